This design comes from an exercise in tuning for small area and a short achievable clock period on the open sky130 flow, not from production work.
Function was checked by simulation only, so behaviour that the tests miss may differ from the original.
Order is by start time. A run may have started before the one above it ended, and the first run may already hold edits.
The series may have gaps, and a smaller design here may also do less where the tests do not look.

==> flow/design.v <==
module adder #(
    parameter  WIDTH = 32
) (
    input  [WIDTH-1:0] operand_a,
    input  [WIDTH-1:0] operand_b,
    output [WIDTH-1:0] result
);
    assign result = operand_a + operand_b;
endmodule
module multiplexer #(
    parameter  WIDTH    = 32,
    parameter  CHANNELS = 2) (
        input  [(CHANNELS * WIDTH) - 1:0]   in_bus,
        input  [$clog2(CHANNELS) - 1:0]     sel,
        output [WIDTH - 1:0]                out
);
    genvar ig;
    logic  [WIDTH - 1:0] input_array [0:CHANNELS - 1];
    assign out = input_array[sel];
    for(ig = 0; ig < CHANNELS; ig = ig + 1) begin: array_assignments
        assign input_array[(CHANNELS - 1) - ig] = in_bus[(ig * WIDTH) +: WIDTH];
    end
endmodule
module multiplexer2 #(
    parameter  WIDTH = 32
) (
    input  [WIDTH-1:0] in0,
    input  [WIDTH-1:0] in1,
    input              sel,
    output [WIDTH-1:0] out
);
    multiplexer #(
        .WIDTH(WIDTH),
        .CHANNELS(2)
    ) multiplexer (
        .in_bus({in0, in1}),
        .sel(sel),
        .out(out)
    );
endmodule
module multiplexer4 #(
    parameter  WIDTH = 32
) (
    input  [WIDTH-1:0] in0,
    input  [WIDTH-1:0] in1,
    input  [WIDTH-1:0] in2,
    input  [WIDTH-1:0] in3,
    input  [1:0]       sel,
    output [WIDTH-1:0] out
);
    multiplexer #(
        .WIDTH(WIDTH),
        .CHANNELS(4)
    ) multiplexer (
        .in_bus({in0, in1, in2, in3}),
        .sel(sel),
        .out(out)
    );
endmodule
module multiplexer8 #(
    parameter  WIDTH = 32
) (
    input  [WIDTH-1:0] in0,
    input  [WIDTH-1:0] in1,
    input  [WIDTH-1:0] in2,
    input  [WIDTH-1:0] in3,
    input  [WIDTH-1:0] in4,
    input  [WIDTH-1:0] in5,
    input  [WIDTH-1:0] in6,
    input  [WIDTH-1:0] in7,
    input  [2:0]       sel,
    output [WIDTH-1:0] out
);
    multiplexer #(
        .WIDTH(WIDTH),
        .CHANNELS(8)
    ) multiplexer (
        .in_bus({in0, in1, in2, in3, in4, in5, in6, in7}),
        .sel(sel),
        .out(out)
    );
endmodule
module register #(
    parameter  WIDTH    = 32,
    parameter  INITIAL  = 0
) (
    input  clock,
    input  reset,
    input  write_enable,
    input  [WIDTH-1:0] next,
    output logic [WIDTH-1:0] value
);
   always_ff @ (posedge clock or posedge reset)
       if (reset) value <= INITIAL;
       else if (write_enable) value <= next;
endmodule
module regfile (
    input  clock,
    input  write_enable,
    input  [4:0] rd_address,
    input  [4:0] rs1_address,
    input  [4:0] rs2_address,
    input  [31:0] rd_data,
    output [31:0] rs1_data,
    output [31:0] rs2_data
);
    logic [31:0] register [0:31];
    assign rs1_data = (rs1_address == 5'b0) ? 32'b0 : register[rs1_address];
    assign rs2_data = (rs2_address == 5'b0) ? 32'b0 : register[rs2_address];
    always_ff @(posedge clock)
        if (write_enable)
            if (rd_address != 5'b0) register[rd_address] <= rd_data;
endmodule
module instruction_decoder(
    input [31:0] inst,
    output [6:0] inst_opcode,
    output [2:0] inst_funct3,
    output [6:0] inst_funct7,
    output [4:0] inst_rd,
    output [4:0] inst_rs1,
    output [4:0] inst_rs2
);
    assign inst_opcode = inst[6:0];
    assign inst_funct3 = inst[14:12];
    assign inst_funct7 = inst[31:25];
    assign inst_rd     = inst[11:7];
    assign inst_rs1    = inst[19:15];
    assign inst_rs2    = inst[24:20];
endmodule
module immediate_generator (
    input        [31:0] inst,
    output logic [31:0] immediate
);
    always_comb begin
        immediate = 32'b0;
        case (inst[6:0])  
            7'b0000011,
            7'b0000111,
            7'b0010011,
            7'b1100111:    
                immediate = { {21{inst[31]}}, inst[30:25], inst[24:20] };
            7'b0100111,
            7'b0100011:   
                immediate = { {21{inst[31]}}, inst[30:25], inst[11:7] };
            7'b1100011:  
                immediate = { {20{inst[31]}}, inst[7], inst[30:25], inst[11:8], 1'b0 };
            7'b0010111,
            7'b0110111:     
                immediate = { {1{inst[31]}}, inst[30:20], inst[19:12], 12'b0 };
            7'b1101111:     
                immediate = { {12{inst[31]}}, inst[19:12], inst[20], inst[30:25], inst[24:21], 1'b0 };
            default: immediate = 32'b0;
        endcase
    end
endmodule
module alu (
    input        [4:0]  alu_function,
    input signed [31:0] operand_a,
    input signed [31:0] operand_b,
    output logic [31:0] result,
    output              result_equal_zero
);
        logic [63:0] signed_multiplication;
        logic [63:0] unsigned_multiplication;
        logic [63:0] signed_unsigned_multiplication;
    assign result_equal_zero = (result == 32'b0);
    always_comb begin
        result = 32'b0;
        case (alu_function)
            5'b00001:   result = operand_a +    operand_b;
            5'b00010:   result = operand_a -    operand_b;
            5'b00011:   result = operand_a <<   operand_b[4:0];
            5'b00100:   result = operand_a >>   operand_b[4:0];
            5'b00101:   result = operand_a >>>  operand_b[4:0];
            5'b00110:   result = {31'b0, operand_a == operand_b};
            5'b00111:   result = {31'b0, operand_a < operand_b};
            5'b01000:  result = {31'b0, $unsigned(operand_a) < $unsigned(operand_b)};
            5'b01001:   result = operand_a ^    operand_b;
            5'b01010:    result = operand_a |    operand_b;
            5'b01011:   result = operand_a &    operand_b;
            5'b01100:   result = signed_multiplication[31:0];
            5'b01101:  result = signed_multiplication[63:32];
            5'b01110:    result = signed_unsigned_multiplication[63:32];
            5'b01111: result = unsigned_multiplication[63:32];
            5'b10000:
                if (operand_b == 32'b0)
                    result = 32'b1;
                else if ((operand_a == 32'h80000000) && (operand_b == 32'b1))
                    result = 32'h80000000;
                else
                    result = operand_a / operand_b;
            5'b10001:
                if (operand_b == 32'b0)
                    result = 32'b1;
                else
                    result = $unsigned(operand_a) / $unsigned(operand_b);
            5'b10010:
                if (operand_b == 32'b0)
                    result = operand_a;
                else if ((operand_a == 32'h80000000) && (operand_b == 32'b1))
                    result = 32'b0;
                else
                    result = operand_a % operand_b;
            5'b10011:
                if (operand_b == 32'b0)
                    result = operand_a;
                else
                    result = $unsigned(operand_a) % $unsigned(operand_b);
            default:
                result = 32'b0;
        endcase
    end
        always_comb begin
            signed_multiplication   = operand_a * operand_b;
            unsigned_multiplication = $unsigned(operand_a) * $unsigned(operand_b);
            signed_unsigned_multiplication = $signed(operand_a) * $unsigned(operand_b);
        end
endmodule
module alu_control (
    input        [1:0] alu_op_type,
    input        [2:0] inst_funct3,
    input        [6:0] inst_funct7,
    output logic [4:0] alu_function
);
    logic [4:0] default_funct;
    logic [4:0] secondary_funct;
    logic [4:0] op_funct;
    logic [4:0] op_imm_funct;
    logic [4:0] branch_funct;
    logic [4:0] m_extension_funct;
    always_comb
        case (alu_op_type)
            2'b00:           alu_function = 5'b00001;
            2'b10:            alu_function = op_funct;
            2'b11:        alu_function = op_imm_funct;
            2'b01:        alu_function = branch_funct;
            default:                alu_function = 5'b00000;
        endcase
    always_comb
        if (inst_funct7[5])     op_funct = secondary_funct;
        else if(inst_funct7[0]) op_funct = m_extension_funct;
        else                    op_funct = default_funct;
    always_comb
        if (inst_funct7[5] && inst_funct3[1:0] == 2'b01)
                op_imm_funct = secondary_funct;
        else    op_imm_funct = default_funct;
    always_comb
        case (inst_funct3)
            3'b000:    default_funct = 5'b00001;
            3'b001:        default_funct = 5'b00011;
            3'b010:        default_funct = 5'b00111;
            3'b011:       default_funct = 5'b01000;
            3'b100:        default_funct = 5'b01001;
            3'b101:     default_funct = 5'b00100;
            3'b110:         default_funct = 5'b01010;
            3'b111:        default_funct = 5'b01011;
            default:                default_funct = 5'b00000;
        endcase
    always_comb
        case (inst_funct3)
            3'b000:    secondary_funct = 5'b00010;
            3'b101:     secondary_funct = 5'b00101;
            default:                secondary_funct = 5'b00000;
        endcase
    always_comb
        case (inst_funct3)
            3'b000:  branch_funct = 5'b00110;
            3'b001:  branch_funct = 5'b00110;
            3'b100:  branch_funct = 5'b00111;
            3'b101:  branch_funct = 5'b00111;
            3'b110: branch_funct = 5'b01000;
            3'b111: branch_funct = 5'b01000;
            default:            branch_funct = 5'b00000;
        endcase
        always_comb
            case (inst_funct3)
                3'b000:    m_extension_funct = 5'b01100;
                3'b001:   m_extension_funct = 5'b01101;
                3'b010: m_extension_funct = 5'b01110;
                3'b011:  m_extension_funct = 5'b01111;
                3'b100:    m_extension_funct = 5'b10000;
                3'b101:   m_extension_funct = 5'b10001;
                3'b110:    m_extension_funct = 5'b10010;
                3'b111:   m_extension_funct = 5'b10011;
                default:            m_extension_funct = 5'b00000;
            endcase
endmodule
module control_transfer (
    input  result_equal_zero,
    input  [2:0] inst_funct3,
    output reg take_branch
);
    always_comb
        case (inst_funct3)
            3'b000:  take_branch = !result_equal_zero;
            3'b001:  take_branch = result_equal_zero;
            3'b100:  take_branch = !result_equal_zero;
            3'b101:  take_branch = result_equal_zero;
            3'b110: take_branch = !result_equal_zero;
            3'b111: take_branch = result_equal_zero;
            default: take_branch = 1'b0;
        endcase
endmodule
module pipeline_control (
    input  [6:0] inst_opcode,
    input  take_branch,
    input  [1:0] branch_status,
    input  want_stall,
    output logic pc_write_enable,
    output logic no_stall,
    output logic jump_start,
    output logic inject_bubble,
    output logic regfile_write_enable,
    output logic alu_operand_a_select,
    output logic alu_operand_b_select,
    output logic [1:0] alu_op_type,
    output logic data_mem_read_enable,
    output logic data_mem_write_enable,
    output logic [2:0] reg_writeback_select,
    output logic [1:0] next_pc_select
);
    logic [1:0] next_pc_select_temp;
    always_comb begin
        if (branch_status[0])
        case (inst_opcode)
            7'b1100011: next_pc_select_temp = (take_branch == 1'b1) ? 2'b01 : 2'b11;
            7'b1100111:   next_pc_select_temp = 2'b10;
            7'b1101111:    next_pc_select_temp = 2'b01;
            default:        next_pc_select_temp = 2'b00;
        endcase
        else next_pc_select_temp = 2'b00;
        next_pc_select = next_pc_select_temp;
    end
    always_comb begin
        pc_write_enable         = 1'b1;
        no_stall                = 1'b1;
        jump_start              = 1'b0;
        inject_bubble           = 1'b0;
        if (want_stall) begin
            pc_write_enable = 1'b0;
            no_stall        = 1'b0;
            inject_bubble   = 1'b1;
        end else case (inst_opcode)
            7'b1100111, 7'b1101111,7'b1100011:
            begin
                pc_write_enable         = |branch_status;
                no_stall                = branch_status[1];
                jump_start              = !(|branch_status);
            end
            default: ;
        endcase
    end
    always_comb begin
        regfile_write_enable    = 1'b0;
        data_mem_read_enable    = 1'b0;
        data_mem_write_enable   = 1'b0;
        case (inst_opcode)
            7'b0000011,7'b0000111:
            begin
                regfile_write_enable    = 1'b1;
                data_mem_read_enable    = 1'b1;
            end
            7'b0100011:
            begin
                regfile_write_enable    = 1'b0;
                data_mem_write_enable   = 1'b1;
            end
            7'b0110011, 7'b0010011, 7'b0110111, 7'b0010111:
                regfile_write_enable    = 1'b1;
            7'b1100111, 7'b1101111:
                regfile_write_enable    = !(|branch_status);
            default: ;
        endcase
    end
    always_comb begin
        alu_operand_a_select    = 1'b1;  
        alu_operand_b_select    = 1'b1;  
        alu_op_type             = 2'b00;
        reg_writeback_select    = 3'b000;
        case (inst_opcode)
            7'b0000011:
            begin
                alu_operand_a_select    = 1'b0;
                alu_operand_b_select    = 1'b1;
                alu_op_type             = 2'b00;
                reg_writeback_select    = 3'b001;
            end
            7'b0001111:
            begin
            end
            7'b0010011:
            begin
                alu_operand_a_select    = 1'b0;
                alu_operand_b_select    = 1'b1;
                alu_op_type             = 2'b11;
                reg_writeback_select    = 3'b000;
            end
            7'b0010111:
            begin
                alu_operand_a_select    = 1'b1;
                alu_operand_b_select    = 1'b1;
                alu_op_type             = 2'b00;
                reg_writeback_select    = 3'b000;
            end
            7'b0100011:
            begin
                alu_operand_a_select    = 1'b0;
                alu_operand_b_select    = 1'b1;
                alu_op_type             = 2'b00;
            end
            7'b0110011:
            begin
                alu_operand_a_select    = 1'b0;
                alu_operand_b_select    = 1'b0;
                reg_writeback_select    = 3'b000;
                alu_op_type             = 2'b10;
            end
            7'b0110111:
            begin
                alu_operand_a_select    = 1'b0;
                alu_operand_b_select    = 1'b0;
                reg_writeback_select    = 3'b011;
            end
            7'b1100011:
            begin
                alu_operand_a_select    = 1'b0;
                alu_operand_b_select    = 1'b0;
                alu_op_type             = 2'b01;
            end
            7'b1100111:
            begin
                alu_operand_a_select    = 1'b0;
                alu_operand_b_select    = 1'b1;
                alu_op_type             = 2'b00;
                reg_writeback_select    = 3'b010;
            end
            7'b1101111:
            begin
                alu_operand_a_select    = 1'b1;
                alu_operand_b_select    = 1'b1;
                alu_op_type             = 2'b00;
                reg_writeback_select    = 3'b010;
            end
            default: ;
        endcase
    end
endmodule
module pipeline_ctlpath (
    input  [6:0] inst_opcode,
    input  [2:0] inst_funct3,
    input  [6:0] inst_funct7,
    input  alu_result_equal_zero,
    input  [1:0] branch_status,
    input  want_stall,
    output pc_write_enable,
    output no_stall,
    output jump_start,
    output inject_bubble,
    output regfile_write_enable,
    output alu_operand_a_select,
    output alu_operand_b_select,
    output data_mem_read_enable,
    output data_mem_write_enable,
    output [2:0] reg_writeback_select,
    output [4:0] alu_function,
    output [1:0] next_pc_select
);
    logic take_branch;
    logic [1:0] alu_op_type;
    pipeline_control pipeline_control(
        .inst_opcode            (inst_opcode),
        .pc_write_enable        (pc_write_enable),
        .no_stall               (no_stall),
        .want_stall             (want_stall),
        .jump_start             (jump_start),
        .inject_bubble          (inject_bubble),
        .regfile_write_enable   (regfile_write_enable),
        .alu_operand_a_select   (alu_operand_a_select),
        .alu_operand_b_select   (alu_operand_b_select),
        .alu_op_type            (alu_op_type),
        .data_mem_read_enable   (data_mem_read_enable),
        .data_mem_write_enable  (data_mem_write_enable),
        .reg_writeback_select   (reg_writeback_select),
        .take_branch            (take_branch),
        .next_pc_select         (next_pc_select),
        .branch_status          (branch_status)
    );
    control_transfer control_transfer (
        .result_equal_zero  (alu_result_equal_zero),
        .inst_funct3        (inst_funct3),
        .take_branch        (take_branch)
    );
    alu_control alu_control(
        .alu_op_type        (alu_op_type),
        .inst_funct3        (inst_funct3),
        .inst_funct7        (inst_funct7),
        .alu_function       (alu_function)
    );
endmodule
module data_memory_interface (
    input  clock,
    input  read_enable,
    input  write_enable,
    input  [2:0]  data_format,
    input  [31:0] address,
    input  [31:0] write_data,
    output [31:0] read_data,
    output       [31:0] bus_address,
    input        [31:0] bus_read_data,
    output       [31:0] bus_write_data,
    output logic [3:0]  bus_byte_enable,
    output              bus_read_enable,
    output              bus_write_enable
);
    logic [31:0] position_fix;
    logic [31:0] sign_fix;
    assign bus_address      = address;
    assign bus_write_enable = write_enable;
    assign bus_read_enable  = read_enable;
    assign bus_write_data   = write_data << (8*address[1:0]);
    always_comb begin
       bus_byte_enable = 4'b0000;
       case (data_format[1:0])
           2'b00:   bus_byte_enable = 4'b0001 << address[1:0];
           2'b01:   bus_byte_enable = 4'b0011 << address[1:0];
           2'b10:   bus_byte_enable = 4'b1111 << address[1:0];
           default: bus_byte_enable = 4'b0000;
       endcase
    end
    always_comb begin
       position_fix = bus_read_data >> ({address[1:0],{3{1'b0}}});
    end
    always_comb begin
       case (data_format[1:0])
           2'b00:   sign_fix = {{24{~data_format[2] & position_fix[7]}}, position_fix[7:0]};
           2'b01:   sign_fix = {{16{~data_format[2] & position_fix[15]}}, position_fix[15:0]};
           2'b10:   sign_fix = position_fix[31:0];
           default: sign_fix = 32'b0;
       endcase
    end
    assign read_data = sign_fix;
endmodule
module pipeline_datapath (
    input  clock,
    input  reset,
    input  [31:0] _data_mem_read_data,
    output [31:0] _data_mem_address,
    output [31:0] _data_mem_write_data,
    output _data_mem_read_enable,
    output _data_mem_write_enable,
    output [2:0] _data_mem_format,
    input  [31:0] _inst,
    output [31:0] _pc,
    output [6:0] inst_opcode,
    output [2:0] inst_funct3,
    output [6:0] inst_funct7,
    output alu_result_equal_zero,
    output [1:0] _branch_status,
    output want_stall,
    input pc_write_enable,
    input no_stall,
    input jump_start,
    input inject_bubble,
    input _regfile_write_enable,
    input _alu_operand_a_select,
    input _alu_operand_b_select,
    input [2:0] _reg_writeback_select,
    input [1:0] next_pc_select,
    input [4:0] _alu_function,
    input _read_enable,
    input _write_enable
);
    localparam PL_IF  = 0;  
    localparam PL_ID  = 1;  
    localparam PL_EX  = 2;  
    localparam PL_MEM = 3;  
    localparam PL_WB  = 4;  
    logic [31:0] inst[PL_IF:PL_MEM];
    logic [31:0] pc[PL_IF:PL_EX];
    logic [31:0] data_mem_read_data[PL_MEM:PL_WB];
    logic regfile_write_enable[PL_ID:PL_WB];
    logic alu_operand_a_select[PL_ID:PL_EX];
    logic alu_operand_b_select[PL_ID:PL_EX];
    logic [4:0] alu_function[PL_ID:PL_EX];
    logic [2:0] reg_writeback_select[PL_ID:PL_WB];
    logic [2:0] data_mem_format[PL_ID:PL_MEM];
    logic data_mem_read_enable[PL_ID:PL_MEM];
    logic data_mem_write_enable[PL_ID:PL_MEM];
    logic branch_status[PL_ID:PL_MEM];
    logic [31:0] rd_data[PL_WB:PL_WB];
    logic [31:0] rs1_data[PL_ID:PL_EX];
    logic [31:0] rs2_data[PL_ID:PL_MEM];
    logic [31:0] pc_plus_4[PL_IF:PL_WB];
    logic [31:0] pc_plus_immediate[PL_EX:PL_EX];
    logic [31:0] next_pc;
    logic [4:0] inst_rd[PL_ID:PL_WB];
    logic [4:0] inst_rs1[PL_ID:PL_MEM];
    logic [4:0] inst_rs2[PL_ID:PL_ID];
    logic [31:0] alu_operand_a[PL_EX:PL_EX];
    logic [31:0] alu_operand_b[PL_EX:PL_EX];
    logic [31:0] alu_result[PL_EX:PL_WB];
    logic [31:0] immediate[PL_ID:PL_WB];
    logic prev_is_load;
    always_ff @(posedge clock or posedge reset) if (reset) begin
        inst[PL_ID] <= 32'h00000013;  
    end else if (no_stall) begin
        inst[PL_ID] <= inst[PL_IF];
        pc[PL_ID] <= pc[PL_IF];
        pc_plus_4[PL_ID] <= pc_plus_4[PL_IF];
    end
    always_ff @(posedge clock or posedge reset) if (reset) begin
        prev_is_load <= 1'b0;
        regfile_write_enable[PL_EX] <= 1'b0;
        data_mem_read_enable[PL_EX] <= 1'b0;
        data_mem_write_enable[PL_EX] <= 1'b0;
        branch_status[PL_EX] <= 1'b0;
    end else begin
        prev_is_load <= (inst[PL_ID][6:0] == 7'b0000011 ) || (inst[PL_ID][6:0] == 7'b0000111);
        rs1_data[PL_EX] <= (~prev_is_load) && (regfile_write_enable[PL_EX] && |inst_rd[PL_EX] && (inst_rd[PL_EX] == inst_rs1[PL_ID])) ? alu_result[PL_EX] : (regfile_write_enable[PL_MEM] && |inst_rd[PL_MEM] && (inst_rd[PL_MEM] == inst_rs1[PL_ID])) && data_mem_read_enable[PL_MEM] ? data_mem_read_data[PL_MEM] : rs1_data[PL_ID];
        rs2_data[PL_EX] <= (~prev_is_load) && (regfile_write_enable[PL_EX] && |inst_rd[PL_EX] && (inst_rd[PL_EX] == inst_rs2[PL_ID])) ? alu_result[PL_EX] : (regfile_write_enable[PL_MEM] && |inst_rd[PL_MEM] && (inst_rd[PL_MEM] == inst_rs2[PL_ID])) && data_mem_read_enable[PL_MEM] ? data_mem_read_data[PL_MEM] : rs2_data[PL_ID];
        immediate[PL_EX] <= immediate[PL_ID];
        pc[PL_EX] <= pc[PL_ID];
        pc_plus_4[PL_EX ] <= pc_plus_4[PL_ID];
        inst_rd[PL_EX] <= inst_rd[PL_ID];
        regfile_write_enable[PL_EX] <= regfile_write_enable[PL_ID];
        alu_operand_a_select[PL_EX] <= alu_operand_a_select[PL_ID];
        alu_operand_b_select[PL_EX] <= alu_operand_b_select[PL_ID];
        alu_function[PL_EX] <= alu_function[PL_ID];
        reg_writeback_select[PL_EX] <= reg_writeback_select[PL_ID];
        data_mem_format[PL_EX] <= data_mem_format[PL_ID];
        data_mem_read_enable[PL_EX] <= data_mem_read_enable[PL_ID];
        data_mem_write_enable[PL_EX] <= data_mem_write_enable[PL_ID];
        branch_status[PL_EX] <= branch_status[PL_ID];
        inst[PL_EX] <= inst[PL_ID];
        inst_rs1[PL_EX] <= inst_rs1[PL_ID];
        if (inject_bubble) begin
            inst[PL_EX] <= 32'h0;
            branch_status[PL_EX] <= 1'b0;
            regfile_write_enable[PL_EX] <= 1'b0;
            data_mem_read_enable[PL_EX] <= 1'b0;
            data_mem_write_enable[PL_EX] <= 1'b0;
        end
    end
    always_ff @(posedge clock or posedge reset) if (reset) begin
        regfile_write_enable[PL_MEM] <= 1'b0;
        data_mem_read_enable[PL_MEM] <= 1'b0;
        data_mem_write_enable[PL_MEM] <= 1'b0;
    end else begin
        inst[PL_MEM] <= inst[PL_EX];
        rs2_data[PL_MEM] <= rs2_data[PL_EX];
        immediate[PL_MEM] <= immediate[PL_EX];
        alu_result[PL_MEM] <= alu_result[PL_EX];
        pc_plus_4[PL_MEM] <= pc_plus_4[PL_EX];
        inst_rd[PL_MEM] <= inst_rd[PL_EX];
        regfile_write_enable[PL_MEM] <= regfile_write_enable[PL_EX];
        reg_writeback_select[PL_MEM] <= reg_writeback_select[PL_EX];
        data_mem_format[PL_MEM] <= data_mem_format[PL_EX];
        data_mem_read_enable[PL_MEM] <= data_mem_read_enable[PL_EX];
        data_mem_write_enable[PL_MEM] <= data_mem_write_enable[PL_EX];
        branch_status[PL_MEM] <= branch_status[PL_EX];
        inst_rs1[PL_MEM] <= inst_rs1[PL_EX];
    end
    always_ff @(posedge clock or posedge reset) if (reset) begin
        regfile_write_enable[PL_WB] <= 1'b0;
    end else begin
        immediate[PL_WB] <= immediate[PL_MEM];
        alu_result[PL_WB] <= alu_result[PL_MEM];
        data_mem_read_data[PL_WB] <= data_mem_read_data[PL_MEM];
        pc_plus_4[PL_WB] <= pc_plus_4[PL_MEM];
        inst_rd[PL_WB] <= inst_rd[PL_MEM];
        regfile_write_enable[PL_WB] <= regfile_write_enable[PL_MEM];
        reg_writeback_select[PL_WB] <= reg_writeback_select[PL_MEM];
    end
    assign inst[PL_IF] = _inst;
    assign data_mem_read_data[PL_MEM]   = _data_mem_read_data;
    assign regfile_write_enable[PL_ID]  = reset ? 1'b0 : _regfile_write_enable;
    assign alu_operand_a_select[PL_ID]  = _alu_operand_a_select;
    assign alu_operand_b_select[PL_ID]  = _alu_operand_b_select;
    assign alu_function[PL_ID]          = _alu_function;
    assign reg_writeback_select[PL_ID]  = _reg_writeback_select;
    assign data_mem_read_enable[PL_ID]  = _read_enable;
    assign data_mem_write_enable[PL_ID] = _write_enable;
    assign data_mem_format[PL_ID] = inst_funct3;
    assign branch_status[PL_ID] = jump_start;
    assign _pc = pc[PL_IF];
    assign _data_mem_address      = alu_result[PL_MEM];
    assign _data_mem_read_enable  = data_mem_read_enable[PL_MEM];
    assign _data_mem_write_data   = rs2_data[PL_MEM];
    assign _data_mem_format       = data_mem_format[PL_MEM];
    assign _data_mem_write_enable = data_mem_write_enable[PL_MEM];
    assign _branch_status         = {branch_status[PL_MEM], branch_status[PL_EX]};
    assign want_stall =
        prev_is_load && ((regfile_write_enable[PL_EX] && inst_rd[PL_EX] == inst_rs1[PL_ID] && |inst_rd[PL_EX] && alu_operand_a_select[PL_ID] == 1'b0)
        || (regfile_write_enable[PL_EX] &&(inst_rd[PL_EX] == inst_rs2[PL_ID] && |inst_rd[PL_EX]) && (alu_operand_b_select[PL_ID] == 1'b0 || data_mem_read_enable[PL_ID])));
    adder #(
        .WIDTH(32)
    ) adder_pc_plus_4 (
        .operand_a      (32'h00000004),
        .operand_b      (pc[PL_IF]),
        .result         (pc_plus_4[PL_IF])
    );
    adder #(
       .WIDTH(32)
    ) adder_pc_plus_immediate (
        .operand_a      (pc[PL_EX]),
        .operand_b      (immediate[PL_EX]),
        .result         (pc_plus_immediate[PL_EX])
    );
    alu alu(
        .alu_function       (alu_function[PL_EX]),
        .operand_a          (alu_operand_a[PL_EX]),
        .operand_b          (alu_operand_b[PL_EX]),
        .result             (alu_result[PL_EX]),
        .result_equal_zero  (alu_result_equal_zero)
    );
    multiplexer4 #(
        .WIDTH(32)
    ) mux_next_pc_select (
        .in0 (pc_plus_4[PL_IF]),
        .in1 (pc_plus_immediate[PL_EX]),
        .in2 ({alu_result[PL_EX][31:1], 1'b0}),
        .in3 (pc_plus_4[PL_EX]),
        .sel (next_pc_select),
        .out (next_pc)
    );
    multiplexer2 #(
        .WIDTH(32)
    ) mux_operand_a (
        .in0 (rs1_data[PL_EX]),
        .in1 (pc[PL_EX]),
        .sel (alu_operand_a_select[PL_EX]),
        .out (alu_operand_a[PL_EX])
    );
    multiplexer2 #(
        .WIDTH(32)
    ) mux_operand_b (
        .in0 (rs2_data[PL_EX]),
        .in1 (immediate[PL_EX]),
        .sel (alu_operand_b_select[PL_EX]),
        .out (alu_operand_b[PL_EX])
    );
    multiplexer8 #(
        .WIDTH(32)
    ) mux_reg_writeback (
        .in0 (alu_result[PL_WB]),
        .in1 (data_mem_read_data[PL_WB]),
        .in2 (pc_plus_4[PL_WB]),
        .in3 (immediate[PL_WB]),
        .in4 (32'b0),
        .in5 (32'b0),
        .in6 (32'b0),
        .in7 (32'b0),
        .sel (reg_writeback_select[PL_WB]),
        .out (rd_data[PL_WB])
    );
    register #(
        .WIDTH(32),
        .INITIAL(32'h00400000)
    ) program_counter(
        .clock              (clock),
        .reset              (reset),
        .write_enable       (pc_write_enable),
        .next               (next_pc),
        .value              (pc[PL_IF])
    );
    regfile regfile(
        .clock              (clock),
        .write_enable       (regfile_write_enable[PL_WB]),
        .rd_address         (inst_rd[PL_WB]),
        .rs1_address        (inst_rs1[PL_ID]),
        .rs2_address        (inst_rs2[PL_ID]),
        .rd_data            (rd_data[PL_WB]),
        .rs1_data           (rs1_data[PL_ID]),
        .rs2_data           (rs2_data[PL_ID])
    );
    instruction_decoder instruction_decoder(
        .inst                   (inst[PL_ID]),
        .inst_opcode            (inst_opcode),
        .inst_funct7            (inst_funct7),
        .inst_funct3            (inst_funct3),
        .inst_rd                (inst_rd[PL_ID]),
        .inst_rs1               (inst_rs1[PL_ID]),
        .inst_rs2               (inst_rs2[PL_ID])
    );
    immediate_generator immediate_generator(
        .inst                   (inst[PL_ID]),
        .immediate              (immediate[PL_ID])
    );
endmodule
module riscv_core (
    input  clock,
    input  reset,
    output [31:0] bus_address,
    input  [31:0] bus_read_data,
    output [31:0] bus_write_data,
    output [3:0]  bus_byte_enable,
    output        bus_read_enable,
    output        bus_write_enable,
    input  [31:0] inst,
    output [31:0] pc
);
    logic pc_write_enable;
    logic regfile_write_enable;
    logic alu_operand_a_select;
    logic alu_operand_b_select;
    logic [2:0] reg_writeback_select;
    logic [6:0] inst_opcode;
    logic [2:0] inst_funct3;
    logic [2:0] data_format;
    logic [6:0] inst_funct7;
    logic [1:0] next_pc_select;
    logic [4:0] alu_function;
    logic alu_result_equal_zero;
    logic [31:0] read_data;
    logic [31:0] write_data;
    logic [31:0] address;
    logic read_enable_id;
    logic write_enable_id;
    logic read_enable;
    logic write_enable;
    logic [1:0] branch_status;
    logic no_stall;
    logic jump_start;
    logic want_stall;
    logic inject_bubble;
    pipeline_datapath pipeline_datapath (
        .clock                  (clock),
        .reset                  (reset),
        ._inst                  (inst),
        ._data_mem_read_data    (read_data),
        ._data_mem_address      (address),
        ._data_mem_write_data   (write_data),
        ._data_mem_read_enable  (read_enable),
        ._data_mem_write_enable (write_enable),
        ._data_mem_format       (data_format),
        ._pc                    (pc),
        .inst_opcode            (inst_opcode),
        .inst_funct3            (inst_funct3),
        .inst_funct7            (inst_funct7),
        .pc_write_enable        (pc_write_enable),
        ._regfile_write_enable  (regfile_write_enable),
        ._alu_operand_a_select  (alu_operand_a_select),
        ._alu_operand_b_select  (alu_operand_b_select),
        ._reg_writeback_select  (reg_writeback_select),
        .next_pc_select         (next_pc_select),
        .alu_result_equal_zero  (alu_result_equal_zero),
        ._alu_function          (alu_function),
        ._read_enable           (read_enable_id),
        ._write_enable          (write_enable_id),
        ._branch_status         (branch_status),
        .no_stall               (no_stall),
        .jump_start             (jump_start),
        .want_stall             (want_stall),
        .inject_bubble          (inject_bubble)
    );
    pipeline_ctlpath pipeline_ctlpath(
        .inst_opcode            (inst_opcode),
        .inst_funct3            (inst_funct3),
        .inst_funct7            (inst_funct7),
        .alu_result_equal_zero  (alu_result_equal_zero),
        .pc_write_enable        (pc_write_enable),
        .regfile_write_enable   (regfile_write_enable),
        .alu_operand_a_select   (alu_operand_a_select),
        .alu_operand_b_select   (alu_operand_b_select),
        .data_mem_read_enable   (read_enable_id),
        .data_mem_write_enable  (write_enable_id),
        .reg_writeback_select   (reg_writeback_select),
        .alu_function           (alu_function),
        .next_pc_select         (next_pc_select),
        .branch_status          (branch_status),
        .no_stall               (no_stall),
        .jump_start             (jump_start),
        .want_stall             (want_stall),
        .inject_bubble          (inject_bubble)
        );
    data_memory_interface data_memory_interface (
        .clock                  (clock),
        .read_enable            (read_enable),
        .write_enable           (write_enable),
        .data_format            (data_format),
        .address                (address),
        .write_data             (write_data),
        .read_data              (read_data),
        .bus_address            (bus_address),
        .bus_read_data          (bus_read_data),
        .bus_write_data         (bus_write_data),
        .bus_read_enable        (bus_read_enable),
        .bus_write_enable       (bus_write_enable),
        .bus_byte_enable        (bus_byte_enable)
    );
endmodule
==> flow/run.sh <==
#!/bin/bash
# synth_recipe.tcl (not shown) runs the flow's synth.tcl, then flattens the netlist and writes it again
# the make line also repeats each setting of config.mk as NAME=value (left out here)
make -C /OpenROAD-flow-scripts/flow DESIGN_CONFIG=/design/flow/config.mk WORK_HOME=/design/flow/orfs CLKGATE_MAP_FILE= SYNTH_SCRIPT=/design/flow/synth_recipe.tcl finish
==> flow/config.mk <==
export PLATFORM = sky130hd
export DESIGN_NAME = riscv_core
export DESIGN_NICKNAME = riscv_core
export VERILOG_FILES = /design/flow/design.v
export SDC_FILE = /design/flow/constraint.sdc
export NUM_CORES = 4
export LEC_CHECK = 0
export CAP_MARGIN = 20
export CORE_MARGIN = 2
export CORE_UTILIZATION = 45
export PLACE_DENSITY = 0.55
export SLEW_MARGIN = 20
==> flow/constraint.sdc <==
create_clock -name core_clock -period 100.0 [get_ports {clock}]
set_input_delay 20.0000 -clock core_clock [delete_from_list [all_inputs] [get_ports {clock}]]
set_output_delay 20.0000 -clock core_clock [all_outputs]
set_load 0.01 [all_outputs]
==> run notes, run 1 <==
* Status: finished clean
* CP Capture Type: register
* Hold Path Class: register to register
* DRC at 0
* Area of the core at 434000 um2
* Worst Min Path Start: pipeline_datapath.data_mem_read_enable[2]$_DFF_PP0_
* Port Buf Inserts at 167
* CTS H-tree depth at 4
* Hold_buf cts at 0
* Slowest stage delay, CP at 0.88 ns
* Nets@finish at 23900
* Hpwl dp at 768000 um
* Initial antenna violation count at 113
* WS Path Type: register to register
* Met1 GRT Util at 57.3%
* Slowest-stage cell, CP: a31oi_1
* Clk_skew at 0.0734 ns
* Final worst slack at 3.74 ns
* Synth Cell Area at 196000 um2
* Total wire length at 989000 um
* Gr ovfl total at 0
* Slew @ Worst Pin at 1.32 ns
* Clk sinks at 1608
* Register area share after synthesis at 24.4%
* CP Data Arrival Time at 96.89 ns
* Layout cells sized above 1 at 12.0%
* #FFs+latches synth at 1608
* Final Hold Violating Endpoints at 0
* Via count of the routed design at 179000
* Fmax at 0.0104 GHz
* # rows at 242
* Slew Viols, Final at 0
* CP max FO at 41
* Crit path top cell by count: ha_1
* Cell count of the worst hold path at 0
* Grt met3 use at 12.2%
* Die Width at 664 um
* Cells on worst reg2reg path at 348
* Avg WL per Cell at 37.1 um
* Final Wtd Congestion at 1.12
* Beginning of the critical path: pipeline_datapath.alu_operand_b_select[2]$_DFFE_PN_
* Initial DRC Count at 24800
* Die H at 664 um
* TritonCTS Buffers at 163
* First-pass GRT wire length at 1370000 um
* Syn Area/Cell at 9.57 um2
* Setup crit start kind: register
* Ys flop type: edfxtp_1
* Clk Latency, worst-skew pair at 0.82 ns
* Starting Density at 45.1%
* Global route hottest layer: met2
* Worst R2R Setup Slack at 3.74 ns
* WHS Endpoint: pipeline_datapath.data_mem_read_enable[3]$_DFF_PP0_
* All-layer global routing usage at 44.0%
* MaxCap Viol Count at 0
* CTS max path bufs at 4
* Fin crit share at 96.3%
* Vias in the first global route at 171000
* Met2 Resource Use GR at 64.2%
* Largest net degree at the start of global routing at 194
* Die Area at 441000 um2
* Filler cell count at 40900
* Worst reg2reg path endpoint: pipeline_datapath.program_counter.value[9]$_DFFE_PP0P_
* R2R Path Start: pipeline_datapath.alu_operand_b_select[2]$_DFFE_PN_
* Area grow syn2layout at 9.64%
* Routed Antenna Nets at 0
* Root buf cell: clkbuf_16
* Slew Limit Headroom at 12.3%
* Clk slew on worst S/H paths at 0.07 ns
* Final worst path period need at 96.26 ns
* Synth warnings at 88
* Required @ worst endpoint at 100.62 ns
* Final Setup Violations at 0
* Mapped Cells at 20500
* DRT Pass-1 Iters at 9
* Io pins at 168
* Vias/cell at 6.70
* Distinct cells, synth at 127
* Number of synthesized flops with an enable pin at 1535
* Async set-reset flop share out of synthesis at 4.54%
* CTS tree: built
* Dpl ws at 0.561 ns
[metrics by stage]
stage                     utilization, %  TNS, ns  cell area [um2]  hold slack [ns]  std cells
after floorplan                        -        0           196000            0.331      20500
after global placement              48.1        0           209000            0.337      26300
after detailed placement            48.1        0           209000            0.344      26300
after CTS                           49.3        0           214000            0.358      26600
after global routing                49.5  -0.0238           215000            0.379      26600
final                               49.5        0           215000            0.356      26700
[layer usage]
layer,vias up,part of all wire [%]
li1,74400,-
met1,89900,38
met2,11500,42
met3,2612,12
met4,66,8.2
met5,-,0.068
[logic make-up (layout without fill, tap and decap cells)]
kind of cell    Yosys count  after routing  synth area share (%)
simple gates           6075           6075                  14.2
other cells               1             94               0.00191
xor+xnor               1052           1052                  4.71
compound gates         4724           4724                  15.8
buf+inv                2845           3208                  5.52
fa+ha+maj              3066           3066                  25.2
mux                    1106           1106                  10.1
flops                  1608           1608                  24.4
[synthesized netlist by cell type (43+ instances only)]
| cell | n | share of area [%] |
|---|---|---|
| nor2b_1 | 172 | 0.55 |
| clkbuf_1 | 694 | 1.3 |
| o31ai_1 | 108 | 0.41 |
| inv_1 | 1899 | 3.6 |
| nand3_1 | 384 | 0.98 |
| o21ai_0 | 852 | 2.2 |
| or3_1 | 157 | 0.50 |
| o2111ai_1 | 43 | 0.19 |
| and3_1 | 120 | 0.38 |
| o22ai_1 | 78 | 0.25 |
| a21o_1 | 436 | 1.7 |
| nor3_1 | 413 | 1.1 |
| a2111oi_0 | 45 | 0.20 |
| nand2_1 | 2203 | 4.2 |
| mux2i_1 | 195 | 1.0 |
| o211ai_1 | 170 | 0.65 |
| xnor2_1 | 676 | 3.0 |
| and4_1 | 47 | 0.21 |
| a221oi_1 | 139 | 0.62 |
| nor2_1 | 1744 | 3.3 |
| mux2_2 | 222 | 1.3 |
| buf_1 | 180 | 0.34 |
| nand4_1 | 174 | 0.56 |
| fa_1 | 1476 | 15 |
| and2_1 | 114 | 0.36 |
| or2_2 | 95 | 0.30 |
| edfxtp_1 | 1535 | 24 |
| ha_1 | 1590 | 10 |
| o21a_1 | 263 | 1.0 |
| o21bai_1 | 145 | 0.56 |
| a22oi_1 | 51 | 0.20 |
| nor4_1 | 94 | 0.30 |
| o31a_1 | 48 | 0.21 |
| a211oi_1 | 166 | 0.64 |
| a31oi_1 | 209 | 0.67 |
| xor2_1 | 374 | 1.7 |
| a21oi_1 | 1346 | 3.4 |
| nand2b_1 | 144 | 0.46 |
| dfrtp_1 | 69 | 0.88 |
| a211o_1 | 54 | 0.24 |
| o221ai_1 | 62 | 0.28 |
| mux4_2 | 672 | 7.7 |
[cells in the final DEF, fill, tap and decap left out, types with 143 or more instances in the layout]
cell type,count
o21a_1,263
a31oi_1,202
o21ai_0,838
nand2_1,2197
or3_1,157
clkbuf_16,165
nor2_1,1692
mux2_2,222
nor2b_1,169
nand3_1,384
xnor2_1,656
a21o_1,435
ha_1,1587
fa_1,1475
xor2_1,370
mux4_2,672
buf_4,811
a21oi_1,1330
edfxtp_1,1535
nand2b_1,144
inv_1,1871
o211ai_1,170
nor3_1,403
nand4_1,174
a211oi_1,157
mux2i_1,143
o21bai_1,145
clkdlybuf4s50_1,167
[repair_timing]
action                                  4_1_cts  5_1_grt
buffers inserted                              0       26
endpoints found under the setup margin        0      128
endpoints found under the hold margin         0        0
resized for setup                             0       62
[sequential cells by signal (all words and copies together) (netlist names)]
name / count
pipeline_datapath.data_mem_write_enable: 2
pipeline_datapath.pc_plus_4: 128
pipeline_datapath.alu_result: 64
pipeline_datapath.program_counter.value: 32
pipeline_datapath.data_mem_read_data: 32
pipeline_datapath.data_mem_read_enable: 2
pipeline_datapath.rs2_data: 64
pipeline_datapath.branch_status: 2
pipeline_datapath.immediate: 96
pipeline_datapath.inst: 32
pipeline_datapath.regfile_write_enable: 3
pipeline_datapath.data_mem_format: 6
pipeline_datapath.pc: 60
pipeline_datapath.rs1_data: 32
pipeline_datapath.regfile.register: 1024
pipeline_datapath.alu_operand_b_select: 1
pipeline_datapath.alu_function: 5
pipeline_datapath.alu_operand_a_select: 1
pipeline_datapath.inst_rd: 15
pipeline_datapath.reg_writeback_select: 6
pipeline_datapath.prev_is_load: 1
[worst max-delay path: cells and delay by family (launching register included)]
family | cells | cell delay [ns]
mux | 7 | 2.55
fa+ha+maj | 32 | 10.95
compound gates | 158 | 42.78
flops | 1 | 0.65
buf+inv | 30 | 7.54
xor+xnor | 2 | 0.62
simple gates | 119 | 30.62
[area by class of cell]
| class | count | area [um2] | share of cell area [%] |
|---|---|---|---|
| timing repair buffer | 1003 | 8150 | 3.79 |
| tap | 5734 | 7170 | 3.34 |
| multi-input combinational | 16100 | 139000 | 64.8 |
| antenna | 62 | 155 | 0.0722 |
| clock buffer | 193 | 4250 | 1.98 |
| sequential | 1608 | 48000 | 22.3 |
| clock inverter | 91 | 807 | 0.375 |
| inverter | 1921 | 7230 | 3.37 |
[how the worst max path moves through the flow]
stage | endpoint | depth (start not counted)
floorplan | pipeline_datapath.program_counter.value[2]$_DFFE_PP0P_ | 382
global placement | pipeline_datapath.program_counter.value[9]$_DFFE_PP0P_ | 339
detailed placement | pipeline_datapath.program_counter.value[9]$_DFFE_PP0P_ | 341
CTS | pipeline_datapath.program_counter.value[9]$_DFFE_PP0P_ | 342
global route | pipeline_datapath.program_counter.value[9]$_DFFE_PP0P_ | 360
finish | pipeline_datapath.program_counter.value[9]$_DFFE_PP0P_ | 348
Power of run 1 is not shown: default switching activity piles up to over one toggle a cycle in this logic, so the estimate is an artifact.
==> run 2: too many edits to list; what changed since run 1 <==
flow/design.v: 891 -> 3412 lines; modules unchanged: 0
  mul33: new, 3077 lines, shown in part
  regfile: edited, 17 -> 16 lines
  mdu: new, 28 lines
  alu: edited, 63 -> 46 lines
  riscv_core: edited, 102 -> 245 lines
  removed: adder, multiplexer, multiplexer2, multiplexer4, multiplexer8, register, instruction_decoder, immediate_generator, alu_control, control_transfer, pipeline_control, pipeline_ctlpath, data_memory_interface, pipeline_datapath
==> module mul33 as of run 2, first 61 of 3077 lines <==
module mul33 (input [32:0] a, input [32:0] b, output [63:0] p);
    wire w1 = a[0] & b[0];
    wire w2 = a[0] & b[1];
    wire w3 = a[0] & b[2];
    wire w4 = a[0] & b[3];
    wire w5 = a[0] & b[4];
    wire w6 = a[0] & b[5];
    wire w7 = a[0] & b[6];
    wire w8 = a[0] & b[7];
    wire w9 = a[0] & b[8];
    wire w10 = a[0] & b[9];
    wire w11 = a[0] & b[10];
    wire w12 = a[0] & b[11];
    wire w13 = a[0] & b[12];
    wire w14 = a[0] & b[13];
    wire w15 = a[0] & b[14];
    wire w16 = a[0] & b[15];
    wire w17 = a[0] & b[16];
    wire w18 = a[0] & b[17];
    wire w19 = a[0] & b[18];
    wire w20 = a[0] & b[19];
    wire w21 = a[0] & b[20];
    wire w22 = a[0] & b[21];
    wire w23 = a[0] & b[22];
    wire w24 = a[0] & b[23];
    wire w25 = a[0] & b[24];
    wire w26 = a[0] & b[25];
    wire w27 = a[0] & b[26];
    wire w28 = a[0] & b[27];
    wire w29 = a[0] & b[28];
    wire w30 = a[0] & b[29];
    wire w31 = a[0] & b[30];
    wire w32 = a[0] & b[31];
    wire w33 = ~(a[0] & b[32]);
    wire w34 = a[1] & b[0];
    wire w35 = a[1] & b[1];
    wire w36 = a[1] & b[2];
    wire w37 = a[1] & b[3];
    wire w38 = a[1] & b[4];
    wire w39 = a[1] & b[5];
    wire w40 = a[1] & b[6];
    wire w41 = a[1] & b[7];
    wire w42 = a[1] & b[8];
    wire w43 = a[1] & b[9];
    wire w44 = a[1] & b[10];
    wire w45 = a[1] & b[11];
    wire w46 = a[1] & b[12];
    wire w47 = a[1] & b[13];
    wire w48 = a[1] & b[14];
    wire w49 = a[1] & b[15];
    wire w50 = a[1] & b[16];
    wire w51 = a[1] & b[17];
    wire w52 = a[1] & b[18];
    wire w53 = a[1] & b[19];
    wire w54 = a[1] & b[20];
    wire w55 = a[1] & b[21];
    wire w56 = a[1] & b[22];
    wire w57 = a[1] & b[23];
    wire w58 = a[1] & b[24];
    wire w59 = a[1] & b[25];
    wire w60 = a[1] & b[26];
==> module regfile as of run 2 <==
module regfile (
    input         clock,
    input         write_enable,
    input  [4:0]  rd_address,
    input  [31:0] rd_data,
    input  [4:0]  rs1_address,
    input  [4:0]  rs2_address,
    output [31:0] rs1_data,
    output [31:0] rs2_data
);
    logic [31:0] register [1:31];
    assign rs1_data = (rs1_address == 5'd0) ? 32'b0 : register[rs1_address];
    assign rs2_data = (rs2_address == 5'd0) ? 32'b0 : register[rs2_address];
    always_ff @(posedge clock)
        if (write_enable && rd_address != 5'd0) register[rd_address] <= rd_data;
endmodule
==> module mdu as of run 2 <==
module mdu (
    input  [4:0]  fn,
    input  [31:0] a,
    input  [31:0] b,
    output [31:0] mul_result,
    output [31:0] div_result
);
    wire mul_signed = (fn == 5'b01101);
    wire [63:0] product;
    mul33 multiplier (
        .a ({mul_signed & a[31], a}),
        .b ({mul_signed & b[31], b}),
        .p (product)
    );
    assign mul_result = (fn == 5'b01100) ? product[31:0] : product[63:32];
    wire div_signed = (fn == 5'b10000) || (fn == 5'b10010);
    wire is_rem     = (fn == 5'b10010) || (fn == 5'b10011);
    wire a_neg = div_signed & a[31];
    wire b_neg = div_signed & b[31];
    wire [31:0] ua = a_neg ? -a : a;
    wire [31:0] ub = b_neg ? -b : b;
    wire [31:0] uq = ua / ub;
    wire [31:0] ur = ua % ub;
    wire [31:0] q = (a_neg ^ b_neg) ? -uq : uq;
    wire [31:0] r = a_neg ? -ur : ur;
    wire b_zero = (b == 32'b0);
    assign div_result = b_zero ? (is_rem ? a : 32'd1) : (is_rem ? r : q);
endmodule
==> module alu as of run 2 <==
module alu (
    input  [4:0]  fn,
    input  [31:0] a,
    input  [31:0] b,
    output logic [31:0] result,
    output [31:0] sum,       
    output        eq,
    output        lt,
    output        ltu
);
    wire sub = (fn == 5'b00010) || (fn == 5'b00110) || (fn == 5'b00111) || (fn == 5'b01000);
    wire [32:0] diff = {1'b0, a} + {1'b0, sub ? ~b : b} + {32'b0, sub};
    assign sum = diff[31:0];
    assign eq  = (a == b);
    assign ltu = ~diff[32];
    assign lt  = (a[31] ^ b[31]) ? a[31] : diff[31];
    wire left = (fn == 5'b00011);
    wire arith = (fn == 5'b00101);
    logic [31:0] a_rev, sh_in, sh_out, sh_rev;
    always_comb for (int i = 0; i < 32; i++) a_rev[i] = a[31 - i];
    assign sh_in = left ? a_rev : a;
    wire [32:0] sh_ext = {arith & a[31], sh_in};
    wire [32:0] sh_full = $signed(sh_ext) >>> b[4:0];
    assign sh_out = sh_full[31:0];
    always_comb for (int i = 0; i < 32; i++) sh_rev[i] = sh_out[31 - i];
    wire [31:0] mul_result, div_result;
    mdu mdu (.fn(fn), .a(a), .b(b), .mul_result(mul_result), .div_result(div_result));
    always_comb begin
        case (fn)
            5'b00001, 5'b00010:          result = sum;
            5'b00011:                    result = sh_rev;
            5'b00100, 5'b00101:          result = sh_out;
            5'b00110:                    result = {31'b0, eq};
            5'b00111:                    result = {31'b0, lt};
            5'b01000:                   result = {31'b0, ltu};
            5'b01001:                    result = a ^ b;
            5'b01010:                     result = a | b;
            5'b01011:                    result = a & b;
            5'b01100, 5'b01101,
            5'b01110, 5'b01111:     result = mul_result;
            5'b10000, 5'b10001,
            5'b10010, 5'b10011:         result = div_result;
            default:                     result = 32'b0;
        endcase
    end
endmodule
==> module riscv_core as of run 2 <==
module riscv_core (
    input  clock,
    input  reset,
    output [31:0] bus_address,
    input  [31:0] bus_read_data,
    output [31:0] bus_write_data,
    output [3:0]  bus_byte_enable,
    output        bus_read_enable,
    output        bus_write_enable,
    input  [31:0] inst,
    output [31:0] pc
);
    logic [31:0] pc_q;                   
    logic [31:0] inst_d, pc_d;           
    logic        prev_is_load;
    logic [31:0] opa_e, opb_e, sd_e;     
    logic [4:0]  rd_e, fn_e;
    logic [2:0]  fmt_e;
    logic        we_e, re_e, wr_e, bs_e, wload_e, wlink_e, wlui_e;
    logic [31:0] res_m, sd_m;            
    logic [4:0]  rd_m;
    logic [2:0]  fmt_m;
    logic        we_m, re_m, wr_m, bs_m, wload_m;
    logic [31:0] res_w;                  
    logic [4:0]  rd_w;
    logic        we_w;
    wire [6:0] opcode = inst_d[6:0];
    wire [2:0] f3     = inst_d[14:12];
    wire [6:0] f7     = inst_d[31:25];
    wire [4:0] rd     = inst_d[11:7];
    wire [4:0] rs1    = inst_d[19:15];
    wire [4:0] rs2    = inst_d[24:20];
    wire is_load    = opcode == 7'b0000011;
    wire is_load_fp = opcode == 7'b0000111;
    wire is_store   = opcode == 7'b0100011;
    wire is_op      = opcode == 7'b0110011;
    wire is_op_imm  = opcode == 7'b0010011;
    wire is_lui     = opcode == 7'b0110111;
    wire is_auipc   = opcode == 7'b0010111;
    wire is_branch  = opcode == 7'b1100011;
    wire is_jalr    = opcode == 7'b1100111;
    wire is_jal     = opcode == 7'b1101111;
    wire is_ctl     = is_branch | is_jal | is_jalr;
    wire [1:0] bs = {bs_m, bs_e};
    wire asel_d = ~(is_load | is_op_imm | is_store | is_op | is_lui | is_branch | is_jalr);
    wire bsel_d = ~(is_op | is_lui | is_branch);
    wire re_d   = is_load | is_load_fp;
    wire wr_d   = is_store;
    wire we_d   = is_load | is_load_fp | is_op | is_op_imm | is_lui | is_auipc |
                  ((is_jal | is_jalr) & ~|bs);
    logic [31:0] imm_d;
    always_comb begin
        case (opcode)
            7'b0000011, 7'b0000111, 7'b0010011, 7'b1100111:
                imm_d = {{21{inst_d[31]}}, inst_d[30:20]};
            7'b0100111, 7'b0100011:
                imm_d = {{21{inst_d[31]}}, inst_d[30:25], inst_d[11:7]};
            7'b1100011:
                imm_d = {{20{inst_d[31]}}, inst_d[7], inst_d[30:25], inst_d[11:8], 1'b0};
            7'b0010111, 7'b0110111:
                imm_d = {inst_d[31:12], 12'b0};
            7'b1101111:
                imm_d = {{12{inst_d[31]}}, inst_d[19:12], inst_d[20], inst_d[30:21], 1'b0};
            default:
                imm_d = 32'b0;
        endcase
    end
    logic [4:0] default_funct, secondary_funct, branch_funct, m_funct, op_funct, op_imm_funct;
    logic [4:0] fn_d;
    always_comb begin
        case (f3)
            3'b000: default_funct = 5'b00001;
            3'b001: default_funct = 5'b00011;
            3'b010: default_funct = 5'b00111;
            3'b011: default_funct = 5'b01000;
            3'b100: default_funct = 5'b01001;
            3'b101: default_funct = 5'b00100;
            3'b110: default_funct = 5'b01010;
            default: default_funct = 5'b01011;
        endcase
        case (f3)
            3'b000: secondary_funct = 5'b00010;
            3'b101: secondary_funct = 5'b00101;
            default: secondary_funct = 5'b00000;
        endcase
        case (f3)
            3'b000, 3'b001: branch_funct = 5'b00110;
            3'b100, 3'b101: branch_funct = 5'b00111;
            3'b110, 3'b111: branch_funct = 5'b01000;
            default:        branch_funct = 5'b00000;
        endcase
        case (f3)
            3'b000: m_funct = 5'b01100;
            3'b001: m_funct = 5'b01101;
            3'b010: m_funct = 5'b01110;
            3'b011: m_funct = 5'b01111;
            3'b100: m_funct = 5'b10000;
            3'b101: m_funct = 5'b10001;
            3'b110: m_funct = 5'b10010;
            default: m_funct = 5'b10011;
        endcase
        op_funct     = f7[5] ? secondary_funct : (f7[0] ? m_funct : default_funct);
        op_imm_funct = (f7[5] && f3[1:0] == 2'b01) ? secondary_funct : default_funct;
        if (is_op)           fn_d = op_funct;
        else if (is_op_imm)  fn_d = op_imm_funct;
        else if (is_branch)  fn_d = branch_funct;
        else                 fn_d = 5'b00001;
    end
    wire rd_e_nz   = |rd_e;
    wire want_stall = prev_is_load & we_e & rd_e_nz &
                      (((rd_e == rs1) & ~asel_d) | ((rd_e == rs2) & (~bsel_d | re_d)));
    wire pc_we      = ~want_stall & (~is_ctl | (|bs));
    wire no_stall   = ~want_stall & (~is_ctl | bs[1]);
    wire jump_start = ~want_stall & is_ctl & ~|bs;
    wire [31:0] rf_rs1, rf_rs2;
    regfile regfile (
        .clock        (clock),
        .write_enable (we_w),
        .rd_address   (rd_w),
        .rd_data      (res_w),
        .rs1_address  (rs1),
        .rs2_address  (rs2),
        .rs1_data     (rf_rs1),
        .rs2_data     (rf_rs2)
    );
    wire [31:0] alu_result, alu_sum;
    wire eq, lt, ltu;
    alu alu (
        .fn     (fn_e),
        .a      (opa_e),
        .b      (opb_e),
        .result (alu_result),
        .sum    (alu_sum),
        .eq     (eq),
        .lt     (lt),
        .ltu    (ltu)
    );
    wire [31:0] load_data;
    logic [31:0] load_data_r;
    logic [3:0]  bus_byte_enable_r;
    wire [31:0] shifted = bus_read_data >> {res_m[1:0], 3'b000};
    always_comb begin
        case (fmt_m[1:0])
            2'b00:   load_data_r = {{24{~fmt_m[2] & shifted[7]}}, shifted[7:0]};
            2'b01:   load_data_r = {{16{~fmt_m[2] & shifted[15]}}, shifted[15:0]};
            2'b10:   load_data_r = shifted;
            default: load_data_r = 32'b0;
        endcase
    end
    assign load_data = load_data_r;
    assign pc               = pc_q;
    assign bus_address      = res_m;
    assign bus_read_enable  = re_m;
    assign bus_write_enable = wr_m;
    assign bus_write_data   = sd_m << {res_m[1:0], 3'b000};
    always_comb begin
        case (fmt_m[1:0])
            2'b00:   bus_byte_enable_r = 4'b0001 << res_m[1:0];
            2'b01:   bus_byte_enable_r = 4'b0011 << res_m[1:0];
            2'b10:   bus_byte_enable_r = 4'b1111 << res_m[1:0];
            default: bus_byte_enable_r = 4'b0000;
        endcase
    end
    assign bus_byte_enable = bus_byte_enable_r;
    wire fwd_e1 = ~prev_is_load & we_e & rd_e_nz & (rd_e == rs1);
    wire fwd_e2 = ~prev_is_load & we_e & rd_e_nz & (rd_e == rs2);
    wire fwd_m1 = we_m & re_m & (|rd_m) & (rd_m == rs1);
    wire fwd_m2 = we_m & re_m & (|rd_m) & (rd_m == rs2);
    wire [31:0] rs1_old = fwd_m1 ? load_data : rf_rs1;
    wire [31:0] rs2_old = fwd_m2 ? load_data : rf_rs2;
    wire [31:0] rs2_val = fwd_e2 ? alu_result : rs2_old;
    wire [31:0] opa_next = (fwd_e1 & ~asel_d) ? alu_result : (asel_d ? pc_d : rs1_old);
    wire [31:0] opb_next = (fwd_e2 & ~bsel_d) ? alu_result : (bsel_d ? imm_d : rs2_old);
    wire [31:0] sd_next  = is_lui ? imm_d : rs2_val;
    logic take;
    always_comb begin
        case (f3)
            3'b000: take = eq;
            3'b001: take = ~eq;
            3'b100: take = lt;
            3'b101: take = ~lt;
            3'b110: take = ltu;
            3'b111: take = ~ltu;
            default: take = 1'b0;
        endcase
    end
    wire [31:0] pc_target = pc_d + imm_d;
    logic [31:0] next_pc;
    always_comb begin
        if (bs_e & is_jalr)                      next_pc = {alu_sum[31:1], 1'b0};
        else if (bs_e & (is_jal | (is_branch & take))) next_pc = pc_target;
        else if (bs_e & is_branch)               next_pc = pc_q;
        else                                     next_pc = pc_q + 32'd4;
    end
    always_ff @(posedge clock or posedge reset)
        if (reset)       pc_q <= 32'h00400000;
        else if (pc_we)  pc_q <= next_pc;
    always_ff @(posedge clock or posedge reset)
        if (reset)          inst_d <= 32'h00000013;
        else if (no_stall)  inst_d <= inst;
    always_ff @(posedge clock)
        if (no_stall) pc_d <= pc_q;
    always_ff @(posedge clock or posedge reset)
        if (reset) begin
            prev_is_load <= 1'b0;
            we_e <= 1'b0;
            re_e <= 1'b0;
            wr_e <= 1'b0;
            bs_e <= 1'b0;
            we_m <= 1'b0;
            re_m <= 1'b0;
            wr_m <= 1'b0;
            bs_m <= 1'b0;
            we_w <= 1'b0;
        end else begin
            prev_is_load <= is_load | is_load_fp;
            we_e <= we_d & ~want_stall;
            re_e <= re_d & ~want_stall;
            wr_e <= wr_d & ~want_stall;
            bs_e <= jump_start;
            we_m <= we_e;
            re_m <= re_e;
            wr_m <= wr_e;
            bs_m <= bs_e;
            we_w <= we_m;
        end
    always_ff @(posedge clock) begin
        opa_e   <= opa_next;
        opb_e   <= opb_next;
        sd_e    <= sd_next;
        rd_e    <= rd;
        fn_e    <= fn_d;
        fmt_e   <= f3;
        wload_e <= is_load;
        wlink_e <= is_jal | is_jalr;
        wlui_e  <= is_lui;
        res_m   <= wlink_e ? pc_q : (wlui_e ? sd_e : alu_result);
        sd_m    <= sd_e;
        rd_m    <= rd_e;
        fmt_m   <= fmt_e;
        wload_m <= wload_e;
        res_w   <= wload_m ? load_data : res_m;
        rd_w    <= rd_m;
    end
endmodule
==> run 2 against run 1 <==
Net effect:
- die area decreased by 31%
- final cell count fell by 33%
- flip-flop and latch count is 288 lower
- critical path depth decreased by 13
- via count decreased by 32%
- first-iteration DRC count shrank 30%
- still clean
- count of clock-buffer cells in the layout shrank 6
- worst hold slack got worse by 0.028 ns
- non-clock buffer count decreased by 451
- highest routed layer unchanged
==> run notes, run 2 <==
* CP Capture Type: register
* WHS Endpoint: fmt_m[2]$_DFF_P_
* Synth cell count leaders: nor2_1, nand2_1, inv_1
* Worst Min Path Start: fmt_e[2]$_DFF_P_
* Most flops, register: regfile.register
* Initial DRC Count at 17400 (-30%)
* Hold_buf cts at 0 (unchanged)
* Largest family of logic cells by synthesized area: adder cells
* Simple-gate share of the synthesized area at 14.1% (-0.043 points)
* First-pass GRT wire length at 914000 um (-33%)
* Slew Limit Headroom at 7.47% (-4.8 points)
* Root buf cell: clkbuf_16
* Crit path top cell by count: ha_1
* Slew Viols, Final at 0 (unchanged)
* Synth Cell Area at 134000 um2 (-32%)
* Cell taking the most area after synthesis: edfxtp_1
* Async set-reset flop share out of synthesis at 5.61% (+1.1 points)
* Hold Path Class: register to register
* Area grow syn2layout at 8.88%
* TritonCTS Buffers at 143 (-12%)
* CTS H-tree depth at 4 (unchanged)
* Starting Density at 45.2% (+0.052 points)
* # rows at 200 (-17%)
* Max reg flops at 992 (-3.1%)
* Final Instance Area at 146000 um2 (-32%)
* Routed Antenna Nets at 0 (unchanged)
* Clk slew on worst S/H paths at 0.07 ns (about the same)
* Final worst path period need at 95.58 ns (-0.683 ns)
* Cells on worst reg2reg path at 335 (-3.7%)
* Required @ worst endpoint at 100.65 ns (+0.03 ns)
* #FFs+latches synth at 1320 (-18%)
* Cell count of the worst hold path at 0 (unchanged)
* WS Path Type: register to register
* Final Hold Violating Endpoints at 0 (unchanged)
* MaxCap Viol Count at 0 (unchanged)
* CTS tree: built
* Register area share after synthesis at 27.6% (+3.2 points)
* Syn Area/Cell at 9.62 um2 (+0.50%)
* Slowest-stage cell, CP: o21ai_0
* Setup crit start kind: register
* Most common cell in the netlist: nor2_1
* Layout cells sized above 1 at 11.5% (-0.51 points)
* Port Buf Inserts at 167 (unchanged)
* Clk Latency, worst-skew pair at 0.81 ns (about the same)
* Die Area at 302000 um2 (-31%)
* Final Setup Violations at 0 (unchanged)
* Fmax at 0.0105 GHz (+0.71%)
* Placed instance area at 141000 um2 (-32%)
* CP Data Arrival Time at 96.23 ns (-0.66 ns)
* Worst R2R Setup Slack at 4.42 ns (+0.68 ns)
* R2R Path Start: opb_e[1]$_DFF_P_
* Number of synthesized flops with an enable pin at 1024 (-33%)
* Slowest stage delay, CP at 0.86 ns (-0.02 ns)
* Io pins at 168 (unchanged)
* Most common cell after layout, fill and taps aside: nor2_1
* Area of the core at 297000 um2 (-32%)
* Via count of the routed design at 121000 (-32%)
* Clk_skew at 0.0824 ns (+0.00895 ns)
* Die H at 550 um (-17%)
* Vias/cell at 6.78 (+1.3%)
* Distinct cells, synth at 137 (+7.9%)
* Synth warnings at 3 (-97%)
* DRT Pass-1 Iters at 8 (-1)
* Status: finished clean
* Fin crit share at 95.6% (-0.68 points)
* Final Wtd Congestion at 1.07 (-5.2%)
* Synth Area in Compound Gates at 15.1% (-0.76 points)
* Synth top area cells: edfxtp_1, fa_1, mux4_2, ha_1, nor2_1
* Nets@finish at 15600 (-35%)
* DRC at 0 (unchanged)
* Gr ovfl total at 0 (unchanged)
* Worst reg2reg path endpoint: sd_e[22]$_DFF_P_
* Commonest non-fill, non-tap cells in the layout: nor2_1, nand2_1, inv_1
* Top cell type's share of synthesized area at 22.9% (-0.57 points)
* Total wire length at 662000 um (-33%)
* Xor-xnor portion of the synthesized cell area at 4.11% (-0.60 points)
* Initial antenna violation count at 40 (-65%)
* Synth Area in Adders at 21.5% (-3.8 points)
* Ys flop type: edfxtp_1
* CP max FO at 38 (-7.3%)
* Mux cell area share after synthesis at 11.8% (+1.7 points)
* Die Width at 550 um (-17%)
* Hpwl dp at 478000 um (-38%)
* CTS max path bufs at 4 (unchanged)
* Vias in the first global route at 119000 (-30%)
* Avg WL per Cell at 36.9 um (-0.43%)
* Slew @ Worst Pin at 1.39 ns (+0.0720 ns)
* Clk sinks at 1320 (-18%)
* Largest net degree at the start of global routing at 104 (-46%)
* All-layer global routing usage at 42.9% (-1.1 points)
* Mapped Cells at 13900 (-32%)
run 2: changes by cell type in the layout (fill, tap and decap cells not counted), sizes merged, moves of 447 or more:
| cell | change |
|---|---|
| buf | -447 |
| edfxtp | -511 |
| fa | -513 |
| inv | -695 |
| nand2 | -971 |
| ha | -832 |
run 2: worst max path at each step:
stage / endpoint / cells after the start / startpoint
floorplan: opb_e[23]$_DFF_P_ / 366 / opb_e[0]$_DFF_P_
global placement: sd_e[22]$_DFF_P_ / 336 / opb_e[1]$_DFF_P_
detailed placement: sd_e[22]$_DFF_P_ / 333 / opb_e[1]$_DFF_P_
CTS: sd_e[22]$_DFF_P_ / 332 / opb_e[1]$_DFF_P_
global route: opb_e[24]$_DFF_P_ / 341 / opb_e[1]$_DFF_P_
finish: sd_e[22]$_DFF_P_ / 335 / opb_e[1]$_DFF_P_
run 2: worst max-delay path, delay by kind of cell (launching register included):
family,cells,cell delay [ns]
adder cells (fa/ha/maj),33,10.03
XOR/XNOR,2,1.01
flip-flops,1,0.30
AO/OA/AOI/OAI,173,48.53
buffers and inverters,28,7.68
multiplexers,4,1.25
AND/OR/NAND/NOR,95,26.16
run 2: cell type report:
type	instances	area, um2
Inverter	1234	4640
Clock inverter	61	566
Fill cell	27600	151000
Timing Repair Buffer	552	4640
Tap cell	3939	4930
Antenna cell	26	65.1
Clock buffer	187	3890
Sequential cell	1320	37100
Multi-Input combinational cell	10600	90100
run 2: repair_timing:
item / 4_1_cts / 5_1_grt
buffers inserted: 0 / 2
gates resized for setup: 0 / 40
setup endpoints to repair: 0 / 128
run 2: metrics by stage:
stage | hold WS, ns | setup slack [ns] | TNS (ns) | utilization [%] | instances
final | 0.328 | 4.42 | 0 | 49.2 | 17900
after floorplan | 0.310 | 19.41 | 0 | - | 13900
after detailed placement | 0.316 | 1.51 | 0 | 47.6 | 17600
after CTS | 0.332 | 1.10 | 0 | 49.1 | 17900
after global placement | 0.323 | 2.99 | 0 | 47.6 | 17600
after global routing | 0.337 | -0.0244 | -0.0433 | 49.2 | 17900
run 2: layer usage:
metal	GRT usage, %	up-vias	wire [um]
li1	-	49600	-
met1	54.1	61100	245000
met2	64.0	8555	283000
met3	10.9	2185	75900
met4	30.7	24	57700
met5	0	-	164
run 2: cells by family after synthesis:
group                    count (synthesis)
AND/OR/NAND/NOR                       4139
AO/OA/AOI/OAI                         3091
buffers and inverters                 2023
adder cells (fa/ha/maj)               1721
flip-flops                            1320
multiplexers                          1011
XOR/XNOR                               626
Power of run 2 is left out for the same reason.
==> run 3: too many edits to list; what changed since run 2 <==
flow/design.v: 3412 -> 3810 lines; modules unchanged: 2
  mul33: edited, 3077 -> 3077 lines, shown in part
  regfile: edited, 16 -> 25 lines
  mdu: edited, 28 -> 28 lines
  divx: new, 389 lines
==> module mul33, changes in run 3, first 40 of 3909 lines <==
@@ -1090,1986 +1090,1986 @@
     wire w1089 = w29 ^ w61;
     wire w1090 = w29 & w61;
-    wire w1091 = w30 ^ w62 ^ w94;
-    wire w1092 = (w30 & w62) | (w30 & w94) | (w62 & w94);
+    wire w1091, w1092;
+    assign {w1092, w1091} = {1'b0, w30} + {1'b0, w62} + {1'b0, w94};
     wire w1093 = w126 ^ w158;
     wire w1094 = w126 & w158;
-    wire w1095 = w31 ^ w63 ^ w95;
-    wire w1096 = (w31 & w63) | (w31 & w95) | (w63 & w95);
-    wire w1097 = w127 ^ w159 ^ w191;
-    wire w1098 = (w127 & w159) | (w127 & w191) | (w159 & w191);
+    wire w1095, w1096;
+    assign {w1096, w1095} = {1'b0, w31} + {1'b0, w63} + {1'b0, w95};
+    wire w1097, w1098;
+    assign {w1098, w1097} = {1'b0, w127} + {1'b0, w159} + {1'b0, w191};
     wire w1099 = w223 ^ w255;
     wire w1100 = w223 & w255;
-    wire w1101 = w32 ^ w64 ^ w96;
-    wire w1102 = (w32 & w64) | (w32 & w96) | (w64 & w96);
-    wire w1103 = w128 ^ w160 ^ w192;
-    wire w1104 = (w128 & w160) | (w128 & w192) | (w160 & w192);
-    wire w1105 = w224 ^ w256 ^ w288;
-    wire w1106 = (w224 & w256) | (w224 & w288) | (w256 & w288);
+    wire w1101, w1102;
+    assign {w1102, w1101} = {1'b0, w32} + {1'b0, w64} + {1'b0, w96};
+    wire w1103, w1104;
+    assign {w1104, w1103} = {1'b0, w128} + {1'b0, w160} + {1'b0, w192};
+    wire w1105, w1106;
+    assign {w1106, w1105} = {1'b0, w224} + {1'b0, w256} + {1'b0, w288};
     wire w1107 = w320 ^ w352;
     wire w1108 = w320 & w352;
-    wire w1109 = w33 ^ w65 ^ w97;
-    wire w1110 = (w33 & w65) | (w33 & w97) | (w65 & w97);
-    wire w1111 = w129 ^ w161 ^ w193;
-    wire w1112 = (w129 & w161) | (w129 & w193) | (w161 & w193);
-    wire w1113 = w225 ^ w257 ^ w289;
-    wire w1114 = (w225 & w257) | (w225 & w289) | (w257 & w289);
-    wire w1115 = w321 ^ w353 ^ w385;
==> module regfile as of run 3 <==
module regfile (
    input         clock,
    input         write_enable,
    input  [4:0]  rd_address,
    input  [31:0] rd_data,
    input  [4:0]  rs1_address,
    input  [4:0]  rs2_address,
    output [31:0] rs1_data,
    output [31:0] rs2_data
);
    logic [31:0] register [1:31];
    logic [31:0] rs1_or, rs2_or;
    always_comb begin
        rs1_or = 32'b0;
        rs2_or = 32'b0;
        for (int i = 1; i < 32; i++) begin
            rs1_or = rs1_or | ({32{rs1_address == 5'(i)}} & register[i]);
            rs2_or = rs2_or | ({32{rs2_address == 5'(i)}} & register[i]);
        end
    end
    assign rs1_data = rs1_or;
    assign rs2_data = rs2_or;
    always_ff @(posedge clock)
        if (write_enable && rd_address != 5'd0) register[rd_address] <= rd_data;
endmodule
==> module mdu, changes in run 3 <==
@@ -20,6 +20,6 @@
     wire [31:0] ua = a_neg ? -a : a;
     wire [31:0] ub = b_neg ? -b : b;
-    wire [31:0] uq = ua / ub;
-    wire [31:0] ur = ua % ub;
+    wire [31:0] uq, ur;
+    divx divider (.a(ua), .d(ub), .q(uq), .r(ur));
     wire [31:0] q = (a_neg ^ b_neg) ? -uq : uq;
     wire [31:0] r = a_neg ? -ur : ur;
==> module divx as of run 3 <==
module divx (input [31:0] a, input [31:0] d, output [31:0] q, output [31:0] r);
    logic [31:0] R [0:16];
    assign R[0] = 32'b0;
    wire [1:0] x1 = a[31:30];
    wire [1:0] k1_1 = 2'(1) * d[1:0];
    wire f1_1 = d <= 32'd3;
    wire [2:0] s1_1 = {1'b0, x1} - {1'b0, k1_1};
    wire g1_1 = f1_1 & ~s1_1[2];
    wire [1:0] k1_2 = 2'(2) * d[1:0];
    wire f1_2 = d <= 32'd1;
    wire [2:0] s1_2 = {1'b0, x1} - {1'b0, k1_2};
    wire g1_2 = f1_2 & ~s1_2[2];
    wire [1:0] k1_3 = 2'(3) * d[1:0];
    wire f1_3 = d <= 32'd1;
    wire [2:0] s1_3 = {1'b0, x1} - {1'b0, k1_3};
    wire g1_3 = f1_3 & ~s1_3[2];
    wire o1_0 = ~g1_1;
    wire o1_1 = g1_1 & ~g1_2;
    wire o1_2 = g1_2 & ~g1_3;
    wire o1_3 = g1_3;
    wire [1:0] n1 = ({2{o1_0}} & x1)
        | ({2{o1_1}} & s1_1[1:0])
        | ({2{o1_2}} & s1_2[1:0])
        | ({2{o1_3}} & s1_3[1:0]);
    assign R[1] = {30'b0, n1[1:0]};
    assign q[30] = o1_1 | o1_3;
    assign q[31] = o1_2 | o1_3;
    wire [3:0] x2 = {R[1][1:0], a[29:28]};
    wire [3:0] k2_1 = 4'(1) * d[3:0];
    wire f2_1 = d <= 32'd15;
    wire [4:0] s2_1 = {1'b0, x2} - {1'b0, k2_1};
    wire g2_1 = f2_1 & ~s2_1[4];
    wire [3:0] k2_2 = 4'(2) * d[3:0];
    wire f2_2 = d <= 32'd7;
    wire [4:0] s2_2 = {1'b0, x2} - {1'b0, k2_2};
    wire g2_2 = f2_2 & ~s2_2[4];
    wire [3:0] k2_3 = 4'(3) * d[3:0];
    wire f2_3 = d <= 32'd5;
    wire [4:0] s2_3 = {1'b0, x2} - {1'b0, k2_3};
    wire g2_3 = f2_3 & ~s2_3[4];
    wire o2_0 = ~g2_1;
    wire o2_1 = g2_1 & ~g2_2;
    wire o2_2 = g2_2 & ~g2_3;
    wire o2_3 = g2_3;
    wire [3:0] n2 = ({4{o2_0}} & x2)
        | ({4{o2_1}} & s2_1[3:0])
        | ({4{o2_2}} & s2_2[3:0])
        | ({4{o2_3}} & s2_3[3:0]);
    assign R[2] = {28'b0, n2[3:0]};
    assign q[28] = o2_1 | o2_3;
    assign q[29] = o2_2 | o2_3;
    wire [5:0] x3 = {R[2][3:0], a[27:26]};
    wire [5:0] k3_1 = 6'(1) * d[5:0];
    wire f3_1 = d <= 32'd63;
    wire [6:0] s3_1 = {1'b0, x3} - {1'b0, k3_1};
    wire g3_1 = f3_1 & ~s3_1[6];
    wire [5:0] k3_2 = 6'(2) * d[5:0];
    wire f3_2 = d <= 32'd31;
    wire [6:0] s3_2 = {1'b0, x3} - {1'b0, k3_2};
    wire g3_2 = f3_2 & ~s3_2[6];
    wire [5:0] k3_3 = 6'(3) * d[5:0];
    wire f3_3 = d <= 32'd21;
    wire [6:0] s3_3 = {1'b0, x3} - {1'b0, k3_3};
    wire g3_3 = f3_3 & ~s3_3[6];
    wire o3_0 = ~g3_1;
    wire o3_1 = g3_1 & ~g3_2;
    wire o3_2 = g3_2 & ~g3_3;
    wire o3_3 = g3_3;
    wire [5:0] n3 = ({6{o3_0}} & x3)
        | ({6{o3_1}} & s3_1[5:0])
        | ({6{o3_2}} & s3_2[5:0])
        | ({6{o3_3}} & s3_3[5:0]);
    assign R[3] = {26'b0, n3[5:0]};
    assign q[26] = o3_1 | o3_3;
    assign q[27] = o3_2 | o3_3;
    wire [7:0] x4 = {R[3][5:0], a[25:24]};
    wire [7:0] k4_1 = 8'(1) * d[7:0];
    wire f4_1 = d <= 32'd255;
    wire [8:0] s4_1 = {1'b0, x4} - {1'b0, k4_1};
    wire g4_1 = f4_1 & ~s4_1[8];
    wire [7:0] k4_2 = 8'(2) * d[7:0];
    wire f4_2 = d <= 32'd127;
    wire [8:0] s4_2 = {1'b0, x4} - {1'b0, k4_2};
    wire g4_2 = f4_2 & ~s4_2[8];
    wire [7:0] k4_3 = 8'(3) * d[7:0];
    wire f4_3 = d <= 32'd85;
    wire [8:0] s4_3 = {1'b0, x4} - {1'b0, k4_3};
    wire g4_3 = f4_3 & ~s4_3[8];
    wire o4_0 = ~g4_1;
    wire o4_1 = g4_1 & ~g4_2;
    wire o4_2 = g4_2 & ~g4_3;
    wire o4_3 = g4_3;
    wire [7:0] n4 = ({8{o4_0}} & x4)
        | ({8{o4_1}} & s4_1[7:0])
        | ({8{o4_2}} & s4_2[7:0])
        | ({8{o4_3}} & s4_3[7:0]);
    assign R[4] = {24'b0, n4[7:0]};
    assign q[24] = o4_1 | o4_3;
    assign q[25] = o4_2 | o4_3;
    wire [9:0] x5 = {R[4][7:0], a[23:22]};
    wire [9:0] k5_1 = 10'(1) * d[9:0];
    wire f5_1 = d <= 32'd1023;
    wire [10:0] s5_1 = {1'b0, x5} - {1'b0, k5_1};
    wire g5_1 = f5_1 & ~s5_1[10];
    wire [9:0] k5_2 = 10'(2) * d[9:0];
    wire f5_2 = d <= 32'd511;
    wire [10:0] s5_2 = {1'b0, x5} - {1'b0, k5_2};
    wire g5_2 = f5_2 & ~s5_2[10];
    wire [9:0] k5_3 = 10'(3) * d[9:0];
    wire f5_3 = d <= 32'd341;
    wire [10:0] s5_3 = {1'b0, x5} - {1'b0, k5_3};
    wire g5_3 = f5_3 & ~s5_3[10];
    wire o5_0 = ~g5_1;
    wire o5_1 = g5_1 & ~g5_2;
    wire o5_2 = g5_2 & ~g5_3;
    wire o5_3 = g5_3;
    wire [9:0] n5 = ({10{o5_0}} & x5)
        | ({10{o5_1}} & s5_1[9:0])
        | ({10{o5_2}} & s5_2[9:0])
        | ({10{o5_3}} & s5_3[9:0]);
    assign R[5] = {22'b0, n5[9:0]};
    assign q[22] = o5_1 | o5_3;
    assign q[23] = o5_2 | o5_3;
    wire [11:0] x6 = {R[5][9:0], a[21:20]};
    wire [11:0] k6_1 = 12'(1) * d[11:0];
    wire f6_1 = d <= 32'd4095;
    wire [12:0] s6_1 = {1'b0, x6} - {1'b0, k6_1};
    wire g6_1 = f6_1 & ~s6_1[12];
    wire [11:0] k6_2 = 12'(2) * d[11:0];
    wire f6_2 = d <= 32'd2047;
    wire [12:0] s6_2 = {1'b0, x6} - {1'b0, k6_2};
    wire g6_2 = f6_2 & ~s6_2[12];
    wire [11:0] k6_3 = 12'(3) * d[11:0];
    wire f6_3 = d <= 32'd1365;
    wire [12:0] s6_3 = {1'b0, x6} - {1'b0, k6_3};
    wire g6_3 = f6_3 & ~s6_3[12];
    wire o6_0 = ~g6_1;
    wire o6_1 = g6_1 & ~g6_2;
    wire o6_2 = g6_2 & ~g6_3;
    wire o6_3 = g6_3;
    wire [11:0] n6 = ({12{o6_0}} & x6)
        | ({12{o6_1}} & s6_1[11:0])
        | ({12{o6_2}} & s6_2[11:0])
        | ({12{o6_3}} & s6_3[11:0]);
    assign R[6] = {20'b0, n6[11:0]};
    assign q[20] = o6_1 | o6_3;
    assign q[21] = o6_2 | o6_3;
    wire [13:0] x7 = {R[6][11:0], a[19:18]};
    wire [13:0] k7_1 = 14'(1) * d[13:0];
    wire f7_1 = d <= 32'd16383;
    wire [14:0] s7_1 = {1'b0, x7} - {1'b0, k7_1};
    wire g7_1 = f7_1 & ~s7_1[14];
    wire [13:0] k7_2 = 14'(2) * d[13:0];
    wire f7_2 = d <= 32'd8191;
    wire [14:0] s7_2 = {1'b0, x7} - {1'b0, k7_2};
    wire g7_2 = f7_2 & ~s7_2[14];
    wire [13:0] k7_3 = 14'(3) * d[13:0];
    wire f7_3 = d <= 32'd5461;
    wire [14:0] s7_3 = {1'b0, x7} - {1'b0, k7_3};
    wire g7_3 = f7_3 & ~s7_3[14];
    wire o7_0 = ~g7_1;
    wire o7_1 = g7_1 & ~g7_2;
    wire o7_2 = g7_2 & ~g7_3;
    wire o7_3 = g7_3;
    wire [13:0] n7 = ({14{o7_0}} & x7)
        | ({14{o7_1}} & s7_1[13:0])
        | ({14{o7_2}} & s7_2[13:0])
        | ({14{o7_3}} & s7_3[13:0]);
    assign R[7] = {18'b0, n7[13:0]};
    assign q[18] = o7_1 | o7_3;
    assign q[19] = o7_2 | o7_3;
    wire [15:0] x8 = {R[7][13:0], a[17:16]};
    wire [15:0] k8_1 = 16'(1) * d[15:0];
    wire f8_1 = d <= 32'd65535;
    wire [16:0] s8_1 = {1'b0, x8} - {1'b0, k8_1};
    wire g8_1 = f8_1 & ~s8_1[16];
    wire [15:0] k8_2 = 16'(2) * d[15:0];
    wire f8_2 = d <= 32'd32767;
    wire [16:0] s8_2 = {1'b0, x8} - {1'b0, k8_2};
    wire g8_2 = f8_2 & ~s8_2[16];
    wire [15:0] k8_3 = 16'(3) * d[15:0];
    wire f8_3 = d <= 32'd21845;
    wire [16:0] s8_3 = {1'b0, x8} - {1'b0, k8_3};
    wire g8_3 = f8_3 & ~s8_3[16];
    wire o8_0 = ~g8_1;
    wire o8_1 = g8_1 & ~g8_2;
    wire o8_2 = g8_2 & ~g8_3;
    wire o8_3 = g8_3;
    wire [15:0] n8 = ({16{o8_0}} & x8)
        | ({16{o8_1}} & s8_1[15:0])
        | ({16{o8_2}} & s8_2[15:0])
        | ({16{o8_3}} & s8_3[15:0]);
    assign R[8] = {16'b0, n8[15:0]};
    assign q[16] = o8_1 | o8_3;
    assign q[17] = o8_2 | o8_3;
    wire [17:0] x9 = {R[8][15:0], a[15:14]};
    wire [17:0] k9_1 = 18'(1) * d[17:0];
    wire f9_1 = d <= 32'd262143;
    wire [18:0] s9_1 = {1'b0, x9} - {1'b0, k9_1};
    wire g9_1 = f9_1 & ~s9_1[18];
    wire [17:0] k9_2 = 18'(2) * d[17:0];
    wire f9_2 = d <= 32'd131071;
    wire [18:0] s9_2 = {1'b0, x9} - {1'b0, k9_2};
    wire g9_2 = f9_2 & ~s9_2[18];
    wire [17:0] k9_3 = 18'(3) * d[17:0];
    wire f9_3 = d <= 32'd87381;
    wire [18:0] s9_3 = {1'b0, x9} - {1'b0, k9_3};
    wire g9_3 = f9_3 & ~s9_3[18];
    wire o9_0 = ~g9_1;
    wire o9_1 = g9_1 & ~g9_2;
    wire o9_2 = g9_2 & ~g9_3;
    wire o9_3 = g9_3;
    wire [17:0] n9 = ({18{o9_0}} & x9)
        | ({18{o9_1}} & s9_1[17:0])
        | ({18{o9_2}} & s9_2[17:0])
        | ({18{o9_3}} & s9_3[17:0]);
    assign R[9] = {14'b0, n9[17:0]};
    assign q[14] = o9_1 | o9_3;
    assign q[15] = o9_2 | o9_3;
    wire [19:0] x10 = {R[9][17:0], a[13:12]};
    wire [19:0] k10_1 = 20'(1) * d[19:0];
    wire f10_1 = d <= 32'd1048575;
    wire [20:0] s10_1 = {1'b0, x10} - {1'b0, k10_1};
    wire g10_1 = f10_1 & ~s10_1[20];
    wire [19:0] k10_2 = 20'(2) * d[19:0];
    wire f10_2 = d <= 32'd524287;
    wire [20:0] s10_2 = {1'b0, x10} - {1'b0, k10_2};
    wire g10_2 = f10_2 & ~s10_2[20];
    wire [19:0] k10_3 = 20'(3) * d[19:0];
    wire f10_3 = d <= 32'd349525;
    wire [20:0] s10_3 = {1'b0, x10} - {1'b0, k10_3};
    wire g10_3 = f10_3 & ~s10_3[20];
    wire o10_0 = ~g10_1;
    wire o10_1 = g10_1 & ~g10_2;
    wire o10_2 = g10_2 & ~g10_3;
    wire o10_3 = g10_3;
    wire [19:0] n10 = ({20{o10_0}} & x10)
        | ({20{o10_1}} & s10_1[19:0])
        | ({20{o10_2}} & s10_2[19:0])
        | ({20{o10_3}} & s10_3[19:0]);
    assign R[10] = {12'b0, n10[19:0]};
    assign q[12] = o10_1 | o10_3;
    assign q[13] = o10_2 | o10_3;
    wire [21:0] x11 = {R[10][19:0], a[11:10]};
    wire [21:0] k11_1 = 22'(1) * d[21:0];
    wire f11_1 = d <= 32'd4194303;
    wire [22:0] s11_1 = {1'b0, x11} - {1'b0, k11_1};
    wire g11_1 = f11_1 & ~s11_1[22];
    wire [21:0] k11_2 = 22'(2) * d[21:0];
    wire f11_2 = d <= 32'd2097151;
    wire [22:0] s11_2 = {1'b0, x11} - {1'b0, k11_2};
    wire g11_2 = f11_2 & ~s11_2[22];
    wire [21:0] k11_3 = 22'(3) * d[21:0];
    wire f11_3 = d <= 32'd1398101;
    wire [22:0] s11_3 = {1'b0, x11} - {1'b0, k11_3};
    wire g11_3 = f11_3 & ~s11_3[22];
    wire o11_0 = ~g11_1;
    wire o11_1 = g11_1 & ~g11_2;
    wire o11_2 = g11_2 & ~g11_3;
    wire o11_3 = g11_3;
    wire [21:0] n11 = ({22{o11_0}} & x11)
        | ({22{o11_1}} & s11_1[21:0])
        | ({22{o11_2}} & s11_2[21:0])
        | ({22{o11_3}} & s11_3[21:0]);
    assign R[11] = {10'b0, n11[21:0]};
    assign q[10] = o11_1 | o11_3;
    assign q[11] = o11_2 | o11_3;
    wire [23:0] x12 = {R[11][21:0], a[9:8]};
    wire [23:0] k12_1 = 24'(1) * d[23:0];
    wire f12_1 = d <= 32'd16777215;
    wire [24:0] s12_1 = {1'b0, x12} - {1'b0, k12_1};
    wire g12_1 = f12_1 & ~s12_1[24];
    wire [23:0] k12_2 = 24'(2) * d[23:0];
    wire f12_2 = d <= 32'd8388607;
    wire [24:0] s12_2 = {1'b0, x12} - {1'b0, k12_2};
    wire g12_2 = f12_2 & ~s12_2[24];
    wire [23:0] k12_3 = 24'(3) * d[23:0];
    wire f12_3 = d <= 32'd5592405;
    wire [24:0] s12_3 = {1'b0, x12} - {1'b0, k12_3};
    wire g12_3 = f12_3 & ~s12_3[24];
    wire o12_0 = ~g12_1;
    wire o12_1 = g12_1 & ~g12_2;
    wire o12_2 = g12_2 & ~g12_3;
    wire o12_3 = g12_3;
    wire [23:0] n12 = ({24{o12_0}} & x12)
        | ({24{o12_1}} & s12_1[23:0])
        | ({24{o12_2}} & s12_2[23:0])
        | ({24{o12_3}} & s12_3[23:0]);
    assign R[12] = {8'b0, n12[23:0]};
    assign q[8] = o12_1 | o12_3;
    assign q[9] = o12_2 | o12_3;
    wire [25:0] x13 = {R[12][23:0], a[7:6]};
    wire [25:0] k13_1 = 26'(1) * d[25:0];
    wire f13_1 = d <= 32'd67108863;
    wire [26:0] s13_1 = {1'b0, x13} - {1'b0, k13_1};
    wire g13_1 = f13_1 & ~s13_1[26];
    wire [25:0] k13_2 = 26'(2) * d[25:0];
    wire f13_2 = d <= 32'd33554431;
    wire [26:0] s13_2 = {1'b0, x13} - {1'b0, k13_2};
    wire g13_2 = f13_2 & ~s13_2[26];
    wire [25:0] k13_3 = 26'(3) * d[25:0];
    wire f13_3 = d <= 32'd22369621;
    wire [26:0] s13_3 = {1'b0, x13} - {1'b0, k13_3};
    wire g13_3 = f13_3 & ~s13_3[26];
    wire o13_0 = ~g13_1;
    wire o13_1 = g13_1 & ~g13_2;
    wire o13_2 = g13_2 & ~g13_3;
    wire o13_3 = g13_3;
    wire [25:0] n13 = ({26{o13_0}} & x13)
        | ({26{o13_1}} & s13_1[25:0])
        | ({26{o13_2}} & s13_2[25:0])
        | ({26{o13_3}} & s13_3[25:0]);
    assign R[13] = {6'b0, n13[25:0]};
    assign q[6] = o13_1 | o13_3;
    assign q[7] = o13_2 | o13_3;
    wire [27:0] x14 = {R[13][25:0], a[5:4]};
    wire [27:0] k14_1 = 28'(1) * d[27:0];
    wire f14_1 = d <= 32'd268435455;
    wire [28:0] s14_1 = {1'b0, x14} - {1'b0, k14_1};
    wire g14_1 = f14_1 & ~s14_1[28];
    wire [27:0] k14_2 = 28'(2) * d[27:0];
    wire f14_2 = d <= 32'd134217727;
    wire [28:0] s14_2 = {1'b0, x14} - {1'b0, k14_2};
    wire g14_2 = f14_2 & ~s14_2[28];
    wire [27:0] k14_3 = 28'(3) * d[27:0];
    wire f14_3 = d <= 32'd89478485;
    wire [28:0] s14_3 = {1'b0, x14} - {1'b0, k14_3};
    wire g14_3 = f14_3 & ~s14_3[28];
    wire o14_0 = ~g14_1;
    wire o14_1 = g14_1 & ~g14_2;
    wire o14_2 = g14_2 & ~g14_3;
    wire o14_3 = g14_3;
    wire [27:0] n14 = ({28{o14_0}} & x14)
        | ({28{o14_1}} & s14_1[27:0])
        | ({28{o14_2}} & s14_2[27:0])
        | ({28{o14_3}} & s14_3[27:0]);
    assign R[14] = {4'b0, n14[27:0]};
    assign q[4] = o14_1 | o14_3;
    assign q[5] = o14_2 | o14_3;
    wire [29:0] x15 = {R[14][27:0], a[3:2]};
    wire [29:0] k15_1 = 30'(1) * d[29:0];
    wire f15_1 = d <= 32'd1073741823;
    wire [30:0] s15_1 = {1'b0, x15} - {1'b0, k15_1};
    wire g15_1 = f15_1 & ~s15_1[30];
    wire [29:0] k15_2 = 30'(2) * d[29:0];
    wire f15_2 = d <= 32'd536870911;
    wire [30:0] s15_2 = {1'b0, x15} - {1'b0, k15_2};
    wire g15_2 = f15_2 & ~s15_2[30];
    wire [29:0] k15_3 = 30'(3) * d[29:0];
    wire f15_3 = d <= 32'd357913941;
    wire [30:0] s15_3 = {1'b0, x15} - {1'b0, k15_3};
    wire g15_3 = f15_3 & ~s15_3[30];
    wire o15_0 = ~g15_1;
    wire o15_1 = g15_1 & ~g15_2;
    wire o15_2 = g15_2 & ~g15_3;
    wire o15_3 = g15_3;
    wire [29:0] n15 = ({30{o15_0}} & x15)
        | ({30{o15_1}} & s15_1[29:0])
        | ({30{o15_2}} & s15_2[29:0])
        | ({30{o15_3}} & s15_3[29:0]);
    assign R[15] = {2'b0, n15[29:0]};
    assign q[2] = o15_1 | o15_3;
    assign q[3] = o15_2 | o15_3;
    wire [31:0] x16 = {R[15][29:0], a[1:0]};
    wire [31:0] k16_1 = 32'(1) * d[31:0];
    wire f16_1 = d <= 32'd4294967295;
    wire [32:0] s16_1 = {1'b0, x16} - {1'b0, k16_1};
    wire g16_1 = f16_1 & ~s16_1[32];
    wire [31:0] k16_2 = 32'(2) * d[31:0];
    wire f16_2 = d <= 32'd2147483647;
    wire [32:0] s16_2 = {1'b0, x16} - {1'b0, k16_2};
    wire g16_2 = f16_2 & ~s16_2[32];
    wire [31:0] k16_3 = 32'(3) * d[31:0];
    wire f16_3 = d <= 32'd1431655765;
    wire [32:0] s16_3 = {1'b0, x16} - {1'b0, k16_3};
    wire g16_3 = f16_3 & ~s16_3[32];
    wire o16_0 = ~g16_1;
    wire o16_1 = g16_1 & ~g16_2;
    wire o16_2 = g16_2 & ~g16_3;
    wire o16_3 = g16_3;
    wire [31:0] n16 = ({32{o16_0}} & x16)
        | ({32{o16_1}} & s16_1[31:0])
        | ({32{o16_2}} & s16_2[31:0])
        | ({32{o16_3}} & s16_3[31:0]);
    assign R[16] = n16[31:0];
    assign q[0] = o16_1 | o16_3;
    assign q[1] = o16_2 | o16_3;
    assign r = R[16];
endmodule
==> run 3 against run 2 <==
Net effect:
- clock skew rose by 0.0089 ns
- register-to-register slack gained 29 ns
- count of clock-buffer cells in the layout decreased by 11
- worst hold slack improved by 0.0036 ns
- wire length is 22% higher
- final area is 8.1% higher
- sequential share of layout area shrank 1.9 points
- flip-flop and latch count unchanged
- setup slack improved by 29 ns
- global-route usage is 5.4 points higher
- non-clock buffer count rose by 148
- final cell count is 13% higher
- critical path type unchanged
- critical endpoint is now opb_e[28]$_DFF_P_
- largest cell class unchanged
==> run notes, run 3 <==
* Status: finished clean
* Hpwl dp at 579000 um (+21%)
* Synth cell count leaders: nor2_1, inv_1, ha_1
* Slew Viols, Final at 0 (unchanged)
* DRC at 0 (unchanged)
* Hold_buf cts at 0 (unchanged)
* Cell taking the most area after synthesis: edfxtp_1
* Nets@finish at 18100 (+16%)
* Synth top area cells: edfxtp_1, fa_1, ha_1, nor2_1, xnor2_1
* Post-CTS Resized at 0 (unchanged)
* Final Hold Violating Endpoints at 0 (unchanged)
* Filler cell count at 30700 (+11%)
* CTS H-tree depth at 4 (unchanged)
* Routed Antenna Nets at 0 (unchanged)
* Slew @ Worst Pin at 1.34 ns (-0.0433 ns)
* Placed cells at 20000 (+13%)
* Most common cell after layout, fill and taps aside: nor2_1
* Postcts setup bufs at 0 (unchanged)
* Final worst slack at 33.40 ns (+28.98 ns)
* Vias/cell at 7.07 (+4.3%)
* WS Path Type: register to register
* Syn Area/Cell at 9.04 um2 (-6.0%)
* Final Instance Area at 158000 um2 (+8.1%)
* MaxCap Viol Count at 0 (unchanged)
* Avg WL per Cell at 39.8 um (+7.8%)
* CP Data Arrival Time at 67.25 ns (-28.98 ns)
* Crit path to: opb_e[28]$_DFF_P_
* Fin crit share at 66.6% (-29 points)
* Io pins at 168 (unchanged)
* Synth Cell Area at 144000 um2 (+7.3%)
* Xor-xnor portion of the synthesized cell area at 5.46% (+1.4 points)
* Most flops, register: regfile.register
* Clk Latency, worst-skew pair at 0.85 ns (+0.04 ns)
* Mapped Cells at 15900 (+14%)
* Starting Density at 45.2% (about the same)
* Largest family of logic cells by synthesized area: adder cells
* Final worst path period need at 66.60 ns (-28.98 ns)
* Area of the core at 318000 um2 (+7.3%)
* Cells on worst reg2reg path at 191 (-43%)
* Largest net degree at the start of global routing at 69 (-34%)
* Dpl ws at 35.94 ns (+34.43 ns)
* CP max FO at 21 (-45%)
* Worst R2R Setup Slack at 33.40 ns (+28.98 ns)
* Setup_tns at 0 ns (unchanged)
* Clk_skew at 0.0912 ns (+0.00888 ns)
* Commonest non-fill, non-tap cells in the layout: nor2_1, inv_1, ha_1
* Distinct cells, synth at 128 (-6.6%)
* Mux cell area share after synthesis at 2.39% (-9.4 points)
* Initial antenna violation count at 76 (+90%)
* Cell count of the worst hold path at 0 (unchanged)
* Fin cells at 20300 (+13%)
* TritonCTS Buffers at 140 (-2.1%)
* Synth warnings at 5 (+2)
* Ys flop type: edfxtp_1
* Clk slew on worst S/H paths at 0.09 ns (+0.02 ns)
* Vias in the first global route at 136000 (+14%)
* Port Buf Inserts at 167 (unchanged)
* Slowest stage delay, CP at 0.98 ns (+0.12 ns)
* Die Width at 569 um (+3.6%)
* R2R Path Start: opb_e[5]$_DFF_P_
* CTS max path bufs at 4 (unchanged)
* Placed instance area at 153000 um2 (+8.2%)
* First-pass GRT wire length at 1090000 um (+20%)
* Async set-reset flop share out of synthesis at 5.61% (unchanged)
* Setup crit start kind: register
* Layout cells sized above 1 at 8.09% (-3.4 points)
* Simple-gate share of the synthesized area at 14.8% (+0.69 points)
* Number of synthesized flops with an enable pin at 1024 (unchanged)
* Area grow syn2layout at 9.65%
* Most common cell in the netlist: nor2_1
* Clk sinks at 1320 (unchanged)
* All-layer global routing usage at 48.3% (+5.4 points)
* RSZ-0062 raised after global routing: false
* Register area share after synthesis at 25.8% (-1.9 points)
* Beginning of the critical path: opb_e[5]$_DFF_P_
* Die H at 569 um (+3.6%)
* Final Setup Violations at 0 (unchanged)
* Total wire length at 808000 um (+22%)
* DRT Pass-1 Iters at 10 (+2)
* Required @ worst endpoint at 100.65 ns (about the same)
* Hold Path Class: register to register
* Via count of the routed design at 143000 (+18%)
* Synth Area in Compound Gates at 22.9% (+7.8 points)
* Fmax at 0.0150 GHz (+44%)
* CTS tree: built
* Final Wtd Congestion at 1.09 (+2.2%)
* CP Capture Type: register
* # rows at 207 (+3.5%)
* Root buf cell: clkbuf_16
* Synth Area in Adders at 23.4% (+1.9 points)
* Slowest-stage cell, CP: nor2_1
* Initial DRC Count at 22700 (+30%)
* Gr ovfl total at 0 (unchanged)
* Top cell type's share of synthesized area at 21.4% (-1.6 points)
* Die Area at 324000 um2 (+7.2%)
* Crit path top cell by count: a21oi_1
* Worst reg2reg path endpoint: opb_e[28]$_DFF_P_
* Max reg flops at 992 (unchanged)
* #FFs+latches synth at 1320 (unchanged)
* Slew Limit Headroom at 9.53% (+2.1 points)
==> run 3: cell types whose count changed after synthesis, sizes merged, moves of 99 or more <==
cell,change
mux4,-434
nand2,-227
ha,+312
nand3,+101
a22o,+244
mux2i,-164
o21ai,+99
a22oi,+417
nor2,+297
a21o,+144
nand4,+149
xnor2,+188
a221oi,+213
==> run 3: critical path, delay by kind of cell, from the launching register on <==
| kind | cells | cell delay, ns |
|---|---|---|
| simple gates | 46 | 16.39 |
| buf+inv | 11 | 2.62 |
| compound gates | 115 | 39.08 |
| xor+xnor | 2 | 0.55 |
| flops | 1 | 0.44 |
| fa+ha+maj | 17 | 7.08 |
==> run 3: layout make-up <==
type	instances	area, um2	area share [%]
Timing Repair Buffer	700	5710	3.62
Multi-Input combinational cell	12600	100000	63.7
Clock inverter	70	772	0.490
Sequential cell	1320	37100	23.5
Inverter	1201	4510	2.86
Antenna cell	52	130	0.0825
Clock buffer	176	3870	2.45
Tap cell	4180	5230	3.32
==> run 3: routing by layer <==
layer / wire length, um / vias up / GRT usage (%)
met5: 601 / - / 0.699
met4: 87400 / 56 / 41.9
met3: 101000 / 3529 / 15.2
met2: 341000 / 11600 / 72.1
met1: 277000 / 69700 / 55.9
li1: - / 58500 / -
==> run 3: cell families after synthesis <==
family / after synthesis
adders and majority gates: 2081
AOI/OAI and AO/OA: 4683
DFF: 1320
xor gates and xnor gates: 897
muxes: 323
and+or+nand+nor: 4588
buffers and inverters: 2017
==> run 3: how the worst min path moves through the flow <==
stage                           startpoint          endpoint
after floorplan           fmt_e[0]$_DFF_P_  fmt_m[0]$_DFF_P_
after global placement    fmt_e[1]$_DFF_P_  fmt_m[1]$_DFF_P_
after detailed placement  fmt_e[1]$_DFF_P_  fmt_m[1]$_DFF_P_
after CTS                 fmt_e[1]$_DFF_P_  fmt_m[1]$_DFF_P_
after global routing      fmt_e[1]$_DFF_P_  fmt_m[1]$_DFF_P_
final                     fmt_e[1]$_DFF_P_  fmt_m[1]$_DFF_P_
==> run 3: metrics by stage <==
stage	util (%)	hold slack (ns)
after floorplan	-	0.310
after global placement	48.0	0.311
after detailed placement	48.0	0.315
after CTS	49.5	0.329
after global routing	49.5	0.335
final	49.6	0.332
Power of run 3 is left out for the same reason.
==> run 4, diff against run 3 <==
--- a/flow/design.v
+++ b/flow/design.v
@@ -3176,391 +3176,521 @@
 endmodule
 module divx (input [31:0] a, input [31:0] d, output [31:0] q, output [31:0] r);
-    logic [31:0] R [0:16];
+    logic [31:0] R [0:11];
     assign R[0] = 32'b0;
-    wire [1:0] x1 = a[31:30];
-    wire [1:0] k1_1 = 2'(1) * d[1:0];
-    wire f1_1 = d <= 32'd3;
-    wire [2:0] s1_1 = {1'b0, x1} - {1'b0, k1_1};
-    wire g1_1 = f1_1 & ~s1_1[2];
-    wire [1:0] k1_2 = 2'(2) * d[1:0];
-    wire f1_2 = d <= 32'd1;
-    wire [2:0] s1_2 = {1'b0, x1} - {1'b0, k1_2};
-    wire g1_2 = f1_2 & ~s1_2[2];
-    wire [1:0] k1_3 = 2'(3) * d[1:0];
-    wire f1_3 = d <= 32'd1;
-    wire [2:0] s1_3 = {1'b0, x1} - {1'b0, k1_3};
-    wire g1_3 = f1_3 & ~s1_3[2];
+    wire [2:0] x1 = a[31:29];
+    wire [2:0] k1_1 = 3'(1) * d[2:0];
+    wire f1_1 = d <= 32'd7;
+    wire [3:0] s1_1 = {1'b0, x1} - {1'b0, k1_1};
+    wire g1_1 = f1_1 & ~s1_1[3];
+    wire [2:0] k1_2 = 3'(2) * d[2:0];
+    wire f1_2 = d <= 32'd3;
+    wire [3:0] s1_2 = {1'b0, x1} - {1'b0, k1_2};
+    wire g1_2 = f1_2 & ~s1_2[3];
+    wire [2:0] k1_3 = 3'(3) * d[2:0];
+    wire f1_3 = d <= 32'd2;
+    wire [3:0] s1_3 = {1'b0, x1} - {1'b0, k1_3};
+    wire g1_3 = f1_3 & ~s1_3[3];
+    wire [2:0] k1_4 = 3'(4) * d[2:0];
+    wire f1_4 = d <= 32'd1;
+    wire [3:0] s1_4 = {1'b0, x1} - {1'b0, k1_4};
+    wire g1_4 = f1_4 & ~s1_4[3];
+    wire [2:0] k1_5 = 3'(5) * d[2:0];
+    wire f1_5 = d <= 32'd1;
+    wire [3:0] s1_5 = {1'b0, x1} - {1'b0, k1_5};
+    wire g1_5 = f1_5 & ~s1_5[3];
+    wire [2:0] k1_6 = 3'(6) * d[2:0];
+    wire f1_6 = d <= 32'd1;
+    wire [3:0] s1_6 = {1'b0, x1} - {1'b0, k1_6};
+    wire g1_6 = f1_6 & ~s1_6[3];
+    wire [2:0] k1_7 = 3'(7) * d[2:0];
+    wire f1_7 = d <= 32'd1;
+    wire [3:0] s1_7 = {1'b0, x1} - {1'b0, k1_7};
+    wire g1_7 = f1_7 & ~s1_7[3];
     wire o1_0 = ~g1_1;
     wire o1_1 = g1_1 & ~g1_2;
     wire o1_2 = g1_2 & ~g1_3;
-    wire o1_3 = g1_3;
-    wire [1:0] n1 = ({2{o1_0}} & x1)
-        | ({2{o1_1}} & s1_1[1:0])
-        | ({2{o1_2}} & s1_2[1:0])
-        | ({2{o1_3}} & s1_3[1:0]);
-    assign R[1] = {30'b0, n1[1:0]};
-    assign q[30] = o1_1 | o1_3;
-    assign q[31] = o1_2 | o1_3;
-    wire [3:0] x2 = {R[1][1:0], a[29:28]};
-    wire [3:0] k2_1 = 4'(1) * d[3:0];
-    wire f2_1 = d <= 32'd15;
-    wire [4:0] s2_1 = {1'b0, x2} - {1'b0, k2_1};
-    wire g2_1 = f2_1 & ~s2_1[4];
-    wire [3:0] k2_2 = 4'(2) * d[3:0];
-    wire f2_2 = d <= 32'd7;
-    wire [4:0] s2_2 = {1'b0, x2} - {1'b0, k2_2};
-    wire g2_2 = f2_2 & ~s2_2[4];
-    wire [3:0] k2_3 = 4'(3) * d[3:0];
-    wire f2_3 = d <= 32'd5;
-    wire [4:0] s2_3 = {1'b0, x2} - {1'b0, k2_3};
-    wire g2_3 = f2_3 & ~s2_3[4];
+    wire o1_3 = g1_3 & ~g1_4;
+    wire o1_4 = g1_4 & ~g1_5;
+    wire o1_5 = g1_5 & ~g1_6;
+    wire o1_6 = g1_6 & ~g1_7;
+    wire o1_7 = g1_7;
+    wire [2:0] n1 = ({3{o1_0}} & x1)
+        | ({3{o1_1}} & s1_1[2:0])
+        | ({3{o1_2}} & s1_2[2:0])
+        | ({3{o1_3}} & s1_3[2:0])
+        | ({3{o1_4}} & s1_4[2:0])
+        | ({3{o1_5}} & s1_5[2:0])
+        | ({3{o1_6}} & s1_6[2:0])
+        | ({3{o1_7}} & s1_7[2:0]);
+    assign R[1] = {29'b0, n1[2:0]};
+    assign q[29] = o1_1 | o1_3 | o1_5 | o1_7;
+    assign q[30] = o1_2 | o1_3 | o1_6 | o1_7;
+    assign q[31] = o1_4 | o1_5 | o1_6 | o1_7;
+    wire [5:0] x2 = {R[1][2:0], a[28:26]};
+    wire [5:0] k2_1 = 6'(1) * d[5:0];
+    wire f2_1 = d <= 32'd63;
+    wire [6:0] s2_1 = {1'b0, x2} - {1'b0, k2_1};
+    wire g2_1 = f2_1 & ~s2_1[6];
+    wire [5:0] k2_2 = 6'(2) * d[5:0];
+    wire f2_2 = d <= 32'd31;
+    wire [6:0] s2_2 = {1'b0, x2} - {1'b0, k2_2};
+    wire g2_2 = f2_2 & ~s2_2[6];
+    wire [5:0] k2_3 = 6'(3) * d[5:0];
+    wire f2_3 = d <= 32'd21;
+    wire [6:0] s2_3 = {1'b0, x2} - {1'b0, k2_3};
+    wire g2_3 = f2_3 & ~s2_3[6];
+    wire [5:0] k2_4 = 6'(4) * d[5:0];
+    wire f2_4 = d <= 32'd15;
+    wire [6:0] s2_4 = {1'b0, x2} - {1'b0, k2_4};
+    wire g2_4 = f2_4 & ~s2_4[6];
+    wire [5:0] k2_5 = 6'(5) * d[5:0];
+    wire f2_5 = d <= 32'd12;
+    wire [6:0] s2_5 = {1'b0, x2} - {1'b0, k2_5};
+    wire g2_5 = f2_5 & ~s2_5[6];
+    wire [5:0] k2_6 = 6'(6) * d[5:0];
+    wire f2_6 = d <= 32'd10;
+    wire [6:0] s2_6 = {1'b0, x2} - {1'b0, k2_6};
+    wire g2_6 = f2_6 & ~s2_6[6];
+    wire [5:0] k2_7 = 6'(7) * d[5:0];
+    wire f2_7 = d <= 32'd9;
+    wire [6:0] s2_7 = {1'b0, x2} - {1'b0, k2_7};
+    wire g2_7 = f2_7 & ~s2_7[6];
     wire o2_0 = ~g2_1;
     wire o2_1 = g2_1 & ~g2_2;
     wire o2_2 = g2_2 & ~g2_3;
-    wire o2_3 = g2_3;
-    wire [3:0] n2 = ({4{o2_0}} & x2)
-        | ({4{o2_1}} & s2_1[3:0])
-        | ({4{o2_2}} & s2_2[3:0])
-        | ({4{o2_3}} & s2_3[3:0]);
-    assign R[2] = {28'b0, n2[3:0]};
-    assign q[28] = o2_1 | o2_3;
-    assign q[29] = o2_2 | o2_3;
-    wire [5:0] x3 = {R[2][3:0], a[27:26]};
-    wire [5:0] k3_1 = 6'(1) * d[5:0];
-    wire f3_1 = d <= 32'd63;
-    wire [6:0] s3_1 = {1'b0, x3} - {1'b0, k3_1};
-    wire g3_1 = f3_1 & ~s3_1[6];
-    wire [5:0] k3_2 = 6'(2) * d[5:0];
-    wire f3_2 = d <= 32'd31;
-    wire [6:0] s3_2 = {1'b0, x3} - {1'b0, k3_2};
-    wire g3_2 = f3_2 & ~s3_2[6];
-    wire [5:0] k3_3 = 6'(3) * d[5:0];
-    wire f3_3 = d <= 32'd21;
-    wire [6:0] s3_3 = {1'b0, x3} - {1'b0, k3_3};
-    wire g3_3 = f3_3 & ~s3_3[6];
+    wire o2_3 = g2_3 & ~g2_4;
+    wire o2_4 = g2_4 & ~g2_5;
+    wire o2_5 = g2_5 & ~g2_6;
+    wire o2_6 = g2_6 & ~g2_7;
+    wire o2_7 = g2_7;
+    wire [5:0] n2 = ({6{o2_0}} & x2)
+        | ({6{o2_1}} & s2_1[5:0])
+        | ({6{o2_2}} & s2_2[5:0])
+        | ({6{o2_3}} & s2_3[5:0])
+        | ({6{o2_4}} & s2_4[5:0])
+        | ({6{o2_5}} & s2_5[5:0])
+        | ({6{o2_6}} & s2_6[5:0])
+        | ({6{o2_7}} & s2_7[5:0]);
+    assign R[2] = {26'b0, n2[5:0]};
+    assign q[26] = o2_1 | o2_3 | o2_5 | o2_7;
+    assign q[27] = o2_2 | o2_3 | o2_6 | o2_7;
+    assign q[28] = o2_4 | o2_5 | o2_6 | o2_7;
+    wire [8:0] x3 = {R[2][5:0], a[25:23]};
+    wire [8:0] k3_1 = 9'(1) * d[8:0];
+    wire f3_1 = d <= 32'd511;
+    wire [9:0] s3_1 = {1'b0, x3} - {1'b0, k3_1};
+    wire g3_1 = f3_1 & ~s3_1[9];
+    wire [8:0] k3_2 = 9'(2) * d[8:0];
+    wire f3_2 = d <= 32'd255;
+    wire [9:0] s3_2 = {1'b0, x3} - {1'b0, k3_2};
+    wire g3_2 = f3_2 & ~s3_2[9];
+    wire [8:0] k3_3 = 9'(3) * d[8:0];
+    wire f3_3 = d <= 32'd170;
+    wire [9:0] s3_3 = {1'b0, x3} - {1'b0, k3_3};
+    wire g3_3 = f3_3 & ~s3_3[9];
+    wire [8:0] k3_4 = 9'(4) * d[8:0];
+    wire f3_4 = d <= 32'd127;
+    wire [9:0] s3_4 = {1'b0, x3} - {1'b0, k3_4};
+    wire g3_4 = f3_4 & ~s3_4[9];
+    wire [8:0] k3_5 = 9'(5) * d[8:0];
+    wire f3_5 = d <= 32'd102;
+    wire [9:0] s3_5 = {1'b0, x3} - {1'b0, k3_5};
+    wire g3_5 = f3_5 & ~s3_5[9];
+    wire [8:0] k3_6 = 9'(6) * d[8:0];
+    wire f3_6 = d <= 32'd85;
+    wire [9:0] s3_6 = {1'b0, x3} - {1'b0, k3_6};
+    wire g3_6 = f3_6 & ~s3_6[9];
+    wire [8:0] k3_7 = 9'(7) * d[8:0];
+    wire f3_7 = d <= 32'd73;
+    wire [9:0] s3_7 = {1'b0, x3} - {1'b0, k3_7};
+    wire g3_7 = f3_7 & ~s3_7[9];
     wire o3_0 = ~g3_1;
     wire o3_1 = g3_1 & ~g3_2;
     wire o3_2 = g3_2 & ~g3_3;
-    wire o3_3 = g3_3;
-    wire [5:0] n3 = ({6{o3_0}} & x3)
-        | ({6{o3_1}} & s3_1[5:0])
-        | ({6{o3_2}} & s3_2[5:0])
-        | ({6{o3_3}} & s3_3[5:0]);
-    assign R[3] = {26'b0, n3[5:0]};
-    assign q[26] = o3_1 | o3_3;
-    assign q[27] = o3_2 | o3_3;
-    wire [7:0] x4 = {R[3][5:0], a[25:24]};
-    wire [7:0] k4_1 = 8'(1) * d[7:0];
-    wire f4_1 = d <= 32'd255;
-    wire [8:0] s4_1 = {1'b0, x4} - {1'b0, k4_1};
-    wire g4_1 = f4_1 & ~s4_1[8];
-    wire [7:0] k4_2 = 8'(2) * d[7:0];
-    wire f4_2 = d <= 32'd127;
-    wire [8:0] s4_2 = {1'b0, x4} - {1'b0, k4_2};
-    wire g4_2 = f4_2 & ~s4_2[8];
-    wire [7:0] k4_3 = 8'(3) * d[7:0];
-    wire f4_3 = d <= 32'd85;
-    wire [8:0] s4_3 = {1'b0, x4} - {1'b0, k4_3};
-    wire g4_3 = f4_3 & ~s4_3[8];
+    wire o3_3 = g3_3 & ~g3_4;
+    wire o3_4 = g3_4 & ~g3_5;
+    wire o3_5 = g3_5 & ~g3_6;
+    wire o3_6 = g3_6 & ~g3_7;
+    wire o3_7 = g3_7;
+    wire [8:0] n3 = ({9{o3_0}} & x3)
+        | ({9{o3_1}} & s3_1[8:0])
+        | ({9{o3_2}} & s3_2[8:0])
+        | ({9{o3_3}} & s3_3[8:0])
+        | ({9{o3_4}} & s3_4[8:0])
+        | ({9{o3_5}} & s3_5[8:0])
+        | ({9{o3_6}} & s3_6[8:0])
+        | ({9{o3_7}} & s3_7[8:0]);
+    assign R[3] = {23'b0, n3[8:0]};
+    assign q[23] = o3_1 | o3_3 | o3_5 | o3_7;
+    assign q[24] = o3_2 | o3_3 | o3_6 | o3_7;
+    assign q[25] = o3_4 | o3_5 | o3_6 | o3_7;
+    wire [11:0] x4 = {R[3][8:0], a[22:20]};
+    wire [11:0] k4_1 = 12'(1) * d[11:0];
+    wire f4_1 = d <= 32'd4095;
+    wire [12:0] s4_1 = {1'b0, x4} - {1'b0, k4_1};
+    wire g4_1 = f4_1 & ~s4_1[12];
+    wire [11:0] k4_2 = 12'(2) * d[11:0];
+    wire f4_2 = d <= 32'd2047;
+    wire [12:0] s4_2 = {1'b0, x4} - {1'b0, k4_2};
+    wire g4_2 = f4_2 & ~s4_2[12];
+    wire [11:0] k4_3 = 12'(3) * d[11:0];
+    wire f4_3 = d <= 32'd1365;
+    wire [12:0] s4_3 = {1'b0, x4} - {1'b0, k4_3};
+    wire g4_3 = f4_3 & ~s4_3[12];
+    wire [11:0] k4_4 = 12'(4) * d[11:0];
+    wire f4_4 = d <= 32'd1023;
+    wire [12:0] s4_4 = {1'b0, x4} - {1'b0, k4_4};
+    wire g4_4 = f4_4 & ~s4_4[12];
+    wire [11:0] k4_5 = 12'(5) * d[11:0];
+    wire f4_5 = d <= 32'd819;
+    wire [12:0] s4_5 = {1'b0, x4} - {1'b0, k4_5};
+    wire g4_5 = f4_5 & ~s4_5[12];
+    wire [11:0] k4_6 = 12'(6) * d[11:0];
+    wire f4_6 = d <= 32'd682;
+    wire [12:0] s4_6 = {1'b0, x4} - {1'b0, k4_6};
+    wire g4_6 = f4_6 & ~s4_6[12];
+    wire [11:0] k4_7 = 12'(7) * d[11:0];
+    wire f4_7 = d <= 32'd585;
+    wire [12:0] s4_7 = {1'b0, x4} - {1'b0, k4_7};
+    wire g4_7 = f4_7 & ~s4_7[12];
     wire o4_0 = ~g4_1;
     wire o4_1 = g4_1 & ~g4_2;
     wire o4_2 = g4_2 & ~g4_3;
-    wire o4_3 = g4_3;
-    wire [7:0] n4 = ({8{o4_0}} & x4)
-        | ({8{o4_1}} & s4_1[7:0])
-        | ({8{o4_2}} & s4_2[7:0])
-        | ({8{o4_3}} & s4_3[7:0]);
-    assign R[4] = {24'b0, n4[7:0]};
-    assign q[24] = o4_1 | o4_3;
-    assign q[25] = o4_2 | o4_3;
-    wire [9:0] x5 = {R[4][7:0], a[23:22]};
-    wire [9:0] k5_1 = 10'(1) * d[9:0];
-    wire f5_1 = d <= 32'd1023;
-    wire [10:0] s5_1 = {1'b0, x5} - {1'b0, k5_1};
-    wire g5_1 = f5_1 & ~s5_1[10];
-    wire [9:0] k5_2 = 10'(2) * d[9:0];
-    wire f5_2 = d <= 32'd511;
-    wire [10:0] s5_2 = {1'b0, x5} - {1'b0, k5_2};
-    wire g5_2 = f5_2 & ~s5_2[10];
-    wire [9:0] k5_3 = 10'(3) * d[9:0];
-    wire f5_3 = d <= 32'd341;
-    wire [10:0] s5_3 = {1'b0, x5} - {1'b0, k5_3};
-    wire g5_3 = f5_3 & ~s5_3[10];
+    wire o4_3 = g4_3 & ~g4_4;
+    wire o4_4 = g4_4 & ~g4_5;
+    wire o4_5 = g4_5 & ~g4_6;
+    wire o4_6 = g4_6 & ~g4_7;
+    wire o4_7 = g4_7;
+    wire [11:0] n4 = ({12{o4_0}} & x4)
+        | ({12{o4_1}} & s4_1[11:0])
+        | ({12{o4_2}} & s4_2[11:0])
+        | ({12{o4_3}} & s4_3[11:0])
+        | ({12{o4_4}} & s4_4[11:0])
+        | ({12{o4_5}} & s4_5[11:0])
+        | ({12{o4_6}} & s4_6[11:0])
+        | ({12{o4_7}} & s4_7[11:0]);
+    assign R[4] = {20'b0, n4[11:0]};
+    assign q[20] = o4_1 | o4_3 | o4_5 | o4_7;
+    assign q[21] = o4_2 | o4_3 | o4_6 | o4_7;
+    assign q[22] = o4_4 | o4_5 | o4_6 | o4_7;
+    wire [14:0] x5 = {R[4][11:0], a[19:17]};
+    wire [14:0] k5_1 = 15'(1) * d[14:0];
+    wire f5_1 = d <= 32'd32767;
+    wire [15:0] s5_1 = {1'b0, x5} - {1'b0, k5_1};
+    wire g5_1 = f5_1 & ~s5_1[15];
+    wire [14:0] k5_2 = 15'(2) * d[14:0];
+    wire f5_2 = d <= 32'd16383;
+    wire [15:0] s5_2 = {1'b0, x5} - {1'b0, k5_2};
+    wire g5_2 = f5_2 & ~s5_2[15];
+    wire [14:0] k5_3 = 15'(3) * d[14:0];
+    wire f5_3 = d <= 32'd10922;
+    wire [15:0] s5_3 = {1'b0, x5} - {1'b0, k5_3};
+    wire g5_3 = f5_3 & ~s5_3[15];
+    wire [14:0] k5_4 = 15'(4) * d[14:0];
+    wire f5_4 = d <= 32'd8191;
+    wire [15:0] s5_4 = {1'b0, x5} - {1'b0, k5_4};
+    wire g5_4 = f5_4 & ~s5_4[15];
+    wire [14:0] k5_5 = 15'(5) * d[14:0];
+    wire f5_5 = d <= 32'd6553;
+    wire [15:0] s5_5 = {1'b0, x5} - {1'b0, k5_5};
+    wire g5_5 = f5_5 & ~s5_5[15];
+    wire [14:0] k5_6 = 15'(6) * d[14:0];
+    wire f5_6 = d <= 32'd5461;
+    wire [15:0] s5_6 = {1'b0, x5} - {1'b0, k5_6};
+    wire g5_6 = f5_6 & ~s5_6[15];
+    wire [14:0] k5_7 = 15'(7) * d[14:0];
+    wire f5_7 = d <= 32'd4681;
+    wire [15:0] s5_7 = {1'b0, x5} - {1'b0, k5_7};
+    wire g5_7 = f5_7 & ~s5_7[15];
     wire o5_0 = ~g5_1;
     wire o5_1 = g5_1 & ~g5_2;
     wire o5_2 = g5_2 & ~g5_3;
-    wire o5_3 = g5_3;
-    wire [9:0] n5 = ({10{o5_0}} & x5)
-        | ({10{o5_1}} & s5_1[9:0])
-        | ({10{o5_2}} & s5_2[9:0])
-        | ({10{o5_3}} & s5_3[9:0]);
-    assign R[5] = {22'b0, n5[9:0]};
-    assign q[22] = o5_1 | o5_3;
-    assign q[23] = o5_2 | o5_3;
-    wire [11:0] x6 = {R[5][9:0], a[21:20]};
-    wire [11:0] k6_1 = 12'(1) * d[11:0];
-    wire f6_1 = d <= 32'd4095;
-    wire [12:0] s6_1 = {1'b0, x6} - {1'b0, k6_1};
-    wire g6_1 = f6_1 & ~s6_1[12];
-    wire [11:0] k6_2 = 12'(2) * d[11:0];
-    wire f6_2 = d <= 32'd2047;
-    wire [12:0] s6_2 = {1'b0, x6} - {1'b0, k6_2};
-    wire g6_2 = f6_2 & ~s6_2[12];
-    wire [11:0] k6_3 = 12'(3) * d[11:0];
-    wire f6_3 = d <= 32'd1365;
-    wire [12:0] s6_3 = {1'b0, x6} - {1'b0, k6_3};
-    wire g6_3 = f6_3 & ~s6_3[12];
+    wire o5_3 = g5_3 & ~g5_4;
+    wire o5_4 = g5_4 & ~g5_5;
+    wire o5_5 = g5_5 & ~g5_6;
+    wire o5_6 = g5_6 & ~g5_7;
+    wire o5_7 = g5_7;
+    wire [14:0] n5 = ({15{o5_0}} & x5)
+        | ({15{o5_1}} & s5_1[14:0])
+        | ({15{o5_2}} & s5_2[14:0])
+        | ({15{o5_3}} & s5_3[14:0])
+        | ({15{o5_4}} & s5_4[14:0])
+        | ({15{o5_5}} & s5_5[14:0])
+        | ({15{o5_6}} & s5_6[14:0])
+        | ({15{o5_7}} & s5_7[14:0]);
+    assign R[5] = {17'b0, n5[14:0]};
+    assign q[17] = o5_1 | o5_3 | o5_5 | o5_7;
+    assign q[18] = o5_2 | o5_3 | o5_6 | o5_7;
+    assign q[19] = o5_4 | o5_5 | o5_6 | o5_7;
+    wire [17:0] x6 = {R[5][14:0], a[16:14]};
+    wire [17:0] k6_1 = 18'(1) * d[17:0];
+    wire f6_1 = d <= 32'd262143;
+    wire [18:0] s6_1 = {1'b0, x6} - {1'b0, k6_1};
+    wire g6_1 = f6_1 & ~s6_1[18];
+    wire [17:0] k6_2 = 18'(2) * d[17:0];
+    wire f6_2 = d <= 32'd131071;
+    wire [18:0] s6_2 = {1'b0, x6} - {1'b0, k6_2};
+    wire g6_2 = f6_2 & ~s6_2[18];
+    wire [17:0] k6_3 = 18'(3) * d[17:0];
+    wire f6_3 = d <= 32'd87381;
+    wire [18:0] s6_3 = {1'b0, x6} - {1'b0, k6_3};
+    wire g6_3 = f6_3 & ~s6_3[18];
+    wire [17:0] k6_4 = 18'(4) * d[17:0];
+    wire f6_4 = d <= 32'd65535;
+    wire [18:0] s6_4 = {1'b0, x6} - {1'b0, k6_4};
+    wire g6_4 = f6_4 & ~s6_4[18];
+    wire [17:0] k6_5 = 18'(5) * d[17:0];
+    wire f6_5 = d <= 32'd52428;
+    wire [18:0] s6_5 = {1'b0, x6} - {1'b0, k6_5};
+    wire g6_5 = f6_5 & ~s6_5[18];
+    wire [17:0] k6_6 = 18'(6) * d[17:0];
+    wire f6_6 = d <= 32'd43690;
+    wire [18:0] s6_6 = {1'b0, x6} - {1'b0, k6_6};
+    wire g6_6 = f6_6 & ~s6_6[18];
+    wire [17:0] k6_7 = 18'(7) * d[17:0];
+    wire f6_7 = d <= 32'd37449;
+    wire [18:0] s6_7 = {1'b0, x6} - {1'b0, k6_7};
+    wire g6_7 = f6_7 & ~s6_7[18];
     wire o6_0 = ~g6_1;
     wire o6_1 = g6_1 & ~g6_2;
     wire o6_2 = g6_2 & ~g6_3;
-    wire o6_3 = g6_3;
-    wire [11:0] n6 = ({12{o6_0}} & x6)
-        | ({12{o6_1}} & s6_1[11:0])
-        | ({12{o6_2}} & s6_2[11:0])
-        | ({12{o6_3}} & s6_3[11:0]);
-    assign R[6] = {20'b0, n6[11:0]};
-    assign q[20] = o6_1 | o6_3;
-    assign q[21] = o6_2 | o6_3;
-    wire [13:0] x7 = {R[6][11:0], a[19:18]};
-    wire [13:0] k7_1 = 14'(1) * d[13:0];
-    wire f7_1 = d <= 32'd16383;
-    wire [14:0] s7_1 = {1'b0, x7} - {1'b0, k7_1};
-    wire g7_1 = f7_1 & ~s7_1[14];
-    wire [13:0] k7_2 = 14'(2) * d[13:0];
-    wire f7_2 = d <= 32'd8191;
-    wire [14:0] s7_2 = {1'b0, x7} - {1'b0, k7_2};
-    wire g7_2 = f7_2 & ~s7_2[14];
-    wire [13:0] k7_3 = 14'(3) * d[13:0];
-    wire f7_3 = d <= 32'd5461;
-    wire [14:0] s7_3 = {1'b0, x7} - {1'b0, k7_3};
-    wire g7_3 = f7_3 & ~s7_3[14];
+    wire o6_3 = g6_3 & ~g6_4;
+    wire o6_4 = g6_4 & ~g6_5;
+    wire o6_5 = g6_5 & ~g6_6;
+    wire o6_6 = g6_6 & ~g6_7;
+    wire o6_7 = g6_7;
+    wire [17:0] n6 = ({18{o6_0}} & x6)
+        | ({18{o6_1}} & s6_1[17:0])
+        | ({18{o6_2}} & s6_2[17:0])
+        | ({18{o6_3}} & s6_3[17:0])
+        | ({18{o6_4}} & s6_4[17:0])
+        | ({18{o6_5}} & s6_5[17:0])
+        | ({18{o6_6}} & s6_6[17:0])
+        | ({18{o6_7}} & s6_7[17:0]);
+    assign R[6] = {14'b0, n6[17:0]};
+    assign q[14] = o6_1 | o6_3 | o6_5 | o6_7;
+    assign q[15] = o6_2 | o6_3 | o6_6 | o6_7;
+    assign q[16] = o6_4 | o6_5 | o6_6 | o6_7;
+    wire [20:0] x7 = {R[6][17:0], a[13:11]};
+    wire [20:0] k7_1 = 21'(1) * d[20:0];
+    wire f7_1 = d <= 32'd2097151;
+    wire [21:0] s7_1 = {1'b0, x7} - {1'b0, k7_1};
+    wire g7_1 = f7_1 & ~s7_1[21];
+    wire [20:0] k7_2 = 21'(2) * d[20:0];
+    wire f7_2 = d <= 32'd1048575;
+    wire [21:0] s7_2 = {1'b0, x7} - {1'b0, k7_2};
+    wire g7_2 = f7_2 & ~s7_2[21];
+    wire [20:0] k7_3 = 21'(3) * d[20:0];
+    wire f7_3 = d <= 32'd699050;
+    wire [21:0] s7_3 = {1'b0, x7} - {1'b0, k7_3};
+    wire g7_3 = f7_3 & ~s7_3[21];
+    wire [20:0] k7_4 = 21'(4) * d[20:0];
+    wire f7_4 = d <= 32'd524287;
+    wire [21:0] s7_4 = {1'b0, x7} - {1'b0, k7_4};
+    wire g7_4 = f7_4 & ~s7_4[21];
+    wire [20:0] k7_5 = 21'(5) * d[20:0];
+    wire f7_5 = d <= 32'd419430;
+    wire [21:0] s7_5 = {1'b0, x7} - {1'b0, k7_5};
+    wire g7_5 = f7_5 & ~s7_5[21];
+    wire [20:0] k7_6 = 21'(6) * d[20:0];
+    wire f7_6 = d <= 32'd349525;
+    wire [21:0] s7_6 = {1'b0, x7} - {1'b0, k7_6};
+    wire g7_6 = f7_6 & ~s7_6[21];
+    wire [20:0] k7_7 = 21'(7) * d[20:0];
+    wire f7_7 = d <= 32'd299593;
+    wire [21:0] s7_7 = {1'b0, x7} - {1'b0, k7_7};
+    wire g7_7 = f7_7 & ~s7_7[21];
     wire o7_0 = ~g7_1;
     wire o7_1 = g7_1 & ~g7_2;
     wire o7_2 = g7_2 & ~g7_3;
-    wire o7_3 = g7_3;
-    wire [13:0] n7 = ({14{o7_0}} & x7)
-        | ({14{o7_1}} & s7_1[13:0])
-        | ({14{o7_2}} & s7_2[13:0])
-        | ({14{o7_3}} & s7_3[13:0]);
-    assign R[7] = {18'b0, n7[13:0]};
-    assign q[18] = o7_1 | o7_3;
-    assign q[19] = o7_2 | o7_3;
-    wire [15:0] x8 = {R[7][13:0], a[17:16]};
-    wire [15:0] k8_1 = 16'(1) * d[15:0];
-    wire f8_1 = d <= 32'd65535;
-    wire [16:0] s8_1 = {1'b0, x8} - {1'b0, k8_1};
-    wire g8_1 = f8_1 & ~s8_1[16];
-    wire [15:0] k8_2 = 16'(2) * d[15:0];
-    wire f8_2 = d <= 32'd32767;
-    wire [16:0] s8_2 = {1'b0, x8} - {1'b0, k8_2};
-    wire g8_2 = f8_2 & ~s8_2[16];
-    wire [15:0] k8_3 = 16'(3) * d[15:0];
-    wire f8_3 = d <= 32'd21845;
-    wire [16:0] s8_3 = {1'b0, x8} - {1'b0, k8_3};
-    wire g8_3 = f8_3 & ~s8_3[16];
+    wire o7_3 = g7_3 & ~g7_4;
+    wire o7_4 = g7_4 & ~g7_5;
+    wire o7_5 = g7_5 & ~g7_6;
+    wire o7_6 = g7_6 & ~g7_7;
+    wire o7_7 = g7_7;
+    wire [20:0] n7 = ({21{o7_0}} & x7)
+        | ({21{o7_1}} & s7_1[20:0])
+        | ({21{o7_2}} & s7_2[20:0])
+        | ({21{o7_3}} & s7_3[20:0])
+        | ({21{o7_4}} & s7_4[20:0])
+        | ({21{o7_5}} & s7_5[20:0])
+        | ({21{o7_6}} & s7_6[20:0])
+        | ({21{o7_7}} & s7_7[20:0]);
+    assign R[7] = {11'b0, n7[20:0]};
+    assign q[11] = o7_1 | o7_3 | o7_5 | o7_7;
+    assign q[12] = o7_2 | o7_3 | o7_6 | o7_7;
+    assign q[13] = o7_4 | o7_5 | o7_6 | o7_7;
+    wire [23:0] x8 = {R[7][20:0], a[10:8]};
+    wire [23:0] k8_1 = 24'(1) * d[23:0];
+    wire f8_1 = d <= 32'd16777215;
+    wire [24:0] s8_1 = {1'b0, x8} - {1'b0, k8_1};
+    wire g8_1 = f8_1 & ~s8_1[24];
+    wire [23:0] k8_2 = 24'(2) * d[23:0];
+    wire f8_2 = d <= 32'd8388607;
+    wire [24:0] s8_2 = {1'b0, x8} - {1'b0, k8_2};
+    wire g8_2 = f8_2 & ~s8_2[24];
+    wire [23:0] k8_3 = 24'(3) * d[23:0];
+    wire f8_3 = d <= 32'd5592405;
+    wire [24:0] s8_3 = {1'b0, x8} - {1'b0, k8_3};
+    wire g8_3 = f8_3 & ~s8_3[24];
+    wire [23:0] k8_4 = 24'(4) * d[23:0];
+    wire f8_4 = d <= 32'd4194303;
+    wire [24:0] s8_4 = {1'b0, x8} - {1'b0, k8_4};
+    wire g8_4 = f8_4 & ~s8_4[24];
+    wire [23:0] k8_5 = 24'(5) * d[23:0];
+    wire f8_5 = d <= 32'd3355443;
+    wire [24:0] s8_5 = {1'b0, x8} - {1'b0, k8_5};
+    wire g8_5 = f8_5 & ~s8_5[24];
+    wire [23:0] k8_6 = 24'(6) * d[23:0];
+    wire f8_6 = d <= 32'd2796202;
+    wire [24:0] s8_6 = {1'b0, x8} - {1'b0, k8_6};
+    wire g8_6 = f8_6 & ~s8_6[24];
+    wire [23:0] k8_7 = 24'(7) * d[23:0];
+    wire f8_7 = d <= 32'd2396745;
+    wire [24:0] s8_7 = {1'b0, x8} - {1'b0, k8_7};
+    wire g8_7 = f8_7 & ~s8_7[24];
     wire o8_0 = ~g8_1;
     wire o8_1 = g8_1 & ~g8_2;
     wire o8_2 = g8_2 & ~g8_3;
-    wire o8_3 = g8_3;
-    wire [15:0] n8 = ({16{o8_0}} & x8)
-        | ({16{o8_1}} & s8_1[15:0])
-        | ({16{o8_2}} & s8_2[15:0])
-        | ({16{o8_3}} & s8_3[15:0]);
-    assign R[8] = {16'b0, n8[15:0]};
-    assign q[16] = o8_1 | o8_3;
-    assign q[17] = o8_2 | o8_3;
-    wire [17:0] x9 = {R[8][15:0], a[15:14]};
-    wire [17:0] k9_1 = 18'(1) * d[17:0];
-    wire f9_1 = d <= 32'd262143;
-    wire [18:0] s9_1 = {1'b0, x9} - {1'b0, k9_1};
-    wire g9_1 = f9_1 & ~s9_1[18];
-    wire [17:0] k9_2 = 18'(2) * d[17:0];
-    wire f9_2 = d <= 32'd131071;
-    wire [18:0] s9_2 = {1'b0, x9} - {1'b0, k9_2};
-    wire g9_2 = f9_2 & ~s9_2[18];
-    wire [17:0] k9_3 = 18'(3) * d[17:0];
-    wire f9_3 = d <= 32'd87381;
-    wire [18:0] s9_3 = {1'b0, x9} - {1'b0, k9_3};
-    wire g9_3 = f9_3 & ~s9_3[18];
+    wire o8_3 = g8_3 & ~g8_4;
+    wire o8_4 = g8_4 & ~g8_5;
+    wire o8_5 = g8_5 & ~g8_6;
+    wire o8_6 = g8_6 & ~g8_7;
+    wire o8_7 = g8_7;
+    wire [23:0] n8 = ({24{o8_0}} & x8)
+        | ({24{o8_1}} & s8_1[23:0])
+        | ({24{o8_2}} & s8_2[23:0])
+        | ({24{o8_3}} & s8_3[23:0])
+        | ({24{o8_4}} & s8_4[23:0])
+        | ({24{o8_5}} & s8_5[23:0])
+        | ({24{o8_6}} & s8_6[23:0])
+        | ({24{o8_7}} & s8_7[23:0]);
+    assign R[8] = {8'b0, n8[23:0]};
+    assign q[8] = o8_1 | o8_3 | o8_5 | o8_7;
+    assign q[9] = o8_2 | o8_3 | o8_6 | o8_7;
+    assign q[10] = o8_4 | o8_5 | o8_6 | o8_7;
+    wire [26:0] x9 = {R[8][23:0], a[7:5]};
+    wire [26:0] k9_1 = 27'(1) * d[26:0];
+    wire f9_1 = d <= 32'd134217727;
+    wire [27:0] s9_1 = {1'b0, x9} - {1'b0, k9_1};
+    wire g9_1 = f9_1 & ~s9_1[27];
+    wire [26:0] k9_2 = 27'(2) * d[26:0];
+    wire f9_2 = d <= 32'd67108863;
+    wire [27:0] s9_2 = {1'b0, x9} - {1'b0, k9_2};
+    wire g9_2 = f9_2 & ~s9_2[27];
+    wire [26:0] k9_3 = 27'(3) * d[26:0];
+    wire f9_3 = d <= 32'd44739242;
+    wire [27:0] s9_3 = {1'b0, x9} - {1'b0, k9_3};
+    wire g9_3 = f9_3 & ~s9_3[27];
+    wire [26:0] k9_4 = 27'(4) * d[26:0];
+    wire f9_4 = d <= 32'd33554431;
+    wire [27:0] s9_4 = {1'b0, x9} - {1'b0, k9_4};
+    wire g9_4 = f9_4 & ~s9_4[27];
+    wire [26:0] k9_5 = 27'(5) * d[26:0];
+    wire f9_5 = d <= 32'd26843545;
+    wire [27:0] s9_5 = {1'b0, x9} - {1'b0, k9_5};
+    wire g9_5 = f9_5 & ~s9_5[27];
+    wire [26:0] k9_6 = 27'(6) * d[26:0];
+    wire f9_6 = d <= 32'd22369621;
+    wire [27:0] s9_6 = {1'b0, x9} - {1'b0, k9_6};
+    wire g9_6 = f9_6 & ~s9_6[27];
+    wire [26:0] k9_7 = 27'(7) * d[26:0];
+    wire f9_7 = d <= 32'd19173961;
+    wire [27:0] s9_7 = {1'b0, x9} - {1'b0, k9_7};
+    wire g9_7 = f9_7 & ~s9_7[27];
     wire o9_0 = ~g9_1;
     wire o9_1 = g9_1 & ~g9_2;
     wire o9_2 = g9_2 & ~g9_3;
-    wire o9_3 = g9_3;
-    wire [17:0] n9 = ({18{o9_0}} & x9)
-        | ({18{o9_1}} & s9_1[17:0])
-        | ({18{o9_2}} & s9_2[17:0])
-        | ({18{o9_3}} & s9_3[17:0]);
-    assign R[9] = {14'b0, n9[17:0]};
-    assign q[14] = o9_1 | o9_3;
-    assign q[15] = o9_2 | o9_3;
-    wire [19:0] x10 = {R[9][17:0], a[13:12]};
-    wire [19:0] k10_1 = 20'(1) * d[19:0];
-    wire f10_1 = d <= 32'd1048575;
-    wire [20:0] s10_1 = {1'b0, x10} - {1'b0, k10_1};
-    wire g10_1 = f10_1 & ~s10_1[20];
-    wire [19:0] k10_2 = 20'(2) * d[19:0];
-    wire f10_2 = d <= 32'd524287;
-    wire [20:0] s10_2 = {1'b0, x10} - {1'b0, k10_2};
-    wire g10_2 = f10_2 & ~s10_2[20];
-    wire [19:0] k10_3 = 20'(3) * d[19:0];
-    wire f10_3 = d <= 32'd349525;
-    wire [20:0] s10_3 = {1'b0, x10} - {1'b0, k10_3};
-    wire g10_3 = f10_3 & ~s10_3[20];
+    wire o9_3 = g9_3 & ~g9_4;
+    wire o9_4 = g9_4 & ~g9_5;
+    wire o9_5 = g9_5 & ~g9_6;
+    wire o9_6 = g9_6 & ~g9_7;
+    wire o9_7 = g9_7;
+    wire [26:0] n9 = ({27{o9_0}} & x9)
+        | ({27{o9_1}} & s9_1[26:0])
+        | ({27{o9_2}} & s9_2[26:0])
+        | ({27{o9_3}} & s9_3[26:0])
+        | ({27{o9_4}} & s9_4[26:0])
+        | ({27{o9_5}} & s9_5[26:0])
+        | ({27{o9_6}} & s9_6[26:0])
+        | ({27{o9_7}} & s9_7[26:0]);
+    assign R[9] = {5'b0, n9[26:0]};
+    assign q[5] = o9_1 | o9_3 | o9_5 | o9_7;
+    assign q[6] = o9_2 | o9_3 | o9_6 | o9_7;
+    assign q[7] = o9_4 | o9_5 | o9_6 | o9_7;
+    wire [29:0] x10 = {R[9][26:0], a[4:2]};
+    wire [29:0] k10_1 = 30'(1) * d[29:0];
+    wire f10_1 = d <= 32'd1073741823;
+    wire [30:0] s10_1 = {1'b0, x10} - {1'b0, k10_1};
+    wire g10_1 = f10_1 & ~s10_1[30];
+    wire [29:0] k10_2 = 30'(2) * d[29:0];
+    wire f10_2 = d <= 32'd536870911;
+    wire [30:0] s10_2 = {1'b0, x10} - {1'b0, k10_2};
+    wire g10_2 = f10_2 & ~s10_2[30];
+    wire [29:0] k10_3 = 30'(3) * d[29:0];
+    wire f10_3 = d <= 32'd357913941;
+    wire [30:0] s10_3 = {1'b0, x10} - {1'b0, k10_3};
+    wire g10_3 = f10_3 & ~s10_3[30];
+    wire [29:0] k10_4 = 30'(4) * d[29:0];
+    wire f10_4 = d <= 32'd268435455;
+    wire [30:0] s10_4 = {1'b0, x10} - {1'b0, k10_4};
+    wire g10_4 = f10_4 & ~s10_4[30];
+    wire [29:0] k10_5 = 30'(5) * d[29:0];
+    wire f10_5 = d <= 32'd214748364;
+    wire [30:0] s10_5 = {1'b0, x10} - {1'b0, k10_5};
+    wire g10_5 = f10_5 & ~s10_5[30];
+    wire [29:0] k10_6 = 30'(6) * d[29:0];
+    wire f10_6 = d <= 32'd178956970;
+    wire [30:0] s10_6 = {1'b0, x10} - {1'b0, k10_6};
+    wire g10_6 = f10_6 & ~s10_6[30];
+    wire [29:0] k10_7 = 30'(7) * d[29:0];
+    wire f10_7 = d <= 32'd153391689;
+    wire [30:0] s10_7 = {1'b0, x10} - {1'b0, k10_7};
+    wire g10_7 = f10_7 & ~s10_7[30];
     wire o10_0 = ~g10_1;
     wire o10_1 = g10_1 & ~g10_2;
     wire o10_2 = g10_2 & ~g10_3;
-    wire o10_3 = g10_3;
-    wire [19:0] n10 = ({20{o10_0}} & x10)
-        | ({20{o10_1}} & s10_1[19:0])
-        | ({20{o10_2}} & s10_2[19:0])
-        | ({20{o10_3}} & s10_3[19:0]);
-    assign R[10] = {12'b0, n10[19:0]};
-    assign q[12] = o10_1 | o10_3;
-    assign q[13] = o10_2 | o10_3;
-    wire [21:0] x11 = {R[10][19:0], a[11:10]};
-    wire [21:0] k11_1 = 22'(1) * d[21:0];
-    wire f11_1 = d <= 32'd4194303;
-    wire [22:0] s11_1 = {1'b0, x11} - {1'b0, k11_1};
-    wire g11_1 = f11_1 & ~s11_1[22];
-    wire [21:0] k11_2 = 22'(2) * d[21:0];
-    wire f11_2 = d <= 32'd2097151;
-    wire [22:0] s11_2 = {1'b0, x11} - {1'b0, k11_2};
-    wire g11_2 = f11_2 & ~s11_2[22];
-    wire [21:0] k11_3 = 22'(3) * d[21:0];
-    wire f11_3 = d <= 32'd1398101;
-    wire [22:0] s11_3 = {1'b0, x11} - {1'b0, k11_3};
-    wire g11_3 = f11_3 & ~s11_3[22];
+    wire o10_3 = g10_3 & ~g10_4;
+    wire o10_4 = g10_4 & ~g10_5;
+    wire o10_5 = g10_5 & ~g10_6;
+    wire o10_6 = g10_6 & ~g10_7;
+    wire o10_7 = g10_7;
+    wire [29:0] n10 = ({30{o10_0}} & x10)
+        | ({30{o10_1}} & s10_1[29:0])
+        | ({30{o10_2}} & s10_2[29:0])
+        | ({30{o10_3}} & s10_3[29:0])
+        | ({30{o10_4}} & s10_4[29:0])
+        | ({30{o10_5}} & s10_5[29:0])
+        | ({30{o10_6}} & s10_6[29:0])
+        | ({30{o10_7}} & s10_7[29:0]);
+    assign R[10] = {2'b0, n10[29:0]};
+    assign q[2] = o10_1 | o10_3 | o10_5 | o10_7;
+    assign q[3] = o10_2 | o10_3 | o10_6 | o10_7;
+    assign q[4] = o10_4 | o10_5 | o10_6 | o10_7;
+    wire [31:0] x11 = {R[10][29:0], a[1:0]};
+    wire [31:0] k11_1 = 32'(1) * d[31:0];
+    wire f11_1 = d <= 32'd4294967295;
+    wire [32:0] s11_1 = {1'b0, x11} - {1'b0, k11_1};
+    wire g11_1 = f11_1 & ~s11_1[32];
+    wire [31:0] k11_2 = 32'(2) * d[31:0];
+    wire f11_2 = d <= 32'd2147483647;
+    wire [32:0] s11_2 = {1'b0, x11} - {1'b0, k11_2};
+    wire g11_2 = f11_2 & ~s11_2[32];
+    wire [31:0] k11_3 = 32'(3) * d[31:0];
+    wire f11_3 = d <= 32'd1431655765;
+    wire [32:0] s11_3 = {1'b0, x11} - {1'b0, k11_3};
+    wire g11_3 = f11_3 & ~s11_3[32];
     wire o11_0 = ~g11_1;
     wire o11_1 = g11_1 & ~g11_2;
     wire o11_2 = g11_2 & ~g11_3;
     wire o11_3 = g11_3;
-    wire [21:0] n11 = ({22{o11_0}} & x11)
-        | ({22{o11_1}} & s11_1[21:0])
-        | ({22{o11_2}} & s11_2[21:0])
-        | ({22{o11_3}} & s11_3[21:0]);
-    assign R[11] = {10'b0, n11[21:0]};
-    assign q[10] = o11_1 | o11_3;
-    assign q[11] = o11_2 | o11_3;
-    wire [23:0] x12 = {R[11][21:0], a[9:8]};
-    wire [23:0] k12_1 = 24'(1) * d[23:0];
-    wire f12_1 = d <= 32'd16777215;
-    wire [24:0] s12_1 = {1'b0, x12} - {1'b0, k12_1};
-    wire g12_1 = f12_1 & ~s12_1[24];
-    wire [23:0] k12_2 = 24'(2) * d[23:0];
-    wire f12_2 = d <= 32'd8388607;
-    wire [24:0] s12_2 = {1'b0, x12} - {1'b0, k12_2};
-    wire g12_2 = f12_2 & ~s12_2[24];
-    wire [23:0] k12_3 = 24'(3) * d[23:0];
-    wire f12_3 = d <= 32'd5592405;
-    wire [24:0] s12_3 = {1'b0, x12} - {1'b0, k12_3};
-    wire g12_3 = f12_3 & ~s12_3[24];
-    wire o12_0 = ~g12_1;
-    wire o12_1 = g12_1 & ~g12_2;
-    wire o12_2 = g12_2 & ~g12_3;
-    wire o12_3 = g12_3;
-    wire [23:0] n12 = ({24{o12_0}} & x12)
-        | ({24{o12_1}} & s12_1[23:0])
-        | ({24{o12_2}} & s12_2[23:0])
-        | ({24{o12_3}} & s12_3[23:0]);
-    assign R[12] = {8'b0, n12[23:0]};
-    assign q[8] = o12_1 | o12_3;
-    assign q[9] = o12_2 | o12_3;
-    wire [25:0] x13 = {R[12][23:0], a[7:6]};
-    wire [25:0] k13_1 = 26'(1) * d[25:0];
-    wire f13_1 = d <= 32'd67108863;
-    wire [26:0] s13_1 = {1'b0, x13} - {1'b0, k13_1};
-    wire g13_1 = f13_1 & ~s13_1[26];
-    wire [25:0] k13_2 = 26'(2) * d[25:0];
-    wire f13_2 = d <= 32'd33554431;
-    wire [26:0] s13_2 = {1'b0, x13} - {1'b0, k13_2};
-    wire g13_2 = f13_2 & ~s13_2[26];
-    wire [25:0] k13_3 = 26'(3) * d[25:0];
-    wire f13_3 = d <= 32'd22369621;
-    wire [26:0] s13_3 = {1'b0, x13} - {1'b0, k13_3};
-    wire g13_3 = f13_3 & ~s13_3[26];
-    wire o13_0 = ~g13_1;
-    wire o13_1 = g13_1 & ~g13_2;
-    wire o13_2 = g13_2 & ~g13_3;
-    wire o13_3 = g13_3;
-    wire [25:0] n13 = ({26{o13_0}} & x13)
-        | ({26{o13_1}} & s13_1[25:0])
-        | ({26{o13_2}} & s13_2[25:0])
-        | ({26{o13_3}} & s13_3[25:0]);
-    assign R[13] = {6'b0, n13[25:0]};
-    assign q[6] = o13_1 | o13_3;
-    assign q[7] = o13_2 | o13_3;
-    wire [27:0] x14 = {R[13][25:0], a[5:4]};
-    wire [27:0] k14_1 = 28'(1) * d[27:0];
-    wire f14_1 = d <= 32'd268435455;
-    wire [28:0] s14_1 = {1'b0, x14} - {1'b0, k14_1};
-    wire g14_1 = f14_1 & ~s14_1[28];
-    wire [27:0] k14_2 = 28'(2) * d[27:0];
-    wire f14_2 = d <= 32'd134217727;
-    wire [28:0] s14_2 = {1'b0, x14} - {1'b0, k14_2};
-    wire g14_2 = f14_2 & ~s14_2[28];
-    wire [27:0] k14_3 = 28'(3) * d[27:0];
-    wire f14_3 = d <= 32'd89478485;
-    wire [28:0] s14_3 = {1'b0, x14} - {1'b0, k14_3};
-    wire g14_3 = f14_3 & ~s14_3[28];
-    wire o14_0 = ~g14_1;
-    wire o14_1 = g14_1 & ~g14_2;
-    wire o14_2 = g14_2 & ~g14_3;
-    wire o14_3 = g14_3;
-    wire [27:0] n14 = ({28{o14_0}} & x14)
-        | ({28{o14_1}} & s14_1[27:0])
-        | ({28{o14_2}} & s14_2[27:0])
-        | ({28{o14_3}} & s14_3[27:0]);
-    assign R[14] = {4'b0, n14[27:0]};
-    assign q[4] = o14_1 | o14_3;
-    assign q[5] = o14_2 | o14_3;
-    wire [29:0] x15 = {R[14][27:0], a[3:2]};
-    wire [29:0] k15_1 = 30'(1) * d[29:0];
-    wire f15_1 = d <= 32'd1073741823;
-    wire [30:0] s15_1 = {1'b0, x15} - {1'b0, k15_1};
-    wire g15_1 = f15_1 & ~s15_1[30];
-    wire [29:0] k15_2 = 30'(2) * d[29:0];
-    wire f15_2 = d <= 32'd536870911;
-    wire [30:0] s15_2 = {1'b0, x15} - {1'b0, k15_2};
-    wire g15_2 = f15_2 & ~s15_2[30];
-    wire [29:0] k15_3 = 30'(3) * d[29:0];
-    wire f15_3 = d <= 32'd357913941;
-    wire [30:0] s15_3 = {1'b0, x15} - {1'b0, k15_3};
-    wire g15_3 = f15_3 & ~s15_3[30];
-    wire o15_0 = ~g15_1;
-    wire o15_1 = g15_1 & ~g15_2;
-    wire o15_2 = g15_2 & ~g15_3;
-    wire o15_3 = g15_3;
-    wire [29:0] n15 = ({30{o15_0}} & x15)
-        | ({30{o15_1}} & s15_1[29:0])
-        | ({30{o15_2}} & s15_2[29:0])
-        | ({30{o15_3}} & s15_3[29:0]);
-    assign R[15] = {2'b0, n15[29:0]};
-    assign q[2] = o15_1 | o15_3;
-    assign q[3] = o15_2 | o15_3;
-    wire [31:0] x16 = {R[15][29:0], a[1:0]};
-    wire [31:0] k16_1 = 32'(1) * d[31:0];
-    wire f16_1 = d <= 32'd4294967295;
-    wire [32:0] s16_1 = {1'b0, x16} - {1'b0, k16_1};
-    wire g16_1 = f16_1 & ~s16_1[32];
-    wire [31:0] k16_2 = 32'(2) * d[31:0];
-    wire f16_2 = d <= 32'd2147483647;
-    wire [32:0] s16_2 = {1'b0, x16} - {1'b0, k16_2};
-    wire g16_2 = f16_2 & ~s16_2[32];
-    wire [31:0] k16_3 = 32'(3) * d[31:0];
-    wire f16_3 = d <= 32'd1431655765;
-    wire [32:0] s16_3 = {1'b0, x16} - {1'b0, k16_3};
-    wire g16_3 = f16_3 & ~s16_3[32];
-    wire o16_0 = ~g16_1;
-    wire o16_1 = g16_1 & ~g16_2;
-    wire o16_2 = g16_2 & ~g16_3;
-    wire o16_3 = g16_3;
-    wire [31:0] n16 = ({32{o16_0}} & x16)
-        | ({32{o16_1}} & s16_1[31:0])
-        | ({32{o16_2}} & s16_2[31:0])
-        | ({32{o16_3}} & s16_3[31:0]);
-    assign R[16] = n16[31:0];
-    assign q[0] = o16_1 | o16_3;
-    assign q[1] = o16_2 | o16_3;
-    assign r = R[16];
+    wire [31:0] n11 = ({32{o11_0}} & x11)
+        | ({32{o11_1}} & s11_1[31:0])
+        | ({32{o11_2}} & s11_2[31:0])
+        | ({32{o11_3}} & s11_3[31:0]);
+    assign R[11] = n11[31:0];
+    assign q[0] = o11_1 | o11_3;
+    assign q[1] = o11_2 | o11_3;
+    assign r = R[11];
 endmodule
 module riscv_core (
==> run 4 against run 3 <==
Net effect:
- now fails the layout checks on capacitance limit, slew limit
- final area is 16% higher
- global-route usage is 4.3 points higher
- critical path type unchanged
- worst hold slack worse by 0.0051 ns
- synthesized area increased by 16%
- synthesized cell count grew 19%
- wire length rose by 25%
- die area is 15% higher
- clock skew shrank 0.044 ns
- sequential share of layout area fell by 3.2 points
- highest routed layer unchanged
- first-iteration DRC count up 29%
==> run notes, run 4 <==
* All-layer global routing usage at 52.5% (+4.3 points)
* CTS max path bufs at 3 (-1)
* Largest net degree at the start of global routing at 69 (unchanged)
* Vias in the first global route at 162000 (+19%)
* Final Hold Violating Endpoints at 0 (unchanged)
* Synth Cell Area at 166000 um2 (+16%)
* Max reg flops at 992 (unchanged)
* Commonest non-fill, non-tap cells in the layout: nor2_1, ha_1, inv_1
* Routed Antenna Nets at 0 (unchanged)
* Cell taking the most area after synthesis: edfxtp_1
* Initial DRC Count at 29300 (+29%)
* Fin crit share at 54.5% (-12 points)
* Port Buf Inserts at 167 (unchanged)
* Post-CTS Resized at 0 (unchanged)
* Die Width at 612 um (+7.5%)
* Die Area at 374000 um2 (+15%)
* RSZ-0062 raised after global routing: false
* Required @ worst endpoint at 100.71 ns (+0.06 ns)
* Layout cells sized above 1 at 8.27% (+0.18 points)
* Postcts setup bufs at 0 (unchanged)
* Slew Limit Headroom at -22.5% (-32 points)
* Area of the core at 368000 um2 (+16%)
* CTS tree: built
* Final worst path period need at 54.51 ns (-12.08 ns)
* Crit path top cell by count: ha_1
* Hold Path Class: register to register
* DRC at 0 (unchanged)
* Async set-reset flop share out of synthesis at 5.61% (unchanged)
* Syn Area/Cell at 8.82 um2 (-2.5%)
* Most flops, register: regfile.register
* CP top delay family: compound AO/OA/AOI/OAI gates
* CP max FO at 32 (+52%)
* Top cell type's share of synthesized area at 18.5% (-2.9 points)
* Filler cell count at 35300 (+15%)
* Distinct cells, synth at 130 (+1.6%)
* Clk slew on worst S/H paths at 0.07 ns (-0.02 ns)
* Placed cells at 23700 (+19%)
* Crit path to: opb_e[15]$_DFF_P_
* Mapped Cells at 18900 (+19%)
* Synth top area cells: edfxtp_1, fa_1, ha_1, nor2_1, xnor2_1
* Slew @ Worst Pin at 1.83 ns (+0.487 ns)
* Status: complete, but fails checks
* DRT Pass-1 Iters at 13 (+3)
* Root buf cell: clkbuf_16
* Placed instance area at 177000 um2 (+16%)
* CTS H-tree depth at 4 (unchanged)
* Setup crit start kind: register
* Hold_buf cts at 0 (unchanged)
* Slowest stage delay, CP at 0.98 ns (about the same)
* CP Capture Type: register
* Most common cell after layout, fill and taps aside: nor2_1
* Hpwl dp at 738000 um (+27%)
* TritonCTS Buffers at 135 (-3.6%)
* Via count of the routed design at 176000 (+23%)
* Ys flop type: edfxtp_1
* Setup_tns at 0 ns (unchanged)
* Final worst slack at 45.49 ns (+12.08 ns)
* Cells on worst reg2reg path at 149 (-22%)
* Number of synthesized flops with an enable pin at 1024 (unchanged)
* #FFs+latches synth at 1320 (unchanged)
* Crit path depth at 149 (-22%)
* Clk_skew at 0.0471 ns (-0.0441 ns)
* MaxCap Viol Count at 2 (+2)
* Worst reg2reg path endpoint: opb_e[15]$_DFF_P_
* Area grow syn2layout at 10.0%
* Gr ovfl total at 0 (unchanged)
* First-pass GRT wire length at 1360000 um (+24%)
* Initial antenna violation count at 135 (+78%)
* Clk sinks at 1320 (unchanged)
* Slowest-stage cell, CP: a311oi_2
* Die H at 612 um (+7.5%)
* Total wire length at 1010000 um (+25%)
* Dpl ws at 48.42 ns (+12.48 ns)
* Final Instance Area at 183000 um2 (+16%)
* Nets@finish at 21700 (+20%)
* CP Buf/Inv Count at 9 (-2)
* Synth cell count leaders: nor2_1, ha_1, inv_1
* Fmax at 0.0183 GHz (+22%)
* Io pins at 168 (unchanged)
* Starting Density at 45.1% (-0.082 points)
* Clk Latency, worst-skew pair at 0.85 ns (about the same)
* Slew Viols, Final at 26 (+26)
* Final Setup Violations at 0 (unchanged)
* Synth warnings at 5 (unchanged)
* Avg WL per Cell at 41.9 um (+5.2%)
* Beginning of the critical path: opb_e[1]$_DFF_P_
* Fin cells at 24200 (+19%)
* Most common cell in the netlist: nor2_1
* R2R Path Start: opb_e[1]$_DFF_P_
* Register area share after synthesis at 22.3% (-3.5 points)
* CP Data Arrival Time at 55.22 ns (-12.03 ns)
* Layout check fault list: capacitance limit, slew limit
* WS Path Type: register to register
* Vias/cell at 7.28 (+2.9%)
* # rows at 223 (+7.7%)
* Worst R2R Setup Slack at 45.49 ns (+12.08 ns)
* Final Wtd Congestion at 1.13 (+3.5%)
## run 4: cell families (layout without fill, tap and decap cells)
kind of cell | Yosys count | count (layout) | share of synthesized area, %
AO/OA/AOI/OAI | 5847 | 5847 | 24.6
AND/OR/NAND/NOR | 5396 | 5396 | 15.6
adder cells (fa/ha/maj) | 2591 | 2591 | 24.2
buffers and inverters | 2176 | 2440 | 4.99
flip-flops | 1320 | 1320 | 22.3
XOR/XNOR | 1259 | 1259 | 6.64
multiplexers | 268 | 268 | 1.72
other | 0 | 194 | 0
## run 4: worst min-delay path by stage
| stage | to | depth (start not counted) | slack (ns) | from |
|---|---|---|---|---|
| after floorplan | fmt_m[0]$_DFF_P_ | 0 | 0.31 | fmt_e[0]$_DFF_P_ |
| after global placement | fmt_m[1]$_DFF_P_ | 0 | 0.31 | fmt_e[1]$_DFF_P_ |
| after detailed placement | wload_m$_DFF_P_ | 0 | 0.31 | wload_e$_DFF_P_ |
| after CTS | wload_m$_DFF_P_ | 0 | 0.33 | wload_e$_DFF_P_ |
| after global routing | wload_m$_DFF_P_ | 0 | 0.33 | wload_e$_DFF_P_ |
| final | wload_m$_DFF_P_ | 0 | 0.33 | wload_e$_DFF_P_ |
## run 4: area by class of cell
class / count / area, um2 / share of cell area, %
Antenna cell: 194 / 485 / 0.265
Clock buffer: 171 / 3620 / 1.98
Clock inverter: 79 / 937 / 0.512
Inverter: 1341 / 5040 / 2.75
Multi-Input combinational cell: 15400 / 123000 / 67.1
Sequential cell: 1320 / 37100 / 20.3
Tap cell: 4837 / 6050 / 3.31
Timing Repair Buffer: 849 / 6900 / 3.77
## run 4: metrics by stage
step           util [%]  hold slack (ns)
6_report           49.7            0.327
5_1_grt            49.6            0.328
4_1_cts            49.4            0.327
3_5_place_dp       48.2            0.313
3_3_place_gp       48.1            0.313
2_1_floorplan         -            0.310
## run 4: routing by layer
layer  track usage (%)  wire (um)  vias up
met3              20.8     141000     4465
met1              61.3     349000    85300
met2              73.6     408000    15500
met4              48.1     113000       66
li1                  -          -    70500
met5             0.439        722        -
Power of run 4 is left out for the same reason.
==> run 5, diff against run 4 <==
--- a/flow/design.v
+++ b/flow/design.v
@@ -3122,8 +3122,10 @@
     wire [31:0] ua = a_neg ? -a : a;
     wire [31:0] ub = b_neg ? -b : b;
-    wire [31:0] uq, ur;
-    divx divider (.a(ua), .d(ub), .q(uq), .r(ur));
-    wire [31:0] q = (a_neg ^ b_neg) ? -uq : uq;
-    wire [31:0] r = a_neg ? -ur : ur;
+    wire [31:0] uq, ur, ur_neg;
+    divx divider (.a(ua), .d(ub), .q(uq), .r(ur), .rn(ur_neg));
+    wire [29:0] uq_hi_neg = -uq[31:2];
+    wire [31:0] uq_neg = {(uq[1:0] == 2'b00) ? uq_hi_neg : ~uq[31:2], 2'(-uq[1:0])};
+    wire [31:0] q = (a_neg ^ b_neg) ? uq_neg : uq;
+    wire [31:0] r = a_neg ? ur_neg : ur;
     wire b_zero = (b == 32'b0);
     assign div_result = b_zero ? (is_rem ? a : 32'd1) : (is_rem ? r : q);
@@ -3175,5 +3177,5 @@
     end
 endmodule
-module divx (input [31:0] a, input [31:0] d, output [31:0] q, output [31:0] r);
+module divx (input [31:0] a, input [31:0] d, output [31:0] q, output [31:0] r, output [31:0] rn);
     logic [31:0] R [0:11];
     assign R[0] = 32'b0;
@@ -3689,4 +3691,12 @@
         | ({32{o11_2}} & s11_2[31:0])
         | ({32{o11_3}} & s11_3[31:0]);
+    wire [31:0] t11_0 = -x11;
+    wire [31:0] t11_1 = k11_1 - x11;
+    wire [31:0] t11_2 = k11_2 - x11;
+    wire [31:0] t11_3 = k11_3 - x11;
+    assign rn = ({32{o11_0}} & t11_0)
+        | ({32{o11_1}} & t11_1)
+        | ({32{o11_2}} & t11_2)
+        | ({32{o11_3}} & t11_3);
     assign R[11] = n11[31:0];
     assign q[0] = o11_1 | o11_3;
@@ -3707,5 +3717,5 @@
 );
     logic [31:0] pc_q;                   
-    logic [31:0] inst_d, pc_d;           
+    logic [31:0] inst_d;                 
     logic        prev_is_load;
     logic [31:0] opa_e, opb_e, sd_e;     
@@ -3720,4 +3730,5 @@
     logic [4:0]  rd_w;
     logic        we_w;
+    wire [31:0] pc_d = pc_q - 32'd4;
     wire [6:0] opcode = inst_d[6:0];
     wire [2:0] f3     = inst_d[14:12];
@@ -3894,6 +3905,4 @@
         if (reset)          inst_d <= 32'h00000013;
         else if (no_stall)  inst_d <= inst;
-    always_ff @(posedge clock)
-        if (no_stall) pc_d <= pc_q;
     always_ff @(posedge clock or posedge reset)
         if (reset) begin
==> flow/flow/run.sh (new file) <==
#!/bin/bash
# Standard layout, with timing repair asked to reach a larger setup slack than the clock needs:
# the clock period and constraints stay the design's; only the repair target changes.
set -euo pipefail
bash standard.sh SETUP_SLACK_MARGIN=64 finish > make_finish.log 2>&1
==> flow/standard.sh (new file) <==
#!/bin/bash
# synth_recipe.tcl (not shown) runs the flow's synth.tcl, then flattens the netlist and writes it again
# the make line also repeats each setting of config.mk as NAME=value (left out here)
make -C /OpenROAD-flow-scripts/flow DESIGN_CONFIG=/design/flow/config.mk WORK_HOME=/design/flow/orfs CLKGATE_MAP_FILE= SYNTH_SCRIPT=/design/flow/synth_recipe.tcl "${@:-finish}"
removed: flow/run.sh
==> run 5 against run 4 <==
Net effect:
- still fails the layout checks on capacitance limit, slew limit
- register-to-register slack improved by 18 ns
- setup slack gained 18 ns
- die area rose by 3.1%
- final cell count increased by 8.3%
- synthesized area rose by 3.2%
- flip-flop and latch count decreased by 32
- global-route usage is 1.2 points lower
- worst hold slack gained 0.020 ns
- non-clock buffer count grew 965
- first-iteration DRC count up 11%
- sequential share of layout area is 2.9 points lower
- largest cell class unchanged
==> run notes, run 5 <==
* Crit path to: res_m[28]$_DFF_P_
* Largest family of logic cells by synthesized area: compound AO/OA/AOI/OAI gates
* Filler cell count at 35100 (-0.53%)
* Vias in the first global route at 174000 (+7.1%)
* TritonCTS Buffers at 130 (-3.7%)
* Synth top area cells: edfxtp_1, fa_1, ha_1, nor2_1, xnor2_1
* Die Width at 621 um (+1.6%)
* Most common cell after layout, fill and taps aside: nor2_1
* Required @ worst endpoint at 100.69 ns (-0.02 ns)
* Clk_skew at 0.0380 ns (-0.00913 ns)
* Layout cells sized above 1 at 18.2% (+9.9 points)
* CP Capture Type: register
* Top cell type's share of synthesized area at 17.4% (-1.1 points)
* # rows at 226 (+1.3%)
* Synth Area in Compound Gates at 25.1% (+0.52 points)
* R2R Path Start: opb_e[0]$_DFF_P_
* DRT Pass-1 Iters at 14 (+1)
* Slowest stage delay, CP at 0.62 ns (-0.36 ns)
* Starting Density at 45.2% (+0.088 points)
* Register area share after synthesis at 21.0% (-1.2 points)
* Port Buf Inserts at 167 (unchanged)
* Synth Cell Area at 171000 um2 (+3.2%)
* First-pass GRT wire length at 1400000 um (+2.9%)
* Clk sinks at 1288 (-2.4%)
* Number of synthesized flops with an enable pin at 992 (-3.1%)
* Vias/cell at 7.19 (-1.1%)
* Max reg flops at 992 (unchanged)
* Mux cell area share after synthesis at 1.79% (+0.065 points)
* DRC at 0 (unchanged)
* #FFs+latches synth at 1288 (-2.4%)
* Setup crit start kind: register
* Async set-reset flop share out of synthesis at 5.75% (+0.14 points)
* Crit path top cell by count: buf_6
* Clk slew on worst S/H paths at 0.07 ns (about the same)
* Avg WL per Cell at 39.7 um (-5.2%)
* Synth cell count leaders: nor2_1, ha_1, a21oi_1
* Simple-gate share of the synthesized area at 16.1% (+0.54 points)
* Worst reg2reg path endpoint: res_m[28]$_DFF_P_
* Mapped Cells at 19900 (+5.8%)
* Most common cell in the netlist: nor2_1
* Layout check fault list: capacitance limit, slew limit
* Ys flop type: edfxtp_1
* Initial antenna violation count at 111 (-18%)
* Hold Path Class: register to register
* Io pins at 168 (unchanged)
* Synth warnings at 5 (unchanged)
* Commonest non-fill, non-tap cells in the layout: nor2_1, ha_1, buf_4
* Cell taking the most area after synthesis: edfxtp_1
* Die H at 621 um (+1.6%)
* Via count of the routed design at 188000 (+7.0%)
* All-layer global routing usage at 51.3% (-1.2 points)
* CTS tree: built
* Total wire length at 1040000 um (+2.6%)
* CP max FO at 11 (-66%)
* Synth Area in Adders at 24.1% (-0.038 points)
* Area of the core at 379000 um2 (+3.0%)
* Routed Antenna Nets at 0 (unchanged)
* Area grow syn2layout at 21.1%
* Largest net degree at the start of global routing at 75 (+8.7%)
* MaxCap Viol Count at 1 (-1)
* Xor-xnor portion of the synthesized cell area at 6.66% (+0.021 points)
* Final Hold Violating Endpoints at 0 (unchanged)
* CTS H-tree depth at 4 (unchanged)
* Worst R2R Setup Slack at 63.04 ns (+17.56 ns)
* Final Setup Violations at 0 (unchanged)
* Initial DRC Count at 32400 (+11%)
* Final worst path period need at 36.96 ns (-17.56 ns)
* Slew @ Worst Pin at 1.53 ns (-0.300 ns)
* Root buf cell: clkbuf_16
* Status: complete, but fails checks
* Setup_tns at 0 ns (unchanged)
* CP Data Arrival Time at 37.65 ns (-17.57 ns)
* Slowest-stage cell, CP: or4_4
* Multi-input gate area at 140000 um2 (+14%)
* WS Path Type: register to register
* Gr ovfl total at 0 (unchanged)
* RSZ-0062 raised after global routing: true
* Fin crit share at 37.0% (-18 points)
* Slew Viols, Final at 3 (-88%)
* Cells on worst reg2reg path at 169 (+13%)
* Register area at 36100 um2 (-2.6%)
* Hpwl dp at 735000 um (-0.37%)
* Slew Limit Headroom at -3.00% (+20 points)
* Die Area at 386000 um2 (+3.1%)
* Distinct cells, synth at 121 (-6.9%)
* Fmax at 0.0271 GHz (+48%)
* CTS max path bufs at 3 (unchanged)
* Clk Latency, worst-skew pair at 0.82 ns (-0.03 ns)
* Beginning of the critical path: opb_e[0]$_DFF_P_
* Nets@finish at 23700 (+9.4%)
* Final Wtd Congestion at 1.11 (-1.9%)
* Most flops, register: regfile.register
* Syn Area/Cell at 8.60 um2 (-2.5%)
## run 5: changes by cell type after synthesis, moves of 38 or more
| cell | delta |
|---|---|
| xnor2_1 | +40 |
| a21oi_1 | +161 |
| nor3_1 | +64 |
| a31oi_1 | +38 |
| a22oi_1 | -55 |
| nand2_1 | +147 |
| clkbuf_1 | +102 |
| nand2b_1 | +47 |
| o21ai_0 | +132 |
| nor2b_1 | +48 |
| ha_1 | +93 |
| inv_1 | +39 |
| nor2_1 | +52 |
## run 5: cell type report
type                       count  share of cell area [%]
clock inverter                61                   0.266
timing repair buffer        1814                    7.76
clock buffer                 175                    1.71
tap                         5016                    3.02
antenna                       71                  0.0856
timing repair inverter         1                 0.00422
multi-input combinational  16300                    67.2
sequential                  1288                    17.4
inverter                    1375                    2.58
## run 5: repair_timing
item / in CTS / in global routing
resized for setup: 1524 / 879
cloned: 14 / 5
setup buffers: 616 / 368
hold buffers: 0 / 0
pin swaps: 360 / 464
endpoints found under the setup margin: 128 / 128
## run 5: worst max-delay path, delay by kind of cell, from the launching register on
kind	cells	cell delay [ns]
buffers and inverters	35	5.64
AND/OR/NAND/NOR	42	9.56
flip-flops	1	0.37
adder cells (fa/ha/maj)	12	3.19
AO/OA/AOI/OAI	78	17.47
XOR/XNOR	2	0.39
## run 5: cell families after synthesis
kind of cell               count (synthesis)
buffers and inverters                   2322
AOI/OAI and AO/OA                       6262
and+or+nand+nor                         5799
adders and majority gates               2685
xor gates and xnor gates                1305
DFF                                     1288
muxes                                    288
## run 5: worst min path at each step
stage / startpoint / to / slack, ns / cells past startpoint
floorplan: fmt_e[0]$_DFF_P_ / fmt_m[0]$_DFF_P_ / 0.31 / 0
global placement: fmt_e[2]$_DFF_P_ / fmt_m[2]$_DFF_P_ / 0.31 / 0
detailed placement: fmt_e[0]$_DFF_P_ / fmt_m[0]$_DFF_P_ / 0.31 / 0
CTS: sd_e[17]$_DFF_P_ / sd_m[17]$_DFF_P_ / 0.34 / 0
global route: sd_e[17]$_DFF_P_ / sd_m[17]$_DFF_P_ / 0.34 / 0
finish: sd_e[17]$_DFF_P_ / sd_m[17]$_DFF_P_ / 0.35 / 0
## run 5: layer usage
metal / wire [um] / vias up / GRT usage, %
li1: - / 75800 / -
met1: 374000 / 91400 / 64.2
met2: 404000 / 16200 / 70.5
met3: 163000 / 4576 / 21.3
met4: 95700 / 90 / 37.2
met5: 1060 / - / 0.383
## run 5: stage by stage
step	hold slack, ns	setup WS (ns)	cell area (um2)	utilization (%)	std cells
floorplan	0.310	64.01	172000	-	19900
global route	0.344	63.00	208000	54.7	26100
finish	0.346	63.04	208000	54.8	26100
global placement	0.315	44.81	183000	48.2	24800
detailed placement	0.312	45.79	183000	48.2	24800
CTS	0.344	64.00	200000	52.7	25700
Power of run 5 is left out for the same reason.

[static timing again, ports no longer ideal]
The results above use ideal ports. As a check the final layouts listed here were re-extracted and re-timed, cells and wires unchanged.
Step 1 assumes that a clkbuf_16 drives the clock port and a buf_2 every other input.
Step 2 times the ports against the registers' clock, not the clock port: input delays grow and output delays shrink by t, the midpoint of the rising clock arrivals with the driver on.
Slacks: no drivers / after step 1 / after step 2; pairs: no drivers / after step 1.
| run | shift t [ns] | slack for setup (ns) | worst setup path at the end | slew at the worst register clock pin (ns) |
|---|---|---|---|---|
| run 1 | 0.873 | 3.737 / 3.737 / 3.737 | register to register | 0.08 / 0.08 |
| run 2 | 0.848 | 4.420 / 4.420 / 4.420 | register to register | 0.07 / 0.07 |
| run 3 | 0.895 | 33.402 / 33.402 / 33.402 | register to register | 0.09 / 0.09 |
| run 4 | 0.905 | 45.486 / 45.486 / 45.486 | register to register | 0.07 / 0.07 |
| run 5 | 0.899 | 63.044 / 63.044 / 63.044 | register to register | 0.08 / 0.08 |
